What follows belongs to an exercise in optimizing a design on an open flow for small area; a production flow would make more cautious choices.
Where RTL was checked, it was by simulation tests only, not by an equivalence proof against the original.
The runs stand in the order in which they began. Some may have run side by side, so a run need not build on the results above it, and the first need not be the original design.
Some runs may be left out. An edit can pass the tests and still lose a function that they never use.
The RTL of runs 1 to 4 and 7 was laid out without a check of its function.
The flow treats the clock pin as an ideal source, which a real chip does not have.

==> flow/design.v <==
module OnePixel(rst,clk,draw_en,startx,starty,color, finished, write_mem_address,data,x,y);
input rst;
input clk;
input draw_en;
input [9:0]startx;
input [9:0]starty;
input [23:0]color;
output reg finished;
output reg [14:0]write_mem_address;
output reg [23:0]data;
output reg [9:0]x;
output reg [9:0]y;
reg [3:0]S;
reg [3:0]NS;
parameter VGA_WIDTH = 16'd640; 
parameter VGA_HEIGHT = 16'd480; 
parameter PIXEL_VIRTUAL_SIZE = 4'd4;
parameter VIRTUAL_PIXEL_HEIGHT =  VGA_HEIGHT / PIXEL_VIRTUAL_SIZE;
parameter START = 4'd0,
			BOUNDRY_CHECK = 4'd1,
			DRAW = 4'd2,
			DONE= 4'd3;
always @(posedge clk or negedge rst)
	if (rst == 1'b0)
	S <= START;
	else
	S <= NS;
always @(*)
begin
		data = color;
	case(S)
	START: if (rst == 1'b0)
			NS = START;
			else
			NS = BOUNDRY_CHECK;
	BOUNDRY_CHECK: if (startx <= VGA_WIDTH & starty <= VGA_HEIGHT & draw_en == 1'b1)
		NS = DRAW;
		else if (draw_en == 1'b0)
		NS = START;
		else
		NS = DONE;
	DRAW: NS = DONE;
	DONE: if (draw_en == 1'b1)
		NS = DONE;
		else
		NS = START;
	default: NS = START;
	endcase
end	
always @(posedge clk or negedge rst)
	if (rst == 1'b0)
	begin
		x <= 10'd0;
		y <= 10'd0;
		write_mem_address <= 15'd0;
		finished <= 1'b0;
	end	
	else
		case(S)
			START: begin 
				x <= startx;
				y <= starty;
				write_mem_address <= 15'd0;
				finished <= 1'b0;
					end		
			DRAW: begin
					write_mem_address <= (x/PIXEL_VIRTUAL_SIZE) * VIRTUAL_PIXEL_HEIGHT + (y/PIXEL_VIRTUAL_SIZE);
					finished <= 1'b1;
					end
			DONE: begin 
					x <= 10'd0;
					y <= 10'd0;
					end
		endcase
endmodule
module vga_driver(
input clk,
input rst,
output reg vga_clk,
output reg hsync,  
output reg vsync,  
output reg active_pixels,  
output reg frame_done,  
output reg [9:0]xPixel,  
output reg [9:0]yPixel,  
output reg VGA_BLANK_N,	 
output reg VGA_SYNC_N		 
);
parameter HA_END = 10'd639;            
parameter HS_STA = HA_END + 16;    
parameter HS_END = HS_STA + 96;    
parameter WIDTH   = 10'd799;            
parameter VA_END = 10'd479;            
parameter VS_STA = VA_END + 10;    
parameter VS_END = VS_STA + 2;     
parameter HEIGHT = 10'd524;            
always @(*)
begin 
	hsync = ~((xPixel >= HS_STA) && (xPixel < HS_END));
	vsync = ~((yPixel >= VS_STA) && (yPixel < VS_END));
	active_pixels = (xPixel <= HA_END && yPixel <= VA_END);
	frame_done = (yPixel >= VA_END);
	VGA_BLANK_N = active_pixels;
	VGA_SYNC_N = 1'b1;
end
always @(posedge clk or negedge rst)
begin
	if (rst == 1'b0)
	begin
		vga_clk <= 1'b0;
		xPixel <= 10'd0;
		yPixel <= 10'd0;
	end
	else
	begin
		vga_clk = ~vga_clk;  
		if (vga_clk == 1'b1)
			if(xPixel == WIDTH)
			begin
				xPixel <= 10'd0;
				if(yPixel == HEIGHT)
				begin
					yPixel<=10'd0;
				end
				else
				begin
					yPixel <= yPixel+1'b1;
				end
			end
			else
			begin
				xPixel <= xPixel+1'b1;
			end
		end
end
endmodule
module vga_driver_memory_double_buf	(
  input         CLOCK_50,     
  input         rst_n,
  input [14:0]external_address,
  input [23:0]external_data,
  input external_start,
  output        VGA_CLK,      
  output        VGA_HS,       
  output        VGA_VS,       
  output        VGA_BLANK_N,  
  output        VGA_SYNC_N,   
  output reg [7:0]  VGA_R,        
  output reg [7:0]  VGA_G,        
  output reg [7:0]  VGA_B,			 
  output reg [14:0] frame_buf_mem_address0,
  output reg [23:0] frame_buf_mem_data0,
  output reg        frame_buf_mem_wren0,
  input      [23:0] frame_buf_mem_q0,
  output reg [14:0] frame_buf_mem_address1,
  output reg [23:0] frame_buf_mem_data1,
  output reg        frame_buf_mem_wren1,
  input      [23:0] frame_buf_mem_q1
);
wire clk;
wire rst;
assign clk = CLOCK_50;
assign rst = rst_n;
wire active_pixels;  
wire frame_done;
wire [9:0]x;  
wire [9:0]y;  
reg [1:0]wr_id;	
reg [14:0] write_buf_mem_address;
reg [23:0] write_buf_mem_data;
reg write_buf_mem_wren;
reg [23:0]read_buf_mem_q;
reg [14:0] read_buf_mem_address;
vga_driver the_vga(
.clk(clk),
.rst(rst),
.vga_clk(VGA_CLK),
.hsync(VGA_HS),
.vsync(VGA_VS),
.active_pixels(active_pixels),
.frame_done(frame_done),
.xPixel(x),
.yPixel(y),
.VGA_BLANK_N(VGA_BLANK_N),
.VGA_SYNC_N(VGA_SYNC_N)
);
always @(*)
begin
	if (S == RFM_INIT_WAIT || S == RFM_INIT_START || S == RFM_DRAWING)
	begin
		{VGA_R, VGA_G, VGA_B} = read_buf_mem_q;
	end
	else  
		{VGA_R, VGA_G, VGA_B} = 24'hFFFFFF;
end
reg [15:0]i;
reg [7:0]S;
reg [7:0]NS;
parameter 
	START 			= 8'd0,
	W2M_DONE 		= 8'd4,
	RFM_INIT_START 	= 8'd5,
	RFM_INIT_WAIT 	= 8'd6,
	RFM_DRAWING 	= 8'd7,
	ERROR 			= 8'hFF;
parameter MEMORY_SIZE = 16'd19200;  
parameter PIXEL_VIRTUAL_SIZE = 16'd4;  
parameter VGA_WIDTH = 16'd640; 
parameter VGA_HEIGHT = 16'd480;
parameter VIRTUAL_PIXEL_WIDTH = VGA_WIDTH / PIXEL_VIRTUAL_SIZE;  
parameter VIRTUAL_PIXEL_HEIGHT = VGA_HEIGHT / PIXEL_VIRTUAL_SIZE;  
always @(*)
	case (S)
		START: 	
		NS = W2M_DONE;
		W2M_DONE: 
			if (frame_done == 1'b1)
				NS = RFM_INIT_START;
			else
				NS = W2M_DONE;
		RFM_INIT_START: NS = RFM_INIT_WAIT;
		RFM_INIT_WAIT: 
			if (frame_done == 1'b0)
				NS = RFM_DRAWING;
			else	
				NS = RFM_INIT_WAIT;
		RFM_DRAWING:
			if (frame_done == 1'b1)
				NS = RFM_INIT_START;
			else
				NS = RFM_DRAWING;
		default:	NS = ERROR;
	endcase
always @(posedge clk or negedge rst)
begin
	if (rst == 1'b0)
	begin
			S <= START;
	end
	else
	begin
			S <= NS;
	end
end
always @(posedge clk or negedge rst)
begin
	if (rst == 1'b0) 
	begin
		write_buf_mem_address <= 14'd0;
		write_buf_mem_data <= 24'd0;
		write_buf_mem_wren <= 1'd0;
		i <= 16'd0;
		wr_id <= MEM_INIT_WRITE;
		read_buf_mem_address <= 15'd0;
	end
	else
	begin
		case (S)
			START:
			begin
				write_buf_mem_address <= 14'd0;
				write_buf_mem_data <= 24'd0;
				write_buf_mem_wren <= 1'd0;
				i <= 16'd0;
				wr_id <= MEM_INIT_WRITE;
			end
			W2M_DONE: write_buf_mem_wren <= 1'd0;  
			RFM_INIT_START: 
			begin
				write_buf_mem_wren <= 1'd0;  
				if (wr_id == MEM_INIT_WRITE)
					wr_id <= MEM_M0_READ_M1_WRITE;
				else if (wr_id == MEM_M0_READ_M1_WRITE)
					wr_id <= MEM_M0_WRITE_M1_READ;
				else
					wr_id <= MEM_M0_READ_M1_WRITE;
				if (y < VGA_HEIGHT-1 && x < VGA_WIDTH-1)  
					read_buf_mem_address <= (x/PIXEL_VIRTUAL_SIZE) * VIRTUAL_PIXEL_HEIGHT + (y/PIXEL_VIRTUAL_SIZE) ;
			end
			RFM_INIT_WAIT:  
			begin
				if (y < VGA_HEIGHT-1 && x < VGA_WIDTH-1)  
					read_buf_mem_address <= (x/PIXEL_VIRTUAL_SIZE) * VIRTUAL_PIXEL_HEIGHT + (y/PIXEL_VIRTUAL_SIZE) ;
			end 
			RFM_DRAWING:  
			begin		
				if (y < VGA_HEIGHT-1 && x < VGA_WIDTH-1)
					read_buf_mem_address <= (x/PIXEL_VIRTUAL_SIZE) * VIRTUAL_PIXEL_HEIGHT + (y/PIXEL_VIRTUAL_SIZE) ;
				if (external_start == 1'b1) 
				begin
					write_buf_mem_address <= external_address;
					write_buf_mem_data <= external_data;
					write_buf_mem_wren <= 1'b1;
				end
				else
					write_buf_mem_wren <= 1'b0;
			end	
		endcase
	end
end
parameter MEM_INIT_WRITE = 2'd0,
		  MEM_M0_READ_M1_WRITE = 2'd1,
		  MEM_M0_WRITE_M1_READ = 2'd2,
		  MEM_ERROR = 2'd3;
always @(*)
begin
	if (wr_id == MEM_INIT_WRITE)  
	begin
		frame_buf_mem_address0 = write_buf_mem_address;
		frame_buf_mem_data0 = write_buf_mem_data;
		frame_buf_mem_wren0 = write_buf_mem_wren;
		frame_buf_mem_address1 = write_buf_mem_address;
		frame_buf_mem_data1 = write_buf_mem_data;
		frame_buf_mem_wren1 = write_buf_mem_wren;
		read_buf_mem_q = frame_buf_mem_q1;  
	end
	else if (wr_id == MEM_M0_WRITE_M1_READ)  
	begin
		frame_buf_mem_address0 = write_buf_mem_address;
		frame_buf_mem_data0 = write_buf_mem_data;
		frame_buf_mem_wren0 = write_buf_mem_wren;
		frame_buf_mem_address1 = read_buf_mem_address;
		frame_buf_mem_data1 = 24'd0;
		frame_buf_mem_wren1 = 1'b0;
		read_buf_mem_q = frame_buf_mem_q1;
	end
	else  
	begin
		frame_buf_mem_address0 = read_buf_mem_address;
		frame_buf_mem_data0 = 24'd0;
		frame_buf_mem_wren0 = 1'b0;
		read_buf_mem_q = frame_buf_mem_q0;
		frame_buf_mem_address1 = write_buf_mem_address;
		frame_buf_mem_data1 = write_buf_mem_data;
		frame_buf_mem_wren1 = write_buf_mem_wren;
	end
end
endmodule
module MASTER_TEST(
	input         CLOCK_50,     
	input         rst_n,        
	input         draw_en,
	input  [9:0]  startx,
	input  [9:0]  starty,
	input  [23:0] color,
	output        VGA_CLK,      
	output        VGA_HS,       
	output        VGA_VS,       
	output        VGA_BLANK_N,  
	output        VGA_SYNC_N,   
	output [7:0]  VGA_R,        
	output [7:0]  VGA_G,        
	output [7:0]  VGA_B,        
	output [14:0] mem0_addr,
	output [23:0] mem0_wdata,
	output        mem0_wren,
	input  [23:0] mem0_q,
	output [14:0] mem1_addr,
	output [23:0] mem1_wdata,
	output        mem1_wren,
	input  [23:0] mem1_q
);
reg  [14:0]external_address;
reg  [23:0]external_data;
wire [23:0]data;
wire finished;
wire [14:0]write_mem_address;
reg external_start;
wire [9:0]x;
wire [9:0]y;
wire clk;
assign clk = CLOCK_50;
always @(*)begin
	external_address = write_mem_address;
	external_data = data;
	external_start = finished;
end
OnePixel pixel (rst_n,clk,draw_en,startx,starty,color, finished, write_mem_address,data,x,y);
vga_driver_memory_double_buf	VGA_MODULE (CLOCK_50, rst_n, external_address, external_data, external_start , VGA_CLK, VGA_HS, VGA_VS, VGA_BLANK_N, VGA_SYNC_N, VGA_R, VGA_G, VGA_B,
	mem0_addr, mem0_wdata, mem0_wren, mem0_q, mem1_addr, mem1_wdata, mem1_wren, mem1_q);
endmodule
==> flow/run.sh <==
#!/bin/bash
# synth_recipe.tcl (not shown) runs the flow's synth.tcl, then flattens the netlist and writes it again
# the make line also repeats each setting of config.mk as NAME=value (left out here)
make -C /OpenROAD-flow-scripts/flow DESIGN_CONFIG=/design/flow/config.mk WORK_HOME=/design/flow/orfs CLKGATE_MAP_FILE= SYNTH_SCRIPT=/design/flow/synth_recipe.tcl finish
==> flow/config.mk <==
export PLATFORM = sky130hd
export DESIGN_NAME = MASTER_TEST
export DESIGN_NICKNAME = MASTER_TEST
export VERILOG_FILES = /design/flow/design.v
export SDC_FILE = /design/flow/constraint.sdc
export NUM_CORES = 4
export LEC_CHECK = 0
export CAP_MARGIN = 20
export CORE_MARGIN = 2
export CORE_UTILIZATION = 40
export SLEW_MARGIN = 20
==> flow/constraint.sdc <==
create_clock -name core_clock -period 10.0 [get_ports {CLOCK_50}]
set_input_delay 2.0000 -clock core_clock [delete_from_list [all_inputs] [get_ports {CLOCK_50}]]
set_output_delay 2.0000 -clock core_clock [all_outputs]
set_load 0.01 [all_outputs]
==> impl_metrics.sql, run 1 <==
INSERT INTO impl_metrics (metric_group, metric, value, unit) VALUES
('logic_synthesis', 'synth-simple-area-share', '20.0', '%'),
('clocking', 'clk_path_buf_depth', '2', ''),
('clocking', 'post_cts_buffers', '0', ''),
('detailed_routing', 'routed_wirelength', '22.2', 'mm'),
('detailed_routing', 'drt_iter0_drc', '256', ''),
('sta', 'post_route_minimum_period', '5.29', 'ns'),
('logic_synthesis', 'synth-warning-count', '4', ''),
('sta', 'maxSlewViolCount', '0', ''),
('sta', 'setup_total_negative_slack', '0', 'ns'),
('global_route', 'antenna_violations_before_repair', '0', ''),
('layout', 'finish.net_count', '1304', ''),
('clocking', 'cts_root_buffer', 'clkbuf_16', ''),
('clocking', 'cts_num_sinks', '116', ''),
('clocking', 'clk_transition_reported_paths', '0.05', 'ns'),
('setup_path', 'timing.critical_path.from_type', 'input port', ''),
('logic_synthesis', 'synth_flop_cell', 'dfrtp_1', ''),
('layout', 'layout.area.seq', '2900', 'µm²'),
('setup_path', 'worstSetupPathType', 'input port to primary output', ''),
('logic_synthesis', 'syn_inst', '931', ''),
('sta', 'hold_violations', '0', ''),
('floorplanning', 'dieHeight', '150', 'µm'),
('sta', 'max_clock_freq', '0.189', 'GHz'),
('placed_design', 'detailedPlacementHpwl', '16.7', 'mm'),
('clocking', 'cts_buffers', '17', ''),
('logic_synthesis', 'synth.avg_cell_area', '9.13', 'µm²'),
('floorplanning', 'coreArea', '21000', 'µm²'),
('layout', 'layoutNonFillerInstCount', '1407', ''),
('logic_synthesis', 'synthMuxAreaShare', '7.98', '%'),
('setup_path', 'worst_setup_path_end_kind', 'primary output', ''),
('status', 'status', 'timing/DRC/antenna clean', ''),
('floorplanning', 'floorplan.initialDensity', '40.6', '%'),
('detailed_routing', 'dr.pass1.iters', '4', ''),
('detailed_routing', 'vias', '6964', ''),
('global_route', 'grt_pass1_vias', '6920', ''),
('min_path', 'hp-class', 'flop to flop', ''),
('detailed_routing', 'drt-vias-per-instance', '4.95', ''),
('logic_synthesis', 'synth-edff-count', '0', ''),
('clocking', 'cts-hold-fix-buffers', '0', ''),
('flow_run', 'timing.max_cap.violations', '0', ''),
('clocking', 'clock_latency', '0.42', 'ns'),
('sta', 'tightest_slew', '1.08', 'ns'),
('logic_synthesis', 'synth-async-reset-ratio', '100', '%'),
('floorplanning', 'io-pin-count', '204', ''),
('logic_synthesis', 'synth_top_family_by_area', 'simple AND/OR/NAND/NOR gates', ''),
('layout', 'fillers', '2009', ''),
('global_route', 'grt_first_pass_wirelength', '35.7', 'mm'),
('logic_synthesis', 'synth_cell_type_count', '69', ''),
('sta', 'max_slew_headroom', '27.6', '%'),
('logic_synthesis', 'yosys.area_share.xor_xnor', '4.33', '%'),
('sta', 'rsz_0062_raised_after_global_routing', 'no', ''),
('floorplanning', 'std_cell_rows', '53', ''),
('layout', 'layout_commonest_cell', 'clkdlybuf4s50_1', ''),
('logic_synthesis', 'seq_area_frac_synth', '34.1', '%'),
('placed_design', 'dpl.cell_count', '1376', ''),
('floorplanning', 'die_area', '22400', 'µm²'),
('global_route', 'pin_count_of_the_biggest_net_entering_global_routing', '67', ''),
('logic_synthesis', 'synth_seq_cells', '116', ''),
('sta', 'finalSetupViolCount', '0', ''),
('layout', 'mostFrequentLayoutCells', 'clkdlybuf4s50_1 (201), nand2_1 (162), dfrtp_1 (115), o21ai_0 (95), inv_1 (63)', ''),
('detailed_routing', 'drt_drc_violations_left', '0', ''),
('global_route', 'grt_use_total', '20.2', '%'),
('detailed_routing', 'routed_wire_length_per_instance', '15.8', 'µm'),
('clocking', 'cts.repair.resized', '0', ''),
('layout', 'multiInputGateArea', '5210', 'µm²'),
('detailed_routing', 'final_antenna_net_count', '0', ''),
('layout', 'syn_to_final_growth', '34.3', '%'),
('logic_synthesis', 'synth_compound_area_share', '13.2', '%'),
('setup_path', 'worstPathMaxFanout', '1', ''),
('sta', 'skew_final', '0.00958', 'ns'),
('logic_synthesis', 'fraction_of_the_mapped_netlist_area_in_adder_cells', '15.6', '%'),
('clocking', 'cts_tree', 'built', ''),
('floorplanning', 'x_dimension_of_the_die', '150', 'µm'),
('setup_path', 'critical_path_arrival', '3.29', 'ns'),
('layout', 'diodes_inserted', '0', ''),
('placed_design', 'port_buffers', '202', ''),
('logic_synthesis', 'mappedNetlistArea', '8500', 'µm²'),
('clocking', 'htree_levels', '4', ''),
('sta', 'timing.final.crit_share', '52.9', '%'),
('setup_path', 'worst_ep_required_time', '8.00', 'ns'),
('layout', 'post_route_cells_drive_above_1_share', '7.95', '%'),
('global_route', 'grt_overflow', '0', ''),
('placed_design', 'routabilityCongestion', '0.790', '');
through the flow:
stage	setup WS (ns)	hold WS, ns	utilization, %	cell area (µm²)
final	4.71	0.480	54.5	11400
after global routing	4.66	0.512	54.5	11400
after CTS	4.68	0.486	54.5	11400
after detailed placement	4.68	0.474	51.4	10800
after global placement	4.67	0.468	51.4	10800
after floorplan	5.79	0.448	-	8500
metal layers:
layer	vias up	part of all wire (%)	wire length [µm]	track usage (%)
li1	3511	-	-	-
met1	3277	46	10200	26.3
met2	155	48	10600	34.4
met3	21	4.8	1070	3.99
met4	0	1.4	311	5.42
met5	-	0	0	0
Yosys cell counts, drive strengths merged, types with 11 or more instances:
cell	instances	area share, %
mux2i	25	2.9
nand3	12	0.85
inv	63	2.8
dfrtp	116	34
a21oi	19	1.1
nor2	38	1.7
clkbuf	33	1.5
a21o	11	0.97
xnor2	30	3.1
fa	28	6.6
ha	61	9.0
o21ai	99	5.8
xor2	12	1.2
nand2b	23	1.7
mux2	38	5.0
and2	29	2.1
nand2	162	7.2
nor2b	31	2.3
area by class of cell:
class                           instances  area share [%]
Clock buffer                           23            4.19
Clock inverter                          8            1.51
Inverter                               63            2.07
Multi-Input combinational cell        713            45.6
Sequential cell                       116            25.4
Tap cell                              275            3.01
Timing Repair Buffer                  209            18.2
worst max-delay path, stage by stage:
cell and delay (ns):
clkdlybuf4s50_1 0.49, mux2i_1 0.09, nand2_1 0.11, clkdlybuf4s50_1 0.60
kinds of logic (layout without fill, tap and decap cells):
logic type / after synthesis / in the layout
and+or+nand+nor: 340 / 340
AOI/OAI and AO/OA: 177 / 177
DFF: 116 / 116
buffers and inverters: 103 / 303
adders and majority gates: 89 / 89
muxes: 63 / 63
xor gates and xnor gates: 42 / 42
other: 1 / 2
path summary, 6_finish.rpt:
check	start	endpoint	slack, ns	depth (start not counted)
max in group asynchronous	rst_n	VGA_MODULE.wr_id[0]$_DFFE_PN0P_	7.01	2
worst max-delay path	mem1_q[6]	VGA_B[6]	4.71	4
worst max register to register	VGA_MODULE.the_vga.xPixel[4]$_DFFE_PN0N_	VGA_MODULE.read_buf_mem_address[14]$_DFFE_PN0P_	6.10	13
worst min-delay path	pixel.write_mem_address[8]$_DFFE_PN0P_	pixel.write_mem_address[8]$_DFFE_PN0P_	0.48	2
worst min register to register	pixel.write_mem_address[8]$_DFFE_PN0P_	pixel.write_mem_address[8]$_DFFE_PN0P_	0.48	2
min in group asynchronous	rst_n	VGA_MODULE.the_vga.xPixel[8]$_DFFE_PN0N_	1.63	1
sequential cells by signal (all words and copies together), names as in the netlist, 2 cells and up, named ones only:
name	count
VGA_MODULE.S	4
VGA_MODULE.read_buf_mem_address	15
VGA_MODULE.the_vga.xPixel	10
VGA_MODULE.the_vga.yPixel	10
VGA_MODULE.wr_id	2
VGA_MODULE.write_buf_mem_address	15
VGA_MODULE.write_buf_mem_data	24
pixel.write_mem_address	15
pixel.x	8
pixel.y	8
Power of run 1 is not shown: the default activity estimate is doubtful for this run.
==> run 2: changes to the inputs <==
==> flow/design.v (replaced) <==
module OnePixel(
	input             rst,
	input             clk,
	input             draw_en,
	input      [9:0]  startx,
	input      [9:0]  starty,
	output reg        finished,
	output     [14:0] write_mem_address
);
localparam START = 2'd0, BOUNDRY_CHECK = 2'd1, DRAW = 2'd2, DONE = 2'd3;
reg [1:0] S;
reg [7:0] bx;    
reg [6:0] by;    
always @(posedge clk or negedge rst)
	if (!rst)
		S <= START;
	else
		case (S)
			START:         S <= BOUNDRY_CHECK;
			BOUNDRY_CHECK: S <= !draw_en ? START :
			                    (startx <= 10'd640 && starty <= 10'd480) ? DRAW : DONE;
			DRAW:          S <= DONE;
			default:       S <= draw_en ? DONE : START;
		endcase
always @(posedge clk or negedge rst)
	if (!rst)
		finished <= 1'b0;
	else if (S == START)
		finished <= 1'b0;
	else if (S == DRAW)
		finished <= 1'b1;
always @(posedge clk)
	if (S == START) begin
		bx <= startx[9:2];
		by <= starty[8:2];
	end
wire [11:0] hi = {bx, by[6:3]} - {4'd0, bx};
assign write_mem_address = {hi, by[2:0]};
endmodule
module vga_driver(
	input            clk,
	input            rst,
	output reg       vga_clk,
	output           hsync,
	output           vsync,
	output           active_pixels,
	output           frame_done,
	output reg [9:0] xPixel,
	output reg [9:0] yPixel,
	output           VGA_BLANK_N,
	output           VGA_SYNC_N
);
assign hsync         = ~(xPixel >= 10'd655 && xPixel < 10'd751);
assign vsync         = ~(yPixel >= 10'd489 && yPixel < 10'd491);
assign active_pixels = xPixel <= 10'd639 && yPixel <= 10'd479;
assign frame_done    = yPixel >= 10'd479;
assign VGA_BLANK_N   = active_pixels;
assign VGA_SYNC_N    = 1'b1;
always @(posedge clk or negedge rst)
	if (!rst) begin
		vga_clk <= 1'b0;
		xPixel  <= 10'd0;
		yPixel  <= 10'd0;
	end else begin
		vga_clk <= ~vga_clk;
		if (!vga_clk) begin
			if (xPixel == 10'd799) begin
				xPixel <= 10'd0;
				yPixel <= (yPixel == 10'd524) ? 10'd0 : yPixel + 10'd1;
			end else
				xPixel <= xPixel + 10'd1;
		end
	end
endmodule
module vga_driver_memory_double_buf(
	input             CLOCK_50,
	input             rst_n,
	input      [14:0] external_address,
	input      [23:0] external_data,
	input             external_start,
	output            VGA_CLK,
	output            VGA_HS,
	output            VGA_VS,
	output            VGA_BLANK_N,
	output            VGA_SYNC_N,
	output     [7:0]  VGA_R,
	output     [7:0]  VGA_G,
	output     [7:0]  VGA_B,
	output     [14:0] frame_buf_mem_address0,
	output     [23:0] frame_buf_mem_data0,
	output            frame_buf_mem_wren0,
	input      [23:0] frame_buf_mem_q0,
	output     [14:0] frame_buf_mem_address1,
	output     [23:0] frame_buf_mem_data1,
	output            frame_buf_mem_wren1,
	input      [23:0] frame_buf_mem_q1
);
wire clk = CLOCK_50;
wire rst = rst_n;
wire       active_pixels;
wire       frame_done;
wire [9:0] x;
wire [9:0] y;
vga_driver the_vga(
	.clk(clk), .rst(rst), .vga_clk(VGA_CLK), .hsync(VGA_HS), .vsync(VGA_VS),
	.active_pixels(active_pixels), .frame_done(frame_done), .xPixel(x), .yPixel(y),
	.VGA_BLANK_N(VGA_BLANK_N), .VGA_SYNC_N(VGA_SYNC_N));
localparam W2M_DONE = 2'd0, RFM_INIT_START = 2'd1, RFM_INIT_WAIT = 2'd2, RFM_DRAWING = 2'd3;
reg [1:0]  S;
reg        sel;
reg [14:0] read_buf_mem_address;
reg [14:0] write_buf_mem_address;
reg [23:0] write_buf_mem_data;
reg        write_buf_mem_wren;
always @(posedge clk or negedge rst)
	if (!rst)
		S <= W2M_DONE;
	else
		case (S)
			W2M_DONE:       S <= frame_done ? RFM_INIT_START : W2M_DONE;
			RFM_INIT_START: S <= RFM_INIT_WAIT;
			RFM_INIT_WAIT:  S <= frame_done ? RFM_INIT_WAIT : RFM_DRAWING;
			default:        S <= frame_done ? RFM_INIT_START : RFM_DRAWING;
		endcase
always @(posedge clk or negedge rst)
	if (!rst)
		sel <= 1'b0;
	else if (S == RFM_INIT_START)
		sel <= ~sel;
always @(posedge clk or negedge rst)
	if (!rst)
		read_buf_mem_address <= 15'd0;
	else if (S != W2M_DONE && VGA_CLK && x[1:0] == 2'd0 && x < 10'd639 && y < 10'd479)
		read_buf_mem_address <= (x[9:2] == 8'd0) ? {8'd0, y[8:2]} :
		                        {read_buf_mem_address[14:3] + 12'd15, read_buf_mem_address[2:0]};
wire write_now = (S == RFM_DRAWING) && external_start;
always @(posedge clk or negedge rst)
	if (!rst) begin
		write_buf_mem_address <= 15'd0;
		write_buf_mem_wren    <= 1'b0;
	end else begin
		write_buf_mem_wren <= write_now;
		if (write_now)
			write_buf_mem_address <= external_address;
	end
always @(posedge clk)
	write_buf_mem_data <= external_data;
assign {VGA_R, VGA_G, VGA_B} = (S == W2M_DONE) ? 24'hFFFFFF :
                               sel ? frame_buf_mem_q0 : frame_buf_mem_q1;
assign frame_buf_mem_address0 = sel ? read_buf_mem_address : write_buf_mem_address;
assign frame_buf_mem_address1 = sel ? write_buf_mem_address : read_buf_mem_address;
assign frame_buf_mem_data0    = write_buf_mem_data;
assign frame_buf_mem_data1    = write_buf_mem_data;
assign frame_buf_mem_wren0    = write_buf_mem_wren & ~sel;
assign frame_buf_mem_wren1    = write_buf_mem_wren & sel;
endmodule
module MASTER_TEST(
	input         CLOCK_50,     
	input         rst_n,        
	input         draw_en,
	input  [9:0]  startx,
	input  [9:0]  starty,
	input  [23:0] color,
	output        VGA_CLK,
	output        VGA_HS,
	output        VGA_VS,
	output        VGA_BLANK_N,
	output        VGA_SYNC_N,
	output [7:0]  VGA_R,
	output [7:0]  VGA_G,
	output [7:0]  VGA_B,
	output [14:0] mem0_addr,
	output [23:0] mem0_wdata,
	output        mem0_wren,
	input  [23:0] mem0_q,
	output [14:0] mem1_addr,
	output [23:0] mem1_wdata,
	output        mem1_wren,
	input  [23:0] mem1_q
);
wire        finished;
wire [14:0] pixel_address;
OnePixel pixel (
	.rst(rst_n), .clk(CLOCK_50), .draw_en(draw_en), .startx(startx), .starty(starty),
	.finished(finished), .write_mem_address(pixel_address));
vga_driver_memory_double_buf VGA_MODULE (
	.CLOCK_50(CLOCK_50), .rst_n(rst_n),
	.external_address(pixel_address), .external_data(color), .external_start(finished),
	.VGA_CLK(VGA_CLK), .VGA_HS(VGA_HS), .VGA_VS(VGA_VS), .VGA_BLANK_N(VGA_BLANK_N), .VGA_SYNC_N(VGA_SYNC_N),
	.VGA_R(VGA_R), .VGA_G(VGA_G), .VGA_B(VGA_B),
	.frame_buf_mem_address0(mem0_addr), .frame_buf_mem_data0(mem0_wdata), .frame_buf_mem_wren0(mem0_wren), .frame_buf_mem_q0(mem0_q),
	.frame_buf_mem_address1(mem1_addr), .frame_buf_mem_data1(mem1_wdata), .frame_buf_mem_wren1(mem1_wren), .frame_buf_mem_q1(mem1_q));
endmodule
==> run 2 against run 1 <==
  * Die area shrank 38%
  * Synthesized area is 39% lower
  * Register-to-register slack improved by 1.2 ns
  * Critical endpoint is now VGA_G[2]
==> impl_metrics.sql, run 2 <==
INSERT INTO impl_metrics (metric_group, metric, value, unit) VALUES
('clocking', 'cts_root_buffer', 'clkbuf_16', ''),
('sta', 'maxSlewViolCount', '0', ''),
('sta', 'skew_final', '0.00618', 'ns'),
('floorplanning', 'floorplan.initialDensity', '41.2', '%'),
('detailed_routing', 'drt_drc_violations_left', '0', ''),
('logic_synthesis', 'synth.cells.most_frequent', 'dfrtp_1 (58), nand2_1 (42), o21ai_0 (33)', ''),
('layout', 'register_with_the_highest_flop_count', 'VGA_MODULE.write_buf_mem_data', ''),
('min_path', 'hp-class', 'flop to flop', ''),
('detailed_routing', 'drt_iter0_drc', '149', ''),
('setup_path', 'crit_chain', 'clkdlybuf4s50_1 > nor2b_1 > a211o_1 > clkdlybuf4s50_1', ''),
('logic_synthesis', 'yosys-top-cells-area', 'dfrtp_1 (28%), dfxtp_1 (9.2%), edfxtp_1 (8.6%), mux2_2 (6.7%), ha_1 (4.8%)', ''),
('setup_path', 'timing.critical_path.to', 'VGA_G[2]', ''),
('logic_synthesis', 'seq_area_frac_synth', '45.7', '%'),
('logic_synthesis', 'synth-warning-count', '3', ''),
('setup_path', 'worst_setup_path_end_kind', 'primary output', ''),
('detailed_routing', 'vias', '4319', ''),
('setup_path', 'worst-r2r-setup-slack', '7.26', 'ns'),
('setup_path', 'timing.critical_path.from_type', 'input port', ''),
('setup_path', 'rr_endpoint', 'VGA_MODULE.read_buf_mem_address[11]$_DFFE_PN0P_', ''),
('setup_path', 'critical_path.most_common_cell', 'clkdlybuf4s50_1', ''),
('layout', 'reg.largest.list', 'VGA_MODULE.write_buf_mem_data: 24 flops, VGA_MODULE.read_buf_mem_address: 15 flops, VGA_MODULE.write_buf_mem_address: 15 flops', ''),
('logic_synthesis', 'post-synth-top-area-fraction', '27.8', '%'),
('clocking', 'clk_path_buf_depth', '2', ''),
('clocking', 'clock_latency', '0.35', 'ns'),
('clocking', 'post_cts_buffers', '0', ''),
('sta', 'tightest_slew', '0.907', 'ns'),
('global_route', 'pin_count_of_the_biggest_net_entering_global_routing', '59', ''),
('clocking', 'cts_buffers', '9', ''),
('logic_synthesis', 'synth.avg_cell_area', '10.2', 'µm²'),
('setup_path', 'r2r_start', 'VGA_MODULE.S[0]$_DFF_PN0_', ''),
('logic_synthesis', 'synth-edff-count', '15', ''),
('setup_path', 'r2r_cells', '8', ''),
('global_route', 'grt_use_total', '19.3', '%'),
('layout', 'layout.cell_area.non_filler', '7530', 'µm²'),
('layout', 'fillers', '1086', ''),
('placed_design', 'dpl.cell_count', '838', ''),
('placed_design', 'port_buffers', '202', ''),
('logic_synthesis', 'synth_area_leader_cell', 'dfrtp_1', ''),
('global_route', 'antenna_violations_before_repair', '0', ''),
('sta', 'timing.final.crit_share', '53.3', '%'),
('layout', 'largest_reg_flops', '24', ''),
('logic_synthesis', 'syn_inst', '509', ''),
('setup_path', 'worstSetupPathType', 'input port to primary output', ''),
('placed_design', 'detailedPlacementHpwl', '9.89', 'mm'),
('setup_path', 'cp_slowest_stage_delay', '0.49', 'ns'),
('detailed_routing', 'routed_wire_length_per_instance', '15.4', 'µm'),
('layout', 'mostFrequentLayoutCells', 'clkdlybuf4s50_1 (201), dfrtp_1 (57), nand2_1 (42), o21ai_0 (33), nor2b_1 (32)', ''),
('placed_design', 'place_ws', '4.67', 'ns'),
('sta', 'hold_violations', '0', ''),
('status', 'status', 'timing/DRC/antenna clean', ''),
('layout', 'finish.net_count', '793', ''),
('floorplanning', 'coreArea', '12700', 'µm²'),
('setup_path', 'worstPathMaxFanout', '1', ''),
('sta', 'finalSetupViolCount', '0', ''),
('setup_path', 'cp_slowest_cell', 'clkdlybuf4s50_1', ''),
('setup_path', 'worst_ep_required_time', '8.00', 'ns'),
('clocking', 'clk_transition_reported_paths', '0.06', 'ns'),
('placed_design', 'routabilityCongestion', '0.834', ''),
('floorplanning', 'dieHeight', '118', 'µm'),
('clocking', 'cts_tree', 'built', ''),
('logic_synthesis', 'synth-async-reset-ratio', '59.8', '%'),
('placed_design', 'placedInstanceArea', '7180', 'µm²'),
('flow_run', 'timing.max_cap.violations', '0', ''),
('layout', 'layoutNonFillerInstCount', '854', ''),
('logic_synthesis', 'synth_cell_type_count', '60', ''),
('detailed_routing', 'dr.pass1.iters', '4', ''),
('logic_synthesis', 'synth_seq_cells', '97', ''),
('layout', 'layout_commonest_cell', 'clkdlybuf4s50_1', ''),
('sta', 'max_slew_headroom', '39.5', '%'),
('global_route', 'grt_first_pass_wirelength', '21.7', 'mm'),
('clocking', 'cts.repair.resized', '0', ''),
('floorplanning', 'std_cell_rows', '41', ''),
('setup_path', 'timing.critical_path.from', 'mem1_q[10]', ''),
('logic_synthesis', 'post-synth-top-count-cell', 'dfrtp_1', ''),
('clocking', 'cts_num_sinks', '97', ''),
('floorplanning', 'io-pin-count', '204', ''),
('sta', 'setup_total_negative_slack', '0', 'ns'),
('logic_synthesis', 'synth_flop_cell', 'dfrtp_1', ''),
('clocking', 'htree_levels', '3', ''),
('global_route', 'grt_pass1_vias', '4346', ''),
('floorplanning', 'x_dimension_of_the_die', '118', 'µm'),
('logic_synthesis', 'mappedNetlistArea', '5220', 'µm²'),
('min_path', 'timing.hold.worst_path_depth', '1', ''),
('sta', 'post_route_minimum_period', '5.33', 'ns'),
('setup_path', 'critical_path_arrival', '3.33', 'ns'),
('clocking', 'cts-hold-fix-buffers', '0', ''),
('floorplanning', 'die_area', '14000', 'µm²'),
('layout', 'diodes_inserted', '0', ''),
('global_route', 'grt_overflow', '0', ''),
('detailed_routing', 'routed_wirelength', '13.2', 'mm'),
('layout', 'syn_to_final_growth', '44.4', '%'),
('sta', 'max_clock_freq', '0.188', 'GHz'),
('layout', 'post_route_cells_drive_above_1_share', '9.24', '%'),
('detailed_routing', 'drt-vias-per-instance', '5.06', ''),
('sta', 'rsz_0062_raised_after_global_routing', 'no', ''),
('detailed_routing', 'final_antenna_net_count', '0', ''),
('sta', 'setup_slack_after_layout', '4.67', 'ns');
## run 2: cell types whose count changed after synthesis, sizes merged, moves of 23 or more
cell	delta
dfxtp	+24
a211o	+24
inv	-41
o21ai	-60
nand2	-120
fa	-27
ha	-41
buf	+25
dfrtp	-58
mux2i	-23
and2	-23
## run 2: metal layers
metal	track usage, %	share of wire, %	up-vias
li1	-	-	2119
met1	24.7	44	2020
met2	31.0	46	169
met3	5.31	8.1	11
met4	7.23	1.5	0
met5	0	0	-
## run 2: cells by family (layout without fill, tap and decap cells)
group / count (synthesis) / after routing / share of synthesized area [%]
multiplexers: 36 / 36 / 7.73
adder cells (fa/ha/maj): 21 / 21 / 5.18
buffers and inverters: 69 / 242 / 6.98
AO/OA/AOI/OAI: 109 / 109 / 14.7
AND/OR/NAND/NOR: 158 / 158 / 16.6
XOR/XNOR: 18 / 18 / 3.02
other: 1 / 1 / 0.0719
flip-flops: 97 / 97 / 45.7
## run 2: worst max-delay path, delay by kind of cell
| family | cells | cell delay [ns] |
|---|---|---|
| AND/OR/NAND/NOR | 1 | 0.13 |
| buffers and inverters | 2 | 0.89 |
| AO/OA/AOI/OAI | 1 | 0.32 |
## run 2: area by class of cell
cell class,count,area (µm²),share of cell area [%]
flip-flops and latches,97,2380,31.6
well taps,172,215,2.86
clock inverters,2,17.5,0.233
repair buffers,204,2030,27.0
inverters,22,82.6,1.10
multi-input cells,343,2470,32.8
clock buffers,14,329,4.37
## run 2: how the worst min path moves through the flow
stage                               startpoint                                         endpoint  slack (ns)
floorplan           pixel.finished$_DFFE_PN0P_                       pixel.finished$_DFFE_PN0P_        0.45
global placement         pixel.by[2]$_DFFE_PP_  VGA_MODULE.write_buf_mem_address[2]$_DFFE_PN0P_        0.47
detailed placement       pixel.by[1]$_DFFE_PP_  VGA_MODULE.write_buf_mem_address[1]$_DFFE_PN0P_        0.48
CTS                      pixel.by[1]$_DFFE_PP_  VGA_MODULE.write_buf_mem_address[1]$_DFFE_PN0P_        0.49
global route             pixel.by[0]$_DFFE_PP_  VGA_MODULE.write_buf_mem_address[0]$_DFFE_PN0P_        0.52
finish                   pixel.by[1]$_DFFE_PP_  VGA_MODULE.write_buf_mem_address[1]$_DFFE_PN0P_        0.49
## run 2: stage by stage
stage | hold WS, ns | util [%]
CTS | 0.492 | 59.4
global placement | 0.471 | 56.7
global route | 0.518 | 59.4
detailed placement | 0.479 | 56.7
finish | 0.488 | 59.4
floorplan | 0.449 | -
Power of run 2 is not shown: the default activity estimate is doubtful for this run.
==> run 3: changes to the inputs <==
==> flow/flow/run.sh (new file) <==
#!/bin/bash
# Standard ORFS layout, with the port buffers made from the smallest buffer cell.
set -euo pipefail
export BUFFER_PORTS_ARGS="-buffer_cell sky130_fd_sc_hd__buf_1"
bash standard.sh finish > standard.log 2>&1
==> flow/standard.sh (new file) <==
#!/bin/bash
# synth_recipe.tcl (not shown) runs the flow's synth.tcl, then flattens the netlist and writes it again
# the make line also repeats each setting of config.mk as NAME=value (left out here)
make -C /OpenROAD-flow-scripts/flow DESIGN_CONFIG=/design/flow/config.mk WORK_HOME=/design/flow/orfs CLKGATE_MAP_FILE= SYNTH_SCRIPT=/design/flow/synth_recipe.tcl "${@:-finish}"
removed: flow/run.sh
==> run 3 against run 2 <==
  * Flip-flop and latch count did not move
  * Via count fell by 1.9%
  * Global-route usage fell by 2.4 points
  * Die area did not move
  * Routed wire length fell by 9.3%
  * Hold slack got worse by 0.0057 ns
  * Clock-buffer cell count fell by 5
  * Register-to-register slack improved by 0.02 ns
==> impl_metrics.sql, run 3 <==
INSERT INTO impl_metrics (metric_group, metric, value, unit) VALUES
('global_route', 'gr-usage-met3', '3.67', '%'),
('clocking', 'cts_buffers', '9', ''),
('sta', 'max_clock_freq', '0.216', 'GHz'),
('logic_synthesis', 'syn_inst', '509', ''),
('floorplanning', 'coreArea', '12700', 'µm²'),
('sta', 'finalSetupViolCount', '0', ''),
('placed_design', 'routabilityCongestion', '0.859', ''),
('layout', 'layout.cell_area.non_filler', '6220', 'µm²'),
('layout', 'diodes_inserted', '0', ''),
('layout', 'register_with_the_highest_flop_count', 'VGA_MODULE.write_buf_mem_data', ''),
('detailed_routing', 'final_antenna_net_count', '0', ''),
('clocking', 'cts_root_buffer', 'clkbuf_16', ''),
('global_route', 'gr-usage-met2', '28.3', '%'),
('logic_synthesis', 'synth_seq_cells', '97', ''),
('detailed_routing', 'drt-vias-per-instance', '4.96', ''),
('global_route', 'grt_use_met1', '21.6', '%'),
('layout', 'syn_to_final_growth', '19.2', '%'),
('layout', 'post_route_cells_drive_above_1_share', '9.38', '%'),
('clocking', 'cts-hold-fix-buffers', '0', ''),
('global_route', 'top_usage_layer', 'met2', ''),
('flow_run', 'timing.max_cap.violations', '0', ''),
('clocking', 'clock_latency', '0.35', 'ns'),
('detailed_routing', 'dr.pass1.iters', '5', ''),
('global_route', 'grt_overflow', '0', ''),
('setup_path', 'r2r_start', 'VGA_MODULE.S[0]$_DFF_PN0_', ''),
('detailed_routing', 'drt_iter0_drc', '183', ''),
('layout', 'finish.net_count', '793', ''),
('floorplanning', 'std_cell_rows', '41', ''),
('logic_synthesis', 'synth.cells.most_frequent', 'dfrtp_1 (58), nand2_1 (42), o21ai_0 (33)', ''),
('logic_synthesis', 'post-synth-top-count-cell', 'dfrtp_1', ''),
('placed_design', 'detailedPlacementHpwl', '8.87', 'mm'),
('detailed_routing', 'routed_wire_length_per_instance', '14.0', 'µm'),
('sta', 'hold_violations', '0', ''),
('floorplanning', 'dieHeight', '118', 'µm'),
('detailed_routing', 'vias', '4237', ''),
('setup_path', 'timing.critical_path.from_type', 'input port', ''),
('setup_path', 'worstPathMaxFanout', '1', ''),
('setup_path', 'worstSetupPathType', 'input port to primary output', ''),
('min_path', 'timing.hold.worst_path_depth', '1', ''),
('detailed_routing', 'drt_drc_violations_left', '0', ''),
('layout', 'fillers', '1204', ''),
('layout', 'layout_commonest_cell', 'buf_1', ''),
('logic_synthesis', 'synth-edff-count', '15', ''),
('setup_path', 'worst_setup_path_end_kind', 'primary output', ''),
('global_route', 'grt_pass1_vias', '4063', ''),
('floorplanning', 'die_area', '14000', 'µm²'),
('floorplanning', 'floorplan.initialDensity', '41.2', '%'),
('detailed_routing', 'routed_wirelength', '11.9', 'mm'),
('logic_synthesis', 'synth-async-reset-ratio', '59.8', '%'),
('logic_synthesis', 'synth.avg_cell_area', '10.2', 'µm²'),
('min_path', 'hp-class', 'flop to flop', ''),
('logic_synthesis', 'seq_area_frac_synth', '45.7', '%'),
('clocking', 'post_cts_buffers', '0', ''),
('logic_synthesis', 'synth_area_leader_cell', 'dfrtp_1', ''),
('sta', 'post_route_minimum_period', '4.63', 'ns'),
('status', 'status', 'timing/DRC/antenna clean', ''),
('floorplanning', 'io-pin-count', '204', ''),
('global_route', 'antenna_violations_before_repair', '0', ''),
('sta', 'maxSlewViolCount', '0', ''),
('global_route', 'grt_first_pass_wirelength', '19.3', 'mm'),
('min_path', 'holdCritStartpoint', 'pixel.by[0]$_DFFE_PP_', ''),
('logic_synthesis', 'mappedNetlistArea', '5220', 'µm²'),
('placed_design', 'placedInstanceArea', '5920', 'µm²'),
('layout', 'largest_reg_flops', '24', ''),
('floorplanning', 'x_dimension_of_the_die', '118', 'µm'),
('sta', 'rsz_0062_raised_after_global_routing', 'no', ''),
('clocking', 'cts.repair.resized', '0', ''),
('placed_design', 'port_buffers', '202', ''),
('layout', 'reg.largest.list', 'VGA_MODULE.write_buf_mem_data: 24 flops, VGA_MODULE.read_buf_mem_address: 15 flops, VGA_MODULE.write_buf_mem_address: 15 flops', ''),
('sta', 'skew_final', '0.00660', 'ns'),
('sta', 'timing.final.crit_share', '46.3', '%'),
('setup_path', 'timing.critical_path.from', 'mem1_q[10]', ''),
('sta', 'max_slew_headroom', '39.6', '%'),
('clocking', 'cts_num_sinks', '97', ''),
('sta', 'setup_total_negative_slack', '0', 'ns'),
('clocking', 'clk_transition_reported_paths', '0.07', 'ns'),
('logic_synthesis', 'synth_flop_cell', 'dfrtp_1', ''),
('setup_path', 'r2r_cells', '8', ''),
('logic_synthesis', 'synth-warning-count', '3', ''),
('setup_path', 'critical_path_arrival', '2.63', 'ns'),
('sta', 'tightest_slew', '0.906', 'ns'),
('global_route', 'pin_count_of_the_biggest_net_entering_global_routing', '59', ''),
('clocking', 'cts_tree', 'built', ''),
('logic_synthesis', 'yosys-top-cells-area', 'dfrtp_1 (28%), dfxtp_1 (9.2%), edfxtp_1 (8.6%), mux2_2 (6.7%), ha_1 (4.8%)', ''),
('logic_synthesis', 'synth_cell_type_count', '60', ''),
('layout', 'mostFrequentLayoutCells', 'buf_1 (201), dfrtp_1 (57), nand2_1 (42), o21ai_0 (33), nor2b_1 (32)', ''),
('clocking', 'clk_path_buf_depth', '2', ''),
('setup_path', 'worst_ep_required_time', '8.00', 'ns'),
('logic_synthesis', 'post-synth-top-area-fraction', '27.8', '%'),
('clocking', 'htree_levels', '3', ''),
('global_route', 'grt_use_total', '16.8', '%');
run 3: cell counts after synthesis:
No cell type changed its count.
run 3: cell families after synthesis:
group                    share of synthesized area [%]
AO/OA/AOI/OAI                                     14.7
XOR/XNOR                                          3.02
adder cells (fa/ha/maj)                           5.18
buffers and inverters                             6.98
flip-flops                                        45.7
multiplexers                                      7.73
other                                           0.0719
AND/OR/NAND/NOR                                   16.6
run 3: path summary, 6_finish.rpt:
check | end | slack, ns
min | VGA_MODULE.write_buf_mem_address[0]$_DFFE_PN0P_ | 0.48
min reg2reg | VGA_MODULE.write_buf_mem_address[0]$_DFFE_PN0P_ | 0.48
min in group asynchronous | VGA_MODULE.the_vga.yPixel[1]$_DFFE_PN0P_ | 1.80
max reg2reg | VGA_MODULE.read_buf_mem_address[11]$_DFFE_PN0P_ | 7.28
max | VGA_G[2] | 5.37
max in group asynchronous | VGA_MODULE.sel$_DFFE_PN0N_ | 7.68
run 3: final cells by class:
| type | instances | area (µm²) | share of cell area (%) |
|---|---|---|---|
| multi-input cells | 343 | 2470 | 39.7 |
| flip-flops and latches | 97 | 2380 | 38.3 |
| repair buffers | 204 | 774 | 12.5 |
| clock buffers | 9 | 225 | 3.62 |
| well taps | 172 | 215 | 3.46 |
| inverters | 22 | 82.6 | 1.33 |
| clock inverters | 7 | 66.3 | 1.07 |
run 3: worst max-delay path: stages:
cell	delay, ns
buf_1	0.06
nor2b_1	0.11
a211o_1	0.31
buf_1	0.14
run 3: routing by layer:
| metal | part of all wire (%) | vias up |
|---|---|---|
| met5 | 0 | - |
| met4 | 1.2 | 0 |
| met3 | 6.3 | 9 |
| met2 | 47 | 164 |
| met1 | 46 | 1949 |
| li1 | - | 2115 |
run 3: stage by stage:
stage | util, % | hold WS [ns] | cells | setup WS, ns
after floorplan | - | 0.449 | 509 | 5.59
after global placement | 46.8 | 0.468 | 838 | 5.37
after detailed placement | 46.8 | 0.470 | 838 | 5.37
after CTS | 49.1 | 0.486 | 854 | 5.37
after global routing | 49.1 | 0.502 | 854 | 5.34
final | 49.1 | 0.482 | 854 | 5.37
Power of run 3 is not shown: the default activity estimate is doubtful for this run.
==> run 4: changes to the inputs <==
--- a/flow/design.v
+++ b/flow/design.v
@@ -38,39 +38,35 @@
 assign write_mem_address = {hi, by[2:0]};
 endmodule
 module vga_driver(
-	input            clk,
-	input            rst,
-	output reg       vga_clk,
-	output           hsync,
-	output           vsync,
-	output           active_pixels,
-	output           frame_done,
-	output reg [9:0] xPixel,
-	output reg [9:0] yPixel,
-	output           VGA_BLANK_N,
-	output           VGA_SYNC_N
+	input             clk,
+	input             rst,
+	output            vga_clk,
+	output            hsync,
+	output            vsync,
+	output            VGA_BLANK_N,
+	output            VGA_SYNC_N,
+	output            line_start,    
+	output reg [10:0] pos,
+	output reg [9:0]  line
 );
-assign hsync         = ~(xPixel >= 10'd655 && xPixel < 10'd751);
-assign vsync         = ~(yPixel >= 10'd489 && yPixel < 10'd491);
-assign active_pixels = xPixel <= 10'd639 && yPixel <= 10'd479;
-assign frame_done    = yPixel >= 10'd479;
-assign VGA_BLANK_N   = active_pixels;
-assign VGA_SYNC_N    = 1'b1;
+assign line_start = pos[10] & pos[9] & (&pos[5:0]);
+wire   last_line  = line[9] & line[3] & line[2];             
+assign vga_clk     = pos[0];
+assign hsync       = ~(pos >= 11'd1309 && pos < 11'd1501);   
+assign vsync       = line_start ? ~(line == 10'd488 || line == 10'd489)
+                                : ~(line == 10'd489 || line == 10'd490);
+assign VGA_BLANK_N = line_start ? (line <= 10'd478 || last_line)
+                                : (pos <= 11'd1278 && line <= 10'd479);
+assign VGA_SYNC_N  = 1'b1;
 always @(posedge clk or negedge rst)
 	if (!rst) begin
-		vga_clk <= 1'b0;
-		xPixel  <= 10'd0;
-		yPixel  <= 10'd0;
-	end else begin
-		vga_clk <= ~vga_clk;
-		if (!vga_clk) begin
-			if (xPixel == 10'd799) begin
-				xPixel <= 10'd0;
-				yPixel <= (yPixel == 10'd524) ? 10'd0 : yPixel + 10'd1;
-			end else
-				xPixel <= xPixel + 10'd1;
-		end
-	end
+		pos  <= 11'd0;
+		line <= 10'd0;
+	end else if (line_start) begin
+		pos  <= 11'd0;
+		line <= last_line ? 10'd0 : line + 10'd1;
+	end else
+		pos <= pos + 11'd1;
 endmodule
 module vga_driver_memory_double_buf(
 	input             CLOCK_50,
@@ -97,18 +93,19 @@
 );
 wire clk = CLOCK_50;
 wire rst = rst_n;
-wire       active_pixels;
-wire       frame_done;
-wire [9:0] x;
-wire [9:0] y;
+wire        line_start;
+wire [10:0] pos;
+wire [9:0]  line;
 vga_driver the_vga(
 	.clk(clk), .rst(rst), .vga_clk(VGA_CLK), .hsync(VGA_HS), .vsync(VGA_VS),
-	.active_pixels(active_pixels), .frame_done(frame_done), .xPixel(x), .yPixel(y),
-	.VGA_BLANK_N(VGA_BLANK_N), .VGA_SYNC_N(VGA_SYNC_N));
+	.VGA_BLANK_N(VGA_BLANK_N), .VGA_SYNC_N(VGA_SYNC_N),
+	.line_start(line_start), .pos(pos), .line(line));
 localparam W2M_DONE = 2'd0, RFM_INIT_START = 2'd1, RFM_INIT_WAIT = 2'd2, RFM_DRAWING = 2'd3;
+wire frame_end   = line_start && line == 10'd478;
+wire frame_begin = line_start && line[9] && line[3] && line[2];
 reg [1:0]  S;
 reg        sel;
-reg [14:0] read_buf_mem_address;
+reg        first;    
 reg [14:0] write_buf_mem_address;
 reg [23:0] write_buf_mem_data;
 reg        write_buf_mem_wren;
@@ -117,10 +114,10 @@
 		S <= W2M_DONE;
 	else
 		case (S)
-			W2M_DONE:       S <= frame_done ? RFM_INIT_START : W2M_DONE;
+			W2M_DONE:       S <= frame_end ? RFM_INIT_START : W2M_DONE;
 			RFM_INIT_START: S <= RFM_INIT_WAIT;
-			RFM_INIT_WAIT:  S <= frame_done ? RFM_INIT_WAIT : RFM_DRAWING;
-			default:        S <= frame_done ? RFM_INIT_START : RFM_DRAWING;
+			RFM_INIT_WAIT:  S <= frame_begin ? RFM_DRAWING : RFM_INIT_WAIT;
+			default:        S <= frame_end ? RFM_INIT_START : RFM_DRAWING;
 		endcase
 always @(posedge clk or negedge rst)
 	if (!rst)
@@ -129,10 +126,15 @@
 		sel <= ~sel;
 always @(posedge clk or negedge rst)
 	if (!rst)
-		read_buf_mem_address <= 15'd0;
-	else if (S != W2M_DONE && VGA_CLK && x[1:0] == 2'd0 && x < 10'd639 && y < 10'd479)
-		read_buf_mem_address <= (x[9:2] == 8'd0) ? {8'd0, y[8:2]} :
-		                        {read_buf_mem_address[14:3] + 12'd15, read_buf_mem_address[2:0]};
+		first <= 1'b1;
+	else if (S == RFM_DRAWING)
+		first <= 1'b0;
+wire       clip_y = line >= 10'd479;
+wire       clip_x = clip_y || pos[10:3] >= 8'd160;
+wire [7:0] rx = first ? 8'd0 : clip_x ? 8'd159 : pos[10:3];
+wire [6:0] ry = first ? 7'd0 : clip_y ? 7'd119 : line[8:2];
+wire [11:0] read_hi = {rx, ry[6:3]} - {4'd0, rx};
+wire [14:0] read_buf_mem_address = {read_hi, ry[2:0]};
 wire write_now = (S == RFM_DRAWING) && external_start;
 always @(posedge clk or negedge rst)
 	if (!rst) begin
==> flow/flow/run.sh (replaced) <==
#!/bin/bash
# Standard ORFS layout (standard.sh) with two changes: the port buffers use
# the smallest buffer cell, and clock tree synthesis uses the options below.
set -euo pipefail
export BUFFER_PORTS_ARGS="-buffer_cell sky130_fd_sc_hd__buf_1"
export CTS_ARGS="-sink_clustering_enable -repair_clock_nets -dont_use_dummy_load -buf_list sky130_fd_sc_hd__clkbuf_8"
bash standard.sh finish > standard.log 2>&1
--- a/flow/config.mk
+++ b/flow/config.mk
@@ -7,5 +7,5 @@
 export LEC_CHECK = 0
 export CAP_MARGIN = 20
 export CORE_MARGIN = 2
-export CORE_UTILIZATION = 40
+export CORE_UTILIZATION = 70
 export SLEW_MARGIN = 20
==> run 4 against run 3 <==
  * Hold slack better by 0.014 ns
  * Sequential share of layout area fell by 4.2 points
  * Non-clock buffer count is 1 higher
  * Still clean on timing, DRC and antenna
  * Register-to-register slack got worse by 0.10 ns
  * Worst setup slack got worse by 1.4 ns
  * Cell count down 1.1%
  * Cell area shrank 4.2%
  * Global-route usage grew 22 points
  * Die area down 41%
==> impl_metrics.sql, run 4 <==
INSERT INTO impl_metrics (metric_group, metric, value, unit) VALUES
('sta', 'setup_slack_after_layout', '4.01', 'ns'),
('flow_run', 'timing.max_cap.violations', '0', ''),
('layout', 'post_route_cells_drive_above_1_share', '6.03', '%'),
('floorplanning', 'std_cell_rows', '31', ''),
('global_route', 'antenna_violations_before_repair', '0', ''),
('global_route', 'grt_first_pass_wirelength', '25.2', 'mm'),
('clocking', 'htree_levels', '3', ''),
('sta', 'timing.final.crit_share', '59.9', '%'),
('setup_path', 'worst-path-stages', '14', ''),
('layout', 'register_with_the_highest_flop_count', 'VGA_MODULE.write_buf_mem_data', ''),
('setup_path', 'worstSetupPathType', 'flop to primary output', ''),
('detailed_routing', 'final_antenna_net_count', '0', ''),
('global_route', 'gr-usage-met2', '68.0', '%'),
('global_route', 'grt_use_met1', '45.7', '%'),
('logic_synthesis', 'syn_inst', '591', ''),
('setup_path', 'cp.buffers_inverters', '1', ''),
('logic_synthesis', 'synth_area_leader_cell', 'dfrtp_1', ''),
('detailed_routing', 'drt-vias-per-instance', '6.27', ''),
('sta', 'tightest_slew', '0.964', 'ns'),
('setup_path', 'critical_path_arrival', '3.99', 'ns'),
('detailed_routing', 'drt_iter0_drc', '441', ''),
('detailed_routing', 'drt_drc_violations_left', '0', ''),
('global_route', 'grt_overflow', '0', ''),
('logic_synthesis', 'synth.cells.most_frequent', 'nor2_1 (56), nand2_1 (50), dfrtp_1 (43), o21ai_0 (43), inv_1 (30)', ''),
('floorplanning', 'io-pin-count', '204', ''),
('logic_synthesis', 'synthMuxAreaShare', '2.57', '%'),
('setup_path', 'worst_setup_path_end_kind', 'primary output', ''),
('logic_synthesis', 'synth_cell_type_count', '68', ''),
('clocking', 'cts_root_buffer', 'clkbuf_8', ''),
('setup_path', 'timing.critical_path.from_type', 'flop', ''),
('logic_synthesis', 'synth_compound_area_share', '21.5', '%'),
('placed_design', 'routabilityCongestion', '0.929', ''),
('detailed_routing', 'dr.pass1.iters', '5', ''),
('setup_path', 'worst-r2r-setup-slack', '7.18', 'ns'),
('setup_path', 'cp_slowest_stage_delay', '0.49', 'ns'),
('setup_path', 'cp_slowest_cell', 'dfrtp_1', ''),
('global_route', 'pin_count_of_the_biggest_net_entering_global_routing', '82', ''),
('sta', 'rsz_0062_raised_after_global_routing', 'no', ''),
('layout', 'diodes_inserted', '0', ''),
('floorplanning', 'coreArea', '7250', 'µm²'),
('sta', 'post_route_minimum_period', '5.99', 'ns'),
('clocking', 'clock_latency', '0.35', 'ns'),
('logic_synthesis', 'post-synth-top-area-fraction', '20.5', '%'),
('layout', 'reg.largest.list', 'VGA_MODULE.write_buf_mem_data: 24 flops, VGA_MODULE.write_buf_mem_address: 15 flops, VGA_MODULE.the_vga.pos: 11 flops', ''),
('status', 'status', 'timing/DRC/antenna clean', ''),
('sta', 'finalSetupViolCount', '0', ''),
('clocking', 'cts.repair.resized', '0', ''),
('setup_path', 'worst_ep_required_time', '8.00', 'ns'),
('layout', 'layout_commonest_cell', 'buf_1', ''),
('logic_synthesis', 'yosys-top-cells-area', 'dfrtp_1 (20%), dfxtp_1 (9.1%), edfxtp_1 (8.6%), ha_1 (6.2%), o21ai_0 (4.1%)', ''),
('sta', 'setup_total_negative_slack', '0', 'ns'),
('floorplanning', 'dieHeight', '90.7', 'µm'),
('sta', 'maxSlewViolCount', '0', ''),
('detailed_routing', 'routed_wire_length_per_instance', '19.0', 'µm'),
('placed_design', 'port_buffers', '202', ''),
('setup_path', 'timing.critical_path.max_delay_family', 'simple AND/OR/NAND/NOR gates', ''),
('clocking', 'post_cts_buffers', '0', ''),
('logic_synthesis', 'mappedNetlistArea', '5260', 'µm²'),
('sta', 'max_slew_headroom', '35.7', '%'),
('sta', 'skew_final', '0.0288', 'ns'),
('logic_synthesis', 'synth_flop_cell', 'dfrtp_1', ''),
('detailed_routing', 'routed_wirelength', '16.0', 'mm'),
('floorplanning', 'floorplan.initialDensity', '72.5', '%'),
('logic_synthesis', 'synth-simple-area-share', '19.1', '%'),
('detailed_routing', 'vias', '5296', ''),
('global_route', 'gr-usage-met3', '6.09', '%'),
('setup_path', 'worstPathMaxFanout', '9', ''),
('setup_path', 'timing.critical_path.from', 'VGA_MODULE.the_vga.line[0]$_DFFE_PN0P_', ''),
('clocking', 'clk_transition_reported_paths', '0.09', 'ns'),
('clocking', 'cts-hold-fix-buffers', '0', ''),
('logic_synthesis', 'post-synth-top-count-cell', 'nor2_1', ''),
('global_route', 'grt_use_total', '38.6', '%'),
('min_path', 'hp-class', 'flop to flop', ''),
('setup_path', 'critical_path.most_common_cell', 'ha_1', ''),
('logic_synthesis', 'seq_area_frac_synth', '38.7', '%'),
('floorplanning', 'die_area', '8220', 'µm²'),
('logic_synthesis', 'synth-warning-count', '3', ''),
('layout', 'largest_reg_flops', '24', ''),
('logic_synthesis', 'synth.avg_cell_area', '8.90', 'µm²'),
('layout', 'syn_to_final_growth', '13.3', '%'),
('clocking', 'clk_path_buf_depth', '2', ''),
('logic_synthesis', 'yosys.area_share.xor_xnor', '2.66', '%'),
('setup_path', 'crit_chain', 'ha_1 > nand4_2 > o2bb2ai_4 > nand2_1 > nor2_1 > or2_2 > ha_1 > nand4b_1 > o31ai_1 > nand4bb_1 > nand3_1 > a211oi_1 > a21oi_1 > buf_1', ''),
('placed_design', 'place_ws', '4.49', 'ns'),
('logic_synthesis', 'synth_top_family_by_area', 'compound AO/OA/AOI/OAI gates', ''),
('layout', 'finish.net_count', '871', ''),
('setup_path', 'r2r_start', 'pixel.bx[1]$_DFFE_PP_', ''),
('sta', 'max_clock_freq', '0.167', 'GHz'),
('placed_design', 'detailedPlacementHpwl', '11.4', 'mm'),
('setup_path', 'r2r_cells', '9', ''),
('layout', 'mostFrequentLayoutCells', 'buf_1 (201), nor2_1 (55), nand2_1 (50), o21ai_0 (43), dfrtp_1 (42)', ''),
('floorplanning', 'x_dimension_of_the_die', '90.7', 'µm'),
('global_route', 'top_usage_layer', 'met2', ''),
('sta', 'hold_violations', '0', ''),
('logic_synthesis', 'fraction_of_the_mapped_netlist_area_in_adder_cells', '6.95', '%'),
('logic_synthesis', 'synth-edff-count', '15', ''),
('clocking', 'cts_buffers', '9', ''),
('global_route', 'grt_pass1_vias', '5034', ''),
('clocking', 'cts_num_sinks', '83', ''),
('setup_path', 'timing.critical_path.to', 'mem0_addr[13]', ''),
('setup_path', 'rr_endpoint', 'VGA_MODULE.write_buf_mem_address[14]$_DFFE_PN0P_', ''),
('logic_synthesis', 'synth-async-reset-ratio', '53.0', '%'),
('logic_synthesis', 'synth_seq_cells', '83', ''),
('clocking', 'cts_tree', 'built', '');
## run 4: worst reg2reg max path, delay by kind of cell (launching register included)
family	cells	cell delay, ns
AO/OA/AOI/OAI	5	1.42
AND/OR/NAND/NOR	2	0.52
flip-flops	1	0.46
adder cells (fa/ha/maj)	1	0.23
buffers and inverters	1	0.11
## run 4: worst min path at each step
stage	cells after the start	slack, ns	start	end
after floorplan	2	0.45	pixel.finished$_DFFE_PN0P_	pixel.finished$_DFFE_PN0P_
after global placement	1	0.46	pixel.by[0]$_DFFE_PP_	VGA_MODULE.write_buf_mem_address[0]$_DFFE_PN0P_
after detailed placement	1	0.48	pixel.by[0]$_DFFE_PP_	VGA_MODULE.write_buf_mem_address[0]$_DFFE_PN0P_
after CTS	1	0.49	pixel.by[1]$_DFFE_PP_	VGA_MODULE.write_buf_mem_address[1]$_DFFE_PN0P_
after global routing	1	0.50	pixel.by[1]$_DFFE_PP_	VGA_MODULE.write_buf_mem_address[1]$_DFFE_PN0P_
final	1	0.50	pixel.by[1]$_DFFE_PP_	VGA_MODULE.write_buf_mem_address[1]$_DFFE_PN0P_
## run 4: cell families after synthesis
kind of cell / Yosys count
xor+xnor: 16
compound gates: 160
other cells: 1
simple gates: 202
fa+ha+maj: 28
flops: 83
buf+inv: 89
mux: 12
## run 4: final cells by class
cell class / instances / area [µm²]
fill: 404 / 1290
timing repair buffer: 205 / 782
inverter: 30 / 113
sequential: 83 / 2030
multi-input combinational: 419 / 2780
tap: 99 / 124
clock buffer: 9 / 124
## run 4: per-stage QoR
stage,util (%),hold slack [ns],std cells,cell area (µm²)
6_report,82.1,0.496,845,5960
3_5_place_dp,80.4,0.478,836,5830
3_3_place_gp,80.4,0.464,836,5830
2_1_floorplan,-,0.449,591,5260
5_1_grt,82.1,0.504,845,5960
4_1_cts,82.1,0.495,845,5960
## run 4: metal layers
metal	wire length, µm	vias to the layer above
li1	-	2365
met1	5940	2481
met2	8000	381
met3	1380	69
met4	729	0
met5	0	-
Power of run 4 is not shown: the default activity estimate is doubtful for this run.
==> run 5: changes to the inputs <==
--- a/flow/design.v
+++ b/flow/design.v
@@ -22,10 +22,8 @@
 			DRAW:          S <= DONE;
 			default:       S <= draw_en ? DONE : START;
 		endcase
-always @(posedge clk or negedge rst)
-	if (!rst)
-		finished <= 1'b0;
-	else if (S == START)
+always @(posedge clk)
+	if (S == START)
 		finished <= 1'b0;
 	else if (S == DRAW)
 		finished <= 1'b1;
@@ -34,8 +32,25 @@
 		bx <= startx[9:2];
 		by <= starty[8:2];
 	end
-wire [11:0] hi = {bx, by[6:3]} - {4'd0, bx};
-assign write_mem_address = {hi, by[2:0]};
+block_address write_addr (.bx(bx), .by(by), .address(write_mem_address));
+endmodule
+module block_address(
+	input      [7:0]  bx,
+	input      [6:0]  by,
+	output reg [14:0] address
+);
+wire [11:0] a = {bx, by[6:3]};
+wire [11:0] b = {4'd0, bx};
+reg         borrow;
+integer     i;
+always @(*) begin
+	borrow = 1'b0;
+	for (i = 0; i < 12; i = i + 1) begin
+		address[i+3] = a[i] ^ b[i] ^ borrow;
+		borrow = (~a[i] & (b[i] | borrow)) | (b[i] & borrow);
+	end
+	address[2:0] = by[2:0];
+end
 endmodule
 module vga_driver(
 	input             clk,
@@ -58,15 +73,31 @@
 assign VGA_BLANK_N = line_start ? (line <= 10'd478 || last_line)
                                 : (pos <= 11'd1278 && line <= 10'd479);
 assign VGA_SYNC_N  = 1'b1;
+reg [10:0] pos_inc;
+reg [9:0]  line_inc;
+reg        c;
+integer    i;
+always @(*) begin
+	c = 1'b1;
+	for (i = 0; i < 11; i = i + 1) begin
+		pos_inc[i] = pos[i] ^ c;
+		c = c & pos[i];
+	end
+	c = 1'b1;
+	for (i = 0; i < 10; i = i + 1) begin
+		line_inc[i] = line[i] ^ c;
+		c = c & line[i];
+	end
+end
 always @(posedge clk or negedge rst)
 	if (!rst) begin
 		pos  <= 11'd0;
 		line <= 10'd0;
 	end else if (line_start) begin
 		pos  <= 11'd0;
-		line <= last_line ? 10'd0 : line + 10'd1;
+		line <= last_line ? 10'd0 : line_inc;
 	end else
-		pos <= pos + 11'd1;
+		pos <= pos_inc;
 endmodule
 module vga_driver_memory_double_buf(
 	input             CLOCK_50,
@@ -133,24 +164,23 @@
 wire       clip_x = clip_y || pos[10:3] >= 8'd160;
 wire [7:0] rx = first ? 8'd0 : clip_x ? 8'd159 : pos[10:3];
 wire [6:0] ry = first ? 7'd0 : clip_y ? 7'd119 : line[8:2];
-wire [11:0] read_hi = {rx, ry[6:3]} - {4'd0, rx};
-wire [14:0] read_buf_mem_address = {read_hi, ry[2:0]};
+wire [14:0] read_buf_mem_address;
+block_address read_addr (.bx(rx), .by(ry), .address(read_buf_mem_address));
 wire write_now = (S == RFM_DRAWING) && external_start;
 always @(posedge clk or negedge rst)
-	if (!rst) begin
-		write_buf_mem_address <= 15'd0;
-		write_buf_mem_wren    <= 1'b0;
-	end else begin
+	if (!rst)
+		write_buf_mem_wren <= 1'b0;
+	else
 		write_buf_mem_wren <= write_now;
-		if (write_now)
-			write_buf_mem_address <= external_address;
-	end
+always @(posedge clk)
+	if (write_now)
+		write_buf_mem_address <= external_address;
 always @(posedge clk)
 	write_buf_mem_data <= external_data;
 assign {VGA_R, VGA_G, VGA_B} = (S == W2M_DONE) ? 24'hFFFFFF :
                                sel ? frame_buf_mem_q0 : frame_buf_mem_q1;
-assign frame_buf_mem_address0 = sel ? read_buf_mem_address : write_buf_mem_address;
-assign frame_buf_mem_address1 = sel ? write_buf_mem_address : read_buf_mem_address;
+assign frame_buf_mem_address0 = (sel | first) ? read_buf_mem_address : write_buf_mem_address;
+assign frame_buf_mem_address1 = (sel & ~first) ? write_buf_mem_address : read_buf_mem_address;
 assign frame_buf_mem_data0    = write_buf_mem_data;
 assign frame_buf_mem_data1    = write_buf_mem_data;
 assign frame_buf_mem_wren0    = write_buf_mem_wren & ~sel;
==> run 5 against run 4 <==
  * Still clean
  * Register-to-register slack lost 1.9 ns
  * Hold slack lost 0.065 ns
  * Maximum frequency shrank 22%
  * First-iteration DRC count shrank 35%
  * Die area shrank 11%
  * Clock-buffer cell count is the same
  * Via count shrank 27%
  * Utilization grew 1.7 points
  * Global-route usage shrank 9.2 points
  * Worst setup slack lost 1.7 ns
  * Routed wire length shrank 32%
  * Critical endpoint is now mem1_addr[14]
  * Largest cell class unchanged
==> impl_metrics.sql, run 5 <==
INSERT INTO impl_metrics (metric_group, metric, value, unit) VALUES
('layout', 'layoutNonFillerInstCount', '678', ''),
('global_route', 'antenna_violations_before_repair', '0', ''),
('detailed_routing', 'vias', '3860', ''),
('global_route', 'grt_overflow', '0', ''),
('sta', 'finalSetupViolCount', '0', ''),
('clocking', 'cts_num_sinks', '83', ''),
('logic_synthesis', 'mappedNetlistArea', '4650', 'µm²'),
('floorplanning', 'dieHeight', '85.5', 'µm'),
('clocking', 'cts-hold-fix-buffers', '0', ''),
('setup_path', 'worst_ep_required_time', '8.00', 'ns'),
('global_route', 'top_usage_layer', 'met2', ''),
('setup_path', 'worstPathMaxFanout', '10', ''),
('clocking', 'cts.repair.resized', '0', ''),
('logic_synthesis', 'post-synth-top-area-fraction', '19.4', '%'),
('global_route', 'grt_use_total', '29.3', '%'),
('layout', 'register_with_the_highest_flop_count', 'VGA_MODULE.write_buf_mem_data', ''),
('layout', 'reg.largest.list', 'VGA_MODULE.write_buf_mem_data: 24 flops, VGA_MODULE.write_buf_mem_address: 15 flops, VGA_MODULE.the_vga.pos: 11 flops', ''),
('sta', 'setup_total_negative_slack', '0', 'ns'),
('setup_path', 'worst_setup_path_end_kind', 'primary output', ''),
('floorplanning', 'die_area', '7320', 'µm²'),
('logic_synthesis', 'synth-edff-count', '30', ''),
('logic_synthesis', 'synth_area_leader_cell', 'edfxtp_1', ''),
('logic_synthesis', 'synth-async-reset-ratio', '33.7', '%'),
('clocking', 'post_cts_buffers', '0', ''),
('logic_synthesis', 'synth_cell_type_count', '56', ''),
('sta', 'tightest_slew', '0.872', 'ns'),
('detailed_routing', 'drt-vias-per-instance', '5.69', ''),
('min_path', 'hp-class', 'flop to flop', ''),
('placed_design', 'port_buffers', '202', ''),
('sta', 'max_clock_freq', '0.130', 'GHz'),
('logic_synthesis', 'synth.cells.most_frequent', 'ha_1 (34), inv_1 (34), nor2_1 (31)', ''),
('global_route', 'grt_first_pass_wirelength', '16.7', 'mm'),
('layout', 'post_route_cells_drive_above_1_share', '5.32', '%'),
('clocking', 'cts_tree', 'built', ''),
('clocking', 'clk_path_buf_depth', '2', ''),
('sta', 'max_slew_headroom', '41.9', '%'),
('placed_design', 'dpl.cell_count', '669', ''),
('global_route', 'grt_use_met1', '37.6', '%'),
('sta', 'timing.final.crit_share', '76.9', '%'),
('sta', 'rsz_0062_raised_after_global_routing', 'no', ''),
('layout', 'mostFrequentLayoutCells', 'buf_1 (202), inv_1 (34), ha_1 (34), edfxtp_1 (30), nor2_1 (30)', ''),
('detailed_routing', 'routed_wire_length_per_instance', '16.0', 'µm'),
('logic_synthesis', 'synth_seq_cells', '83', ''),
('layout', 'largest_reg_flops', '24', ''),
('setup_path', 'critical_path_arrival', '5.69', 'ns'),
('detailed_routing', 'drt_iter0_drc', '287', ''),
('layout', 'syn_to_final_growth', '15.1', '%'),
('placed_design', 'routabilityCongestion', '0.956', ''),
('global_route', 'gr-usage-met2', '49.7', '%'),
('setup_path', 'timing.critical_path.from_type', 'flop', ''),
('logic_synthesis', 'syn_inst', '434', ''),
('clocking', 'clk_transition_reported_paths', '0.07', 'ns'),
('sta', 'hold_violations', '0', ''),
('logic_synthesis', 'yosys-top-cells-area', 'edfxtp_1 (19%), dfrtp_1 (15%), dfxtp_1 (11%), ha_1 (9.1%), fa_1 (6.0%)', ''),
('floorplanning', 'x_dimension_of_the_die', '85.5', 'µm'),
('sta', 'maxSlewViolCount', '0', ''),
('layout', 'diodes_inserted', '0', ''),
('floorplanning', 'coreArea', '6390', 'µm²'),
('floorplanning', 'io-pin-count', '204', ''),
('sta', 'skew_final', '0.0248', 'ns'),
('logic_synthesis', 'seq_area_frac_synth', '45.2', '%'),
('clocking', 'cts_root_buffer', 'clkbuf_8', ''),
('floorplanning', 'floorplan.initialDensity', '72.9', '%'),
('logic_synthesis', 'synth-warning-count', '4', ''),
('logic_synthesis', 'synth_flop_cell', 'edfxtp_1', ''),
('global_route', 'pin_count_of_the_biggest_net_entering_global_routing', '56', ''),
('clocking', 'htree_levels', '3', ''),
('logic_synthesis', 'synth.avg_cell_area', '10.7', 'µm²'),
('global_route', 'gr-usage-met3', '5.20', '%'),
('floorplanning', 'std_cell_rows', '29', ''),
('setup_path', 'worstSetupPathType', 'flop to primary output', ''),
('global_route', 'grt_pass1_vias', '3581', ''),
('detailed_routing', 'final_antenna_net_count', '0', ''),
('layout', 'finish.net_count', '746', ''),
('layout', 'layout_commonest_cell', 'buf_1', ''),
('sta', 'post_route_minimum_period', '7.69', 'ns'),
('flow_run', 'timing.max_cap.violations', '0', ''),
('placed_design', 'detailedPlacementHpwl', '8.33', 'mm'),
('detailed_routing', 'drt_drc_violations_left', '0', ''),
('detailed_routing', 'dr.pass1.iters', '7', ''),
('clocking', 'clock_latency', '0.34', 'ns'),
('status', 'status', 'timing/DRC/antenna clean', ''),
('detailed_routing', 'routed_wirelength', '10.8', 'mm'),
('clocking', 'cts_buffers', '9', '');
run 5: routing by layer:
metal | vias to the layer above | share of wire (%)
li1 | 1809 | -
met1 | 1816 | 40
met2 | 207 | 50
met3 | 28 | 8.4
met4 | 0 | 2.0
met5 | - | 0
run 5: area by class of cell:
cell class	instances	area, µm²
Sequential cell	83	2100
Clock buffer	9	124
Fill cell	369	1030
Inverter	34	128
Multi-Input combinational cell	271	2130
Timing Repair Buffer	204	773
Tap cell	77	96.3
run 5: worst max-delay path, cell delays in order, from the launching register on:
cell and delay [ns]:
dfrtp_1 0.47, and4b_4 0.40, a21o_1 0.32, a21o_4 0.17, o21a_1 0.17, ha_1 0.18, fa_1 0.17, inv_1 0.05
fa_1 0.37, fa_1 0.40, fa_1 0.38, inv_1 0.09, fa_1 0.17, inv_1 0.05, fa_1 0.39, fa_1 0.37
inv_1 0.07, ha_1 0.15, ha_1 0.15, ha_1 0.26, nor4_1 0.10, a311oi_2 0.30, buf_1 0.19
run 5: path summary, 6_finish.rpt:
check,from,to,slack [ns],cells past startpoint
setup / recovery,VGA_MODULE.the_vga.line[9]$_DFFE_PN0P_,mem1_addr[14],2.31,22
hold / removal,pixel.by[2]$_DFFE_PP_,VGA_MODULE.write_buf_mem_address[2]$_DFFE_PP_,0.43,0
setup reg to reg,pixel.bx[0]$_DFFE_PP_,VGA_MODULE.write_buf_mem_address[14]$_DFFE_PP_,5.25,14
hold reg to reg,pixel.by[2]$_DFFE_PP_,VGA_MODULE.write_buf_mem_address[2]$_DFFE_PP_,0.43,0
max in group asynchronous,rst_n,VGA_MODULE.first$_DFFE_PN1N_,8.00,2
min in group asynchronous,rst_n,VGA_MODULE.the_vga.pos[7]$_DFF_PN0_,1.67,2
run 5: logic make-up after synthesis:
group | Yosys count | share of synthesized area [%]
AND/OR/NAND/NOR | 130 | 14.9
other | 1 | 0.0806
flip-flops | 83 | 45.2
AO/OA/AOI/OAI | 83 | 13.4
multiplexers | 7 | 1.77
buffers and inverters | 80 | 9.11
XOR/XNOR | 2 | 0.377
adder cells (fa/ha/maj) | 48 | 15.2
run 5: metrics by stage:
| step | hold slack (ns) | area, µm² | utilization [%] | setup slack, ns |
|---|---|---|---|---|
| 5_1_grt | 0.450 | 5350 | 83.8 | 1.99 |
| 2_1_floorplan | 0.400 | 4650 | - | 3.33 |
| 6_report | 0.431 | 5350 | 83.8 | 2.31 |
| 4_1_cts | 0.438 | 5350 | 83.8 | 2.35 |
| 3_5_place_dp | 0.409 | 5230 | 81.9 | 2.70 |
| 3_3_place_gp | 0.411 | 5230 | 81.9 | 2.87 |
Power of run 5 is not shown: the default activity estimate is doubtful for this run.
==> run 6: changes to the inputs <==
--- a/flow/config.mk
+++ b/flow/config.mk
@@ -5,7 +5,7 @@
 export SDC_FILE = /design/flow/constraint.sdc
 export NUM_CORES = 4
 export LEC_CHECK = 0
-export CAP_MARGIN = 20
+export CAP_MARGIN = 0
 export CORE_MARGIN = 2
 export CORE_UTILIZATION = 70
-export SLEW_MARGIN = 20
+export SLEW_MARGIN = 0
==> run 6 against run 5 <==
  * Synthesized cell count did not move
  * Worst setup slack improved by 0.0013 ns
  * Die area did not move
  * Cell count did not move
  * Clock skew barely moved
  * Still clean on timing, DRC and antenna
  * Sequential share of layout area barely moved
  * Clock-buffer cell count did not move
  * Cell area barely moved
  * Via count fell by 0.31%
  * Register-to-register slack barely moved
==> impl_metrics.sql, run 6 <==
INSERT INTO impl_metrics (metric_group, metric, value, unit) VALUES
('logic_synthesis', 'yosys.area_share.xor_xnor', '0.376', '%'),
('clocking', 'cts_buffers', '9', ''),
('clocking', 'htree_levels', '3', ''),
('layout', 'largest_reg_flops', '24', ''),
('global_route', 'grt_use_total', '29.3', '%'),
('logic_synthesis', 'synth-edff-count', '30', ''),
('logic_synthesis', 'yosys-top-cells-area', 'edfxtp_1 (19%), dfrtp_1 (15%), dfxtp_1 (11%), ha_1 (9.1%), fa_1 (6.0%)', ''),
('clocking', 'cts_root_buffer', 'clkbuf_8', ''),
('floorplanning', 'floorplan.initialDensity', '72.9', '%'),
('sta', 'holdWs', '0.434', 'ns'),
('global_route', 'grt_pass1_vias', '3581', ''),
('logic_synthesis', 'synth-warning-count', '4', ''),
('detailed_routing', 'drt_drc_violations_left', '0', ''),
('logic_synthesis', 'synth_cell_type_count', '56', ''),
('sta', 'skew_final', '0.0248', 'ns'),
('detailed_routing', 'routed_wirelength', '10.8', 'mm'),
('logic_synthesis', 'synth_flop_cell', 'edfxtp_1', ''),
('setup_path', 'timing.critical_path.from', 'VGA_MODULE.the_vga.line[9]$_DFFE_PN0P_', ''),
('setup_path', 'cp_slowest_stage_delay', '0.47', 'ns'),
('floorplanning', 'coreArea', '6390', 'µm²'),
('layout', 'post_route_cells_drive_above_1_share', '5.16', '%'),
('logic_synthesis', 'synth-async-reset-ratio', '33.7', '%'),
('sta', 'max_slew_headroom', '24.0', '%'),
('detailed_routing', 'routed_wire_length_per_instance', '16.0', 'µm'),
('logic_synthesis', 'seq_area_frac_synth', '45.2', '%'),
('clocking', 'cts_num_sinks', '83', ''),
('setup_path', 'worst_setup_path_end_kind', 'primary output', ''),
('sta', 'maxSlewViolCount', '0', ''),
('sta', 'post_route_minimum_period', '7.69', 'ns'),
('global_route', 'grt_overflow', '0', ''),
('logic_synthesis', 'post-synth-top-area-fraction', '19.4', '%'),
('clocking', 'clk_path_buf_depth', '2', ''),
('floorplanning', 'x_dimension_of_the_die', '85.5', 'µm'),
('setup_path', 'cp.buffers_inverters', '5', ''),
('layout', 'syn_to_final_growth', '15.0', '%'),
('clocking', 'clk_transition_reported_paths', '0.07', 'ns'),
('logic_synthesis', 'mappedNetlistArea', '4650', 'µm²'),
('sta', 'max_clock_freq', '0.130', 'GHz'),
('sta', 'finalSetupViolCount', '0', ''),
('flow_run', 'timing.max_cap.violations', '0', ''),
('global_route', 'pin_count_of_the_biggest_net_entering_global_routing', '56', ''),
('floorplanning', 'std_cell_rows', '29', ''),
('layout', 'reg.largest.list', 'VGA_MODULE.write_buf_mem_data: 24 flops, VGA_MODULE.write_buf_mem_address: 15 flops, VGA_MODULE.the_vga.pos: 11 flops', ''),
('setup_path', 'cp_slowest_cell', 'dfrtp_1', ''),
('global_route', 'antenna_violations_before_repair', '0', ''),
('floorplanning', 'io-pin-count', '204', ''),
('logic_synthesis', 'synth.cells.most_frequent', 'ha_1 (34), inv_1 (34), nor2_1 (31)', ''),
('logic_synthesis', 'synth_area_leader_cell', 'edfxtp_1', ''),
('detailed_routing', 'dr.pass1.iters', '6', ''),
('sta', 'setup_total_negative_slack', '0', 'ns'),
('setup_path', 'critical_path_arrival', '5.69', 'ns'),
('sta', 'rsz_0062_raised_after_global_routing', 'no', ''),
('floorplanning', 'die_area', '7320', 'µm²'),
('setup_path', 'timing.critical_path.from_type', 'flop', ''),
('layout', 'register_with_the_highest_flop_count', 'VGA_MODULE.write_buf_mem_data', ''),
('logic_synthesis', 'synth_compound_area_share', '13.4', '%'),
('logic_synthesis', 'fraction_of_the_mapped_netlist_area_in_adder_cells', '15.2', '%'),
('setup_path', 'worst-r2r-setup-slack', '5.25', 'ns'),
('placed_design', 'detailedPlacementHpwl', '8.33', 'mm'),
('setup_path', 'worst_ep_required_time', '8.00', 'ns'),
('min_path', 'hp-class', 'flop to flop', ''),
('logic_synthesis', 'synth-simple-area-share', '14.9', '%'),
('setup_path', 'worstSetupPathType', 'flop to primary output', ''),
('logic_synthesis', 'syn_inst', '434', ''),
('layout', 'mostFrequentLayoutCells', 'buf_1 (202), inv_1 (34), ha_1 (34), nor2_1 (31), edfxtp_1 (30)', ''),
('floorplanning', 'dieHeight', '85.5', 'µm'),
('status', 'status', 'timing/DRC/antenna clean', ''),
('clocking', 'clock_latency', '0.35', 'ns'),
('layout', 'layout_commonest_cell', 'buf_1', ''),
('setup_path', 'timing.critical_path.max_delay_family', 'adder cells', ''),
('logic_synthesis', 'synthMuxAreaShare', '1.77', '%'),
('detailed_routing', 'final_antenna_net_count', '0', ''),
('clocking', 'cts.repair.resized', '0', ''),
('logic_synthesis', 'synth_seq_cells', '83', ''),
('clocking', 'cts_tree', 'built', ''),
('setup_path', 'critical_path.most_common_cell', 'fa_1', ''),
('layout', 'finish.net_count', '746', ''),
('sta', 'hold_violations', '0', ''),
('layout', 'utilization', '83.8', '%'),
('logic_synthesis', 'synth_top_family_by_area', 'adder cells', ''),
('detailed_routing', 'drt-vias-per-instance', '5.68', ''),
('logic_synthesis', 'synth.avg_cell_area', '10.7', 'µm²'),
('placed_design', 'port_buffers', '202', ''),
('min_path', 'holdCritStartpoint', 'pixel.by[2]$_DFFE_PP_', ''),
('clocking', 'post_cts_buffers', '0', ''),
('setup_path', 'crit_chain', 'and4b_4 > a21o_1 > a21o_4 > o21a_1 > ha_1 > fa_1 > inv_1 > fa_1 > fa_1 > fa_1 > inv_1 > fa_1 > inv_1 > fa_1 > fa_1 > inv_1 > ha_1 > ha_1 > ha_1 > nor4_1 > a311oi_2 > buf_1', ''),
('placed_design', 'routabilityCongestion', '0.956', ''),
('sta', 'timing.final.crit_share', '76.9', '%'),
('sta', 'tightest_slew', '1.14', 'ns'),
('setup_path', 'worstPathMaxFanout', '10', ''),
('layout', 'diodes_inserted', '0', ''),
('detailed_routing', 'vias', '3848', ''),
('global_route', 'grt_first_pass_wirelength', '16.7', 'mm'),
('setup_path', 'r2r_start', 'pixel.bx[0]$_DFFE_PP_', ''),
('clocking', 'cts-hold-fix-buffers', '0', ''),
('detailed_routing', 'drt_iter0_drc', '287', '');
==> run 6: cell counts after synthesis <==
Identical to the previous run, type by type.
==> run 6: area by class of cell <==
cell class,instances,area [µm²]
clock buffers,9,124
fillers,371,1030
inverters,34,128
multi-input cells,271,2130
flip-flops and latches,83,2100
well taps,77,96.3
repair buffers,204,773
==> run 6: through the flow <==
step	cells	cell area, µm²	worst slack (ns)
floorplan	434	4650	3.33
global placement	669	5230	2.87
detailed placement	669	5230	2.70
CTS	678	5350	2.35
global route	678	5350	1.99
finish	678	5350	2.31
==> run 6: metal layers <==
| metal | up-vias | wire [µm] | track usage (%) |
|---|---|---|---|
| met5 | - | 0 | 0 |
| met4 | 0 | 228 | 12.1 |
| met3 | 29 | 928 | 5.20 |
| met2 | 203 | 5400 | 49.7 |
| met1 | 1808 | 4290 | 37.6 |
| li1 | 1808 | - | - |
==> run 6: path summary, 6_finish.rpt <==
check,to,cells after the start
setup / recovery,mem1_addr[14],22
hold / removal,VGA_MODULE.write_buf_mem_address[2]$_DFFE_PP_,0
setup reg to reg,VGA_MODULE.write_buf_mem_address[14]$_DFFE_PP_,14
hold reg to reg,VGA_MODULE.write_buf_mem_address[2]$_DFFE_PP_,0
max in group asynchronous,VGA_MODULE.first$_DFFE_PN1N_,2
min in group asynchronous,VGA_MODULE.the_vga.pos[7]$_DFF_PN0_,2
==> run 6: logic make-up after synthesis <==
logic type,after synthesis
adder cells (fa/ha/maj),48
AND/OR/NAND/NOR,130
buffers and inverters,80
flip-flops,83
other,1
multiplexers,7
XOR/XNOR,2
AO/OA/AOI/OAI,83
Power of run 6 is not shown: the default activity estimate is doubtful for this run.
==> run 7: changes to the inputs <==
--- a/flow/design.v
+++ b/flow/design.v
@@ -137,7 +137,7 @@
 reg [1:0]  S;
 reg        sel;
 reg        first;    
-reg [14:0] write_buf_mem_address;
+reg [14:0] write_buf_mem_address_n;
 reg [23:0] write_buf_mem_data;
 reg        write_buf_mem_wren;
 always @(posedge clk or negedge rst)
@@ -174,13 +174,17 @@
 		write_buf_mem_wren <= write_now;
 always @(posedge clk)
 	if (write_now)
-		write_buf_mem_address <= external_address;
+		write_buf_mem_address_n <= ~external_address;    
 always @(posedge clk)
 	write_buf_mem_data <= external_data;
-assign {VGA_R, VGA_G, VGA_B} = (S == W2M_DONE) ? 24'hFFFFFF :
-                               sel ? frame_buf_mem_q0 : frame_buf_mem_q1;
-assign frame_buf_mem_address0 = (sel | first) ? read_buf_mem_address : write_buf_mem_address;
-assign frame_buf_mem_address1 = (sel & ~first) ? write_buf_mem_address : read_buf_mem_address;
+wire white = (S == W2M_DONE);
+wire hide0 = white | ~sel;
+wire hide1 = white | sel;
+assign {VGA_R, VGA_G, VGA_B} = ({24{hide0}} | frame_buf_mem_q0) & ({24{hide1}} | frame_buf_mem_q1);
+wire read0 = sel | first;     
+wire read1 = ~sel | first;    
+assign frame_buf_mem_address0 = ~(({15{~read0}} | ~read_buf_mem_address) & ({15{read0}} | write_buf_mem_address_n));
+assign frame_buf_mem_address1 = ~(({15{~read1}} | ~read_buf_mem_address) & ({15{read1}} | write_buf_mem_address_n));
 assign frame_buf_mem_data0    = write_buf_mem_data;
 assign frame_buf_mem_data1    = write_buf_mem_data;
 assign frame_buf_mem_wren0    = write_buf_mem_wren & ~sel;
==> flow/flow/run.sh (replaced) <==
#!/bin/bash
# The standard layout (standard.sh) with these changes:
# - synthesis maps the logic for area (flow/synth.tcl, flow/abc_area.script)
#   and leaves adders to ABC instead of mapping them to full-adder cells;
# - the port buffers use the smallest buffer cell;
# - clock tree synthesis uses the options in CTS_ARGS.
# ORFS's logs are in orfs/logs; make's output goes to standard.log.
set -euo pipefail
F=$(pwd)/flow
export FLOW_ABC_SCRIPT=$F/abc_area.script
export BUFFER_PORTS_ARGS="-buffer_cell sky130_fd_sc_hd__buf_1"
export CTS_ARGS="-sink_clustering_enable -repair_clock_nets -dont_use_dummy_load -buf_list {sky130_fd_sc_hd__clkbuf_4 sky130_fd_sc_hd__clkbuf_8}"
bash standard.sh finish SYNTH_SCRIPT=$F/synth.tcl ADDER_MAP_FILE= > standard.log 2>&1
==> flow/flow/abc_area.script (new file) <==
strash
fraig
balance -l; resub -K 6 -l; rewrite -l; resub -K 6 -N 2 -l; refactor -l; resub -K 8 -l; balance -l; resub -K 8 -N 2 -l; rewrite -l; resub -K 10 -l; rewrite -z -l; resub -K 10 -N 2 -l; balance -l; resub -K 12 -l; refactor -z -l; resub -K 12 -N 2 -l; rewrite -z -l; balance -l
dch -f
amap -m
topo
==> flow/flow/synth.tcl (new file) <==
# The standard flow's synthesis script (synth_recipe.tcl) with one change: ABC maps the
# logic with flow/abc_area.script instead of ORFS's script.
proc synth {args} { yosys synth -nofsm -noshare {*}$args }
proc abc {args} {
  set i [lsearch $args -script]
  if { $i >= 0 } {
    set args [lreplace $args [expr {$i + 1}] [expr {$i + 1}] $::env(FLOW_ABC_SCRIPT)]
  }
  yosys abc {*}$args
}
source $::env(SCRIPTS_DIR)/synth.tcl
# left out here: clear keep_hierarchy, flatten, clean up, hide names made inside functions, write 1_2_yosys.v
--- a/flow/config.mk
+++ b/flow/config.mk
@@ -5,7 +5,7 @@
 export SDC_FILE = /design/flow/constraint.sdc
 export NUM_CORES = 4
 export LEC_CHECK = 0
-export CAP_MARGIN = 0
+export CAP_MARGIN = 20
 export CORE_MARGIN = 2
 export CORE_UTILIZATION = 70
-export SLEW_MARGIN = 0
+export SLEW_MARGIN = 20
==> run 7 against run 6 <==
  * Routed wire length up 17%
  * Die area shrank 15%
  * Highest routed layer unchanged
  * Utilization increased by 2.8 points
  * Hold slack gained 0.061 ns
  * Critical endpoint is now mem1_addr[13]
  * Via count up 9.4%
  * First-iteration DRC count up 40%
  * Flip-flop and latch count unchanged
  * Global-route usage grew 11 points
  * Sequential share of layout area rose by 5.3 points
  * Worst setup slack worse by 0.99 ns
  * Clock-buffer cell count unchanged
==> impl_metrics.sql, run 7 <==
INSERT INTO impl_metrics (metric_group, metric, value, unit) VALUES
('setup_path', 'critical_path.most_common_cell', 'o21ai_0', ''),
('setup_path', 'worst_setup_path_end_kind', 'primary output', ''),
('logic_synthesis', 'synth_flop_cell', 'edfxtp_1', ''),
('floorplanning', 'coreArea', '5440', 'µm²'),
('clocking', 'cts_root_buffer', 'clkbuf_8', ''),
('logic_synthesis', 'synth.avg_cell_area', '9.14', 'µm²'),
('layout', 'layout.area.seq', '2100', 'µm²'),
('logic_synthesis', 'synth-async-reset-ratio', '33.7', '%'),
('floorplanning', 'die_area', '6200', 'µm²'),
('detailed_routing', 'final_antenna_net_count', '0', ''),
('setup_path', 'cp_slowest_cell', 'o31ai_1', ''),
('layout', 'largest_reg_flops', '24', ''),
('logic_synthesis', 'post-synth-top-count-cell', 'nor2_1', ''),
('placed_design', 'routabilityCongestion', '0.919', ''),
('sta', 'max_slew_headroom', '40.1', '%'),
('global_route', 'grt_pass1_vias', '3988', ''),
('global_route', 'antenna_violations_before_repair', '0', ''),
('status', 'status', 'timing/DRC/antenna clean', ''),
('layout', 'multiInputGateArea', '1450', 'µm²'),
('global_route', 'grt_overflow', '0', ''),
('clocking', 'cts.repair.resized', '0', ''),
('setup_path', 'worstSetupPathType', 'flop to primary output', ''),
('clocking', 'cts_tree', 'built', ''),
('clocking', 'cts-hold-fix-buffers', '0', ''),
('setup_path', 'worst-r2r-setup-slack', '5.24', 'ns'),
('clocking', 'cts_buffers', '9', ''),
('placed_design', 'detailedPlacementHpwl', '9.56', 'mm'),
('logic_synthesis', 'synth_area_leader_cell', 'edfxtp_1', ''),
('layout', 'reg.largest.list', 'VGA_MODULE.write_buf_mem_data: 24 flops, VGA_MODULE.write_buf_mem_address_n: 15 flops, VGA_MODULE.the_vga.pos: 11 flops', ''),
('logic_synthesis', 'synth-warning-count', '4', ''),
('setup_path', 'worst_ep_required_time', '8.00', 'ns'),
('clocking', 'htree_levels', '3', ''),
('sta', 'finalSetupViolCount', '0', ''),
('setup_path', 'worstPathMaxFanout', '9', ''),
('layout', 'diodes_inserted', '0', ''),
('min_path', 'whs_endpoint', 'VGA_MODULE.the_vga.pos[0]$_DFF_PN0_', ''),
('sta', 'timing.final.crit_share', '86.8', '%'),
('detailed_routing', 'routed_wirelength', '12.7', 'mm'),
('floorplanning', 'dieHeight', '78.8', 'µm'),
('clocking', 'post_cts_buffers', '0', ''),
('logic_synthesis', 'yosys-top-cells-area', 'edfxtp_1 (23%), dfrtp_1 (17%), dfxtp_1 (13%), o21ai_0 (6.5%), nor2_1 (5.5%)', ''),
('sta', 'post_route_minimum_period', '8.68', 'ns'),
('detailed_routing', 'vias', '4210', ''),
('flow_run', 'timing.max_cap.violations', '0', ''),
('global_route', 'pin_count_of_the_biggest_net_entering_global_routing', '29', ''),
('setup_path', 'rr_endpoint', 'VGA_MODULE.write_buf_mem_address_n[13]$_DFFE_PP_', ''),
('sta', 'skew_final', '0.0206', 'ns'),
('global_route', 'grt_use_total', '40.5', '%'),
('global_route', 'grt_first_pass_wirelength', '19.1', 'mm'),
('setup_path', 'r2r_start', 'pixel.bx[1]$_DFFE_PP_', ''),
('logic_synthesis', 'syn_inst', '428', ''),
('clocking', 'cts_num_sinks', '83', ''),
('layout', 'syn_to_final_growth', '20.4', '%'),
('sta', 'setup_total_negative_slack', '0', 'ns'),
('sta', 'hold_violations', '0', ''),
('floorplanning', 'std_cell_rows', '27', ''),
('logic_synthesis', 'synth-edff-count', '30', ''),
('sta', 'maxSlewViolCount', '0', ''),
('setup_path', 'cp_slowest_stage_delay', '0.72', 'ns'),
('sta', 'max_clock_freq', '0.115', 'GHz'),
('setup_path', 'timing.critical_path.from_type', 'flop', ''),
('logic_synthesis', 'synth_cell_type_count', '33', ''),
('logic_synthesis', 'mappedNetlistArea', '3910', 'µm²'),
('logic_synthesis', 'synth.cells.most_frequent', 'nor2_1 (57), o21ai_0 (51), clkinv_1 (46)', ''),
('logic_synthesis', 'seq_area_frac_synth', '53.8', '%'),
('layout', 'post_route_cells_drive_above_1_share', '1.95', '%'),
('sta', 'rsz_0062_raised_after_global_routing', 'no', ''),
('min_path', 'hp-class', 'flop to flop', ''),
('floorplanning', 'floorplan.initialDensity', '71.9', '%'),
('detailed_routing', 'routed_wire_length_per_instance', '18.4', 'µm'),
('layout', 'mostFrequentLayoutCells', 'buf_1 (202), nor2_1 (57), o21ai_0 (51), clkinv_1 (46), nand2_1 (41)', ''),
('min_path', 'timing.hold.worst_path_depth', '1', ''),
('detailed_routing', 'drt_drc_violations_left', '0', ''),
('floorplanning', 'io-pin-count', '204', ''),
('layout', 'register_with_the_highest_flop_count', 'VGA_MODULE.write_buf_mem_data', ''),
('clocking', 'clk_transition_reported_paths', '0.07', 'ns'),
('clocking', 'clk_path_buf_depth', '2', ''),
('detailed_routing', 'drt-vias-per-instance', '6.12', ''),
('layout', 'finish.net_count', '713', ''),
('detailed_routing', 'drt_iter0_drc', '401', ''),
('min_path', 'holdCritStartpoint', 'VGA_MODULE.the_vga.pos[0]$_DFF_PN0_', ''),
('placed_design', 'port_buffers', '202', ''),
('logic_synthesis', 'synth_seq_cells', '83', ''),
('sta', 'tightest_slew', '0.891', 'ns'),
('layout', 'fillers', '309', ''),
('clocking', 'clock_latency', '0.36', 'ns'),
('detailed_routing', 'dr.pass1.iters', '5', ''),
('layout', 'layout_commonest_cell', 'buf_1', ''),
('setup_path', 'critical_path_arrival', '6.68', 'ns'),
('setup_path', 'r2r_cells', '28', ''),
('floorplanning', 'x_dimension_of_the_die', '78.8', 'µm'),
('logic_synthesis', 'post-synth-top-area-fraction', '23.0', '%');
run 7: changes by cell type in the layout (fill, tap and decap cells not counted), sizes merged, moves of 9 or more:
cell,before,now
a211o,25,0
nor2,32,57
and2,10,1
clkinv,0,46
fa,14,0
ha,34,0
o22ai,1,30
nand2,27,41
o21ai,9,51
o22a,0,24
inv,34,0
nor2b,28,4
run 7: cell families after synthesis:
group	count (synthesis)	synth area share (%)
other cells	1	0.0959
simple gates	129	13.9
buf+inv	71	9.21
flops	83	53.8
compound gates	144	23.0
run 7: routing by layer:
metal | GRT usage (%) | wire length (µm)
met5 | 0 | 0
met1 | 45.3 | 4500
met4 | 19.3 | 597
met2 | 72.8 | 6470
met3 | 9.32 | 1120
run 7: critical path, delay by kind of cell (launching register included):
kind	cells	cell delay, ns
AO/OA/AOI/OAI	17	3.56
AND/OR/NAND/NOR	15	2.01
flip-flops	1	0.45
buffers and inverters	2	0.29
run 7: per-stage QoR:
step	util, %	cells	cell area, µm²	setup slack (ns)	hold WS (ns)
after global placement	84.2	678	4580	2.43	0.426
after global routing	86.6	688	4710	0.366	0.514
after floorplan	-	428	3910	2.94	0.416
after detailed placement	84.3	679	4590	1.88	0.484
after CTS	86.6	688	4710	1.49	0.500
final	86.6	688	4710	1.32	0.495
run 7: layout make-up:
| type | count | share of cell area (%) |
|---|---|---|
| Multi-Input combinational cell | 274 | 30.7 |
| Timing Repair Buffer | 204 | 16.4 |
| Clock buffer | 9 | 2.63 |
| Sequential cell | 83 | 44.6 |
| Inverter | 46 | 3.67 |
| Tap cell | 72 | 1.91 |
run 7: worst max path at each step:
stage                                                start             to  slack (ns)
floorplan           VGA_MODULE.the_vga.line[2]$_DFFE_PN0P_  mem1_addr[13]        2.94
CTS                 VGA_MODULE.the_vga.line[3]$_DFFE_PN0P_  mem1_addr[13]        1.49
global route        VGA_MODULE.the_vga.line[1]$_DFFE_PN0P_  mem1_addr[13]        0.37
finish              VGA_MODULE.the_vga.line[3]$_DFFE_PN0P_  mem1_addr[13]        1.32
detailed placement  VGA_MODULE.the_vga.line[3]$_DFFE_PN0P_  mem1_addr[13]        1.88
global placement    VGA_MODULE.the_vga.line[2]$_DFFE_PN0P_  mem1_addr[13]        2.43
Power of run 7 is not shown: the default activity estimate is doubtful for this run.
==> run 8: changes to the inputs <==
--- a/flow/design.v
+++ b/flow/design.v
@@ -8,20 +8,22 @@
 	output     [14:0] write_mem_address
 );
 localparam START = 2'd0, BOUNDRY_CHECK = 2'd1, DRAW = 2'd2, DONE = 2'd3;
-reg [1:0] S;
+reg       s0, s1;    
+wire [1:0] S = {s1, s0};
 reg [7:0] bx;    
 reg [6:0] by;    
-always @(posedge clk or negedge rst)
-	if (!rst)
-		S <= START;
+wire in_range = startx <= 10'd640 && starty <= 10'd480;
+always @(posedge clk or negedge rst)
+	if (!rst)
+		s0 <= 1'b0;
 	else
-		case (S)
-			START:         S <= BOUNDRY_CHECK;
-			BOUNDRY_CHECK: S <= !draw_en ? START :
-			                    (startx <= 10'd640 && starty <= 10'd480) ? DRAW : DONE;
-			DRAW:          S <= DONE;
-			default:       S <= draw_en ? DONE : START;
-		endcase
+		s0 <= (S == START) || S == DRAW || (S == BOUNDRY_CHECK && draw_en && !in_range) ||
+		        (S == DONE && draw_en);
+always @(posedge clk or negedge rst)
+	if (!rst)
+		s1 <= 1'b0;
+	else if (s0)    
+		s1 <= draw_en;
 always @(posedge clk)
 	if (S == START)
 		finished <= 1'b0;
--- a/flow/flow/run.sh
+++ b/flow/flow/run.sh
@@ -9,5 +9,5 @@
 F=$(pwd)/flow
 export FLOW_ABC_SCRIPT=$F/abc_area.script
 export BUFFER_PORTS_ARGS="-buffer_cell sky130_fd_sc_hd__buf_1"
-export CTS_ARGS="-sink_clustering_enable -repair_clock_nets -dont_use_dummy_load -buf_list {sky130_fd_sc_hd__clkbuf_4 sky130_fd_sc_hd__clkbuf_8}"
+export CTS_ARGS="-sink_clustering_enable -repair_clock_nets -dont_use_dummy_load -buf_list sky130_fd_sc_hd__clkbuf_8"
 bash standard.sh finish SYNTH_SCRIPT=$F/synth.tcl ADDER_MAP_FILE= > standard.log 2>&1
==> run 8 against run 7 <==
  * Synthesized area down 0.32%
  * Clock-buffer cell count unchanged
  * Critical endpoint unchanged
  * Non-clock buffer count down 1
  * Via count up 0.29%
  * Maximum frequency down 0.88%
  * Sequential share of layout area up 0.17 points
  * Utilization down 0.32 points
  * Register-to-register slack better by 0.16 ns
  * Routed wire length down 6.5%
  * Clock skew up 0.00084 ns
==> impl_metrics.sql, run 8 <==
INSERT INTO impl_metrics (metric_group, metric, value, unit) VALUES
('global_route', 'grt_first_pass_wirelength', '17.6', 'mm'),
('sta', 'post_route_minimum_period', '8.75', 'ns'),
('clocking', 'post_cts_buffers', '0', ''),
('layout', 'post_route_cells_drive_above_1_share', '1.96', '%'),
('floorplanning', 'dieHeight', '78.6', 'µm'),
('logic_synthesis', 'synth-async-reset-ratio', '33.7', '%'),
('clocking', 'clk_path_buf_depth', '2', ''),
('detailed_routing', 'drt_drc_violations_left', '0', ''),
('floorplanning', 'io-pin-count', '204', ''),
('clocking', 'cts_root_buffer', 'clkbuf_8', ''),
('setup_path', 'critical_path.most_common_cell', 'o21ai_0', ''),
('layout', 'register_with_the_highest_flop_count', 'VGA_MODULE.write_buf_mem_data', ''),
('setup_path', 'cp.buffers_inverters', '2', ''),
('setup_path', 'worst_setup_path_end_kind', 'primary output', ''),
('layout', 'layoutNonFillerInstCount', '684', ''),
('logic_synthesis', 'syn_inst', '425', ''),
('sta', 'skew_final', '0.0215', 'ns'),
('global_route', 'antenna_violations_before_repair', '0', ''),
('placed_design', 'routabilityCongestion', '0.875', ''),
('sta', 'finalSetupViolCount', '0', ''),
('logic_synthesis', 'synth_seq_cells', '83', ''),
('global_route', 'gr-usage-met2', '65.0', '%'),
('layout', 'layout_commonest_cell', 'buf_1', ''),
('sta', 'maxSlewViolCount', '0', ''),
('setup_path', 'critical_path_arrival', '6.75', 'ns'),
('detailed_routing', 'routed_wirelength', '11.9', 'mm'),
('clocking', 'cts_tree', 'built', ''),
('setup_path', 'timing.critical_path.from_type', 'flop', ''),
('sta', 'max_slew_headroom', '40.8', '%'),
('sta', 'hold_violations', '0', ''),
('layout', 'reg.largest.list', 'VGA_MODULE.write_buf_mem_data: 24 flops, VGA_MODULE.write_buf_mem_address_n: 15 flops, VGA_MODULE.the_vga.pos: 11 flops', ''),
('detailed_routing', 'routed_wire_length_per_instance', '17.3', 'µm'),
('setup_path', 'timing.critical_path.max_delay_family', 'compound AO/OA/AOI/OAI gates', ''),
('logic_synthesis', 'synth_cell_type_count', '32', ''),
('logic_synthesis', 'post-synth-top-count-cell', 'o21ai_0', ''),
('clocking', 'clk_transition_reported_paths', '0.08', 'ns'),
('logic_synthesis', 'post-synth-top-area-fraction', '23.1', '%'),
('clocking', 'cts.repair.resized', '0', ''),
('detailed_routing', 'final_antenna_net_count', '0', ''),
('sta', 'timing.final.crit_share', '87.5', '%'),
('global_route', 'pin_count_of_the_biggest_net_entering_global_routing', '29', ''),
('floorplanning', 'die_area', '6180', 'µm²'),
('min_path', 'hp-class', 'flop to flop', ''),
('global_route', 'top_usage_layer', 'met2', ''),
('global_route', 'grt_use_met1', '45.5', '%'),
('floorplanning', 'std_cell_rows', '27', ''),
('status', 'status', 'timing/DRC/antenna clean', ''),
('global_route', 'gr-usage-met3', '7.93', '%'),
('detailed_routing', 'dr.pass1.iters', '6', ''),
('layout', 'mostFrequentLayoutCells', 'buf_1 (202), o21ai_0 (57), nor2_1 (51), nand2_1 (47), clkinv_1 (41)', ''),
('setup_path', 'r2r_cells', '28', ''),
('layout', 'syn_to_final_growth', '20.4', '%'),
('logic_synthesis', 'yosys-top-cells-area', 'edfxtp_1 (23%), dfrtp_1 (17%), dfxtp_1 (13%), o21ai_0 (7.3%), o22a_1 (5.4%)', ''),
('sta', 'tightest_slew', '0.884', 'ns'),
('floorplanning', 'floorplan.initialDensity', '71.7', '%'),
('setup_path', 'cp_slowest_stage_delay', '0.63', 'ns'),
('detailed_routing', 'drt_iter0_drc', '449', ''),
('sta', 'rsz_0062_raised_after_global_routing', 'no', ''),
('layout', 'diodes_inserted', '0', ''),
('sta', 'max_clock_freq', '0.114', 'GHz'),
('placed_design', 'dpl.cell_count', '675', ''),
('floorplanning', 'coreArea', '5440', 'µm²'),
('sta', 'setup_total_negative_slack', '0', 'ns'),
('setup_path', 'worst-path-stages', '34', ''),
('logic_synthesis', 'synth-edff-count', '30', ''),
('logic_synthesis', 'synth-warning-count', '4', ''),
('detailed_routing', 'drt-vias-per-instance', '6.17', ''),
('global_route', 'grt_overflow', '0', ''),
('logic_synthesis', 'synth.avg_cell_area', '9.17', 'µm²'),
('setup_path', 'worstPathMaxFanout', '9', ''),
('clocking', 'cts-hold-fix-buffers', '0', ''),
('setup_path', 'worstSetupPathType', 'flop to primary output', ''),
('logic_synthesis', 'synth_flop_cell', 'edfxtp_1', ''),
('clocking', 'cts_num_sinks', '83', ''),
('detailed_routing', 'vias', '4222', ''),
('placed_design', 'detailedPlacementHpwl', '8.88', 'mm'),
('clocking', 'cts_buffers', '9', ''),
('logic_synthesis', 'synth_area_leader_cell', 'edfxtp_1', ''),
('setup_path', 'worst_ep_required_time', '8.00', 'ns'),
('clocking', 'clock_latency', '0.35', 'ns'),
('global_route', 'grt_use_total', '37.2', '%'),
('placed_design', 'port_buffers', '202', ''),
('layout', 'largest_reg_flops', '24', ''),
('setup_path', 'cp_slowest_cell', 'o21ai_0', ''),
('floorplanning', 'x_dimension_of_the_die', '78.6', 'µm'),
('logic_synthesis', 'seq_area_frac_synth', '53.9', '%'),
('layout', 'finish.net_count', '709', ''),
('logic_synthesis', 'mappedNetlistArea', '3900', 'µm²'),
('min_path', 'timing.hold.worst_path_depth', '2', ''),
('global_route', 'grt_pass1_vias', '3682', ''),
('clocking', 'htree_levels', '3', ''),
('flow_run', 'timing.max_cap.violations', '0', ''),
('logic_synthesis', 'synth.cells.most_frequent', 'o21ai_0 (57), nor2_1 (52), nand2_1 (47)', '');
-- run 8: changes by cell type after synthesis, sizes merged, moves of 4 or more --
cell,before,now
nor2,57,52
a21oi,20,16
o21ai,51,57
clkinv,46,41
nand2,41,47
-- run 8: final cells by class --
type                       instances  area, µm²
clock buffer                       9        124
fill                             302        746
inverter                          41        154
multi-input combinational        276       1460
sequential                        83       2100
tap                               72       90.1
timing repair buffer             203        766
-- run 8: logic make-up (layout without fill, tap and decap cells) --
kind of cell,count (synthesis),count (layout),synth area share (%)
AO/OA/AOI/OAI,144,144,23.0
buffers and inverters,66,253,8.76
flip-flops,83,83,53.9
other,1,1,0.0962
AND/OR/NAND/NOR,131,131,14.2
-- run 8: per-layer routing --
metal,part of all wire (%),vias up
met2,51,339
met1,36,1937
met3,9.4,67
met4,4.2,0
li1,-,1879
met5,0,-
-- run 8: final timing paths --
path / startpoint / end / slack [ns]
min in group asynchronous: rst_n / VGA_MODULE.the_vga.pos[1]$_DFF_PN0_ / 1.65
hold / removal: pixel.finished$_SDFFE_PP0P_ / pixel.finished$_SDFFE_PP0P_ / 0.47
max in group asynchronous: rst_n / VGA_MODULE.first$_DFFE_PN1N_ / 8.04
hold reg to reg: pixel.finished$_SDFFE_PP0P_ / pixel.finished$_SDFFE_PP0P_ / 0.47
setup / recovery: VGA_MODULE.the_vga.line[2]$_DFFE_PN0P_ / mem1_addr[13] / 1.25
setup reg to reg: pixel.bx[1]$_DFFE_PP_ / VGA_MODULE.write_buf_mem_address_n[13]$_DFFE_PP_ / 5.40
-- run 8: stage by stage --
stage	hold slack [ns]	setup WS, ns	utilization [%]	area [µm²]
after floorplan	0.416	2.98	-	3900
after global placement	0.430	2.44	84.0	4570
after detailed placement	0.437	1.92	84.0	4570
after CTS	0.465	1.51	86.2	4690
after global routing	0.492	0.434	86.3	4690
final	0.473	1.25	86.3	4690
-- run 8: worst reg2reg max path: cells and delay by family (launching register included) --
kind,cells,cell delay (ns)
simple gates,14,1.53
flops,1,0.39
buf+inv,1,0.13
compound gates,13,2.30
Power of run 8 is not shown: the default activity estimate is doubtful for this run.
==> run 9: changes to the inputs <==
--- a/flow/design.v
+++ b/flow/design.v
@@ -95,11 +95,11 @@
 	if (!rst) begin
 		pos  <= 11'd0;
 		line <= 10'd0;
-	end else if (line_start) begin
-		pos  <= 11'd0;
-		line <= last_line ? 10'd0 : line_inc;
-	end else
-		pos <= pos_inc;
+	end else begin
+		pos <= pos_inc & ~({11{line_start}} & 11'b110_0100_0000);
+		if (line_start)
+			line <= line_inc & ~({10{last_line}} & 10'b10_0000_1101);
+	end
 endmodule
 module vga_driver_memory_double_buf(
 	input             CLOCK_50,
==> flow/flow/run.sh (replaced) <==
#!/bin/bash
# The standard layout (standard.sh) with these changes:
# - synthesis maps the logic for area (flow/synth.tcl, flow/abc_area.script)
#   and leaves adders to ABC instead of mapping them to full-adder cells;
# - the port buffers use the smallest buffer cell;
# - clock tree synthesis uses the options in CTS_ARGS, and then
#   flow/post_cts.tcl sizes each clock buffer down as far as the clock
#   pins slews allow.
# ORFS's logs are in orfs/logs; make's output goes to standard.log.
set -euo pipefail
F=$(pwd)/flow
export FLOW_ABC_SCRIPT=$F/abc_area.script
export BUFFER_PORTS_ARGS="-buffer_cell sky130_fd_sc_hd__buf_1"
export CTS_ARGS="-sink_clustering_enable -repair_clock_nets -dont_use_dummy_load -buf_list sky130_fd_sc_hd__clkbuf_8"
export POST_CTS_TCL=$F/post_cts.tcl
bash standard.sh finish SYNTH_SCRIPT=$F/synth.tcl ADDER_MAP_FILE= > standard.log 2>&1
==> flow/flow/post_cts.tcl (new file) <==
estimate_parasitics -placement
proc my_clk_maxslew {} {
  set m 0
  foreach p [get_pins -hierarchical */CLK] {
    set s [get_property $p slew_max]
    if { $s > $m } { set m $s }
  }
  return $m
}
set my_slew_limit 0.105
set my_sizes {sky130_fd_sc_hd__clkbuf_2 sky130_fd_sc_hd__clkbuf_4 sky130_fd_sc_hd__clkbuf_8 sky130_fd_sc_hd__clkbuf_16}
puts "post_cts: clock pin slew before resizing [my_clk_maxslew]"
foreach c [get_cells -filter "ref_name =~ sky130_fd_sc_hd__clkbuf_*"] {
  set orig [get_property $c ref_name]
  set i [lsearch $my_sizes $orig]
  if { $i <= 0 } { continue }
  # a buffer that drives flip-flops directly keeps at least clkbuf_4: the
  # placement estimate underrates the routed slew of a clkbuf_2
  set out [get_pins -of_objects $c -filter "direction == output"]
  set j0 0
  foreach p [get_pins -of_objects [get_nets -of_objects $out] -filter "direction == input"] {
    if { [get_property $p name] == "CLK" } { set j0 1 }
  }
  for { set j $j0 } { $j < $i } { incr j } {
    replace_cell $c [lindex $my_sizes $j]
    estimate_parasitics -placement
    if { [my_clk_maxslew] <= $my_slew_limit } { break }
    replace_cell $c $orig
    estimate_parasitics -placement
  }
  puts "post_cts: [get_full_name $c] $orig -> [get_property $c ref_name]"
}
puts "post_cts: clock pin slew after resizing [my_clk_maxslew]"
==> run 9 against run 8 <==
  * Still clean
  * Die area shrank 1.2%
  * Synthesized area fell by 1.3%
  * Worst setup slack better by 0.20 ns
  * Critical path type unchanged
==> impl_metrics.sql, run 9 <==
INSERT INTO impl_metrics (metric_group, metric, value, unit) VALUES
('status', 'status', 'timing/DRC/antenna clean', ''),
('layout', 'reg.largest.list', 'VGA_MODULE.write_buf_mem_data: 24 flops, VGA_MODULE.write_buf_mem_address_n: 15 flops, VGA_MODULE.the_vga.pos: 11 flops', ''),
('sta', 'maxSlewViolCount', '0', ''),
('setup_path', 'worstSetupPathType', 'flop to primary output', ''),
('layout', 'register_with_the_highest_flop_count', 'VGA_MODULE.write_buf_mem_data', ''),
('global_route', 'gr-usage-met3', '11.3', '%'),
('sta', 'finalSetupViolCount', '0', ''),
('global_route', 'grt_pass1_vias', '3929', ''),
('floorplanning', 'dieHeight', '78.2', 'µm'),
('detailed_routing', 'routed_wirelength', '12.7', 'mm'),
('logic_synthesis', 'post-synth-top-area-fraction', '23.4', '%'),
('setup_path', 'worst_ep_required_time', '8.00', 'ns'),
('global_route', 'grt_use_total', '40.8', '%'),
('global_route', 'antenna_violations_before_repair', '0', ''),
('global_route', 'grt_overflow', '0', ''),
('sta', 'setup_total_negative_slack', '0', 'ns'),
('logic_synthesis', 'yosys-top-cells-area', 'edfxtp_1 (23%), dfrtp_1 (18%), dfxtp_1 (13%), o21ai_0 (6.2%), o22a_1 (5.5%)', ''),
('clocking', 'cts_num_sinks', '83', ''),
('placed_design', 'dpl.cell_count', '664', ''),
('layout', 'finish.net_count', '698', ''),
('logic_synthesis', 'synth.cells.most_frequent', 'nor2_1 (53), o21ai_0 (48), nand2_1 (46)', ''),
('setup_path', 'critical_path.most_common_cell', 'o21ai_0', ''),
('detailed_routing', 'final_antenna_net_count', '0', ''),
('layout', 'utilization', '85.4', '%'),
('floorplanning', 'x_dimension_of_the_die', '78.2', 'µm'),
('sta', 'max_slew_headroom', '33.9', '%'),
('logic_synthesis', 'synth_area_leader_cell', 'edfxtp_1', ''),
('logic_synthesis', 'synth-edff-count', '30', ''),
('floorplanning', 'std_cell_rows', '27', ''),
('floorplanning', 'io-pin-count', '204', ''),
('layout', 'layout.area.seq', '2100', 'µm²'),
('sta', 'post_route_minimum_period', '8.55', 'ns'),
('logic_synthesis', 'synth_flop_cell', 'edfxtp_1', ''),
('global_route', 'gr-usage-met2', '71.0', '%'),
('clocking', 'clk_transition_reported_paths', '0.11', 'ns'),
('logic_synthesis', 'post-synth-top-count-cell', 'nor2_1', ''),
('global_route', 'grt_use_met1', '43.4', '%'),
('layout', 'multiInputGateArea', '1430', 'µm²'),
('sta', 'tightest_slew', '0.988', 'ns'),
('global_route', 'pin_count_of_the_biggest_net_entering_global_routing', '29', ''),
('flow_run', 'timing.max_cap.violations', '0', ''),
('sta', 'max_clock_freq', '0.117', 'GHz'),
('detailed_routing', 'routed_wire_length_per_instance', '18.8', 'µm'),
('global_route', 'grt_first_pass_wirelength', '19.0', 'mm'),
('sta', 'timing.final.crit_share', '85.5', '%'),
('global_route', 'top_usage_layer', 'met2', ''),
('layout', 'layout_commonest_cell', 'buf_1', ''),
('layout', 'post_route_cells_drive_above_1_share', '2.33', '%'),
('detailed_routing', 'dr.pass1.iters', '5', ''),
('logic_synthesis', 'synth-async-reset-ratio', '33.7', '%'),
('layout', 'largest_reg_flops', '24', ''),
('logic_synthesis', 'synth-warning-count', '4', ''),
('sta', 'rsz_0062_raised_after_global_routing', 'no', ''),
('logic_synthesis', 'syn_inst', '413', ''),
('placed_design', 'detailedPlacementHpwl', '8.52', 'mm'),
('detailed_routing', 'drt_drc_violations_left', '0', ''),
('logic_synthesis', 'synth.avg_cell_area', '9.32', 'µm²'),
('detailed_routing', 'drt-vias-per-instance', '6.25', ''),
('layout', 'mostFrequentLayoutCells', 'buf_1 (202), nor2_1 (51), o21ai_0 (48), nand2_1 (46), clkinv_1 (36)', ''),
('detailed_routing', 'vias', '4205', ''),
('setup_path', 'critical_path_arrival', '6.55', 'ns'),
('setup_path', 'cp_slowest_cell', 'dfrtp_1', ''),
('setup_path', 'worst_setup_path_end_kind', 'primary output', ''),
('layout', 'layoutNonFillerInstCount', '673', ''),
('layout', 'fillers', '282', ''),
('clocking', 'clock_latency', '0.55', 'ns'),
('detailed_routing', 'drt_iter0_drc', '531', ''),
('placed_design', 'routabilityCongestion', '0.990', ''),
('setup_path', 'worstPathMaxFanout', '8', ''),
('sta', 'hold_violations', '0', ''),
('layout', 'diodes_inserted', '0', ''),
('logic_synthesis', 'seq_area_frac_synth', '54.6', '%'),
('sta', 'skew_final', '0.0389', 'ns'),
('floorplanning', 'die_area', '6110', 'µm²'),
('logic_synthesis', 'synth_seq_cells', '83', ''),
('sta', 'holdWs', '0.477', 'ns'),
('floorplanning', 'coreArea', '5410', 'µm²'),
('logic_synthesis', 'synth_cell_type_count', '32', ''),
('floorplanning', 'floorplan.initialDensity', '71.2', '%'),
('setup_path', 'timing.critical_path.from_type', 'flop', ''),
('setup_path', 'cp_slowest_stage_delay', '0.44', 'ns'),
('placed_design', 'port_buffers', '202', ''),
('min_path', 'hp-class', 'flop to flop', ''),
('clocking', 'cts_tree', 'built', ''),
('logic_synthesis', 'mappedNetlistArea', '3850', 'µm²'),
('layout', 'syn_to_final_growth', '19.9', '%');
[run 9: cell count changes after synthesis, sizes merged, moves of 2 or more]
cell,previous run,this run
o21a,7,10
nand4,4,1
a22oi,2,0
clkinv,41,36
o21ai,57,48
nand3,6,3
a21oi,16,21
[run 9: cell families (layout without fill, tap and decap cells)]
kind of cell	count (synthesis)	count (layout)	share of synthesized area [%]
compound gates	141	141	23.0
buf+inv	61	249	8.38
simple gates	127	127	13.9
flops	83	83	54.6
other cells	1	1	0.0974
[run 9: layer usage]
layer | share of wire (%) | vias up
met5 | 0 | -
met4 | 6.7 | 0
met3 | 11 | 93
met2 | 49 | 408
met1 | 33 | 1855
li1 | - | 1849
[run 9: final cells by class]
type	count	area share [%]
Inverter	36	2.93
Timing Repair Buffer	204	16.8
Multi-Input combinational cell	269	31.0
Tap cell	72	1.95
Sequential cell	83	45.6
Clock buffer	9	1.82
[run 9: worst max-delay path, delay by kind of cell (launching register included)]
kind	cells	cell delay, ns
AO/OA/AOI/OAI	17	3.13
AND/OR/NAND/NOR	15	1.98
buffers and inverters	3	0.46
flip-flops	1	0.44
[run 9: worst paths after layout]
| check | from | end | slack, ns | cells past startpoint |
|---|---|---|---|---|
| min in group asynchronous | rst_n | VGA_MODULE.the_vga.line[1]$_DFFE_PN0P_ | 1.44 | 2 |
| max in group asynchronous | rst_n | pixel.s0$_DFF_PN0_ | 8.23 | 2 |
| hold reg to reg | pixel.finished$_SDFFE_PP0P_ | pixel.finished$_SDFFE_PP0P_ | 0.48 | 2 |
| setup reg to reg | pixel.bx[1]$_DFFE_PP_ | VGA_MODULE.write_buf_mem_address_n[14]$_DFFE_PP_ | 4.56 | 27 |
| hold / removal | pixel.finished$_SDFFE_PP0P_ | pixel.finished$_SDFFE_PP0P_ | 0.48 | 2 |
| setup / recovery | VGA_MODULE.the_vga.line[6]$_DFFE_PN0P_ | mem1_addr[13] | 1.45 | 35 |
[run 9: metrics by stage]
step | instance area (µm²) | setup WS (ns)
after floorplan | 3850 | 2.93
after global placement | 4530 | 2.67
after detailed placement | 4530 | 2.26
after global routing | 4610 | 0.587
final | 4610 | 1.45
Power of run 9 is not shown: the default activity estimate is doubtful for this run.
==> run 10: changes to the inputs <==
--- a/flow/flow/post_cts.tcl
+++ b/flow/flow/post_cts.tcl
@@ -7,7 +7,7 @@
   }
   return $m
 }
-set my_slew_limit 0.105
+set my_slew_limit 0.100
 set my_sizes {sky130_fd_sc_hd__clkbuf_2 sky130_fd_sc_hd__clkbuf_4 sky130_fd_sc_hd__clkbuf_8 sky130_fd_sc_hd__clkbuf_16}
 puts "post_cts: clock pin slew before resizing [my_clk_maxslew]"
 foreach c [get_cells -filter "ref_name =~ sky130_fd_sc_hd__clkbuf_*"] {
==> run 10 against run 9 <==
  * Largest cell class unchanged
  * Synthesized area is the same
  * Via count shrank 0.98%
  * Cell area grew 0.27%
  * Global-route usage grew 0.13 points
  * Still clean on timing, DRC and antenna
  * Hold slack is essentially flat
==> impl_metrics.sql, run 10 <==
INSERT INTO impl_metrics (metric_group, metric, value, unit) VALUES
('status', 'status', 'timing/DRC/antenna clean', ''),
('min_path', 'hp-class', 'flop to flop', ''),
('logic_synthesis', 'synth_seq_cells', '83', ''),
('clocking', 'cts_tree', 'built', ''),
('detailed_routing', 'dr.pass1.iters', '6', ''),
('placed_design', 'port_buffers', '202', ''),
('detailed_routing', 'vias', '4164', ''),
('setup_path', 'worst_ep_required_time', '8.00', 'ns'),
('layout', 'layout_commonest_cell', 'buf_1', ''),
('sta', 'post_route_minimum_period', '8.58', 'ns'),
('setup_path', 'cp_slowest_cell', 'o21ai_0', ''),
('detailed_routing', 'drt_drc_violations_left', '0', ''),
('layout', 'layout.cell_area.non_filler', '4630', 'µm²'),
('detailed_routing', 'drt-vias-per-instance', '6.19', ''),
('global_route', 'grt_overflow', '0', ''),
('setup_path', 'critical_path_arrival', '6.58', 'ns'),
('layout', 'post_route_cells_drive_above_1_share', '2.33', '%'),
('sta', 'tightest_slew', '1.02', 'ns'),
('global_route', 'antenna_violations_before_repair', '0', ''),
('floorplanning', 'dieHeight', '78.2', 'µm'),
('logic_synthesis', 'synth-edff-count', '30', ''),
('sta', 'skew_final', '0.0415', 'ns'),
('layout', 'mostFrequentLayoutCells', 'buf_1 (202), nor2_1 (51), o21ai_0 (48), nand2_1 (46), clkinv_1 (36)', ''),
('layout', 'register_with_the_highest_flop_count', 'VGA_MODULE.write_buf_mem_data', ''),
('global_route', 'grt_pass1_vias', '3923', ''),
('logic_synthesis', 'synth.avg_cell_area', '9.32', 'µm²'),
('detailed_routing', 'drt_iter0_drc', '562', ''),
('floorplanning', 'x_dimension_of_the_die', '78.2', 'µm'),
('setup_path', 'timing.critical_path.from_type', 'flop', ''),
('logic_synthesis', 'seq_area_frac_synth', '54.6', '%'),
('layout', 'diodes_inserted', '0', ''),
('setup_path', 'worst_setup_path_end_kind', 'primary output', ''),
('floorplanning', 'die_area', '6110', 'µm²'),
('layout', 'reg.largest.list', 'VGA_MODULE.write_buf_mem_data: 24 flops, VGA_MODULE.write_buf_mem_address_n: 15 flops, VGA_MODULE.the_vga.pos: 11 flops', ''),
('floorplanning', 'std_cell_rows', '27', ''),
('global_route', 'pin_count_of_the_biggest_net_entering_global_routing', '29', ''),
('sta', 'max_slew_headroom', '31.8', '%'),
('sta', 'setup_total_negative_slack', '0', 'ns'),
('logic_synthesis', 'synth_flop_cell', 'edfxtp_1', ''),
('global_route', 'grt_first_pass_wirelength', '19.1', 'mm'),
('layout', 'largest_reg_flops', '24', ''),
('sta', 'hold_violations', '0', ''),
('setup_path', 'worstSetupPathType', 'flop to primary output', ''),
('clocking', 'clk_transition_reported_paths', '0.11', 'ns'),
('logic_synthesis', 'synth-async-reset-ratio', '33.7', '%'),
('sta', 'max_clock_freq', '0.117', 'GHz'),
('sta', 'finalSetupViolCount', '0', ''),
('clocking', 'clock_latency', '0.55', 'ns'),
('setup_path', 'worstPathMaxFanout', '8', ''),
('global_route', 'grt_use_total', '41.0', '%'),
('detailed_routing', 'final_antenna_net_count', '0', ''),
('layout', 'fillers', '278', ''),
('logic_synthesis', 'mappedNetlistArea', '3850', 'µm²'),
('setup_path', 'cp_slowest_stage_delay', '0.45', 'ns'),
('floorplanning', 'floorplan.initialDensity', '71.2', '%'),
('placed_design', 'placedInstanceArea', '4530', 'µm²'),
('logic_synthesis', 'post-synth-top-area-fraction', '23.4', '%'),
('clocking', 'cts_num_sinks', '83', ''),
('detailed_routing', 'routed_wirelength', '12.5', 'mm'),
('flow_run', 'timing.max_cap.violations', '0', ''),
('logic_synthesis', 'syn_inst', '413', ''),
('floorplanning', 'io-pin-count', '204', ''),
('layout', 'finish.net_count', '698', ''),
('logic_synthesis', 'synth_cell_type_count', '32', ''),
('sta', 'rsz_0062_raised_after_global_routing', 'no', ''),
('sta', 'timing.final.crit_share', '85.8', '%'),
('setup_path', 'critical_path.most_common_cell', 'o21ai_0', ''),
('logic_synthesis', 'synth-warning-count', '4', ''),
('logic_synthesis', 'post-synth-top-count-cell', 'nor2_1', ''),
('logic_synthesis', 'synth.cells.most_frequent', 'nor2_1 (53), o21ai_0 (48), nand2_1 (46)', ''),
('sta', 'maxSlewViolCount', '0', ''),
('layout', 'syn_to_final_growth', '20.2', '%'),
('placed_design', 'detailedPlacementHpwl', '8.52', 'mm'),
('logic_synthesis', 'yosys-top-cells-area', 'edfxtp_1 (23%), dfrtp_1 (18%), dfxtp_1 (13%), o21ai_0 (6.2%), o22a_1 (5.5%)', ''),
('logic_synthesis', 'synth_area_leader_cell', 'edfxtp_1', ''),
('placed_design', 'routabilityCongestion', '0.990', ''),
('detailed_routing', 'routed_wire_length_per_instance', '18.6', 'µm'),
('floorplanning', 'coreArea', '5410', 'µm²');
[run 10: cell counts after synthesis]
Identical to the previous run, type by type.
[run 10: worst max-delay path: cells and delay by family (launching register included)]
kind | cells | cell delay (ns)
DFF | 1 | 0.44
and+or+nand+nor | 13 | 1.81
buffers and inverters | 3 | 0.46
AOI/OAI and AO/OA | 17 | 3.31
[run 10: path summary, 6_finish.rpt]
path                       slack, ns                                    from  depth (start not counted)                                               end
hold reg to reg                 0.48             pixel.finished$_SDFFE_PP0P_                          2                       pixel.finished$_SDFFE_PP0P_
hold / removal                  0.48             pixel.finished$_SDFFE_PP0P_                          2                       pixel.finished$_SDFFE_PP0P_
max in group asynchronous       8.20                                   rst_n                          2                      VGA_MODULE.first$_DFFE_PN1N_
min in group asynchronous       1.44                                   rst_n                          2            VGA_MODULE.the_vga.line[2]$_DFFE_PN0P_
setup / recovery                1.42  VGA_MODULE.the_vga.line[6]$_DFFE_PN0P_                         33                                     mem1_addr[13]
setup reg to reg                4.54                   pixel.bx[1]$_DFFE_PP_                         26  VGA_MODULE.write_buf_mem_address_n[14]$_DFFE_PP_
[run 10: logic make-up after synthesis]
kind of cell,share of synthesized area (%)
other cells,0.0974
compound gates,23.0
buf+inv,8.38
simple gates,13.9
flops,54.6
[run 10: metrics by stage]
step | util (%) | hold WS (ns) | setup slack (ns) | cells
floorplan | - | 0.421 | 2.93 | 413
global placement | 83.7 | 0.428 | 2.67 | 664
detailed placement | 83.7 | 0.445 | 2.26 | 664
global route | 85.6 | 0.496 | 0.575 | 673
finish | 85.6 | 0.477 | 1.42 | 673
[run 10: cell type report]
type	instances	area [µm²]	area share [%]
Multi-Input combinational cell	269	1430	30.9
Clock buffer	9	96.3	2.08
Inverter	36	135	2.92
Timing Repair Buffer	204	773	16.7
Sequential cell	83	2100	45.5
Tap cell	72	90.1	1.95
[run 10: per-layer routing]
| metal | routed length, µm | GRT usage (%) |
|---|---|---|
| met5 | 0 | 0 |
| met4 | 758 | 25.8 |
| met3 | 1480 | 11.1 |
| met2 | 6210 | 71.5 |
| met1 | 4080 | 43.9 |
Power of run 10 is not shown: the default activity estimate is doubtful for this run.
==> run 11: changes to the inputs <==
--- a/flow/config.mk
+++ b/flow/config.mk
@@ -7,5 +7,5 @@
 export LEC_CHECK = 0
 export CAP_MARGIN = 20
 export CORE_MARGIN = 2
-export CORE_UTILIZATION = 70
+export CORE_UTILIZATION = 85
 export SLEW_MARGIN = 20
==> run 11 against run 10 <==
  * The flow now stops in global placement
  * Synthesized cell count unchanged
  * Synthesized area is the same
==> impl_metrics.sql, run 11 <==
INSERT INTO impl_metrics (metric_group, metric, value, unit) VALUES
('status', 'status', 'did not finish', ''),
('status', 'lastStage', 'global placement', ''),
('status', 'run.stop_error', '[ERROR GPL-0301] Utilization 112.023 % exceeds 100%.', ''),
('floorplanning', 'std_cell_rows', '24', ''),
('logic_synthesis', 'synth.avg_cell_area', '9.32', 'µm²'),
('logic_synthesis', 'synth.cells.most_frequent', 'nor2_1 (53), o21ai_0 (48), nand2_1 (46)', ''),
('logic_synthesis', 'synth_area_leader_cell', 'edfxtp_1', ''),
('logic_synthesis', 'yosys-top-cells-area', 'edfxtp_1 (23%), dfrtp_1 (18%), dfxtp_1 (13%), o21ai_0 (6.2%), o22a_1 (5.5%)', ''),
('logic_synthesis', 'synth_seq_cells', '83', ''),
('logic_synthesis', 'synth-edff-count', '30', ''),
('floorplanning', 'x_dimension_of_the_die', '71.3', 'µm'),
('logic_synthesis', 'mappedNetlistArea', '3850', 'µm²'),
('logic_synthesis', 'syn_inst', '413', ''),
('logic_synthesis', 'synth-async-reset-ratio', '33.7', '%'),
('floorplanning', 'floorplan.initialDensity', '88.4', '%'),
('logic_synthesis', 'synth_cell_type_count', '32', ''),
('floorplanning', 'dieHeight', '71.3', 'µm'),
('logic_synthesis', 'synth_flop_cell', 'edfxtp_1', ''),
('placed_design', 'port_buffers', '202', ''),
('logic_synthesis', 'seq_area_frac_synth', '54.6', '%'),
('floorplanning', 'io-pin-count', '204', ''),
('logic_synthesis', 'post-synth-top-count-cell', 'nor2_1', ''),
('logic_synthesis', 'synth-warning-count', '4', ''),
('logic_synthesis', 'post-synth-top-area-fraction', '23.4', '%');
-- run 11: logic make-up after synthesis --
family,count (synthesis),synth area share (%)
AO/OA/AOI/OAI,141,23.0
AND/OR/NAND/NOR,127,13.9
flip-flops,83,54.6
buffers and inverters,61,8.38
other,1,0.0974
==> run 12: changes to the inputs <==
--- a/flow/design.v
+++ b/flow/design.v
@@ -174,12 +174,12 @@
 		write_buf_mem_wren <= 1'b0;
 	else
 		write_buf_mem_wren <= write_now;
-always @(posedge clk)
-	if (write_now)
-		write_buf_mem_address_n <= ~external_address;    
+wire white = (S == W2M_DONE);
+always @(posedge clk)
+	if (write_now || white)
+		write_buf_mem_address_n <= ~external_address | {15{white}};
 always @(posedge clk)
 	write_buf_mem_data <= external_data;
-wire white = (S == W2M_DONE);
 wire hide0 = white | ~sel;
 wire hide1 = white | sel;
 assign {VGA_R, VGA_G, VGA_B} = ({24{hide0}} | frame_buf_mem_q0) & ({24{hide1}} | frame_buf_mem_q1);
--- a/flow/config.mk
+++ b/flow/config.mk
@@ -7,5 +7,5 @@
 export LEC_CHECK = 0
 export CAP_MARGIN = 20
 export CORE_MARGIN = 2
-export CORE_UTILIZATION = 85
+export CORE_UTILIZATION = 70
 export SLEW_MARGIN = 20
==> run 12 against run 11 <==
  * Synthesized cell count is 3.4% higher
  * The run now finishes clean
  * Synthesized area is 1.8% higher
==> impl_metrics.sql, run 12 <==
INSERT INTO impl_metrics (metric_group, metric, value, unit) VALUES
('logic_synthesis', 'synth.avg_cell_area', '9.17', 'µm²'),
('sta', 'setup_total_negative_slack', '0', 'ns'),
('floorplanning', 'coreArea', '5440', 'µm²'),
('setup_path', 'rr_endpoint', 'VGA_MODULE.write_buf_mem_address_n[13]$_DFFE_PP_', ''),
('logic_synthesis', 'synth_cell_type_count', '36', ''),
('setup_path', 'timing.critical_path.from_type', 'flop', ''),
('logic_synthesis', 'synth-simple-area-share', '15.3', '%'),
('logic_synthesis', 'yosys-top-cells-area', 'edfxtp_1 (23%), dfrtp_1 (17%), dfxtp_1 (13%), nor2_1 (6.4%), o21ai_0 (6.1%)', ''),
('layout', 'mostFrequentLayoutCells', 'buf_1 (202), nor2_1 (67), o21ai_0 (47), nand2_1 (38), clkinv_1 (35)', ''),
('global_route', 'grt_overflow', '0', ''),
('logic_synthesis', 'synth_top_family_by_area', 'compound AO/OA/AOI/OAI gates', ''),
('sta', 'skew_final', '0.0313', 'ns'),
('sta', 'post_route_minimum_period', '8.70', 'ns'),
('setup_path', 'worstSetupPathType', 'flop to primary output', ''),
('logic_synthesis', 'yosys.area_share.xor_xnor', '0', '%'),
('logic_synthesis', 'synthMuxAreaShare', '0', '%'),
('logic_synthesis', 'synth-edff-count', '30', ''),
('sta', 'rsz_0062_raised_after_global_routing', 'no', ''),
('setup_path', 'cp_slowest_stage_delay', '0.40', 'ns'),
('logic_synthesis', 'synth_compound_area_share', '22.7', '%'),
('layout', 'diodes_inserted', '0', ''),
('flow_run', 'timing.max_cap.violations', '0', ''),
('sta', 'hold_violations', '0', ''),
('status', 'status', 'timing/DRC/antenna clean', ''),
('logic_synthesis', 'fraction_of_the_mapped_netlist_area_in_adder_cells', '0', '%'),
('clocking', 'clk_transition_reported_paths', '0.09', 'ns'),
('logic_synthesis', 'synth_seq_cells', '83', ''),
('logic_synthesis', 'syn_inst', '427', ''),
('layout', 'layout.area.seq', '2100', 'µm²'),
('setup_path', 'cp_slowest_cell', 'dfrtp_1', ''),
('setup_path', 'worst_setup_path_end_kind', 'primary output', ''),
('floorplanning', 'floorplan.initialDensity', '72.0', '%'),
('logic_synthesis', 'synth.cells.most_frequent', 'nor2_1 (67), o21ai_0 (48), nand2_1 (38)', ''),
('floorplanning', 'std_cell_rows', '27', ''),
('clocking', 'cts_tree', 'built', ''),
('layout', 'multiInputGateArea', '1500', 'µm²'),
('clocking', 'cts_num_sinks', '83', ''),
('min_path', 'hp-class', 'flop to flop', ''),
('layout', 'layout_commonest_cell', 'buf_1', ''),
('setup_path', 'r2r_start', 'pixel.bx[0]$_DFFE_PP_', ''),
('floorplanning', 'x_dimension_of_the_die', '78.8', 'µm'),
('placed_design', 'port_buffers', '202', ''),
('logic_synthesis', 'post-synth-top-area-fraction', '23.0', '%'),
('floorplanning', 'die_area', '6210', 'µm²'),
('setup_path', 'worst-r2r-setup-slack', '3.41', 'ns'),
('logic_synthesis', 'synth-async-reset-ratio', '33.7', '%'),
('layout', 'finish.net_count', '712', ''),
('detailed_routing', 'drt-vias-per-instance', '6.40', ''),
('placed_design', 'routabilityCongestion', '0.936', ''),
('layout', 'post_route_cells_drive_above_1_share', '2.11', '%'),
('setup_path', 'critical_path.most_common_cell', 'o21ai_0', ''),
('detailed_routing', 'drt_iter0_drc', '643', ''),
('global_route', 'grt_pass1_vias', '4162', ''),
('global_route', 'antenna_violations_before_repair', '0', ''),
('sta', 'maxSlewViolCount', '0', ''),
('detailed_routing', 'dr.pass1.iters', '6', ''),
('detailed_routing', 'vias', '4394', ''),
('setup_path', 'critical_path_arrival', '6.70', 'ns'),
('detailed_routing', 'final_antenna_net_count', '0', ''),
('detailed_routing', 'routed_wire_length_per_instance', '19.6', 'µm'),
('logic_synthesis', 'seq_area_frac_synth', '53.7', '%'),
('sta', 'finalSetupViolCount', '0', ''),
('floorplanning', 'dieHeight', '78.8', 'µm'),
('logic_synthesis', 'post-synth-top-count-cell', 'nor2_1', ''),
('sta', 'tightest_slew', '0.979', 'ns'),
('logic_synthesis', 'synth_area_leader_cell', 'edfxtp_1', ''),
('setup_path', 'r2r_cells', '32', ''),
('min_path', 'holdCritStartpoint', 'pixel.finished$_SDFFE_PP0P_', ''),
('layout', 'register_with_the_highest_flop_count', 'VGA_MODULE.write_buf_mem_data', ''),
('floorplanning', 'io-pin-count', '204', ''),
('setup_path', 'worstPathMaxFanout', '8', ''),
('layout', 'reg.largest.list', 'VGA_MODULE.write_buf_mem_data: 24 flops, VGA_MODULE.write_buf_mem_address_n: 15 flops, VGA_MODULE.the_vga.pos: 11 flops', ''),
('layout', 'fillers', '291', ''),
('layout', 'syn_to_final_growth', '19.8', '%'),
('setup_path', 'worst_ep_required_time', '8.00', 'ns'),
('sta', 'timing.final.crit_share', '87.0', '%'),
('logic_synthesis', 'synth_flop_cell', 'edfxtp_1', ''),
('logic_synthesis', 'synth-warning-count', '4', ''),
('sta', 'max_clock_freq', '0.115', 'GHz'),
('layout', 'largest_reg_flops', '24', ''),
('logic_synthesis', 'mappedNetlistArea', '3920', 'µm²'),
('detailed_routing', 'drt_drc_violations_left', '0', ''),
('placed_design', 'detailedPlacementHpwl', '9.09', 'mm'),
('global_route', 'grt_first_pass_wirelength', '20.0', 'mm'),
('min_path', 'timing.hold.worst_path_depth', '2', ''),
('sta', 'max_slew_headroom', '34.5', '%'),
('min_path', 'whs_endpoint', 'VGA_MODULE.write_buf_mem_wren$_DFF_PN0_', ''),
('clocking', 'clock_latency', '0.55', 'ns'),
('global_route', 'grt_use_total', '42.4', '%'),
('global_route', 'pin_count_of_the_biggest_net_entering_global_routing', '29', ''),
('detailed_routing', 'routed_wirelength', '13.5', 'mm');
-- run 12: cell count changes after synthesis, sizes merged, moves of 3 or more --
cell	before	now
nor2b	2	6
a21oi	21	26
nand2	46	38
nor2	53	67
or2	0	3
o21a	10	6
-- run 12: layout make-up --
class / count / share of cell area (%)
flip-flops and latches: 83 / 44.8
multi-input cells: 284 / 31.9
repair buffers: 204 / 16.5
inverters: 35 / 2.80
clock buffers: 9 / 2.05
well taps: 72 / 1.92
-- run 12: worst max-delay path by stage --
stage	start	to	slack, ns
floorplan	VGA_MODULE.the_vga.line[1]$_DFFE_PN0P_	mem1_addr[13]	3.13
global placement	VGA_MODULE.the_vga.line[1]$_DFFE_PN0P_	mem1_addr[13]	2.69
detailed placement	VGA_MODULE.the_vga.line[1]$_DFFE_PN0P_	mem1_addr[13]	2.24
global route	VGA_MODULE.the_vga.line[1]$_DFFE_PN0P_	mem1_addr[13]	0.66
finish	VGA_MODULE.the_vga.line[1]$_DFFE_PN0P_	mem1_addr[13]	1.30
-- run 12: logic make-up (layout without fill, tap and decap cells) --
logic type | Yosys count | after routing
flops | 83 | 83
buf+inv | 60 | 248
simple gates | 140 | 140
compound gates | 143 | 143
other cells | 1 | 1
-- run 12: routing by layer --
layer	vias up	part of all wire, %	global-route usage (%)
met1	1929	31	43.1
met2	465	50	75.0
met3	114	13	13.9
met4	0	6.4	26.4
met5	-	0	0
li1	1886	-	-
-- run 12: per-stage QoR --
stage / util, % / setup slack, ns / hold slack, ns / std cells / area [µm²]
finish: 86.3 / 1.30 / 0.493 / 687 / 4690
floorplan: - / 3.13 / 0.409 / 427 / 3920
global route: 86.3 / 0.659 / 0.499 / 687 / 4690
detailed placement: 84.4 / 2.24 / 0.448 / 678 / 4590
global placement: 84.3 / 2.69 / 0.426 / 677 / 4590
-- run 12: worst max-delay path, delay by kind of cell (launching register included) --
family | cells | cell delay (ns)
buf+inv | 3 | 0.42
compound gates | 17 | 3.42
flops | 1 | 0.40
simple gates | 13 | 1.91
Power of run 12 is not shown: the default activity estimate is doubtful for this run.
==> run 13: changes to the inputs <==
--- a/flow/config.mk
+++ b/flow/config.mk
@@ -7,5 +7,5 @@
 export LEC_CHECK = 0
 export CAP_MARGIN = 20
 export CORE_MARGIN = 2
-export CORE_UTILIZATION = 70
+export CORE_UTILIZATION = 60
 export SLEW_MARGIN = 20
==> run 13 against run 12 <==
  * Worst setup slack better by 0.32 ns
  * Synthesized cell count unchanged
  * Non-clock buffer count down 1
  * Maximum frequency up 3.8%
  * Utilization down 12 points
  * Clock-buffer cell count unchanged
  * Critical endpoint is now mem0_addr[13]
==> impl_metrics.sql, run 13 <==
INSERT INTO impl_metrics (metric_group, metric, value, unit) VALUES
('status', 'status', 'timing/DRC/antenna clean', ''),
('layout', 'multiInputGateArea', '1500', 'µm²'),
('logic_synthesis', 'synth.cells.most_frequent', 'nor2_1 (67), o21ai_0 (48), nand2_1 (38)', ''),
('floorplanning', 'floorplan.initialDensity', '61.7', '%'),
('layout', 'diodes_inserted', '0', ''),
('min_path', 'hp-class', 'flop to flop', ''),
('logic_synthesis', 'synth-edff-count', '30', ''),
('logic_synthesis', 'syn_inst', '427', ''),
('setup_path', 'cp_slowest_cell', 'dfrtp_1', ''),
('setup_path', 'worst_ep_required_time', '8.00', 'ns'),
('layout', 'layout_commonest_cell', 'buf_1', ''),
('global_route', 'antenna_violations_before_repair', '0', ''),
('floorplanning', 'dieHeight', '84.8', 'µm'),
('global_route', 'grt_use_total', '25.5', '%'),
('setup_path', 'timing.critical_path.from_type', 'flop', ''),
('layout', 'post_route_cells_drive_above_1_share', '2.12', '%'),
('global_route', 'grt_first_pass_wirelength', '14.4', 'mm'),
('placed_design', 'placedInstanceArea', '4600', 'µm²'),
('sta', 'max_clock_freq', '0.119', 'GHz'),
('floorplanning', 'std_cell_rows', '29', ''),
('logic_synthesis', 'synth-warning-count', '4', ''),
('floorplanning', 'coreArea', '6350', 'µm²'),
('placed_design', 'detailedPlacementHpwl', '7.49', 'mm'),
('clocking', 'clk_transition_reported_paths', '0.10', 'ns'),
('setup_path', 'cp_slowest_stage_delay', '0.40', 'ns'),
('global_route', 'gr-usage-met3', '5.41', '%'),
('clocking', 'cts_tree', 'built', ''),
('sta', 'rsz_0062_raised_after_global_routing', 'no', ''),
('floorplanning', 'io-pin-count', '204', ''),
('detailed_routing', 'drt_drc_violations_left', '0', ''),
('detailed_routing', 'routed_wirelength', '9.46', 'mm'),
('sta', 'finalSetupViolCount', '0', ''),
('detailed_routing', 'vias', '3816', ''),
('layout', 'syn_to_final_growth', '19.7', '%'),
('logic_synthesis', 'yosys-top-cells-area', 'edfxtp_1 (23%), dfrtp_1 (17%), dfxtp_1 (13%), nor2_1 (6.4%), o21ai_0 (6.1%)', ''),
('layout', 'layout.cell_area.non_filler', '4690', 'µm²'),
('sta', 'hold_violations', '0', ''),
('setup_path', 'worst-r2r-setup-slack', '5.20', 'ns'),
('logic_synthesis', 'post-synth-top-area-fraction', '23.0', '%'),
('detailed_routing', 'dr.pass1.iters', '5', ''),
('detailed_routing', 'drt_iter0_drc', '209', ''),
('layout', 'finish.net_count', '711', ''),
('floorplanning', 'x_dimension_of_the_die', '84.8', 'µm'),
('sta', 'skew_final', '0.0240', 'ns'),
('setup_path', 'critical_path_arrival', '6.39', 'ns'),
('global_route', 'gr-usage-met2', '45.0', '%'),
('sta', 'max_slew_headroom', '43.3', '%'),
('sta', 'timing.final.crit_share', '83.9', '%'),
('setup_path', 'r2r_cells', '32', ''),
('layout', 'utilization', '73.9', '%'),
('logic_synthesis', 'synth_area_leader_cell', 'edfxtp_1', ''),
('setup_path', 'critical_path.most_common_cell', 'o21ai_0', ''),
('setup_path', 'worstPathMaxFanout', '8', ''),
('global_route', 'pin_count_of_the_biggest_net_entering_global_routing', '29', ''),
('layout', 'mostFrequentLayoutCells', 'buf_1 (202), nor2_1 (66), o21ai_0 (47), nand2_1 (38), clkinv_1 (35)', ''),
('flow_run', 'timing.max_cap.violations', '0', ''),
('layout', 'fillers', '505', ''),
('setup_path', 'worstSetupPathType', 'flop to primary output', ''),
('global_route', 'top_usage_layer', 'met2', ''),
('sta', 'setup_total_negative_slack', '0', 'ns'),
('sta', 'post_route_minimum_period', '8.39', 'ns'),
('global_route', 'grt_overflow', '0', ''),
('sta', 'maxSlewViolCount', '0', ''),
('logic_synthesis', 'synth.avg_cell_area', '9.17', 'µm²'),
('layout', 'layout.area.seq', '2100', 'µm²'),
('logic_synthesis', 'synth_flop_cell', 'edfxtp_1', ''),
('global_route', 'grt_pass1_vias', '3343', ''),
('detailed_routing', 'final_antenna_net_count', '0', ''),
('layout', 'register_with_the_highest_flop_count', 'VGA_MODULE.write_buf_mem_data', ''),
('floorplanning', 'die_area', '7190', 'µm²'),
('placed_design', 'port_buffers', '202', ''),
('logic_synthesis', 'synth-async-reset-ratio', '33.7', '%'),
('min_path', 'timing.hold.worst_path_depth', '1', ''),
('layout', 'largest_reg_flops', '24', ''),
('logic_synthesis', 'synth_seq_cells', '83', ''),
('clocking', 'clock_latency', '0.40', 'ns'),
('clocking', 'cts_num_sinks', '83', ''),
('detailed_routing', 'drt-vias-per-instance', '5.52', ''),
('global_route', 'grt_use_met1', '29.6', '%'),
('sta', 'tightest_slew', '0.847', 'ns'),
('logic_synthesis', 'seq_area_frac_synth', '53.7', '%'),
('layout', 'reg.largest.list', 'VGA_MODULE.write_buf_mem_data: 24 flops, VGA_MODULE.write_buf_mem_address_n: 15 flops, VGA_MODULE.the_vga.pos: 11 flops', ''),
('logic_synthesis', 'mappedNetlistArea', '3920', 'µm²'),
('logic_synthesis', 'post-synth-top-count-cell', 'nor2_1', ''),
('placed_design', 'routabilityCongestion', '0.964', ''),
('setup_path', 'worst_setup_path_end_kind', 'primary output', ''),
('logic_synthesis', 'synth_cell_type_count', '36', ''),
('detailed_routing', 'routed_wire_length_per_instance', '13.7', 'µm');
[run 13: routing by layer]
layer	wire length [µm]	share of wire, %
met2	4810	51
met5	0	0
met1	3680	39
met3	712	7.5
met4	262	2.8
[run 13: path summary, 6_finish.rpt]
| path | startpoint | end |
|---|---|---|
| hold reg to reg | VGA_MODULE.S[1]$_DFF_PN0_ | VGA_MODULE.first$_DFFE_PN1N_ |
| min in group asynchronous | rst_n | VGA_MODULE.the_vga.pos[10]$_DFF_PN0_ |
| setup reg to reg | pixel.bx[0]$_DFFE_PP_ | VGA_MODULE.write_buf_mem_address_n[13]$_DFFE_PP_ |
| setup / recovery | VGA_MODULE.the_vga.line[1]$_DFFE_PN0P_ | mem0_addr[13] |
| hold / removal | VGA_MODULE.S[1]$_DFF_PN0_ | VGA_MODULE.first$_DFFE_PN1N_ |
| max in group asynchronous | rst_n | VGA_MODULE.first$_DFFE_PN1N_ |
[run 13: area by class of cell]
| class | instances | area share [%] |
|---|---|---|
| sequential | 83 | 44.8 |
| multi-input combinational | 284 | 32.0 |
| timing repair buffer | 203 | 16.3 |
| inverter | 35 | 2.80 |
| tap | 77 | 2.05 |
| clock buffer | 9 | 1.97 |
[run 13: critical path: cells and delay by family (launching register included)]
kind | cells | cell delay (ns)
AO/OA/AOI/OAI | 17 | 3.23
buffers and inverters | 3 | 0.42
flip-flops | 1 | 0.40
AND/OR/NAND/NOR | 15 | 1.97
[run 13: logic make-up after synthesis]
kind of cell	count (synthesis)	synth area share (%)
other	1	0.0957
DFF	83	53.7
and+or+nand+nor	140	15.3
AOI/OAI and AO/OA	143	22.7
buffers and inverters	60	8.14
[run 13: per-stage QoR]
step / setup slack, ns / std cells / hold WS [ns]
2_1_floorplan: 3.13 / 427 / 0.409
5_1_grt: 0.629 / 691 / 0.506
6_report: 1.61 / 691 / 0.472
3_3_place_gp: 2.69 / 682 / 0.427
3_5_place_dp: 2.25 / 682 / 0.464
Power of run 13 is not shown: the default activity estimate is doubtful for this run.
==> run 14: changes to the inputs <==
==> flow/flow/abc_area.script (replaced) <==
strash
fraig
balance -l; resub -K 6 -l; rewrite -l; resub -K 6 -N 2 -l; refactor -l; resub -K 8 -l; balance -l; resub -K 8 -N 2 -l; rewrite -l; resub -K 10 -l; rewrite -z -l; resub -K 10 -N 2 -l; balance -l; resub -K 12 -l; refactor -z -l; resub -K 12 -N 2 -l; rewrite -z -l; balance -l
dc2
balance -l; resub -K 6 -l; rewrite -l; resub -K 6 -N 2 -l; refactor -l; resub -K 8 -l; balance -l; resub -K 8 -N 2 -l; rewrite -l; resub -K 10 -l; rewrite -z -l; resub -K 10 -N 2 -l; balance -l; resub -K 12 -l; refactor -z -l; resub -K 12 -N 2 -l; rewrite -z -l; balance -l
dch -f
amap -m -F 2 -A 8
topo
--- a/flow/flow/post_cts.tcl
+++ b/flow/flow/post_cts.tcl
@@ -7,7 +7,7 @@
   }
   return $m
 }
-set my_slew_limit 0.100
+set my_slew_limit 0.105
 set my_sizes {sky130_fd_sc_hd__clkbuf_2 sky130_fd_sc_hd__clkbuf_4 sky130_fd_sc_hd__clkbuf_8 sky130_fd_sc_hd__clkbuf_16}
 puts "post_cts: clock pin slew before resizing [my_clk_maxslew]"
 foreach c [get_cells -filter "ref_name =~ sky130_fd_sc_hd__clkbuf_*"] {
--- a/flow/config.mk
+++ b/flow/config.mk
@@ -7,5 +7,5 @@
 export LEC_CHECK = 0
 export CAP_MARGIN = 20
 export CORE_MARGIN = 2
-export CORE_UTILIZATION = 60
+export CORE_UTILIZATION = 70
 export SLEW_MARGIN = 20
==> run 14 against run 13 <==
  * Clock skew grew 0.0061 ns
  * Routed wire length up 24%
  * Via count grew 9.4%
  * Flip-flop and latch count unchanged
  * Critical endpoint unchanged
  * Largest cell class unchanged
==> impl_metrics.sql, run 14 <==
INSERT INTO impl_metrics (metric_group, metric, value, unit) VALUES
('status', 'status', 'timing/DRC/antenna clean', ''),
('layout', 'fillers', '303', ''),
('logic_synthesis', 'synth_area_leader_cell', 'edfxtp_1', ''),
('sta', 'tightest_slew', '0.926', 'ns'),
('setup_path', 'cp_slowest_stage_delay', '0.37', 'ns'),
('floorplanning', 'x_dimension_of_the_die', '78.8', 'µm'),
('sta', 'holdWs', '0.464', 'ns'),
('clocking', 'clock_latency', '0.54', 'ns'),
('floorplanning', 'io-pin-count', '204', ''),
('floorplanning', 'floorplan.initialDensity', '71.9', '%'),
('flow_run', 'timing.max_cap.violations', '0', ''),
('sta', 'rsz_0062_raised_after_global_routing', 'no', ''),
('detailed_routing', 'drt-vias-per-instance', '6.07', ''),
('setup_path', 'critical_path.most_common_cell', 'nand2_1', ''),
('global_route', 'grt_pass1_vias', '3933', ''),
('detailed_routing', 'routed_wirelength', '11.8', 'mm'),
('detailed_routing', 'drt_iter0_drc', '480', ''),
('logic_synthesis', 'synth_flop_cell', 'edfxtp_1', ''),
('logic_synthesis', 'synth_seq_cells', '83', ''),
('setup_path', 'worst_ep_required_time', '8.00', 'ns'),
('setup_path', 'cp_slowest_cell', 'dfrtp_1', ''),
('logic_synthesis', 'synth-warning-count', '4', ''),
('layout', 'post_route_cells_drive_above_1_share', '2.11', '%'),
('sta', 'timing.final.crit_share', '86.1', '%'),
('logic_synthesis', 'synth-async-reset-ratio', '33.7', '%'),
('detailed_routing', 'drt_drc_violations_left', '0', ''),
('floorplanning', 'die_area', '6200', 'µm²'),
('logic_synthesis', 'synth_cell_type_count', '32', ''),
('global_route', 'antenna_violations_before_repair', '0', ''),
('global_route', 'pin_count_of_the_biggest_net_entering_global_routing', '29', ''),
('logic_synthesis', 'syn_inst', '428', ''),
('sta', 'finalSetupViolCount', '0', ''),
('layout', 'diodes_inserted', '0', ''),
('layout', 'largest_reg_flops', '24', ''),
('setup_path', 'timing.critical_path.from_type', 'flop', ''),
('logic_synthesis', 'post-synth-top-area-fraction', '23.0', '%'),
('clocking', 'cts_num_sinks', '83', ''),
('detailed_routing', 'dr.pass1.iters', '6', ''),
('global_route', 'grt_overflow', '0', ''),
('layout', 'syn_to_final_growth', '19.7', '%'),
('clocking', 'cts_tree', 'built', ''),
('placed_design', 'detailedPlacementHpwl', '8.65', 'mm'),
('sta', 'max_slew_headroom', '37.8', '%'),
('sta', 'post_route_minimum_period', '8.61', 'ns'),
('floorplanning', 'coreArea', '5440', 'µm²'),
('sta', 'maxSlewViolCount', '0', ''),
('layout', 'mostFrequentLayoutCells', 'buf_1 (202), nor2_1 (57), clkinv_1 (52), o21ai_0 (41), nand2_1 (39)', ''),
('layout', 'finish.net_count', '713', ''),
('floorplanning', 'std_cell_rows', '27', ''),
('placed_design', 'routabilityCongestion', '0.867', ''),
('detailed_routing', 'vias', '4175', ''),
('sta', 'setup_total_negative_slack', '0', 'ns'),
('logic_synthesis', 'yosys-top-cells-area', 'edfxtp_1 (23%), dfrtp_1 (17%), dfxtp_1 (13%), nor2_1 (5.5%), o21ai_0 (5.4%)', ''),
('setup_path', 'worstPathMaxFanout', '8', ''),
('logic_synthesis', 'mappedNetlistArea', '3910', 'µm²'),
('placed_design', 'port_buffers', '202', ''),
('global_route', 'grt_use_total', '37.1', '%'),
('logic_synthesis', 'post-synth-top-count-cell', 'nor2_1', ''),
('detailed_routing', 'routed_wire_length_per_instance', '17.1', 'µm'),
('sta', 'max_clock_freq', '0.116', 'GHz'),
('sta', 'hold_violations', '0', ''),
('global_route', 'grt_first_pass_wirelength', '17.7', 'mm'),
('layout', 'register_with_the_highest_flop_count', 'VGA_MODULE.write_buf_mem_data', ''),
('setup_path', 'worstSetupPathType', 'flop to primary output', ''),
('clocking', 'clk_transition_reported_paths', '0.09', 'ns'),
('logic_synthesis', 'synth-edff-count', '30', ''),
('layout', 'reg.largest.list', 'VGA_MODULE.write_buf_mem_data: 24 flops, VGA_MODULE.write_buf_mem_address_n: 15 flops, VGA_MODULE.the_vga.pos: 11 flops', ''),
('logic_synthesis', 'synth.cells.most_frequent', 'nor2_1 (57), clkinv_1 (52), o21ai_0 (42)', ''),
('layout', 'layout_commonest_cell', 'buf_1', ''),
('setup_path', 'worst_setup_path_end_kind', 'primary output', ''),
('sta', 'skew_final', '0.0301', 'ns'),
('setup_path', 'critical_path_arrival', '6.61', 'ns'),
('logic_synthesis', 'seq_area_frac_synth', '53.8', '%'),
('logic_synthesis', 'synth.avg_cell_area', '9.14', 'µm²'),
('floorplanning', 'dieHeight', '78.8', 'µm'),
('detailed_routing', 'final_antenna_net_count', '0', ''),
('min_path', 'hp-class', 'flop to flop', '');
-- run 14: layout make-up --
class	count	area, µm²	area share (%)
clock buffers	9	90.1	1.92
inverters	52	195	4.17
multi-input cells	268	1430	30.5
flip-flops and latches	83	2100	44.9
well taps	72	90.1	1.92
repair buffers	204	773	16.5
-- run 14: kinds of logic after synthesis --
| family | Yosys count | share of synthesized area (%) |
|---|---|---|
| buffers and inverters | 77 | 9.79 |
| flip-flops | 83 | 53.8 |
| AND/OR/NAND/NOR | 119 | 12.5 |
| AO/OA/AOI/OAI | 148 | 23.8 |
| other | 1 | 0.0959 |
-- run 14: stage by stage --
stage                     cells  utilization (%)  setup slack, ns  cell area, µm²
final                       688             86.1             1.39            4680
after global routing        688             86.1            0.497            4680
after detailed placement    679             84.3             2.20            4590
after global placement      678             84.2             2.70            4580
after floorplan             428                -             3.15            3910
-- run 14: worst paths after layout --
kind,from,end,slack [ns],depth (start not counted)
max reg2reg,pixel.bx[0]$_DFFE_PP_,VGA_MODULE.write_buf_mem_address_n[14]$_DFFE_PP_,5.28,25
min in group asynchronous,rst_n,VGA_MODULE.the_vga.pos[9]$_DFF_PN0_,1.45,2
max in group asynchronous,rst_n,VGA_MODULE.first$_DFFE_PN1N_,8.25,2
min reg2reg,pixel.finished$_SDFFE_PP0P_,VGA_MODULE.write_buf_mem_wren$_DFF_PN0_,0.46,2
min,pixel.finished$_SDFFE_PP0P_,VGA_MODULE.write_buf_mem_wren$_DFF_PN0_,0.46,2
max,VGA_MODULE.the_vga.line[6]$_DFFE_PN0P_,mem0_addr[13],1.39,39
-- run 14: worst max-delay path, delay by kind of cell (launching register included) --
| kind | cells | cell delay [ns] |
|---|---|---|
| and+or+nand+nor | 19 | 2.36 |
| AOI/OAI and AO/OA | 16 | 2.80 |
| DFF | 1 | 0.37 |
| buffers and inverters | 4 | 0.53 |
-- run 14: per-layer routing --
layer	GRT usage (%)	part of all wire, %	up-vias
li1	-	-	1886
met1	39.5	32	1868
met2	66.9	51	352
met3	7.84	11	69
met4	23.0	5.2	0
met5	0	0	-
Power of run 14 is not shown: the default activity estimate is doubtful for this run.
==> run 15: changes to the inputs <==
--- a/flow/design.v
+++ b/flow/design.v
@@ -85,7 +85,7 @@
 		pos_inc[i] = pos[i] ^ c;
 		c = c & pos[i];
 	end
-	c = 1'b1;
+	c = line_start;
 	for (i = 0; i < 10; i = i + 1) begin
 		line_inc[i] = line[i] ^ c;
 		c = c & line[i];
@@ -96,9 +96,8 @@
 		pos  <= 11'd0;
 		line <= 10'd0;
 	end else begin
-		pos <= pos_inc & ~({11{line_start}} & 11'b110_0100_0000);
-		if (line_start)
-			line <= line_inc & ~({10{last_line}} & 10'b10_0000_1101);
+		pos  <= pos_inc & ~({11{line_start}} & 11'b110_0100_0000);
+		line <= line_inc & ~({10{line_start & last_line}} & 10'b10_0000_1101);
 	end
 endmodule
 module vga_driver_memory_double_buf(
==> run 15 against run 14 <==
  * Still clean on timing, DRC and antenna
  * Utilization is 0.51 points lower
  * Cell area is 0.59% lower
  * Sequential share of layout area is 0.27 points higher
  * Clock-buffer cell count stayed put
  * Clock skew is 0.0041 ns higher
  * Flip-flop and latch count stayed put
  * Cell count is 1.6% lower
  * Non-clock buffer count is 1 lower
  * Highest routed layer unchanged
==> impl_metrics.sql, run 15 <==
INSERT INTO impl_metrics (metric_group, metric, value, unit) VALUES
('logic_synthesis', 'synth-edff-count', '30', ''),
('floorplanning', 'x_dimension_of_the_die', '78.5', 'µm'),
('floorplanning', 'std_cell_rows', '27', ''),
('detailed_routing', 'drt-vias-per-instance', '6.08', ''),
('sta', 'hold_violations', '0', ''),
('layout', 'post_route_cells_drive_above_1_share', '2.15', '%'),
('floorplanning', 'dieHeight', '78.5', 'µm'),
('sta', 'tightest_slew', '0.945', 'ns'),
('clocking', 'clk_transition_reported_paths', '0.09', 'ns'),
('detailed_routing', 'vias', '4117', ''),
('logic_synthesis', 'synth_seq_cells', '83', ''),
('global_route', 'grt_use_total', '39.2', '%'),
('logic_synthesis', 'synth.cells.most_frequent', 'nor2_1 (54), o21ai_0 (46), clkinv_1 (40)', ''),
('layout', 'layout_commonest_cell', 'buf_1', ''),
('placed_design', 'detailedPlacementHpwl', '8.87', 'mm'),
('global_route', 'grt_pass1_vias', '3943', ''),
('clocking', 'cts_tree', 'built', ''),
('logic_synthesis', 'post-synth-top-area-fraction', '23.2', '%'),
('logic_synthesis', 'synth-warning-count', '4', ''),
('sta', 'post_route_minimum_period', '9.02', 'ns'),
('detailed_routing', 'routed_wire_length_per_instance', '17.9', 'µm'),
('logic_synthesis', 'synth_cell_type_count', '35', ''),
('layout', 'largest_reg_flops', '24', ''),
('setup_path', 'worstPathMaxFanout', '10', ''),
('flow_run', 'timing.max_cap.violations', '0', ''),
('setup_path', 'worstSetupPathType', 'flop to primary output', ''),
('detailed_routing', 'dr.pass1.iters', '6', ''),
('sta', 'finalSetupViolCount', '0', ''),
('layout', 'syn_to_final_growth', '19.7', '%'),
('setup_path', 'worst_ep_required_time', '8.00', 'ns'),
('placed_design', 'routabilityCongestion', '0.902', ''),
('setup_path', 'worst_setup_path_end_kind', 'primary output', ''),
('setup_path', 'timing.critical_path.from', 'VGA_MODULE.the_vga.line[9]$_DFF_PN0_', ''),
('sta', 'setup_total_negative_slack', '0', 'ns'),
('sta', 'max_slew_headroom', '36.8', '%'),
('layout', 'mostFrequentLayoutCells', 'buf_1 (202), nor2_1 (53), o21ai_0 (44), clkinv_1 (40), nand2_1 (38)', ''),
('layout', 'reg.largest.list', 'VGA_MODULE.write_buf_mem_data: 24 flops, VGA_MODULE.write_buf_mem_address_n: 15 flops, VGA_MODULE.the_vga.pos: 11 flops', ''),
('clocking', 'clock_latency', '0.52', 'ns'),
('floorplanning', 'die_area', '6170', 'µm²'),
('global_route', 'pin_count_of_the_biggest_net_entering_global_routing', '29', ''),
('setup_path', 'cp_slowest_stage_delay', '0.56', 'ns'),
('layout', 'diodes_inserted', '0', ''),
('setup_path', 'rr_endpoint', 'VGA_MODULE.write_buf_mem_address_n[14]$_DFFE_PP_', ''),
('setup_path', 'critical_path_arrival', '7.02', 'ns'),
('logic_synthesis', 'seq_area_frac_synth', '54.1', '%'),
('logic_synthesis', 'synth_flop_cell', 'edfxtp_1', ''),
('sta', 'rsz_0062_raised_after_global_routing', 'no', ''),
('logic_synthesis', 'synth-async-reset-ratio', '33.7', '%'),
('global_route', 'antenna_violations_before_repair', '0', ''),
('logic_synthesis', 'yosys-top-cells-area', 'edfxtp_1 (23%), dfrtp_1 (17%), dfxtp_1 (13%), o21ai_0 (5.9%), o22a_1 (5.4%)', ''),
('setup_path', 'r2r_start', 'pixel.bx[0]$_DFFE_PP_', ''),
('floorplanning', 'coreArea', '5440', 'µm²'),
('logic_synthesis', 'mappedNetlistArea', '3890', 'µm²'),
('sta', 'max_clock_freq', '0.111', 'GHz'),
('sta', 'skew_final', '0.0342', 'ns'),
('sta', 'timing.final.crit_share', '90.2', '%'),
('sta', 'maxSlewViolCount', '0', ''),
('layout', 'finish.net_count', '702', ''),
('logic_synthesis', 'syn_inst', '418', ''),
('logic_synthesis', 'post-synth-top-count-cell', 'nor2_1', ''),
('logic_synthesis', 'synth.avg_cell_area', '9.30', 'µm²'),
('global_route', 'grt_overflow', '0', ''),
('floorplanning', 'floorplan.initialDensity', '71.5', '%'),
('setup_path', 'critical_path.most_common_cell', 'o21ai_0', ''),
('placed_design', 'port_buffers', '202', ''),
('detailed_routing', 'drt_iter0_drc', '394', ''),
('min_path', 'timing.hold.worst_path_depth', '2', ''),
('detailed_routing', 'final_antenna_net_count', '0', ''),
('detailed_routing', 'routed_wirelength', '12.1', 'mm'),
('detailed_routing', 'drt_drc_violations_left', '0', ''),
('min_path', 'hp-class', 'flop to flop', ''),
('setup_path', 'timing.critical_path.to', 'mem1_addr[13]', ''),
('setup_path', 'cp_slowest_cell', 'or4b_1', ''),
('layout', 'register_with_the_highest_flop_count', 'VGA_MODULE.write_buf_mem_data', ''),
('logic_synthesis', 'synth_area_leader_cell', 'edfxtp_1', ''),
('global_route', 'grt_first_pass_wirelength', '18.2', 'mm'),
('setup_path', 'timing.critical_path.from_type', 'flop', ''),
('setup_path', 'r2r_cells', '27', ''),
('clocking', 'cts_num_sinks', '83', ''),
('layout', 'fillers', '296', ''),
('status', 'status', 'timing/DRC/antenna clean', ''),
('floorplanning', 'io-pin-count', '204', ''),
('setup_path', 'worst-r2r-setup-slack', '5.16', 'ns');
[run 15: critical path: cells and delay by family (launching register included)]
kind	cells	cell delay [ns]
compound gates	18	3.68
buf+inv	4	0.54
flops	1	0.41
simple gates	12	1.88
[run 15: cell type report]
class                      instances  area, µm²  share of cell area (%)
tap                               72       90.1                    1.94
multi-input combinational        270       1450                    31.2
sequential                        83       2100                    45.2
clock buffer                       9       90.1                    1.94
inverter                          40        150                    3.23
timing repair buffer             203        766                    16.5
[run 15: worst min path at each step]
stage	endpoint	slack (ns)	from
2_1_floorplan	VGA_MODULE.write_buf_mem_wren$_DFF_PN0_	0.41	pixel.finished$_SDFFE_PP0P_
3_3_place_gp	VGA_MODULE.write_buf_mem_wren$_DFF_PN0_	0.43	pixel.finished$_SDFFE_PP0P_
3_5_place_dp	VGA_MODULE.write_buf_mem_wren$_DFF_PN0_	0.44	pixel.finished$_SDFFE_PP0P_
5_1_grt	VGA_MODULE.write_buf_mem_wren$_DFF_PN0_	0.48	pixel.finished$_SDFFE_PP0P_
6_report	VGA_MODULE.write_buf_mem_wren$_DFF_PN0_	0.47	pixel.finished$_SDFFE_PP0P_
[run 15: kinds of logic (layout without fill, tap and decap cells)]
kind of cell	after synthesis	count (layout)	synth area share, %
AOI/OAI and AO/OA	151	151	24.2
xor gates and xnor gates	1	1	0.225
buffers and inverters	65	252	8.69
and+or+nand+nor	117	117	12.7
DFF	83	83	54.1
other	1	1	0.0964
[run 15: metrics by stage]
stage               utilization [%]  setup slack [ns]  cells  hold WS, ns  area (µm²)
detailed placement             83.8              1.63    668        0.442        4560
global placement               83.8              2.10    668        0.425        4560
finish                         85.6             0.980    677        0.474        4650
global route                   85.6             0.213    677        0.481        4650
floorplan                         -              2.61    418        0.409        3890
[run 15: layer usage]
metal | up-vias | part of all wire [%] | GRT usage [%]
met5 | - | 0 | 0
met4 | 0 | 5.9 | 24.2
met3 | 86 | 8.6 | 10.0
met2 | 316 | 53 | 72.1
met1 | 1850 | 33 | 39.1
li1 | 1865 | - | -
Power of run 15 is not shown: the default activity estimate is doubtful for this run.

==> port drivers added, routing unchanged <==
The flow's constraints put no driver on any port. The routed layouts listed below were extracted and timed again, unchanged, in two steps. Step 1 sets driving cells, clkbuf_16 on the clock port and buf_2 on the other inputs (assumed; they add their load-dependent delay and slew). Step 2, shift: input delay + t, output delay - t, t = (earliest + latest rising clock arrival at the registers) / 2. This alone moves slack from input paths to output paths. Three values: no drivers, after step 1, after step 2; two values: the first two.
run	shift t [ns]	setup WS [ns]	hold WS [ns]	clock arrival spread, ns	slew at the worst register clock pin (ns)
run 1	0.453	4.709 / 4.679 / 4.679	0.480 / 0.480 / 0.480	0.009 / 0.010	0.06 / 0.06
run 2	0.386	4.673 / 4.644 / 4.644	0.488 / 0.488 / 0.488	0.007 / 0.007	0.07 / 0.07
run 3	0.384	5.374 / 5.350 / 5.350	0.482 / 0.482 / 0.482	0.007 / 0.007	0.07 / 0.07
run 4	0.373	4.007 / 3.973 / 4.346	0.496 / 0.496 / 0.496	0.036 / 0.036	0.10 / 0.10
run 5	0.358	2.310 / 2.284 / 2.643	0.431 / 0.431 / 0.431	0.025 / 0.025	0.09 / 0.09
run 6	0.360	2.311 / 2.285 / 2.645	0.434 / 0.434 / 0.434	0.025 / 0.025	0.09 / 0.09
run 7	0.377	1.324 / 1.298 / 1.675	0.495 / 0.495 / 0.495	0.028 / 0.028	0.09 / 0.09
run 8	0.372	1.248 / 1.217 / 1.589	0.473 / 0.473 / 0.473	0.023 / 0.024	0.08 / 0.08
run 9	0.555	1.448 / 1.419 / 1.975	0.477 / 0.477 / 0.477	0.039 / 0.039	0.11 / 0.11
run 10	0.553	1.419 / 1.391 / 1.944	0.477 / 0.477 / 0.477	0.041 / 0.042	0.11 / 0.11
run 12	0.569	1.296 / 1.266 / 1.835	0.493 / 0.493 / 0.493	0.032 / 0.031	0.10 / 0.10
run 13	0.420	1.611 / 1.582 / 2.002	0.472 / 0.472 / 0.472	0.024 / 0.024	0.10 / 0.10
run 14	0.555	1.395 / 1.368 / 1.923	0.464 / 0.464 / 0.464	0.030 / 0.030	0.10 / 0.10
run 15	0.538	0.980 / 0.948 / 1.486	0.474 / 0.474 / 0.474	0.035 / 0.035	0.11 / 0.11
After both steps setup and hold are still met in every run listed. The setup slack of run 1, which loses most, moves by -0.030 ns with the drivers and by -0.030 ns with both steps.
